This design comes from an exercise in tuning for small area, a short achievable clock period and few clock cycles on the open sky130 flow, not from production work. At most, simulation tests tie the RTL to the original design; equivalence was not proved. Runs are listed by start time; runs that overlapped did not see each other's results, and the first one shown may already differ from the original design. The series may have gaps, and a smaller design here may also do less where the tests do not look. Function not checked in runs 2 to 5, 7 and 8: the RTL went through the layout flow alone. Power figures rest on the tool's default switching activity, not on a simulated workload.

===== flow/config.mk =====
export PLATFORM = sky130hd
export DESIGN_NAME = mext_top
export DESIGN_NICKNAME = mext_top
export VERILOG_FILES = /design/flow/design.v
export SDC_FILE = /design/flow/constraint.sdc
export NUM_CORES = 4
export LEC_CHECK = 0
export CAP_MARGIN = 20
export CORE_MARGIN = 2
export CORE_UTILIZATION = 40
export SETUP_SLACK_MARGIN = 0.3
export SLEW_MARGIN = 20

===== flow/design.v =====
typedef enum logic [16-1:0] {
    MTIME_LOW_R     = 16'hbff8,
    MTIME_HIGH_R    = 16'hbffc,
    MTIMECMP_LOW_R  = 16'h4000,
    MTIMECMP_HIGH_R = 16'h4004
} type_mtime_regs_e;
localparam int unsigned CSR_MTVEC_BASE_ALIGN_VECTOR = 6;
localparam int unsigned CSR_MTVEC_BASE_ALIGN_DIRECT = 2;
localparam int unsigned MODE_BIT = 0;
localparam int unsigned CSR_STVEC_BASE_ALIGN_VECTOR = 6;
localparam int unsigned CSR_STVEC_BASE_ALIGN_DIRECT = 2;
typedef enum logic [11:0] {
    CSR_ADDR_MVENDORID  = 12'hF11,
    CSR_ADDR_MARCHID    = 12'hF12,
    CSR_ADDR_MIMPID     = 12'hF13,
    CSR_ADDR_MHARTID    = 12'hF14,
    CSR_ADDR_MSTATUS    = 12'h300,   
    CSR_ADDR_MISA       = 12'h301,   
    CSR_ADDR_MEDELEG    = 12'h302,   
    CSR_ADDR_MIDELEG    = 12'h303,   
    CSR_ADDR_MIE        = 12'h304,   
    CSR_ADDR_MTVEC      = 12'h305,   
    CSR_ADDR_MCOUNTEREN = 12'h306,   
    CSR_ADDR_MSTATUSH   = 12'h310,   
    CSR_ADDR_MSCRATCH   = 12'h340,   
    CSR_ADDR_MEPC       = 12'h341,   
    CSR_ADDR_MCAUSE     = 12'h342,   
    CSR_ADDR_MTVAL      = 12'h343,   
    CSR_ADDR_MIP        = 12'h344,   
    CSR_ADDR_SSTATUS    = 12'h100,
    CSR_ADDR_SIE        = 12'h104,
    CSR_ADDR_STVEC      = 12'h105,
    CSR_ADDR_SCOUNTEREN = 12'h106,
    CSR_ADDR_SSCRATCH   = 12'h140,
    CSR_ADDR_SEPC       = 12'h141,
    CSR_ADDR_SCAUSE     = 12'h142,
    CSR_ADDR_STVAL      = 12'h143,
    CSR_ADDR_SIP        = 12'h144,
    CSR_ADDR_SATP       = 12'h180,
    CSR_ADDR_PMPCFG0   = 12'h3A0,
    CSR_ADDR_PMPADDR0  = 12'h3B0,
    CSR_ADDR_PMPADDR1  = 12'h3B1,
    CSR_ADDR_PMPADDR2  = 12'h3B2,
    CSR_ADDR_PMPADDR3  = 12'h3B3,
    CSR_ADDR_MCYCLE        = 12'hB00,
    CSR_ADDR_MCYCLEH       = 12'hB80,
    CSR_ADDR_MINSTRET      = 12'hB02,
    CSR_ADDR_MINSTRETH     = 12'hB82,
    CSR_ADDR_MHPMCOUNTER3  = 12'hB03,
    CSR_ADDR_MHPMCOUNTER3H = 12'hB83,
    CSR_ADDR_MCOUNTINHIBIT = 12'h320,
    CSR_ADDR_CYCLE         = 12'hC00,
    CSR_ADDR_TIME          = 12'hC01,
    CSR_ADDR_INSTRET       = 12'hC02,
    CSR_ADDR_CYCLEH        = 12'hC80,
    CSR_ADDR_TIMEH         = 12'hC81,
    CSR_ADDR_INSTRETH      = 12'hC82
} type_csr_addr_e;
localparam int unsigned EXC_CODE_WIDTH = 4;
typedef enum logic [EXC_CODE_WIDTH-1:0] {
    EXC_CODE_INSTR_MISALIGN        = 4'd0,      
    EXC_CODE_INSTR_ACCESS_FAULT    = 4'd1,      
    EXC_CODE_ILLEGAL_INSTR         = 4'd2,      
    EXC_CODE_BREAKPOINT            = 4'd3,      
    EXC_CODE_LD_ADDR_MISALIGN      = 4'd4,      
    EXC_CODE_LD_ACCESS_FAULT       = 4'd5,      
    EXC_CODE_ST_ADDR_MISALIGN      = 4'd6,      
    EXC_CODE_ST_ACCESS_FAULT       = 4'd7,      
    EXC_CODE_ECALL_UMODE           = 4'd8,      
    EXC_CODE_ECALL_SMODE           = 4'd9,      
    EXC_CODE_ECALL_MMODE           = 4'd11,     
    EXC_CODE_INST_PAGE_FAULT       = 4'd12,     
    EXC_CODE_LD_PAGE_FAULT         = 4'd13,     
    EXC_CODE_ST_PAGE_FAULT         = 4'd15,     
    EXC_CODE_NO_EXCEPTION          = 4'd14      
} type_exc_code_e;
localparam int unsigned S_SOFT_INT_IDX  = 1;
localparam int unsigned M_SOFT_INT_IDX  = 3;
localparam int unsigned S_TIMER_INT_IDX = 5;
localparam int unsigned M_TIMER_INT_IDX = 7;
localparam int unsigned S_EXT_INT_IDX   = 9;
localparam int unsigned M_EXT_INT_IDX   = 11;
localparam logic [32-1:0] MIE_SSIP = 1 << S_SOFT_INT_IDX;
localparam logic [32-1:0] MIE_MSIP = 1 << M_SOFT_INT_IDX;
localparam logic [32-1:0] MIE_STIP = 1 << S_TIMER_INT_IDX;
localparam logic [32-1:0] MIE_MTIP = 1 << M_TIMER_INT_IDX;
localparam logic [32-1:0] MIE_SEIP = 1 << S_EXT_INT_IDX;
localparam logic [32-1:0] MIE_MEIP = 1 << M_EXT_INT_IDX;
localparam logic [32-1:0] MIE_MASK = MIE_SSIP | MIE_STIP | MIE_SEIP | MIE_MSIP | MIE_MTIP | MIE_MEIP;
localparam logic [32-1:0] MIP_MASK = MIE_MASK;
localparam logic [32-1:0] SIE_MASK = MIE_SSIP | MIE_STIP | MIE_SEIP;
localparam logic [32-1:0] SIP_MASK = SIE_MASK;
localparam logic [32-1:0] SIE_SSIP = MIE_SSIP;
localparam logic [32-1:0] SIP_SSIP = SIE_SSIP;
localparam int unsigned IRQ_CODE_WIDTH = 4;
typedef enum logic [IRQ_CODE_WIDTH-1:0] {
    IRQ_CODE_NONE       = 4'd0,
    IRQ_CODE_S_SOFTWARE = 4'd1,      
    IRQ_CODE_M_SOFTWARE = 4'd3,      
    IRQ_CODE_S_TIMER    = 4'd5,      
    IRQ_CODE_M_TIMER    = 4'd7,      
    IRQ_CODE_S_EXTERNAL = 4'd9,      
    IRQ_CODE_M_EXTERNAL = 4'd11      
} type_irq_code_e;
typedef enum logic[1:0] {
    PRIV_MODE_M = 2'b11,
    PRIV_MODE_S = 2'b01,
    PRIV_MODE_U = 2'b00
} type_priv_mode_e;
 typedef struct packed {
    logic              sd;      
    logic [7:0]        wpri3;   
    logic              tsr;     
    logic              tw;      
    logic              tvm;     
    logic              mxr;     
    logic              sum;     
    logic              mprv;    
    logic [1:0]        xs;      
    logic [1:0]        fs;      
    type_priv_mode_e   mpp;     
    logic [1:0]        vs;      
    logic              spp;     
    logic              mpie;    
    logic              ube;     
    logic              spie;    
    logic              wpri2;   
    logic              mie;     
    logic              wpri1;   
    logic              sie;     
    logic              wpri0;   
} type_status_reg_s;
localparam logic [32-1:0] STATUS_SIE  = 'h00000002;
localparam logic [32-1:0] STATUS_SPIE = 'h00000020;
localparam logic [32-1:0] STATUS_UBE  = 'h00000040;
localparam logic [32-1:0] STATUS_SPP  = 'h00000100;
localparam logic [32-1:0] STATUS_VS   = 'h00000600;
localparam logic [32-1:0] STATUS_FS   = 'h00006000;
localparam logic [32-1:0] STATUS_XS   = 'h00018000;
localparam logic [32-1:0] STATUS_SUM  = 'h00040000;
localparam logic [32-1:0] STATUS_MXR  = 'h00080000;
localparam logic [32-1:0] STATUS_SD   = 'h80000000;
localparam logic [32-1:0] SSTATUS_READ_MASK  = STATUS_SIE | STATUS_SPIE
                                                | STATUS_UBE | STATUS_SPP
                                                | STATUS_VS  | STATUS_FS
                                                | STATUS_XS  | STATUS_SUM
                                                | STATUS_MXR | STATUS_SD;
localparam logic [32-1:0] SSTATUS_WRITE_MASK = STATUS_SIE | STATUS_SPIE
                                                | STATUS_SPP | STATUS_FS
                                                | STATUS_SUM | STATUS_MXR;
localparam logic [32-1:0] SATP_ASID_MASK  = 'h803FFFFF;
localparam SATP_MODE_WIDTH = 1;
localparam SATP_ASID_WIDTH = 9;
localparam SATP_PPN_WIDTH  = 22;
localparam MODE_SV32       = 1;
typedef struct packed {
    logic [SATP_MODE_WIDTH-1:0] mode;
    logic [SATP_ASID_WIDTH-1:0] asid;
    logic [SATP_PPN_WIDTH-1:0]  ppn;
} type_satp_reg_s;
localparam TVEC_MODE_WIDTH = 2;
localparam TVEC_BASE_WIDTH = 30;
typedef struct packed {
    logic [TVEC_BASE_WIDTH-1:0] base;
    logic [TVEC_MODE_WIDTH-1:0] mode;
} type_tvec_reg_s;
typedef struct packed {
    logic [14:0]                warl7;    
    logic                       uart;
    logic [3:0]                 warl6;
    logic                       meie;     
    logic                       warl5;
    logic                       seie;     
    logic                       warl4;
    logic                       mtie;     
    logic                       warl3;
    logic                       stie;     
    logic                       warl2;
    logic                       msie;     
    logic                       warl1;
    logic                       ssie;     
    logic                       warl0;
} type_mie_reg_s;
typedef struct packed {
    logic [14:0]                warl7;    
    logic                       uart;
    logic [3:0]                 warl6;
    logic                       meip;     
    logic                       warl5;
    logic                       seip;     
    logic                       warl4;
    logic                       mtip;     
    logic                       warl3;
    logic                       stip;     
    logic                       warl2;
    logic                       msip;     
    logic                       warl1;
    logic                       ssip;     
    logic                       warl0;
} type_mip_reg_s;
typedef struct packed {
    logic [14:0]                warl10;    
    logic                       uart;
    logic [3:0]                 warl9;
    logic                       warl8;   
    logic                       warl7;
    logic                       seie;     
    logic                       warl6;
    logic                       warl5;    
    logic                       warl4;
    logic                       stie;     
    logic                       warl3;
    logic                       warl2;    
    logic                       warl1;
    logic                       ssie;     
    logic                       warl0;
} type_sie_reg_s;
typedef struct packed {
    logic [14:0]                warl10;    
    logic                       uart;
    logic [3:0]                 warl9;
    logic                       warl8;   
    logic                       warl7;
    logic                       seip;     
    logic                       warl6;
    logic                       warl5;    
    logic                       warl4;
    logic                       stip;     
    logic                       warl3;
    logic                       warl2;    
    logic                       warl1;
    logic                       ssip;     
    logic                       warl0;
} type_sip_reg_s;
typedef struct packed {
    logic [27:0]               warl1;
    logic                       hpm3;
    logic                       ir;
    logic                       warl0;
    logic                       cy;
} type_mcountinhibit_reg_s;
 typedef enum logic [3:0] {
    AMO_OPS_NONE = '0,
    AMO_OPS_LR,
    AMO_OPS_SC,
    AMO_OPS_SWAP,
    AMO_OPS_ADD,
    AMO_OPS_XOR,
    AMO_OPS_AND,
    AMO_OPS_OR,
    AMO_OPS_MIN,
    AMO_OPS_MAX,
    AMO_OPS_MINU,
    AMO_OPS_MAXU
} type_amo_ops_e;
typedef enum logic [2:0] {
    AMO_IDLE  = 3'h0,
    AMO_LOAD  = 3'h1,
    AMO_OP    = 3'h2,
    AMO_ST    = 3'h3,
    AMO_DONE  = 3'h4
} type_amo_states_e;
typedef struct packed {                            
    type_amo_ops_e                   amo_ops;              
    logic                            is_amo; 
    logic                            amo_flush; 
    logic                            ack;  
} type_lsu2amo_ctrl_s;
typedef struct packed {                            
    logic [32-1:0]                lsu_addr;
    logic [32-1:0]                rs2_operand;
    logic [32-1:0]                r_data; 
} type_lsu2amo_data_s;
typedef struct packed {                      
    logic                            amo_done;      
    logic                            ld_req;     
    logic                            st_req; 
    logic                            rd_wr_req;
} type_amo2lsu_ctrl_s;
typedef struct packed {                            
    logic [32-1:0]                w_data; 
    logic [32-1:0]                amo_wrb_data; 
} type_amo2lsu_data_s;
typedef enum logic [4:0] {
    OPCODE_LOAD_INST      = 5'b00000,
    OPCODE_STORE_INST     = 5'b01000,
    OPCODE_MEM_FENCE_INST = 5'b00011,
    OPCODE_IMM_INST       = 5'b00100,
    OPCODE_AUIPC_INST     = 5'b00101,
    OPCODE_ARITH_INST     = 5'b01100,
    OPCODE_LUI_INST       = 5'b01101,
    OPCODE_BRANCH_INST    = 5'b11000,
    OPCODE_JALR_INST      = 5'b11001,
    OPCODE_JAL_INST       = 5'b11011,
    OPCODE_AMO_INST       = 5'b01011,
    OPCODE_SYSTEM_INST    = 5'b11100
} type_rv_opcode_e;
typedef enum logic {
    ALU_OPR1_PC = '0,        
    ALU_OPR1_REG             
} type_alu_opr1_sel_e;
typedef enum logic {
    ALU_OPR2_IMM = '0,      
    ALU_OPR2_REG            
} type_alu_opr2_sel_e;
typedef enum logic {
    ALU_CMP_OPR2_IMM = '0,  
    ALU_CMP_OPR2_REG        
} type_alu_cmp_opr2_sel_e;
typedef enum logic [3:0] {
    ALU_I_OPS_NONE = '0,    
    ALU_I_OPS_ADD,           
    ALU_I_OPS_SUB,           
    ALU_I_OPS_AND,           
    ALU_I_OPS_OR,            
    ALU_I_OPS_XOR,           
    ALU_I_OPS_SLT,           
    ALU_I_OPS_SLTU,          
    ALU_I_OPS_SLL,           
    ALU_I_OPS_SRL,           
    ALU_I_OPS_SRA,           
    ALU_I_OPS_COPY_OPR1,     
    ALU_I_OPS_COPY_OPR2      
} type_alu_i_ops_e;
typedef enum logic [3:0] {
    ALU_M_OPS_NONE = '0,    
    ALU_M_OPS_MUL    =  4'b0100,         
    ALU_M_OPS_MULH   =  4'b0101,         
    ALU_M_OPS_MULHSU =  4'b0110,         
    ALU_M_OPS_MULHU  =  4'b0111,         
    ALU_M_OPS_DIV    =  4'b1000,           
    ALU_M_OPS_DIVU   =  4'b1001,          
    ALU_M_OPS_REM    =  4'b1010,           
    ALU_M_OPS_REMU   =  4'b1011           
} type_alu_m_ops_e;
typedef enum logic [2:0] {
    BR_OPS_NONE = '0,   
    BR_OPS_EQ,           
    BR_OPS_NE,           
    BR_OPS_GE,           
    BR_OPS_GEU,          
    BR_OPS_LT,           
    BR_OPS_LTU           
} type_br_ops_e;
typedef enum logic [2:0] {
    LD_OPS_NONE = '0,
    LD_OPS_LB,
    LD_OPS_LBU,
    LD_OPS_LH,
    LD_OPS_LHU,
    LD_OPS_LW
} type_ld_ops_e;
typedef enum logic [1:0] {
    ST_OPS_NONE = '0,
    ST_OPS_SB,
    ST_OPS_SH,
    ST_OPS_SW
} type_st_ops_e;
typedef enum logic [2:0] {
    RD_WRB_NONE = '0,
    RD_WRB_ALU,                            
    RD_WRB_INC_PC,                         
    RD_WRB_DMEM,                           
    RD_WRB_CSR,                            
    RD_WRB_M_ALU                           
} type_rd_wrb_sel_e;
 typedef enum logic [2:0] {
    SYS_OPS_NONE = '0,
    SYS_OPS_SFENCE_VMA,
    SYS_OPS_SRET,
    SYS_OPS_MRET,
    SYS_OPS_WFI 
} type_sys_ops_e;
 typedef enum logic [1:0] {
    CSR_OPS_NONE = '0,
    CSR_OPS_WRITE,
    CSR_OPS_SET,
    CSR_OPS_CLEAR
} type_csr_ops_e;
typedef enum logic {
    CSR_OPR_REG = '0,        
    CSR_OPR_IMM              
} type_csr_opr_sel_e;
typedef struct packed {                            
    logic [32-1:0]                addr;
    logic                            req; 
} type_if2imem_s;
typedef struct packed {                            
    logic [32-1:0]                r_data;
    logic                            ack;  
} type_imem2if_s;
typedef struct packed {
    logic [32-1:0]                instr;
} type_pref2if_data_s;
typedef struct packed {
    logic                           stall;
    logic [1:0]                     fifo_empty;
    logic                           ack;
} type_pref2if_ctrl_s;
typedef struct packed {
    logic                           pc_ff;
    logic                           instr_req;
    logic                           is_comp;
    logic                           clear;
} type_if2pref_s;
typedef struct packed {                            
    logic [32-1:0]                instr;
    type_exc_code_e                  exc_code;
    logic                            instr_flushed;
} type_if2id_data_s;
typedef struct packed {                            
    logic                            exc_req;
} type_if2id_ctrl_s;
typedef struct packed {                            
    logic [32-1:0]                rs1_data;     
    logic [32-1:0]                rs2_data;
    logic [32-1:0]                instr;
    logic [32-1:0]                pc;
    logic [32-1:0]                pc_next;
    logic [32-1:0]                imm;  
    type_exc_code_e                  exc_code;
    logic                            instr_flushed;   
} type_id2exe_data_s;
typedef struct packed {                           
    type_alu_i_ops_e                 alu_i_ops;
    type_alu_m_ops_e                 alu_m_ops;
    type_ld_ops_e                    ld_ops;
    type_st_ops_e                    st_ops;
    type_br_ops_e                    branch_ops;
    type_csr_ops_e                   csr_ops;
    type_amo_ops_e                   amo_ops;
    type_sys_ops_e                   sys_ops;
    type_alu_opr1_sel_e              alu_opr1_sel;
    type_alu_opr2_sel_e              alu_opr2_sel;
    type_alu_cmp_opr2_sel_e          alu_cmp_opr2_sel;
    type_csr_opr_sel_e               csr_opr_sel;
    type_rd_wrb_sel_e                rd_wrb_sel;
    logic                            exc_req;
    logic                            rd_wr_req;
    logic                            jump_req;
    logic                            branch_req;
    logic                            fence_i_req;
    logic                            fence_req;
} type_id2exe_ctrl_s;
typedef struct packed {                            
    logic [32-1:0]                alu_result;
    logic [32-1:0]                pc_next;
    logic [32-1:0]                rs2_data;
} type_exe2lsu_data_s;
typedef struct packed {  
    logic [4:0]                      rd_addr;                         
    type_rd_wrb_sel_e                rd_wrb_sel;
    type_ld_ops_e                    ld_ops;
    type_st_ops_e                    st_ops;
    type_amo_ops_e                   amo_ops;
    logic                            rd_wr_req;
    logic                            jump_req;
    logic                            branch_req;
    logic                            fence_req;
} type_exe2lsu_ctrl_s;
typedef struct packed {                            
    logic [11:0]                     csr_addr;
    logic [32-1:0]                pc;
    logic [32-1:0]                instr;
    logic [32-1:0]                csr_wdata;  
    type_exc_code_e                  exc_code; 
    logic                            instr_flushed;     
} type_exe2csr_data_s;
typedef struct packed {                           
    type_csr_ops_e                   csr_ops;
    type_sys_ops_e                   sys_ops;
    logic                            exc_req;
    logic                            csr_rd_req;
    logic                            csr_wr_req;
    logic                            fence_i_req;
} type_exe2csr_ctrl_s;
typedef struct packed {                           
    type_ld_ops_e                    ld_ops;
    type_st_ops_e                    st_ops;
    logic                            ld_page_fault;
    logic                            st_page_fault;
    logic                            dcache_flush_ack;  
} type_lsu2csr_ctrl_s;
typedef struct packed {                            
    logic [32-1:0]                dbus_addr;
    logic [32-1:0]                pc_next; 
} type_lsu2csr_data_s;
typedef struct packed {                            
    logic [32-1:0]                csr_rdata;     
} type_csr2wrb_data_s;
typedef struct packed { 
    logic [32-1:0]                csr_mhartid;                           
    logic [1:0]                      ext_irq;   
    logic                            timer_irq;   
    logic                            soft_irq; 
    logic                            uart_irq;    
} type_pipe2csr_s;
typedef struct packed {                            
    logic [32-1:0]                alu_result;
    logic [32-1:0]                pc_next;
    logic [32-1:0]                r_data;  
    logic [5-1:0]           rd_addr; 
} type_lsu2wrb_data_s;
typedef struct packed {                           
    type_rd_wrb_sel_e                rd_wrb_sel;
    logic                            rd_wr_req;
} type_lsu2wrb_ctrl_s;
typedef struct packed {                            
    logic [32-1:0]                addr;
    logic [32-1:0]                w_data;
    type_st_ops_e                    st_ops;
    logic                            ld_req;  
    logic                            st_req;  
} type_lsu2dbus_s;
typedef struct packed {                            
    logic [32-1:0]                r_data;
    logic                            ack;  
} type_dbus2lsu_s;
typedef struct packed {                            
    logic [32-1:0]                addr;
    logic [32-1:0]                w_data;
    logic [3:0]                      sel_byte;  
    logic                            w_en;  
    logic                            req;
} type_dbus2peri_s;
typedef struct packed {                            
    logic [32-1:0]                r_data;
    logic                            ack;  
} type_peri2dbus_s;
typedef struct packed {                            
    logic [32-1:0]                pc_new;
} type_exe2if_fb_s;
typedef struct packed {                            
    logic [32-1:0]                pc_new;
    logic                            icache_flush;  
} type_csr2if_fb_s;
typedef struct packed {                            
    type_priv_mode_e                 priv_mode;
} type_csr2id_fb_s;
typedef struct packed {                            
    logic [32-1:0]                rd_data;
    logic [5-1:0]           rd_addr;
    logic                            rd_wr_req;  
} type_wrb2id_fb_s;
typedef struct packed {                        
    logic [5-1:0]           rd_addr;
    logic                            rd_wr_req;  
    logic                            lsu_req;
    logic                            lsu_ack;   
} type_lsu2fwd_s;
typedef struct packed {                            
    logic [5-1:0]           rd_addr;
    logic                            rd_wr_req;    
} type_wrb2fwd_s;
typedef struct packed {                            
    logic [5-1:0]           rs1_addr;
    logic [5-1:0]           rs2_addr;
    logic                            new_pc_req;  
    logic                            use_rs1;
    logic                            use_rs2; 
} type_exe2fwd_s;
typedef struct packed {                            
    logic                            new_pc_req; 
    logic                            irq_flush_lsu;
    logic                            wfi_req; 
    logic                            csr_read_req;
} type_csr2fwd_s;
typedef struct packed {  
    logic                            exe_new_pc_req;                            
    logic                            csr_new_pc_req;
    logic                            wfi_req; 
    logic                            if_stall;
} type_fwd2if_s;
typedef struct packed {                            
    logic                            fwd_wrb_rs1;
    logic                            fwd_wrb_rs2; 
    logic                            fwd_lsu_rs1;
    logic                            fwd_lsu_rs2; 
} type_fwd2exe_s;
typedef struct packed {  
    logic                            if2id_pipe_flush; 
    logic                            if2id_pipe_stall;
    logic                            id2exe_pipe_flush;  
    logic                            id2exe_pipe_stall; 
    logic                            exe2lsu_pipe_stall;
    logic                            exe2lsu_pipe_flush;
    logic                            lsu2wrb_pipe_flush; 
    logic                            pipe_fwd_wrb_rs1; 
    logic                            pipe_fwd_wrb_rs2;                          
} type_fwd2ptop_s;
typedef struct packed {  
    logic                            pipe_stall; 
    logic                            irq_stall;                           
} type_fwd2csr_s;
typedef struct packed {  
    logic                            lsu_flush;                           
} type_fwd2lsu_s;
typedef struct packed {                            
    logic [22-1:0]           satp_ppn;  
    logic                            en_vaddr;
    logic                            en_ld_st_vaddr;
    logic                            mxr; 
    logic                            tlb_flush;
    logic                            dcache_flush;
} type_csr2lsu_data_s;
typedef struct packed {                            
    logic [32-1:0]                timer_val;  
    logic                            flag;
} type_clint2csr_s;
typedef struct packed {                            
    logic [32-1:0]                reg_data;
    logic [5-1:0]           reg_addr;
    logic                            reg_wr_req;  
} type_debug_port_s;
typedef struct packed {                            
    logic [32-1:0]                alu_operand_1;     
    logic [32-1:0]                alu_operand_2; 
    type_alu_m_ops_e                 alu_m_ops;
} type_exe2mul_s;
typedef struct packed {                            
    logic                            mul_req;
    logic                            mul_ack;
} type_mul2fwd_s;
typedef struct packed {                            
    logic  [32-1:0]                alu_m_result;   
} type_mul2wrb_s;
typedef enum logic [1:0] {
    MULDIV_IDLE  = 2'h0,
    MULDIV_START = 2'h1,
    MULDIV_DONE  = 2'h2
} type_muldiv_states_e;
module divider (     
    input wire logic                        clk,      
    input wire logic                        rst,      
    input wire logic                        start_i,  
    input wire logic [32-1:0]            opr1_i,   
    input wire logic [32-1:0]            opr2_i,   
    output     logic                        done_o,   
    output     logic [32-1:0]            quo_o,    
    output     logic [32-1:0]            rem_o     
);
    logic                       busy_ff;
    logic                       done_ff;
    logic [32-1:0]           opr2_ff;              
    logic [32-1:0]           quo_ff, quo_next;     
    logic [32:0]             acc_ff, acc_next;     
    logic [32:0]             rem_ff;               
    logic [$clog2(32)-1:0]   counter;              
    always_comb begin
        if (acc_ff >= {1'b0, opr2_ff}) begin
            acc_next = acc_ff - opr2_ff;
            {acc_next, quo_next} = {acc_next[32-1:0], quo_ff, 1'b1};
        end else begin
            {acc_next, quo_next} = {acc_ff, quo_ff} << 1;
        end
    end
    always_ff @(posedge clk) begin
        done_ff <= 0;
        if (!rst) begin
            busy_ff <= 0;
            done_ff <= 0;
            quo_ff  <= 0;
            rem_ff  <= 0;
        end else if (busy_ff) begin
            if (counter == 32-1) begin         
                busy_ff <= 0;
                done_ff <= 1;
                quo_ff  <= quo_next;
                rem_ff  <= acc_next[32:1];     
            end else begin                        
                counter <= counter + 1;
                acc_ff  <= acc_next;
                quo_ff  <= quo_next;
            end
        end else if (start_i) begin
            counter <= 0;
            if (opr2_i == 0) begin                
                busy_ff <= 0;
                done_ff <= 1;
                quo_ff  <= {32{1'b1}};
                rem_ff  <= opr1_i;
            end else begin
                busy_ff <= 1;
                opr2_ff <= opr2_i;
                {acc_ff, quo_ff} <= {{32{1'b0}}, opr1_i, 1'b0};   
            end
        end
    end
assign rem_o  = rem_ff;
assign quo_o  = quo_ff;
assign done_o = done_ff;
endmodule
module muldiv (
    input   logic                        rst_n,                     
    input   logic                        clk,                       
    input  wire type_exe2mul_s           exe2mul_i,
    input wire                           fwd2mul_stall_i,
    input wire                           fwd2mul_flush_i,
    output type_mul2fwd_s                mul2fwd_o,
    output type_mul2wrb_s                mul2wrb_o
);
type_exe2mul_s                       exe2mul;
type_mul2fwd_s                       mul2fwd;
type_mul2wrb_s                       mul2wrb;
type_alu_m_ops_e                     alu_m_ops, alu_m_ops_next, alu_m_ops_ff;
logic  [32-1:0]                   alu_opr_1, alu_m_opr_1, alu_m_opr1_next, alu_m_opr1_ff;
logic  [32-1:0]                   alu_opr_2, alu_m_opr_2, alu_m_opr2_next, alu_m_opr2_ff;
logic                                alu_m_opr1_sign_next, alu_m_opr1_sign_ff;
logic                                alu_m_opr2_sign_next, alu_m_opr2_sign_ff;
logic                                alu_m_req;
logic                                alu_m_ack_next, alu_m_ack_ff;
logic  [32-1:0]                   alu_m_result_next;
logic  [2*32-1:0]                 mult;
logic  [2*32-1:0]                 mult_ss;
logic  [2*32-1:0]                 mult_su;
logic  [2*32-1:0]                 mult_su_int;
logic  [32-1:0]                   div;
logic  [32-1:0]                   div_u;
logic  [32-1:0]                   rem;
logic  [32-1:0]                   rem_u;
logic                                div_done;
logic                                div_valid;
assign exe2mul = exe2mul_i;
assign alu_m_ops = type_alu_m_ops_e'(exe2mul.alu_m_ops);
assign alu_opr_1 = exe2mul.alu_operand_1;
assign alu_opr_2 = exe2mul.alu_operand_2;
assign alu_m_req = |alu_m_ops_ff;
always_comb begin
    if (alu_m_ops == ALU_M_OPS_DIV || alu_m_ops == ALU_M_OPS_REM || alu_m_ops == ALU_M_OPS_MULHSU) begin
        alu_m_opr_1 = alu_opr_1[32-1] ? (~alu_opr_1 + 1) : alu_opr_1;
    end else begin
        alu_m_opr_1 = alu_opr_1;
    end
end
always_comb begin
    if (alu_m_ops == ALU_M_OPS_DIV || alu_m_ops == ALU_M_OPS_REM) begin
        alu_m_opr_2 = alu_opr_2[32-1] ? (~alu_opr_2+1) : alu_opr_2;
    end else begin
        alu_m_opr_2 = alu_opr_2;
    end
end
always_ff @(negedge rst_n, posedge clk ) begin
    if (~rst_n) begin
        alu_m_ops_ff       <= type_alu_m_ops_e'(0);
        alu_m_opr1_ff      <= '0;
        alu_m_opr2_ff      <= '0;
        alu_m_opr1_sign_ff <= '0;
        alu_m_opr2_sign_ff <= '0;
    end else if (fwd2mul_flush_i) begin
        alu_m_ops_ff       <= type_alu_m_ops_e'(0);
        alu_m_opr1_ff      <= '0;
        alu_m_opr2_ff      <= '0;
        alu_m_opr1_sign_ff <= '0;
        alu_m_opr2_sign_ff <= '0;
    end else begin
        alu_m_ops_ff       <= alu_m_ops_next; 
        alu_m_opr1_ff      <= alu_m_opr1_next;
        alu_m_opr2_ff      <= alu_m_opr2_next;
        alu_m_opr1_sign_ff <= alu_m_opr1_sign_next;
        alu_m_opr2_sign_ff <= alu_m_opr2_sign_next;
    end 
end
always_comb begin
    if (fwd2mul_stall_i) begin
        alu_m_ops_next       = alu_m_ops_ff; 
        alu_m_opr1_next      = alu_m_opr1_ff;
        alu_m_opr2_next      = alu_m_opr2_ff;
        alu_m_opr1_sign_next = alu_m_opr1_sign_ff;
        alu_m_opr2_sign_next = alu_m_opr2_sign_ff;
    end else begin
        alu_m_ops_next       = alu_m_ops;
        alu_m_opr1_next      = alu_m_opr_1;
        alu_m_opr2_next      = alu_m_opr_2;
        alu_m_opr1_sign_next = alu_opr_1[32-1];
        alu_m_opr2_sign_next = alu_opr_2[32-1];
    end
end
always_comb begin
    mult    = alu_m_opr1_ff          * alu_m_opr2_ff;
    mult_ss = $signed(alu_m_opr1_ff) * $signed(alu_m_opr2_ff);
end
always_comb begin
    alu_m_result_next = '0;
    alu_m_ack_next    = '0;
    mult_su_int       = alu_m_opr1_sign_ff ? (~mult + 1) : mult;
    case (alu_m_ops_ff)
        ALU_M_OPS_MUL    : begin
            alu_m_ack_next    = 1'b1;
            alu_m_result_next = mult_ss[31:0];
        end
        ALU_M_OPS_MULH   : begin
            alu_m_ack_next    = 1'b1;
            alu_m_result_next = mult_ss[63:32];
        end
        ALU_M_OPS_MULHSU : begin
            alu_m_ack_next    = 1'b1;
            alu_m_result_next = mult_su_int[63:32];
        end
        ALU_M_OPS_MULHU  : begin
            alu_m_ack_next    = 1'b1;
            alu_m_result_next = mult[63:32];
        end
        ALU_M_OPS_DIV  : begin
            alu_m_ack_next    = div_done; 
            alu_m_result_next = ((alu_m_opr1_sign_ff ^ alu_m_opr2_sign_ff) && ~div_u[32-1]) 
                              ? (~div_u+1): div_u;
        end
        ALU_M_OPS_DIVU  : begin
            alu_m_ack_next    = div_done; 
            alu_m_result_next = div_u;
        end
        ALU_M_OPS_REM  : begin
            alu_m_ack_next    = div_done; 
            alu_m_result_next = ((alu_m_opr1_sign_ff && ~alu_m_opr2_sign_ff) || (alu_m_opr1_sign_ff && alu_m_opr2_sign_ff)) 
                              ? (~rem_u+1): rem_u;
        end
        ALU_M_OPS_REMU  : begin
            alu_m_ack_next    = div_done; 
            alu_m_result_next = rem_u;
        end
        default : begin
            alu_m_ack_next    = 1'b0;
            alu_m_result_next = '0;
        end
    endcase
end
always_ff @(negedge rst_n, posedge clk ) begin
    if (~rst_n) begin
        alu_m_ack_ff <= 1'b0;       
    end else begin
        alu_m_ack_ff <= alu_m_ack_next & fwd2mul_stall_i & ~fwd2mul_flush_i;
    end
end
assign mul2fwd.mul_req = alu_m_req; 
assign mul2wrb.alu_m_result = alu_m_result_next; 
assign mul2fwd.mul_ack      = alu_m_ack_ff;
assign mul2fwd_o = mul2fwd;
assign mul2wrb_o = mul2wrb;
divider divider_module(                                                         
    .clk                (clk),                                                  
    .rst                (rst_n & ~fwd2mul_flush_i),                                                
    .start_i            (alu_m_ops_ff[3] & ~(alu_m_ack_next | alu_m_ack_ff)),   
    .opr1_i             (alu_m_opr1_ff),                                        
    .opr2_i             (alu_m_opr2_ff),                                        
    .done_o             (div_done),                                             
    .quo_o              (div_u),                                                
    .rem_o              (rem_u)                                                 
);
endmodule
module mext_top (
    input  logic        rst_n,           
    input  logic        clk,             
    input  logic [31:0] alu_operand_1,
    input  logic [31:0] alu_operand_2,
    input  logic [3:0]  alu_m_ops,
    input  logic        stall_i,
    input  logic        flush_i,
    output logic        mul_req_o,
    output logic        mul_ack_o,
    output logic [31:0] alu_m_result_o
);
type_exe2mul_s  exe2mul;
type_mul2fwd_s  mul2fwd;
type_mul2wrb_s  mul2wrb;
assign exe2mul.alu_operand_1 = alu_operand_1;
assign exe2mul.alu_operand_2 = alu_operand_2;
assign exe2mul.alu_m_ops     = type_alu_m_ops_e'(alu_m_ops);
muldiv muldiv_module (
    .rst_n            (rst_n),
    .clk              (clk),
    .exe2mul_i        (exe2mul),
    .fwd2mul_stall_i  (stall_i),
    .fwd2mul_flush_i  (flush_i),
    .mul2fwd_o        (mul2fwd),
    .mul2wrb_o        (mul2wrb)
);
assign mul_req_o      = mul2fwd.mul_req;
assign mul_ack_o      = mul2fwd.mul_ack;
assign alu_m_result_o = mul2wrb.alu_m_result;
endmodule

===== flow/constraint.sdc =====
create_clock -name core_clock -period 14.5 [get_ports {clk}]
set_input_delay 2.9000 -clock core_clock [delete_from_list [all_inputs] [get_ports {clk}]]
set_output_delay 2.9000 -clock core_clock [all_outputs]
set_load 0.01 [all_outputs]

===== flow/run.sh =====
#!/bin/bash
# synth_recipe.tcl (not shown) runs the flow's synth.tcl, then flattens the netlist and writes it again
# the make line also repeats each setting of config.mk as NAME=value (left out here)
make -C /OpenROAD-flow-scripts/flow DESIGN_CONFIG=/design/flow/config.mk WORK_HOME=/design/flow/orfs CLKGATE_MAP_FILE= SYNTH_SCRIPT=/design/flow/synth_recipe.tcl finish

==> results by group, run 1 <==
Setup path
  • Slack of the worst reg-to-reg path: 9.79 ns
  • CP endpoint kind: primary output
  • Dominant cell type by count on the critical path: sky130_fd_sc_hd__fa_1
  • Critical path origin: muldiv_module.alu_m_opr1_ff[2]$_DFFE_PN0P_
  • Largest fanout of any net on the critical path: 17
  • Slowest stage cell, crit path: sky130_fd_sc_hd__dfrtp_1
  • Max incr delay on CP: 1.03 ns
  • Critical Path Start Type: flip-flop
  • Endpoint of the most critical register-to-register path: muldiv_module.divider_module.rem_ff[0]$_SDFFE_PN0P_
  • Destination of the critical timing path: alu_m_result_o[8]
  • Worst Path Arrival: 11.07 ns
  • Start-to-end type of the worst setup path: reg -> out
  • Startpoint of the most critical register-to-register path: muldiv_module.divider_module.opr2_ff[1]$_DFFE_PP_
  • Logic depth of the worst register-to-register path: 14
  • Required arrival time at the worst endpoint: 11.60 ns

Global routing
  • Total grt overflow: 0
  • Global router's overall resource usage: 0.273
  • Number of antenna violations at the first check in global routing: 18
  • Vias in the first global route: 55.9k
  • Global-route wire length before repair: 351,000 µm
  • Pin count of the biggest net entering global routing: 104

Worst hold path
  • Hold path cells: 2
  • Min-delay worst type: reg -> reg

Floorplan
  • Ports placed on the boundary: 106
  • Die area: 171,000 µm²
  • Effective utilization at floorplan: 0.402
  • Number of cell rows: 150
  • Width of the chip: 414 µm
  • Core area: 167,000 µm²
  • Floorplan die height: 414 µm

Timing
  • Final-report hold violation count: 0
  • Setup TNS Final: 0 ns
  • Ratio of final minimum period to clock period: 0.963
  • Worst setup slack after layout: 0.533 ns
  • Clk_skew: 0.0271 ns
  • Max transition margin: 0.267
  • Shortest period the worst path allows: 13.97 ns
  • Max Clock Freq: 71.6 MHz
  • Transition time at the pin with the least slew margin: 1.09 ns
  • Unrepaired setup endpoints after global routing: true
  • Final slew viol count: 0
  • # setup viols final: 0

Yosys
  • Post-synthesis register bit count: 207
  • Net count after synthesis: 9,509
  • Avg Synthesized Cell Area: 8.92 µm²
  • Top cell types by occurrence after synthesis: 1,715 x sky130_fd_sc_hd__inv_1, 1,473 x sky130_fd_sc_hd__fa_1, 700 x sky130_fd_sc_hd__nand2_1, 571 x sky130_fd_sc_hd__and2_1, 430 x sky130_fd_sc_hd__ha_1
  • Top-count cell post-synth: sky130_fd_sc_hd__inv_1
  • Cells after synthesis: 7,534
  • Portion of the post-synthesis area used by sequential elements: 0.0774
  • Predominant post-synthesis flop cell: sky130_fd_sc_hd__dfrtp_1
  • Count of flip-flops with a built-in enable after synthesis: 70
  • Leading area contributor after synthesis: sky130_fd_sc_hd__fa_1
  • Cells taking the most area after synthesis: sky130_fd_sc_hd__fa_1 44%, sky130_fd_sc_hd__inv_1 9.6%, sky130_fd_sc_hd__ha_1 8.0%
  • Number of synthesis warnings: 2
  • Post-synthesis async set-or-reset flop share: 0.343
  • Count of cell types in the netlist: 98
  • Cell area after synthesis: 67,200 µm²
  • Area share of the largest cell type after synthesis: 0.439

Final layout
  • Multi-input gate area in the final layout: 54,200 µm²
  • Final nets: 9,449
  • Synthesis-to-layout area growth: 7.02%
  • FILL cells: 16.5k
  • Layout cell share with drive strength beyond 1: 0.0474
  • Combined flip-flop and latch cell area: 5290 µm²

Power and ir drop
  • Worst-case vdd ir drop: 0.0689 mV
  • Leakage: 33.7 nW
  • PD cells: 73.2 nW/µm²

CTS
  • Clk Latency, worst-skew pair: 0.55 ns
  • Maximum level of the CTS H-tree: 1
  • Number of buffers on the longest clock path: 3
  • TritonCTS buffer count: 22
  • CTS tree: done
  • Root cell of the clock tree: sky130_fd_sc_hd__clkbuf_16
  • Clk sink count: 207
  • Clock transition time at the flip-flop clock pins of the worst setup and hold paths: 0.07 ns

Detailed routing
  • Starting DRC count in detailed routing: 4,388
  • Initial DRT Pass Iterations: 6
  • Number of routed nets with antenna violations: 0
  • Total wirelength of the detailed-routed design: 230,000 µm
  • Number of DRC violations after detailed routing: 0
  • Number of vias per cell: 5.39
  • Wire per inst: 23.7 µm
  • Via total after detailed routing: 52.3k

Placed design
  • DP HPWL: 195,000 µm
  • Final RePlAce weighted congestion: 0.972
  • Post-Place Worst Slack: 0.328 ns
  • Number of port buffers: 105

Job
  • Number of max-cap violations: 0

Outcome
  • Result of the run: complete, no violations
==> report_power, final <==
part	internal, mW	leakage, nW	switching [mW]
registers	0.622	2.04	0.113
clock network	0.328	0.351	0.261
logic	1.40	31.3	2.54
total	2.35	33.7	2.92
==> what timing repair did <==
item / in CTS / in global routing
setup buffers: 0 / 8
gates resized for setup: 31 / 24
setup endpoints to repair: 32 / 31
pin swaps: 0 / 3
cloned: 0 / 0
hold buffers: 0 / 0
==> through the flow <==
step | hold slack, ns | util | cell area [µm²] | cells | power, mW
after floorplan | 0.423 | - | 67200 | 7534 | 3.26
after global placement | 0.469 | 0.425 | 71000 | 9646 | 4.63
after detailed placement | 0.480 | 0.425 | 71000 | 9646 | 4.65
after CTS | 0.490 | 0.430 | 71800 | 9686 | 5.26
after global routing | 0.517 | 0.431 | 71900 | 9694 | 5.71
final | 0.495 | 0.431 | 71900 | 9698 | 5.27
==> worst max-delay path: cells and delay by family (launching register included) <==
kind / cells / cell delay, ns
flip-flops: 1 / 1.03
buffers and inverters: 7 / 1.60
XOR/XNOR: 2 / 0.41
AO/OA/AOI/OAI: 4 / 1.43
AND/OR/NAND/NOR: 7 / 2.03
adder cells (fa/ha/maj): 9 / 3.97
==> registers in the layout (all words and copies together) (netlist names) <==
name / cells
muldiv_module.divider_module.opr2_ff: 32
muldiv_module.alu_m_opr2_ff: 32
muldiv_module.alu_m_opr1_ff: 32
muldiv_module.divider_module.rem_ff: 32
muldiv_module.alu_m_opr1_sign_ff: 1
muldiv_module.divider_module.busy_ff: 1
muldiv_module.alu_m_ack_ff: 1
muldiv_module.divider_module.quo_ff: 32
muldiv_module.alu_m_ops_ff: 4
muldiv_module.divider_module.done_ff: 1
muldiv_module.divider_module.counter: 5
muldiv_module.divider_module.acc_ff: 33
muldiv_module.alu_m_opr2_sign_ff: 1
==> how the worst min path moves through the flow <==
| stage | start | endpoint | slack [ns] |
|---|---|---|---|
| CTS | muldiv_module.divider_module.rem_ff[11]$_SDFFE_PN0P_ | muldiv_module.divider_module.rem_ff[11]$_SDFFE_PN0P_ | 0.49 |
| global placement | muldiv_module.divider_module.rem_ff[11]$_SDFFE_PN0P_ | muldiv_module.divider_module.rem_ff[11]$_SDFFE_PN0P_ | 0.47 |
| detailed placement | muldiv_module.divider_module.rem_ff[11]$_SDFFE_PN0P_ | muldiv_module.divider_module.rem_ff[11]$_SDFFE_PN0P_ | 0.48 |
| floorplan | muldiv_module.alu_m_opr2_ff[0]$_DFFE_PN0P_ | muldiv_module.divider_module.opr2_ff[0]$_DFFE_PP_ | 0.42 |
| global route | muldiv_module.divider_module.rem_ff[11]$_SDFFE_PN0P_ | muldiv_module.divider_module.rem_ff[11]$_SDFFE_PN0P_ | 0.52 |
| finish | muldiv_module.divider_module.rem_ff[11]$_SDFFE_PN0P_ | muldiv_module.divider_module.rem_ff[11]$_SDFFE_PN0P_ | 0.50 |
==> logic make-up (layout without fill, tap and decap cells) <==
group,count (synthesis),after routing,synth area share
XOR/XNOR,263,263,0.0343
other,0,4,0
multiplexers,52,52,0.00785
AND/OR/NAND/NOR,2034,2034,0.150
adder cells (fa/ha/maj),1903,1903,0.519
buffers and inverters,2099,2055,0.118
AO/OA/AOI/OAI,976,976,0.0942
flip-flops,207,207,0.0774
==> routing by layer <==
metal / global-route usage / vias up / share of wire
met5: 0 / - / 0.000052
met4: 0.0891 / 2 / 0.042
met3: 0.0284 / 359 / 0.065
met2: 0.451 / 1777 / 0.47
met1: 0.377 / 27200 / 0.42
li1: - / 22900 / -
==> layout by cell type (no fill, tap or decap), types with 35 or more instances in the layout <==
cell / instances
sky130_fd_sc_hd__edfxtp_1: 70
sky130_fd_sc_hd__nand2b_1: 46
sky130_fd_sc_hd__a21oi_1: 313
sky130_fd_sc_hd__nor4_1: 35
sky130_fd_sc_hd__nor2_1: 393
sky130_fd_sc_hd__xor2_1: 103
sky130_fd_sc_hd__ha_1: 430
sky130_fd_sc_hd__xnor2_1: 159
sky130_fd_sc_hd__nor3_1: 55
sky130_fd_sc_hd__mux2i_1: 46
sky130_fd_sc_hd__a211oi_1: 76
sky130_fd_sc_hd__buf_4: 192
sky130_fd_sc_hd__dfrtp_2: 42
sky130_fd_sc_hd__inv_1: 1715
sky130_fd_sc_hd__and2_1: 571
sky130_fd_sc_hd__o21ai_0: 156
sky130_fd_sc_hd__dfxtp_1: 65
sky130_fd_sc_hd__clkdlybuf4s50_1: 102
sky130_fd_sc_hd__fa_1: 1473
sky130_fd_sc_hd__o22ai_1: 43
sky130_fd_sc_hd__nand3_1: 47
sky130_fd_sc_hd__a21o_1: 80
sky130_fd_sc_hd__nand2_1: 699
==> area by class of cell <==
cell class | instances | area share
flip-flops and latches | 207 | 0.0736
clock buffers | 35 | 0.00962
diodes | 4 | 0.000139
inverters | 1716 | 0.0895
multi-input cells | 5228 | 0.753
repair buffers | 299 | 0.0353
clock inverters | 5 | 0.000470
well taps | 2204 | 0.0383
Testbench counts, summed over its fixed seeds: cycles 140,943.
==> run 2, diff against run 1 <==
--- a/flow/design.v
+++ b/flow/design.v
@@ -630,221 +630,44 @@
     MULDIV_DONE  = 2'h2
 } type_muldiv_states_e;
-module divider (     
-    input wire logic                        clk,      
-    input wire logic                        rst,      
-    input wire logic                        start_i,  
-    input wire logic [32-1:0]            opr1_i,   
-    input wire logic [32-1:0]            opr2_i,   
-    output     logic                        done_o,   
-    output     logic [32-1:0]            quo_o,    
-    output     logic [32-1:0]            rem_o     
+module lzc32 (
+    input  logic [31:0] x,
+    output logic [5:0]  n
 );
-    logic                       busy_ff;
-    logic                       done_ff;
-    logic [32-1:0]           opr2_ff;              
-    logic [32-1:0]           quo_ff, quo_next;     
-    logic [32:0]             acc_ff, acc_next;     
-    logic [32:0]             rem_ff;               
-    logic [$clog2(32)-1:0]   counter;              
-    always_comb begin
-        if (acc_ff >= {1'b0, opr2_ff}) begin
-            acc_next = acc_ff - opr2_ff;
-            {acc_next, quo_next} = {acc_next[32-1:0], quo_ff, 1'b1};
-        end else begin
-            {acc_next, quo_next} = {acc_ff, quo_ff} << 1;
-        end
-    end
-    always_ff @(posedge clk) begin
-        done_ff <= 0;
-        if (!rst) begin
-            busy_ff <= 0;
-            done_ff <= 0;
-            quo_ff  <= 0;
-            rem_ff  <= 0;
-        end else if (busy_ff) begin
-            if (counter == 32-1) begin         
-                busy_ff <= 0;
-                done_ff <= 1;
-                quo_ff  <= quo_next;
-                rem_ff  <= acc_next[32:1];     
-            end else begin                        
-                counter <= counter + 1;
-                acc_ff  <= acc_next;
-                quo_ff  <= quo_next;
-            end
-        end else if (start_i) begin
-            counter <= 0;
-            if (opr2_i == 0) begin                
-                busy_ff <= 0;
-                done_ff <= 1;
-                quo_ff  <= {32{1'b1}};
-                rem_ff  <= opr1_i;
-            end else begin
-                busy_ff <= 1;
-                opr2_ff <= opr2_i;
-                {acc_ff, quo_ff} <= {{32{1'b0}}, opr1_i, 1'b0};   
-            end
-        end
-    end
-assign rem_o  = rem_ff;
-assign quo_o  = quo_ff;
-assign done_o = done_ff;
-endmodule
-module muldiv (
-    input   logic                        rst_n,                     
-    input   logic                        clk,                       
-    input  wire type_exe2mul_s           exe2mul_i,
-    input wire                           fwd2mul_stall_i,
-    input wire                           fwd2mul_flush_i,
-    output type_mul2fwd_s                mul2fwd_o,
-    output type_mul2wrb_s                mul2wrb_o
-);
-type_exe2mul_s                       exe2mul;
-type_mul2fwd_s                       mul2fwd;
-type_mul2wrb_s                       mul2wrb;
-type_alu_m_ops_e                     alu_m_ops, alu_m_ops_next, alu_m_ops_ff;
-logic  [32-1:0]                   alu_opr_1, alu_m_opr_1, alu_m_opr1_next, alu_m_opr1_ff;
-logic  [32-1:0]                   alu_opr_2, alu_m_opr_2, alu_m_opr2_next, alu_m_opr2_ff;
-logic                                alu_m_opr1_sign_next, alu_m_opr1_sign_ff;
-logic                                alu_m_opr2_sign_next, alu_m_opr2_sign_ff;
-logic                                alu_m_req;
-logic                                alu_m_ack_next, alu_m_ack_ff;
-logic  [32-1:0]                   alu_m_result_next;
-logic  [2*32-1:0]                 mult;
-logic  [2*32-1:0]                 mult_ss;
-logic  [2*32-1:0]                 mult_su;
-logic  [2*32-1:0]                 mult_su_int;
-logic  [32-1:0]                   div;
-logic  [32-1:0]                   div_u;
-logic  [32-1:0]                   rem;
-logic  [32-1:0]                   rem_u;
-logic                                div_done;
-logic                                div_valid;
-assign exe2mul = exe2mul_i;
-assign alu_m_ops = type_alu_m_ops_e'(exe2mul.alu_m_ops);
-assign alu_opr_1 = exe2mul.alu_operand_1;
-assign alu_opr_2 = exe2mul.alu_operand_2;
-assign alu_m_req = |alu_m_ops_ff;
-always_comb begin
-    if (alu_m_ops == ALU_M_OPS_DIV || alu_m_ops == ALU_M_OPS_REM || alu_m_ops == ALU_M_OPS_MULHSU) begin
-        alu_m_opr_1 = alu_opr_1[32-1] ? (~alu_opr_1 + 1) : alu_opr_1;
-    end else begin
-        alu_m_opr_1 = alu_opr_1;
-    end
-end
 always_comb begin
-    if (alu_m_ops == ALU_M_OPS_DIV || alu_m_ops == ALU_M_OPS_REM) begin
-        alu_m_opr_2 = alu_opr_2[32-1] ? (~alu_opr_2+1) : alu_opr_2;
-    end else begin
-        alu_m_opr_2 = alu_opr_2;
-    end
-end
-always_ff @(negedge rst_n, posedge clk ) begin
-    if (~rst_n) begin
-        alu_m_ops_ff       <= type_alu_m_ops_e'(0);
-        alu_m_opr1_ff      <= '0;
-        alu_m_opr2_ff      <= '0;
-        alu_m_opr1_sign_ff <= '0;
-        alu_m_opr2_sign_ff <= '0;
-    end else if (fwd2mul_flush_i) begin
-        alu_m_ops_ff       <= type_alu_m_ops_e'(0);
-        alu_m_opr1_ff      <= '0;
-        alu_m_opr2_ff      <= '0;
-        alu_m_opr1_sign_ff <= '0;
-        alu_m_opr2_sign_ff <= '0;
-    end else begin
-        alu_m_ops_ff       <= alu_m_ops_next; 
-        alu_m_opr1_ff      <= alu_m_opr1_next;
-        alu_m_opr2_ff      <= alu_m_opr2_next;
-        alu_m_opr1_sign_ff <= alu_m_opr1_sign_next;
-        alu_m_opr2_sign_ff <= alu_m_opr2_sign_next;
-    end 
+    n = 6'd32;
+    for (int i = 0; i < 32; i++)
+        if (x[i]) n = 6'(31 - i);
 end
+endmodule
+module mul33 (
+    input  logic [32:0] a,
+    input  logic [32:0] b,
+    output logic [63:0] p
+);
+localparam int NR = 17;
+localparam logic [63:0] SEXT = 64'h5555555600000000;
+logic [34:0] bx;        
+logic [34:0] ax;        
+assign bx = {b[32], b, 1'b0};
+assign ax = {a[32], a, 1'b0};
+logic [63:0]   rows [NR+1];
+logic [NR-1:0] one, two, neg;
+logic [33:0]   pp [NR];
 always_comb begin
-    if (fwd2mul_stall_i) begin
-        alu_m_ops_next       = alu_m_ops_ff; 
-        alu_m_opr1_next      = alu_m_opr1_ff;
-        alu_m_opr2_next      = alu_m_opr2_ff;
-        alu_m_opr1_sign_next = alu_m_opr1_sign_ff;
-        alu_m_opr2_sign_next = alu_m_opr2_sign_ff;
-    end else begin
-        alu_m_ops_next       = alu_m_ops;
-        alu_m_opr1_next      = alu_m_opr_1;
-        alu_m_opr2_next      = alu_m_opr_2;
-        alu_m_opr1_sign_next = alu_opr_1[32-1];
-        alu_m_opr2_sign_next = alu_opr_2[32-1];
+    for (int i = 0; i < NR; i++) begin
+        one[i] = bx[2*i+1] ^ bx[2*i];
+        two[i] = (bx[2*i+2] & ~bx[2*i+1] & ~bx[2*i]) | (~bx[2*i+2] & bx[2*i+1] & bx[2*i]);
+        neg[i] = bx[2*i+2];
+        for (int j = 0; j < 34; j++)
+            pp[i][j] = ((one[i] & ax[j+1]) | (two[i] & ax[j])) ^ neg[i];
+        rows[i] = 64'({~pp[i][33], pp[i][32:0]}) << (2*i);
     end
+    rows[NR] = '0;
+    for (int i = 0; i < NR; i++) rows[NR][2*i] = neg[i];
 end
 always_comb begin
-    mult    = alu_m_opr1_ff          * alu_m_opr2_ff;
-    mult_ss = $signed(alu_m_opr1_ff) * $signed(alu_m_opr2_ff);
+    p = SEXT;
+    for (int i = 0; i <= NR; i++) p = p + rows[i];
 end
-always_comb begin
-    alu_m_result_next = '0;
-    alu_m_ack_next    = '0;
-    mult_su_int       = alu_m_opr1_sign_ff ? (~mult + 1) : mult;
-    case (alu_m_ops_ff)
-        ALU_M_OPS_MUL    : begin
-            alu_m_ack_next    = 1'b1;
-            alu_m_result_next = mult_ss[31:0];
-        end
-        ALU_M_OPS_MULH   : begin
-            alu_m_ack_next    = 1'b1;
-            alu_m_result_next = mult_ss[63:32];
-        end
-        ALU_M_OPS_MULHSU : begin
-            alu_m_ack_next    = 1'b1;
-            alu_m_result_next = mult_su_int[63:32];
-        end
-        ALU_M_OPS_MULHU  : begin
-            alu_m_ack_next    = 1'b1;
-            alu_m_result_next = mult[63:32];
-        end
-        ALU_M_OPS_DIV  : begin
-            alu_m_ack_next    = div_done; 
-            alu_m_result_next = ((alu_m_opr1_sign_ff ^ alu_m_opr2_sign_ff) && ~div_u[32-1]) 
-                              ? (~div_u+1): div_u;
-        end
-        ALU_M_OPS_DIVU  : begin
-            alu_m_ack_next    = div_done; 
-            alu_m_result_next = div_u;
-        end
-        ALU_M_OPS_REM  : begin
-            alu_m_ack_next    = div_done; 
-            alu_m_result_next = ((alu_m_opr1_sign_ff && ~alu_m_opr2_sign_ff) || (alu_m_opr1_sign_ff && alu_m_opr2_sign_ff)) 
-                              ? (~rem_u+1): rem_u;
-        end
-        ALU_M_OPS_REMU  : begin
-            alu_m_ack_next    = div_done; 
-            alu_m_result_next = rem_u;
-        end
-        default : begin
-            alu_m_ack_next    = 1'b0;
-            alu_m_result_next = '0;
-        end
-    endcase
-end
-always_ff @(negedge rst_n, posedge clk ) begin
-    if (~rst_n) begin
-        alu_m_ack_ff <= 1'b0;       
-    end else begin
-        alu_m_ack_ff <= alu_m_ack_next & fwd2mul_stall_i & ~fwd2mul_flush_i;
-    end
-end
-assign mul2fwd.mul_req = alu_m_req; 
-assign mul2wrb.alu_m_result = alu_m_result_next; 
-assign mul2fwd.mul_ack      = alu_m_ack_ff;
-assign mul2fwd_o = mul2fwd;
-assign mul2wrb_o = mul2wrb;
-divider divider_module(                                                         
-    .clk                (clk),                                                  
-    .rst                (rst_n & ~fwd2mul_flush_i),                                                
-    .start_i            (alu_m_ops_ff[3] & ~(alu_m_ack_next | alu_m_ack_ff)),   
-    .opr1_i             (alu_m_opr1_ff),                                        
-    .opr2_i             (alu_m_opr2_ff),                                        
-    .done_o             (div_done),                                             
-    .quo_o              (div_u),                                                
-    .rem_o              (rem_u)                                                 
-);
 endmodule
 module mext_top (
@@ -860,21 +683,107 @@
     output logic [31:0] alu_m_result_o
 );
-type_exe2mul_s  exe2mul;
-type_mul2fwd_s  mul2fwd;
-type_mul2wrb_s  mul2wrb;
-assign exe2mul.alu_operand_1 = alu_operand_1;
-assign exe2mul.alu_operand_2 = alu_operand_2;
-assign exe2mul.alu_m_ops     = type_alu_m_ops_e'(alu_m_ops);
-muldiv muldiv_module (
-    .rst_n            (rst_n),
-    .clk              (clk),
-    .exe2mul_i        (exe2mul),
-    .fwd2mul_stall_i  (stall_i),
-    .fwd2mul_flush_i  (flush_i),
-    .mul2fwd_o        (mul2fwd),
-    .mul2wrb_o        (mul2wrb)
-);
-assign mul_req_o      = mul2fwd.mul_req;
-assign mul_ack_o      = mul2fwd.mul_ack;
-assign alu_m_result_o = mul2wrb.alu_m_result;
+localparam int K  = 3;           
+localparam int DW = 32 + K;      
+localparam int CW = 4;           
+logic [3:0]  op;
+logic [31:0] a, b;
+assign op = alu_m_ops;
+assign a  = alu_operand_1;
+assign b  = alu_operand_2;
+logic is_div, is_mul, div_sgn, a_neg, b_neg, b_zero;
+assign is_div  = op[3];
+assign is_mul  = ~op[3] & op[2];
+assign div_sgn = is_div & ~op[0];
+assign a_neg   = div_sgn & a[31];
+assign b_neg   = div_sgn & b[31];
+assign b_zero  = (b == 32'd0);
+logic [31:0] a_abs, b_abs;
+assign a_abs = a_neg ? (~a + 32'd1) : a;
+assign b_abs = b_neg ? (~b + 32'd1) : b;
+logic [5:0] lza, lzb;    
+lzc32 u_lza (.x(a_neg ? ~a : a), .n(lza));
+lzc32 u_lzb (.x(b_neg ? ~b : b), .n(lzb));
+logic signed [7:0] nbits;
+assign nbits = $signed({2'b0, lzb}) - $signed({2'b0, lza}) + $signed({7'b0, a_neg}) + 8'sd1;
+logic        div_now;      
+assign div_now = b_zero | (nbits <= 0);
+logic [CW-1:0] ncyc;
+logic [5:0]    shamt;
+always_comb begin
+    ncyc  = '0;
+    shamt = '0;
+    if (is_div && !div_now) begin
+        ncyc  = CW'((nbits + K - 1) / K);
+        shamt = 6'(ncyc * K - 1);
+    end
+end
+logic [DW-1:0] b_al;
+assign b_al = DW'({{(DW-32){1'b0}}, b_abs} << shamt);
+logic          held_ff, ack_ff;
+logic [CW-1:0] cnt_ff;
+logic [31:0]   r_ff;        
+logic [DW-1:0] d_ff;        
+logic [31:0]   q_ff;        
+logic          xa_ff, xb_ff;    
+logic [1:0]    sel_ff;      
+logic          neg_ff;      
+logic take;
+assign take = ~stall_i;
+logic          iter;
+logic [31:0]   r_it;
+logic [31:0]   q_it;
+assign iter = (cnt_ff != '0);
+always_comb begin
+    logic [DW-1:0] t;
+    logic [32:0]   diff;
+    logic          ge;
+    r_it = r_ff;
+    q_it = q_ff;
+    for (int j = 0; j < K; j++) begin
+        t    = d_ff >> j;
+        diff = {1'b0, r_it} - {1'b0, t[31:0]};
+        ge   = ~diff[32] & (t[DW-1:32] == '0);
+        if (ge) r_it = diff[31:0];
+        q_it = {q_it[30:0], ge};
+    end
+end
+always_ff @(posedge clk or negedge rst_n) begin
+    if (~rst_n) begin
+        held_ff <= 1'b0;
+        ack_ff  <= 1'b0;
+    end else if (flush_i) begin
+        held_ff <= 1'b0;
+        ack_ff  <= 1'b0;
+    end else if (take) begin
+        held_ff <= is_div | is_mul;
+        ack_ff  <= is_mul | (is_div & div_now);
+    end else begin
+        ack_ff  <= ack_ff | (held_ff & (cnt_ff == CW'(1)));
+    end
+end
+always_ff @(posedge clk) begin
+    if (take) begin
+        cnt_ff <= ncyc;
+        r_ff   <= a_abs;
+        d_ff   <= b_al;
+        q_ff   <= {32{b_zero}};
+        xa_ff  <= is_mul & ~(op[1] & op[0]) & a[31];
+        xb_ff  <= is_mul & ~op[1] & b[31];
+        sel_ff <= {is_div, is_div ? op[1] : (op[1:0] != 2'b00)};
+        neg_ff <= op[1] ? a_neg : ((a_neg ^ b_neg) & ~b_zero);
+    end else if (iter) begin
+        cnt_ff <= cnt_ff - CW'(1);
+        r_ff   <= r_it;
+        d_ff   <= d_ff >> K;
+        q_ff   <= q_it;
+    end
+end
+logic [63:0] prod;
+mul33 u_mul (.a({xa_ff, r_ff}), .b({xb_ff, d_ff[31:0]}), .p(prod));
+logic [31:0] dv, dv_o;
+assign dv   = sel_ff[0] ? r_ff : q_ff;
+assign dv_o = neg_ff ? (~dv + 32'd1) : dv;
+assign alu_m_result_o = sel_ff[1] ? dv_o : (sel_ff[0] ? prod[63:32] : prod[31:0]);
+assign mul_req_o      = held_ff;
+assign mul_ack_o      = ack_ff;
 endmodule
--- a/flow/config.mk
+++ b/flow/config.mk
@@ -6,4 +6,5 @@
 export NUM_CORES = 4
 export LEC_CHECK = 0
+export ABC_AREA = 1
 export CAP_MARGIN = 20
 export CORE_MARGIN = 2
==> results by group, run 2 <==
Floorplan
  • Floorplan die height: 328 µm
  • Width of the chip: 328 µm
  • Effective utilization at floorplan: 0.404
  • Core area: 104,000 µm²
  • Die area: 107,000 µm²
  • Ports placed on the boundary: 106
  • Number of cell rows: 118

Yosys
  • Area share of the largest cell type after synthesis: 0.218
  • Post-synthesis register bit count: 110
  • Cell area after synthesis: 41,900 µm²
  • Top-count cell post-synth: sky130_fd_sc_hd__nand2_1
  • Avg Synthesized Cell Area: 7.37 µm²
  • Number of synthesis warnings: 5
  • Cells after synthesis: 5,683
  • Cells taking the most area after synthesis: sky130_fd_sc_hd__fa_1 22%, sky130_fd_sc_hd__xor2_1 14%, sky130_fd_sc_hd__ha_1 10%
  • Count of cell types in the netlist: 59
  • Leading area contributor after synthesis: sky130_fd_sc_hd__fa_1
  • Net count after synthesis: 6,550
  • Post-synthesis async set-or-reset flop share: 0.0182
  • Portion of the post-synthesis area used by sequential elements: 0.0786
  • Count of flip-flops with a built-in enable after synthesis: 108
  • Top cell types by occurrence after synthesis: 934 x sky130_fd_sc_hd__nand2_1, 731 x sky130_fd_sc_hd__inv_1, 655 x sky130_fd_sc_hd__xor2_1, 529 x sky130_fd_sc_hd__o22ai_1, 456 x sky130_fd_sc_hd__fa_1
  • Predominant post-synthesis flop cell: sky130_fd_sc_hd__edfxtp_1

Timing
  • Unrepaired setup endpoints after global routing: false
  • Final slew viol count: 0
  • Clk_skew: 0.0307 ns
  • Max Clock Freq: 74.2 MHz
  • Shortest period the worst path allows: 13.48 ns
  • # setup viols final: 0
  • Setup TNS Final: 0 ns
  • Worst setup slack after layout: 1.02 ns
  • Hold_ws: 0.539 ns
  • Max transition margin: 0.227
  • Ratio of final minimum period to clock period: 0.930
  • Transition time at the pin with the least slew margin: 1.16 ns
  • Final-report hold violation count: 0

Setup path
  • Largest fanout of any net on the critical path: 29
  • Slowest stage cell, crit path: sky130_fd_sc_hd__nand2_1
  • Critical Path Start Type: flip-flop
  • Worst Path Arrival: 10.58 ns
  • Start-to-end type of the worst setup path: reg -> out
  • Dominant cell type by count on the critical path: sky130_fd_sc_hd__a21oi_1
  • Max incr delay on CP: 0.75 ns
  • CP endpoint kind: primary output
  • Slack of the worst reg-to-reg path: 1.84 ns
  • Count of buffer and inverter cells on the critical path: 8
  • Required arrival time at the worst endpoint: 11.60 ns
  • Family of cells with the greatest summed delay on the critical path: compound AO/OA/AOI/OAI gates

CTS
  • Root cell of the clock tree: sky130_fd_sc_hd__clkbuf_16
  • Hold-fix buffers at CTS: 0
  • Clk sink count: 110
  • Clock transition time at the flip-flop clock pins of the worst setup and hold paths: 0.12 ns
  • CTS tree: done
  • TritonCTS buffer count: 9
  • Maximum level of the CTS H-tree: 3
  • Clk Latency, worst-skew pair: 0.41 ns
  • Number of buffers on the longest clock path: 2

Detailed routing
  • Starting DRC count in detailed routing: 4,465
  • Number of vias per cell: 5.94
  • Via total after detailed routing: 41.5k
  • Wire per inst: 24.1 µm
  • Number of routed nets with antenna violations: 0
  • Number of DRC violations after detailed routing: 0
  • Initial DRT Pass Iterations: 8
  • Total wirelength of the detailed-routed design: 169,000 µm

Placed design
  • Post-Place Worst Slack: 0.862 ns
  • Number of port buffers: 105
  • Final RePlAce weighted congestion: 1.05
  • # placed instances: 6,972
  • DP HPWL: 130,000 µm

Final layout
  • Register ranked first by flip-flop count: d_ff
  • FILL cells: 10.7k
  • Top library cells by usage in the layout, fill and taps aside: 932 x sky130_fd_sc_hd__nand2_1, 728 x sky130_fd_sc_hd__inv_1, 654 x sky130_fd_sc_hd__xor2_1
  • Registers with the highest flip-flop counts: d_ff x35, q_ff x32, r_ff x32
  • Synthesis-to-layout area growth: 7.42%
  • Most common cell after layout, fill and taps aside: sky130_fd_sc_hd__nand2_1
  • Layout cell share with drive strength beyond 1: 0.0520
  • Final nets: 6,473
  • Non-filler instance count after layout: 6,993
  • Largest register FFs: 35

Global routing
  • Number of antenna violations at the first check in global routing: 4
  • Global-route wire length before repair: 254,000 µm
  • Global router's overall resource usage: 0.310
  • Vias in the first global route: 40.7k
  • Pin count of the biggest net entering global routing: 80
  • Total grt overflow: 0

Job
  • Number of max-cap violations: 0

Outcome
  • Result of the run: complete, no violations

Worst hold path
  • Min-delay worst type: reg -> reg
run 2: kinds of logic after synthesis:
| logic type | count (synthesis) | share of synthesized area |
|---|---|---|
| flops | 110 | 0.0786 |
| fa+ha+maj | 795 | 0.319 |
| xor+xnor | 737 | 0.154 |
| buf+inv | 1121 | 0.102 |
| simple gates | 1592 | 0.162 |
| compound gates | 1328 | 0.185 |
run 2: final timing paths:
check / from / endpoint / cells after the start
max: d_ff[3]$_DFFE_PP_ / alu_m_result_o[20] / 39
min: q_ff[26]$_DFFE_PP_ / q_ff[29]$_DFFE_PP_ / 2
max reg2reg: r_ff[0]$_DFFE_PP_ / r_ff[6]$_DFFE_PP_ / 80
min reg2reg: q_ff[26]$_DFFE_PP_ / q_ff[29]$_DFFE_PP_ / 2
max in group asynchronous: rst_n / held_ff$_DFFE_PN0P_ / 1
min in group asynchronous: rst_n / ack_ff$_DFF_PN0_ / 1
run 2: cell type report:
class	count	area (µm²)	area share
Clock buffer	9	225	0.00500
Tap cell	1380	1730	0.0384
Inverter	754	2840	0.0631
Clock inverter	7	96.3	0.00214
Multi-Input combinational cell	4452	34500	0.766
Timing Repair Buffer	278	2340	0.0521
Antenna cell	2	5.00	0.000111
Timing Repair inverter	1	7.51	0.000167
Sequential cell	110	3290	0.0732
run 2: worst reg2reg max path, delay by kind of cell, from the launching register on:
kind / cells / cell delay (ns)
buf+inv: 14 / 1.85
flops: 1 / 0.53
fa+ha+maj: 5 / 1.57
simple gates: 28 / 2.69
compound gates: 33 / 5.75
run 2: per-stage QoR:
step,utilization,instance area (µm²)
after floorplan,-,41900
after global placement,0.430,44600
after detailed placement,0.430,44600
after CTS,0.433,44900
after global routing,0.434,45000
final,0.434,45000
run 2: repair_timing:
item                                    in CTS  in global routing
setup buffers                                0                  2
gates resized for setup                      0                 13
endpoints found under the setup margin       0                 66
run 2: metal layers:
layer / global-route usage / routed length [µm] / vias to the layer above
met3: 0.0749 / 18400 / 559
met5: 0 / 12 / -
met4: 0.182 / 12000 / 2
met2: 0.490 / 74300 / 2285
met1: 0.385 / 64200 / 19900
li1: - / - / 18800
Power of run 2 is left out: the tool's default activity adds up to more than one toggle a clock period on the data nets, which glitch-free logic cannot reach.
## Run 3: large edit since run 2, in outline
flow/design.v: 789 -> 4271 lines; modules unchanged: 0
  lzc32: edited, 10 -> 31 lines
  mul33cs: new, 3485 lines, shown in part
  mext_top: edited, 117 -> 124 lines
  removed: mul33
==> module lzc32 as of run 3 <==
module lzc32 (
    input  logic [31:0] x,
    output logic [5:0]  n
);
logic [15:0] v1;  logic [15:0][0:0] p1;
logic [7:0]  v2;  logic [7:0][1:0]  p2;
logic [3:0]  v3;  logic [3:0][2:0]  p3;
logic [1:0]  v4;  logic [1:0][3:0]  p4;
logic        v5;  logic [4:0]       p5;
always_comb begin
    for (int i = 0; i < 16; i++) begin
        v1[i] = x[2*i+1] | x[2*i];
        p1[i] = ~x[2*i+1];
    end
    for (int i = 0; i < 8; i++) begin
        v2[i] = v1[2*i+1] | v1[2*i];
        p2[i] = v1[2*i+1] ? {1'b0, p1[2*i+1]} : {1'b1, p1[2*i]};
    end
    for (int i = 0; i < 4; i++) begin
        v3[i] = v2[2*i+1] | v2[2*i];
        p3[i] = v2[2*i+1] ? {1'b0, p2[2*i+1]} : {1'b1, p2[2*i]};
    end
    for (int i = 0; i < 2; i++) begin
        v4[i] = v3[2*i+1] | v3[2*i];
        p4[i] = v3[2*i+1] ? {1'b0, p3[2*i+1]} : {1'b1, p3[2*i]};
    end
    v5 = v4[1] | v4[0];
    p5 = v4[1] ? {1'b0, p4[1]} : {1'b1, p4[0]};
    n  = v5 ? {1'b0, p5} : 6'd32;
end
endmodule
==> module mul33cs as of run 3, first 46 of 3485 lines <==
module mul33cs (
    input  logic [32:0] a,
    input  logic [32:0] b,
    output logic [63:0] s,
    output logic [63:0] c
);
logic [34:0] bx;
logic [33:0] ax;
assign bx = {b[32], b, 1'b0};
assign ax = {a[32], a};
logic [16:0] one, two, neg;
assign one[0] = bx[1] ^ bx[0];
assign two[0] = (bx[2] & ~bx[1] & ~bx[0]) | (~bx[2] & bx[1] & bx[0]);
assign neg[0] = bx[2];
assign one[1] = bx[3] ^ bx[2];
assign two[1] = (bx[4] & ~bx[3] & ~bx[2]) | (~bx[4] & bx[3] & bx[2]);
assign neg[1] = bx[4];
assign one[2] = bx[5] ^ bx[4];
assign two[2] = (bx[6] & ~bx[5] & ~bx[4]) | (~bx[6] & bx[5] & bx[4]);
assign neg[2] = bx[6];
assign one[3] = bx[7] ^ bx[6];
assign two[3] = (bx[8] & ~bx[7] & ~bx[6]) | (~bx[8] & bx[7] & bx[6]);
assign neg[3] = bx[8];
assign one[4] = bx[9] ^ bx[8];
assign two[4] = (bx[10] & ~bx[9] & ~bx[8]) | (~bx[10] & bx[9] & bx[8]);
assign neg[4] = bx[10];
assign one[5] = bx[11] ^ bx[10];
assign two[5] = (bx[12] & ~bx[11] & ~bx[10]) | (~bx[12] & bx[11] & bx[10]);
assign neg[5] = bx[12];
assign one[6] = bx[13] ^ bx[12];
assign two[6] = (bx[14] & ~bx[13] & ~bx[12]) | (~bx[14] & bx[13] & bx[12]);
assign neg[6] = bx[14];
assign one[7] = bx[15] ^ bx[14];
assign two[7] = (bx[16] & ~bx[15] & ~bx[14]) | (~bx[16] & bx[15] & bx[14]);
assign neg[7] = bx[16];
assign one[8] = bx[17] ^ bx[16];
assign two[8] = (bx[18] & ~bx[17] & ~bx[16]) | (~bx[18] & bx[17] & bx[16]);
assign neg[8] = bx[18];
assign one[9] = bx[19] ^ bx[18];
assign two[9] = (bx[20] & ~bx[19] & ~bx[18]) | (~bx[20] & bx[19] & bx[18]);
assign neg[9] = bx[20];
assign one[10] = bx[21] ^ bx[20];
assign two[10] = (bx[22] & ~bx[21] & ~bx[20]) | (~bx[22] & bx[21] & bx[20]);
assign neg[10] = bx[22];
assign one[11] = bx[23] ^ bx[22];
assign two[11] = (bx[24] & ~bx[23] & ~bx[22]) | (~bx[24] & bx[23] & bx[22]);
==> module mext_top as of run 3 <==
module mext_top (
    input  logic        rst_n,           
    input  logic        clk,             
    input  logic [31:0] alu_operand_1,
    input  logic [31:0] alu_operand_2,
    input  logic [3:0]  alu_m_ops,
    input  logic        stall_i,
    input  logic        flush_i,
    output logic        mul_req_o,
    output logic        mul_ack_o,
    output logic [31:0] alu_m_result_o
);
localparam int LK = 2;          
localparam int K  = 1 << LK;    
localparam int DW = 32 + K;      
localparam int CW = 4;           
logic [3:0]  op;
logic [31:0] a, b;
assign op = alu_m_ops;
assign a  = alu_operand_1;
assign b  = alu_operand_2;
logic is_div, is_mul, div_sgn, a_neg, b_neg, b_zero;
assign is_div  = op[3];
assign is_mul  = ~op[3] & op[2];
assign div_sgn = is_div & ~op[0];
assign a_neg   = div_sgn & a[31];
assign b_neg   = div_sgn & b[31];
assign b_zero  = (b == 32'd0);
logic        xa, xb;
logic [63:0] ms, mc;
assign xa = ~(op[1] & op[0]) & a[31];
assign xb = ~op[1] & b[31];
mul33cs u_mul (.a({xa, a}), .b({xb, b}), .s(ms), .c(mc));
logic [31:0] a_abs, b_abs;
assign a_abs = a_neg ? (~a + 32'd1) : a;
assign b_abs = b_neg ? (~b + 32'd1) : b;
logic [5:0] lza, lzb;
lzc32 u_lza (.x(a_neg ? ~a : a), .n(lza));
lzc32 u_lzb (.x(b_neg ? ~b : b), .n(lzb));
logic signed [7:0] nbits;
assign nbits = $signed({2'b0, lzb}) - $signed({2'b0, lza}) + $signed({7'b0, a_neg}) + 8'sd1;
logic div_now;       
assign div_now = b_zero | (nbits <= 0);
logic [CW-1:0] ncyc;
logic [5:0]    shamt;
always_comb begin
    ncyc  = '0;
    shamt = '0;
    if (!div_now) begin
        shamt = 6'(nbits - 8'sd1) | 6'(K - 1);
        ncyc  = CW'(shamt >> LK) + CW'(1);
    end
end
logic [DW-1:0] b_al;
assign b_al = DW'({{(DW-32){1'b0}}, b_abs} << shamt);
logic          held_ff, ack_ff;
logic [CW-1:0] cnt_ff;
logic [63:0]   s_ff;        
logic [63:0]   c_ff;        
logic [1:0]    sel_ff;      
logic          neg_ff;      
logic take;
assign take = ~stall_i;
logic          iter;
logic [31:0]   r_it, q_it;
logic [DW-1:0] d_cur;
assign iter  = (cnt_ff != '0);
assign d_cur = c_ff[DW-1:0];
always_comb begin
    logic [DW-1:0] t;
    logic [32:0]   diff;
    logic          ge;
    r_it = s_ff[31:0];
    q_it = s_ff[63:32];
    for (int j = 0; j < K; j++) begin
        t    = d_cur >> j;
        diff = {1'b0, r_it} - {1'b0, t[31:0]};
        ge   = ~diff[32] & (t[DW-1:32] == '0);
        if (ge) r_it = diff[31:0];
        q_it = {q_it[30:0], ge};
    end
end
always_ff @(posedge clk or negedge rst_n) begin
    if (~rst_n) begin
        held_ff <= 1'b0;
        ack_ff  <= 1'b0;
    end else if (flush_i) begin
        held_ff <= 1'b0;
        ack_ff  <= 1'b0;
    end else if (take) begin
        held_ff <= is_div | is_mul;
        ack_ff  <= is_mul | (is_div & div_now);
    end else begin
        ack_ff  <= ack_ff | (held_ff & (cnt_ff == CW'(1)));
    end
end
always_ff @(posedge clk) begin
    if (take) begin
        cnt_ff <= is_div ? ncyc : '0;
        sel_ff <= {is_div, is_div ? op[1] : (op[1:0] != 2'b00)};
        neg_ff <= op[1] ? a_neg : ((a_neg ^ b_neg) & ~b_zero);
        if (is_div) begin
            s_ff           <= {{32{b_zero}}, a_abs};
            c_ff[DW-1:0]   <= b_al;
        end else begin
            s_ff           <= ms;
            c_ff[DW-1:0]   <= mc[DW-1:0];
        end
        c_ff[63:DW] <= mc[63:DW];
    end else if (iter) begin
        cnt_ff       <= cnt_ff - CW'(1);
        s_ff         <= {q_it, r_it};
        c_ff[DW-1:0] <= d_cur >> K;
    end
end
logic [63:0] prod;
assign prod = s_ff + c_ff;
logic [31:0] dv, dv_o;
assign dv   = sel_ff[0] ? s_ff[31:0] : s_ff[63:32];
assign dv_o = neg_ff ? (~dv + 32'd1) : dv;
assign alu_m_result_o = sel_ff[1] ? dv_o : (sel_ff[0] ? prod[63:32] : prod[31:0]);
assign mul_req_o      = held_ff;
assign mul_ack_o      = ack_ff;
endmodule
==> results by group, run 3 <==
CTS
  • Clock transition time at the flip-flop clock pins of the worst setup and hold paths: 0.07 ns
  • Maximum level of the CTS H-tree: 4
  • TritonCTS buffer count: 17
  • Post-CTS setup repair buffer count: 0
  • Hold-fix buffers at CTS: 0
  • CTS tree: done
  • Root cell of the clock tree: sky130_fd_sc_hd__clkbuf_16
  • Number of buffers on the longest clock path: 2
  • Clk sink count: 137
  • Post-CTS Resized: 0
  • Clk Latency, worst-skew pair: 0.46 ns

Yosys
  • Count of cell types in the netlist: 65
  • Post-synthesis register bit count: 137
  • Cells taking the most area after synthesis: sky130_fd_sc_hd__fa_1 20%, sky130_fd_sc_hd__xor2_1 12%, sky130_fd_sc_hd__edfxtp_1 8.6%
  • Portion of the post-synthesis area used by sequential elements: 0.0872
  • Count of flip-flops with a built-in enable after synthesis: 135
  • Top cell types by occurrence after synthesis: 1,078 x sky130_fd_sc_hd__nand2_1, 1,046 x sky130_fd_sc_hd__inv_1, 664 x sky130_fd_sc_hd__xor2_1, 521 x sky130_fd_sc_hd__o22ai_1, 489 x sky130_fd_sc_hd__a21oi_1
  • Predominant post-synthesis flop cell: sky130_fd_sc_hd__edfxtp_1
  • Post-synthesis async set-or-reset flop share: 0.0146
  • Top-count cell post-synth: sky130_fd_sc_hd__nand2_1
  • Number of synthesis warnings: 2
  • Cells after synthesis: 6,783
  • Avg Synthesized Cell Area: 6.94 µm²
  • Area share of the largest cell type after synthesis: 0.198
  • Net count after synthesis: 7,600
  • Leading area contributor after synthesis: sky130_fd_sc_hd__fa_1
  • Cell area after synthesis: 47,100 µm²

Floorplan
  • Core area: 117,000 µm²
  • Number of cell rows: 125
  • Width of the chip: 347 µm
  • Floorplan die height: 347 µm
  • Effective utilization at floorplan: 0.404
  • Ports placed on the boundary: 106
  • Die area: 120,000 µm²

Outcome
  • Result of the run: complete, no violations

Timing
  • Max transition margin: 0.283
  • Final-report hold violation count: 0
  • Transition time at the pin with the least slew margin: 1.06 ns
  • Unrepaired setup endpoints after global routing: false
  • # setup viols final: 0
  • Clk_skew: 0.0185 ns
  • Ratio of final minimum period to clock period: 0.832
  • Setup TNS Final: 0 ns
  • Max Clock Freq: 82.9 MHz
  • Final slew viol count: 0
  • Shortest period the worst path allows: 12.07 ns

Global routing
  • Global-route wire length before repair: 350,000 µm
  • Pin count of the biggest net entering global routing: 84
  • Number of antenna violations at the first check in global routing: 8
  • Total grt overflow: 0
  • Vias in the first global route: 49.0k
  • Global router's overall resource usage: 0.400

Final layout
  • Synthesis-to-layout area growth: 6.37%
  • Most common cell after layout, fill and taps aside: sky130_fd_sc_hd__nand2_1
  • Final nets: 7,471
  • Layout cell share with drive strength beyond 1: 0.0405
  • Registers with the highest flip-flop counts: c_ff x64, s_ff x64, cnt_ff x4
  • Top library cells by usage in the layout, fill and taps aside: 1,077 x sky130_fd_sc_hd__nand2_1, 1,027 x sky130_fd_sc_hd__inv_1, 664 x sky130_fd_sc_hd__xor2_1

Placed design
  • DP HPWL: 192,000 µm
  • Number of port buffers: 105
  • Final RePlAce weighted congestion: 1.07

Setup path
  • Logic depth of the worst register-to-register path: 65
  • CP endpoint kind: flip-flop
  • Largest fanout of any net on the critical path: 35
  • Start-to-end type of the worst setup path: reg -> reg
  • Slowest stage cell, crit path: sky130_fd_sc_hd__inv_1
  • Startpoint of the most critical register-to-register path: c_ff[23]$_DFFE_PP_
  • Endpoint of the most critical register-to-register path: s_ff[8]$_DFFE_PP_
  • Dominant cell type by count on the critical path: sky130_fd_sc_hd__nand2_1
  • Worst Path Arrival: 12.38 ns
  • Slack of the worst reg-to-reg path: 2.43 ns
  • Required arrival time at the worst endpoint: 14.81 ns
  • Max incr delay on CP: 0.54 ns
  • Critical Path Start Type: flip-flop

Detailed routing
  • Number of vias per cell: 6.16
  • Number of routed nets with antenna violations: 0
  • Via total after detailed routing: 50.4k
  • Number of DRC violations after detailed routing: 0
  • Starting DRC count in detailed routing: 6,171
  • Total wirelength of the detailed-routed design: 248,000 µm
  • Initial DRT Pass Iterations: 10
  • Wire per inst: 30.2 µm

Worst hold path
  • Hold EP: c_ff[24]$_DFFE_PP_
  • Hold path cells: 2
  • Min-Delay Startpoint: c_ff[28]$_DFFE_PP_
  • Min-delay worst type: reg -> reg

Job
  • Number of max-cap violations: 0
==> run 3: cell types whose count changed in the layout (fill, tap and decap cells not counted), sizes merged, moves of 30 or more <==
| cell | before | now |
|---|---|---|
| inv | 749 | 1066 |
| a21oi | 277 | 489 |
| nor2 | 246 | 446 |
| nand2 | 953 | 1083 |
| o21ai | 366 | 437 |
| ha | 339 | 280 |
| nand3 | 279 | 333 |
| buf | 174 | 135 |
| xnor2 | 82 | 43 |
| clkinv | 11 | 41 |
==> run 3: worst max path at each step <==
stage                               to  slack (ns)               start  cells after the start
floorplan           s_ff[18]$_DFFE_PP_        5.87   s_ff[0]$_DFFE_PP_                     72
global route         s_ff[9]$_DFFE_PP_        1.55  c_ff[21]$_DFFE_PP_                     67
CTS                  s_ff[9]$_DFFE_PP_        2.71  c_ff[23]$_DFFE_PP_                     67
finish               s_ff[8]$_DFFE_PP_        2.43  c_ff[23]$_DFFE_PP_                     65
global placement     s_ff[0]$_DFFE_PP_        2.93  c_ff[23]$_DFFE_PP_                     65
detailed placement   s_ff[9]$_DFFE_PP_        2.76  c_ff[23]$_DFFE_PP_                     67
==> run 3: cells by family after synthesis <==
kind of cell,after synthesis,synth area share
mux,3,0.000691
flops,137,0.0872
fa+ha+maj,745,0.272
simple gates,2052,0.185
xor+xnor,707,0.132
compound gates,1659,0.203
buf+inv,1480,0.120
==> run 3: worst max-delay path, delay by kind of cell (launching register included) <==
kind | cells | cell delay [ns]
flip-flops | 1 | 0.43
AND/OR/NAND/NOR | 34 | 4.09
AO/OA/AOI/OAI | 11 | 2.17
buffers and inverters | 14 | 3.26
adder cells (fa/ha/maj) | 6 | 1.89
==> run 3: stage by stage <==
stage                     setup WS, ns  area [µm²]  instances  hold slack (ns)  utilization
after floorplan                   5.87       47100       6783            0.544            -
final                             2.43       50100       8192            0.671        0.430
after global placement            2.93       49500       8157            0.630        0.425
after global routing              1.55       50100       8191            0.690        0.430
after detailed placement          2.76       49500       8157            0.643        0.425
after CTS                         2.71       50000       8189            0.662        0.430
==> run 3: metal layers <==
layer  global-route usage  vias up  routed length, µm
li1                     -    22100                  -
met1                0.503    24100              94900
met2                0.617     3401             106000
met3               0.0907      869              26600
met4                0.254       12              20000
met5                    0        -                154
==> run 3: area by class of cell <==
class                           instances  area [µm²]
Fill cell                           12300       66400
Multi-Input combinational cell       5166       37300
Inverter                             1093        4110
Sequential cell                       137        4100
Timing Repair Buffer                  239        2050
Tap cell                             1524        1910
Clock buffer                           17         425
Clock inverter                         15         133
Antenna cell                            1        2.50
Power of run 3 is left out for the same reason.
==> run 4, diff against run 3 <==
--- a/flow/config.mk
+++ b/flow/config.mk
@@ -9,5 +9,5 @@
 export CAP_MARGIN = 20
 export CORE_MARGIN = 2
-export CORE_UTILIZATION = 40
-export SETUP_SLACK_MARGIN = 0.3
+export CORE_UTILIZATION = 60
+export SETUP_SLACK_MARGIN = 4.5
 export SLEW_MARGIN = 20
==> results by group, run 4 <==
Setup path
  • Start-to-end type of the worst setup path: reg -> reg
  • Slowest stage cell, crit path: sky130_fd_sc_hd__nor2_2
  • Required arrival time at the worst endpoint: 14.70 ns
  • Dominant cell type by count on the critical path: sky130_fd_sc_hd__nand2_1
  • Startpoint of the most critical register-to-register path: c_ff[35]$_SDFFCE_PP0P_
  • CP endpoint kind: flip-flop
  • Logic depth of the worst register-to-register path: 50
  • Worst Path Arrival: 10.05 ns
  • Max incr delay on CP: 0.80 ns
  • Largest fanout of any net on the critical path: 11
  • Endpoint of the most critical register-to-register path: s_ff[1]$_DFFE_PP_
  • Critical Path Start Type: flip-flop
  • Slack of the worst reg-to-reg path: 4.65 ns

Timing
  • Worst setup slack after layout: 4.65 ns
  • Final slew viol count: 0
  • Shortest period the worst path allows: 9.85 ns
  • Max Clock Freq: 102 MHz
  • Unrepaired setup endpoints after global routing: false
  • Clk_skew: 0.0172 ns
  • Transition time at the pin with the least slew margin: 1.16 ns
  • Final-report hold violation count: 0
  • Setup TNS Final: 0 ns
  • Max transition margin: 0.224
  • # setup viols final: 0
  • Ratio of final minimum period to clock period: 0.679

Final layout
  • Most common cell after layout, fill and taps aside: sky130_fd_sc_hd__nand2_1
  • Layout cell share with drive strength beyond 1: 0.0588
  • Final nets: 7,521
  • Registers with the highest flip-flop counts: c_ff x64, s_ff x64, cnt_ff x4
  • Final core utilization: 0.651
  • Top library cells by usage in the layout, fill and taps aside: 1,064 x sky130_fd_sc_hd__nand2_1, 1,029 x sky130_fd_sc_hd__inv_1, 663 x sky130_fd_sc_hd__xor2_1
  • Synthesis-to-layout area growth: 7.24%
  • Non-filler instance count after layout: 7,763

Yosys
  • Avg Synthesized Cell Area: 6.94 µm²
  • Post-synthesis register bit count: 137
  • Number of synthesis warnings: 2
  • Count of flip-flops with a built-in enable after synthesis: 135
  • Top cell types by occurrence after synthesis: 1,078 x sky130_fd_sc_hd__nand2_1, 1,046 x sky130_fd_sc_hd__inv_1, 664 x sky130_fd_sc_hd__xor2_1, 521 x sky130_fd_sc_hd__o22ai_1, 489 x sky130_fd_sc_hd__a21oi_1
  • Count of cell types in the netlist: 65
  • Area share of the largest cell type after synthesis: 0.198
  • Top-count cell post-synth: sky130_fd_sc_hd__nand2_1
  • Cells taking the most area after synthesis: sky130_fd_sc_hd__fa_1 20%, sky130_fd_sc_hd__xor2_1 12%, sky130_fd_sc_hd__edfxtp_1 8.6%
  • Post-synthesis async set-or-reset flop share: 0.0146
  • Net count after synthesis: 7,600
  • Predominant post-synthesis flop cell: sky130_fd_sc_hd__edfxtp_1
  • Cells after synthesis: 6,783
  • Portion of the post-synthesis area used by sequential elements: 0.0872
  • Leading area contributor after synthesis: sky130_fd_sc_hd__fa_1
  • Cell area after synthesis: 47,100 µm²

CTS
  • Number of buffers on the longest clock path: 2
  • Maximum level of the CTS H-tree: 4
  • TritonCTS buffer count: 17
  • Hold-fix buffers at CTS: 0
  • CTS tree: done
  • Clock transition time at the flip-flop clock pins of the worst setup and hold paths: 0.06 ns
  • Root cell of the clock tree: sky130_fd_sc_hd__clkbuf_16
  • Clk sink count: 137
  • Clk Latency, worst-skew pair: 0.47 ns

Detailed routing
  • Via total after detailed routing: 53.1k
  • Starting DRC count in detailed routing: 8,426
  • Number of routed nets with antenna violations: 0
  • Number of DRC violations after detailed routing: 0
  • Wire per inst: 29.0 µm
  • Initial DRT Pass Iterations: 12
  • Total wirelength of the detailed-routed design: 225,000 µm
  • Number of vias per cell: 6.84

Floorplan
  • Number of cell rows: 102
  • Floorplan die height: 284 µm
  • Core area: 77,600 µm²
  • Ports placed on the boundary: 106
  • Die area: 80,700 µm²
  • Width of the chip: 284 µm
  • Effective utilization at floorplan: 0.607

Global routing
  • Pin count of the biggest net entering global routing: 84
  • Number of antenna violations at the first check in global routing: 11
  • Global-route wire length before repair: 324,000 µm
  • Total grt overflow: 0
  • Vias in the first global route: 50.9k
  • Global router's overall resource usage: 0.538

Worst hold path
  • Hold EP: cnt_ff[0]$_DFFE_PP_
  • Min-delay worst type: reg -> reg
  • Hold path cells: 1
  • Min-Delay Startpoint: cnt_ff[0]$_DFFE_PP_

Placed design
  • DP HPWL: 167,000 µm
  • # placed instances: 7,660
  • Post-Place Worst Slack: 1.68 ns
  • Number of port buffers: 105
  • Final RePlAce weighted congestion: 1.11

Job
  • Number of max-cap violations: 0

Outcome
  • Result of the run: complete, no violations
## run 4: cell counts after synthesis
Identical to the previous run, type by type.
## run 4: per-stage QoR
step / hold slack, ns / area [µm²]
detailed placement: 0.619 / 48800
floorplan: 0.544 / 47100
global route: 0.679 / 50500
CTS: 0.658 / 49600
finish: 0.660 / 50500
global placement: 0.625 / 48800
## run 4: cell type report
| class | count | area [µm²] |
|---|---|---|
| clock buffers | 17 | 425 |
| multi-input cells | 5172 | 37800 |
| inverters | 1093 | 4170 |
| diodes | 6 | 15.0 |
| clock inverters | 15 | 159 |
| fillers | 6871 | 27100 |
| flip-flops and latches | 137 | 4100 |
| well taps | 1040 | 1300 |
| repair buffers | 282 | 2480 |
| repair inverters | 1 | 7.51 |
## run 4: critical path: cells and delay by family (launching register included)
kind	cells	cell delay (ns)
simple gates	28	4.41
flops	1	0.58
fa+ha+maj	5	1.56
compound gates	11	2.17
buf+inv	6	0.86
## run 4: layer usage
metal	vias up	global-route usage	part of all wire
li1	22200	-	-
met4	18	0.476	0.12
met1	24100	0.621	0.32
met3	1812	0.205	0.16
met5	-	0.0125	0.0011
met2	5009	0.774	0.40
## run 4: worst max path at each step
stage / startpoint / end / depth (start not counted) / slack [ns]
floorplan: s_ff[0]$_DFFE_PP_ / s_ff[18]$_DFFE_PP_ / 72 / 5.87
global placement: c_ff[3]$_DFFE_PP_ / s_ff[0]$_DFFE_PP_ / 66 / 2.00
detailed placement: c_ff[21]$_DFFE_PP_ / s_ff[0]$_DFFE_PP_ / 61 / 1.68
CTS: c_ff[3]$_DFFE_PP_ / s_ff[31]$_DFFE_PP_ / 59 / 4.53
global route: s_ff[0]$_DFFE_PP_ / s_ff[0]$_DFFE_PP_ / 69 / 4.41
finish: c_ff[35]$_SDFFCE_PP0P_ / s_ff[1]$_DFFE_PP_ / 50 / 4.65
## run 4: timing repair
item,CTS,global route
pin swaps,3,18
resized for setup,46,101
endpoints found under the hold margin,0,0
gates cloned,2,8
setup endpoints to repair,65,66
setup buffers,9,46
## run 4: kinds of logic after synthesis
kind of cell               share of synthesized area
and+or+nand+nor                                0.185
adders and majority gates                      0.272
buffers and inverters                          0.120
xor gates and xnor gates                       0.132
AOI/OAI and AO/OA                              0.203
DFF                                           0.0872
muxes                                       0.000691
Power of run 4 is left out for the same reason.
==> run 5, diff against run 4 <==
--- a/flow/config.mk
+++ b/flow/config.mk
@@ -9,5 +9,5 @@
 export CAP_MARGIN = 20
 export CORE_MARGIN = 2
-export CORE_UTILIZATION = 60
-export SETUP_SLACK_MARGIN = 4.5
+export CORE_UTILIZATION = 50
+export SETUP_SLACK_MARGIN = 5
 export SLEW_MARGIN = 20
==> results by group, run 5 <==
Detailed routing
  • Initial DRT Pass Iterations: 9
  • Number of DRC violations after detailed routing: 0
  • Via total after detailed routing: 52.1k
  • Wire per inst: 29.9 µm
  • Number of routed nets with antenna violations: 0
  • Total wirelength of the detailed-routed design: 240,000 µm
  • Starting DRC count in detailed routing: 7,094
  • Number of vias per cell: 6.50

Setup path
  • Max incr delay on CP: 1.03 ns
  • Critical path, cell by cell: clkdlybuf4s50_1 > nand2_1 > inv_1 > o21ai_0 > xor2_1 > fa_1 > inv_1 > fa_1 > inv_1 > fa_1 > fa_1 > fa_1 > inv_1 > fa_1 > a21oi_1 > a22oi_1
  • Slowest stage cell, crit path: sky130_fd_sc_hd__clkdlybuf4s50_1
  • Worst Path Arrival: 9.94 ns
  • Largest fanout of any net on the critical path: 12
  • Required arrival time at the worst endpoint: 14.69 ns
  • Logic depth of the worst register-to-register path: 62
  • Startpoint of the most critical register-to-register path: s_ff[0]$_DFFE_PP_
  • Critical Path Start Type: input pin
  • Dominant cell type by count on the critical path: sky130_fd_sc_hd__fa_1
  • CP endpoint kind: flip-flop
  • Family of cells with the greatest summed delay on the critical path: adder cells
  • Critical path origin: alu_operand_1[31]
  • Endpoint of the most critical register-to-register path: s_ff[0]$_DFFE_PP_
  • Slack of the worst reg-to-reg path: 5.31 ns
  • Count of buffer and inverter cells on the critical path: 5
  • Start-to-end type of the worst setup path: in -> reg

Final layout
  • Registers with the highest flip-flop counts: c_ff x64, s_ff x64, cnt_ff x4
  • Combined flip-flop and latch cell area: 4100 µm²
  • Layout cell share with drive strength beyond 1: 0.0771
  • Most common cell after layout, fill and taps aside: sky130_fd_sc_hd__nand2_1
  • Multi-input gate area in the final layout: 38,300 µm²
  • Synthesis-to-layout area growth: 9.81%
  • Top library cells by usage in the layout, fill and taps aside: 1,056 x sky130_fd_sc_hd__nand2_1, 1,002 x sky130_fd_sc_hd__inv_1, 664 x sky130_fd_sc_hd__xor2_1
  • Final nets: 7,546
  • FILL cells: 9,314

Yosys
  • Cell area after synthesis: 47,100 µm²
  • Simple-Gate Fraction of Synth Area: 0.185
  • Count of flip-flops with a built-in enable after synthesis: 135
  • Avg Synthesized Cell Area: 6.94 µm²
  • Post-synthesis register bit count: 137
  • Post-Synth Adder-Cell Area: 0.272
  • Cells after synthesis: 6,783
  • Synthesized-area fraction occupied by ao, oa, aoi and oai cells: 0.203
  • Count of cell types in the netlist: 65
  • Area share of the largest cell type after synthesis: 0.198
  • XOR/XNOR share of the synthesized area: 0.132
  • Top cell types by occurrence after synthesis: 1,078 x sky130_fd_sc_hd__nand2_1, 1,046 x sky130_fd_sc_hd__inv_1, 664 x sky130_fd_sc_hd__xor2_1, 521 x sky130_fd_sc_hd__o22ai_1, 489 x sky130_fd_sc_hd__a21oi_1
  • Top-count cell post-synth: sky130_fd_sc_hd__nand2_1
  • Largest family of logic cells by synthesized area: adder cells
  • Leading area contributor after synthesis: sky130_fd_sc_hd__fa_1
  • Portion of the post-synthesis area used by sequential elements: 0.0872
  • Cells taking the most area after synthesis: sky130_fd_sc_hd__fa_1 20%, sky130_fd_sc_hd__xor2_1 12%, sky130_fd_sc_hd__edfxtp_1 8.6%
  • Mux contribution to synthesized area: 0.000691
  • Net count after synthesis: 7,600
  • Number of synthesis warnings: 2
  • Predominant post-synthesis flop cell: sky130_fd_sc_hd__edfxtp_1
  • Post-synthesis async set-or-reset flop share: 0.0146

Global routing
  • Vias in the first global route: 49.5k
  • Global router's overall resource usage: 0.478
  • Total grt overflow: 0
  • Global-route wire length before repair: 340,000 µm
  • Pin count of the biggest net entering global routing: 81
  • Number of antenna violations at the first check in global routing: 14

Timing
  • Max transition margin: 0.170
  • Final-report hold violation count: 0
  • Final slew viol count: 0
  • Transition time at the pin with the least slew margin: 1.23 ns
  • Clk_skew: 0.0211 ns
  • Setup TNS Final: 0 ns
  • Shortest period the worst path allows: 9.75 ns
  • # setup viols final: 0
  • Max Clock Freq: 103 MHz
  • Ratio of final minimum period to clock period: 0.673
  • Unrepaired setup endpoints after global routing: true

Floorplan
  • Ports placed on the boundary: 106
  • Width of the chip: 311 µm
  • Core area: 93,300 µm²
  • Effective utilization at floorplan: 0.504
  • Die area: 96,600 µm²
  • Number of cell rows: 112
  • Floorplan die height: 311 µm

Placed design
  • DP HPWL: 180,000 µm
  • Final RePlAce weighted congestion: 1.06
  • Number of port buffers: 105

Worst hold path
  • Min-delay worst type: reg -> reg
  • Min-Delay Startpoint: held_ff$_DFFE_PN0P_
  • Hold path cells: 2
  • Hold EP: held_ff$_DFFE_PN0P_

CTS
  • Clock transition time at the flip-flop clock pins of the worst setup and hold paths: 0.08 ns
  • CTS tree: done
  • Clk sink count: 137
  • Maximum level of the CTS H-tree: 4
  • Clk Latency, worst-skew pair: 0.47 ns
  • TritonCTS buffer count: 17
  • Root cell of the clock tree: sky130_fd_sc_hd__clkbuf_16
  • Number of buffers on the longest clock path: 2

Job
  • Number of max-cap violations: 0

Outcome
  • Result of the run: complete, no violations
-- run 5: cell counts after synthesis --
Identical to the previous run, type by type.
-- run 5: layer usage --
| layer | vias up | track usage | wire length, µm |
|---|---|---|---|
| met5 | - | 0 | 34 |
| met4 | 6 | 0.349 | 22800 |
| met3 | 1157 | 0.159 | 32500 |
| met2 | 4132 | 0.709 | 99300 |
| met1 | 24500 | 0.578 | 85200 |
| li1 | 22300 | - | - |
-- run 5: cell type report --
cell class / instances / share of cell area
tap: 1254 / 0.0304
antenna: 12 / 0.000581
multi-input combinational: 5171 / 0.741
inverter: 1093 / 0.0812
timing repair buffer: 309 / 0.0557
clock inverter: 15 / 0.00332
sequential: 137 / 0.0794
clock buffer: 17 / 0.00823
-- run 5: through the flow --
stage	util	std cells	instance area [µm²]	setup WS (ns)	hold slack, ns
floorplan	-	6783	47100	5.87	0.544
global placement	0.526	7878	49100	2.92	0.541
detailed placement	0.526	7878	49100	2.69	0.552
CTS	0.541	7946	50500	5.04	0.568
global route	0.554	7999	51700	4.91	0.607
finish	0.554	8008	51700	4.75	0.560
-- run 5: worst max path at each step --
stage | slack, ns | depth (start not counted) | end
floorplan | 5.87 | 72 | s_ff[18]$_DFFE_PP_
finish | 4.75 | 16 | s_ff[37]$_DFFE_PP_
global route | 4.91 | 60 | s_ff[28]$_DFFE_PP_
global placement | 2.92 | 68 | s_ff[0]$_DFFE_PP_
detailed placement | 2.69 | 68 | s_ff[29]$_DFFE_PP_
CTS | 5.04 | 69 | s_ff[0]$_DFFE_PP_
-- run 5: cells by family (layout without fill, tap and decap cells) --
logic type                 Yosys count  in the layout
and+or+nand+nor                   2052           2057
AOI/OAI and AO/OA                 1659           1659
buffers and inverters             1480           1434
adders and majority gates          745            745
xor gates and xnor gates           707            707
DFF                                137            137
muxes                                3              3
other                                0             12
-- run 5: worst reg2reg max path, delay by kind of cell (launching register included) --
family / cells / cell delay (ns)
compound gates: 8 / 1.22
fa+ha+maj: 6 / 1.78
buf+inv: 13 / 1.73
flops: 1 / 0.37
simple gates: 35 / 3.96
-- run 5: what timing repair did --
| action | in CTS | in global routing |
|---|---|---|
| setup endpoints to repair | 76 | 75 |
| buffers inserted | 26 | 49 |
| hold buffers | 0 | 0 |
| gates resized for setup | 97 | 197 |
| pin swaps | 13 | 33 |
| gates cloned | 10 | 1 |
Power of run 5 is left out for the same reason.
==> run 6, diff against run 5 <==
--- a/flow/design.v
+++ b/flow/design.v
@@ -4188,13 +4188,13 @@
 assign nbits = $signed({2'b0, lzb}) - $signed({2'b0, lza}) + $signed({7'b0, a_neg}) + 8'sd1;
 logic div_now;       
-assign div_now = b_zero | (nbits <= 0);
+assign div_now = b_zero | (nbits <= 2);
 logic [CW-1:0] ncyc;
 logic [5:0]    shamt;
 always_comb begin
     ncyc  = '0;
-    shamt = '0;
+    shamt = 6'd1;
     if (!div_now) begin
-        shamt = 6'(nbits - 8'sd1) | 6'(K - 1);
-        ncyc  = CW'(shamt >> LK) + CW'(1);
+        shamt = (6'(nbits - 8'sd3) | 6'(K - 1)) + 6'd2;
+        ncyc  = CW'((shamt - 6'd1) >> LK);
     end
 end
@@ -4263,6 +4263,21 @@
 logic [63:0] prod;
 assign prod = s_ff + c_ff;
+logic [31:0] rlast, qlast;
+always_comb begin
+    logic [DW-1:0] t;
+    logic [32:0]   diff;
+    logic          ge;
+    rlast = s_ff[31:0];
+    qlast = s_ff[63:32];
+    for (int j = 0; j < 2; j++) begin
+        t    = d_cur >> j;
+        diff = {1'b0, rlast} - {1'b0, t[31:0]};
+        ge   = ~diff[32] & (t[DW-1:32] == '0);
+        if (ge) rlast = diff[31:0];
+        qlast = {qlast[30:0], ge};
+    end
+end
 logic [31:0] dv, dv_o;
-assign dv   = sel_ff[0] ? s_ff[31:0] : s_ff[63:32];
+assign dv   = sel_ff[0] ? rlast : qlast;
 assign dv_o = neg_ff ? (~dv + 32'd1) : dv;
 assign alu_m_result_o = sel_ff[1] ? dv_o : (sel_ff[0] ? prod[63:32] : prod[31:0]);
--- a/flow/config.mk
+++ b/flow/config.mk
@@ -9,5 +9,5 @@
 export CAP_MARGIN = 20
 export CORE_MARGIN = 2
-export CORE_UTILIZATION = 50
+export CORE_UTILIZATION = 40
 export SETUP_SLACK_MARGIN = 5
 export SLEW_MARGIN = 20
==> results by group, run 6 <==
Floorplan
  • Die area: 121,000 µm²
  • Width of the chip: 348 µm
  • Core area: 118,000 µm²
  • Effective utilization at floorplan: 0.402
  • Number of cell rows: 126
  • Floorplan die height: 348 µm
  • Ports placed on the boundary: 106

Setup path
  • Largest fanout of any net on the critical path: 17
  • CP endpoint kind: primary output
  • Max incr delay on CP: 0.54 ns
  • Worst Path Arrival: 6.43 ns
  • Required arrival time at the worst endpoint: 11.60 ns
  • Slowest stage cell, crit path: sky130_fd_sc_hd__edfxtp_1
  • Start-to-end type of the worst setup path: reg -> out
  • Critical Path Start Type: flip-flop

Yosys
  • Count of cell types in the netlist: 62
  • Net count after synthesis: 7,668
  • Cells after synthesis: 6,851
  • Predominant post-synthesis flop cell: sky130_fd_sc_hd__edfxtp_1
  • Number of synthesis warnings: 2
  • Area share of the largest cell type after synthesis: 0.197
  • Cells taking the most area after synthesis: sky130_fd_sc_hd__fa_1 20%, sky130_fd_sc_hd__xor2_1 12%, sky130_fd_sc_hd__nand2_1 9.7%
  • Count of flip-flops with a built-in enable after synthesis: 135
  • Cell area after synthesis: 47,200 µm²
  • Post-synthesis async set-or-reset flop share: 0.0146
  • Avg Synthesized Cell Area: 6.90 µm²
  • Portion of the post-synthesis area used by sequential elements: 0.0869
  • Top-count cell post-synth: sky130_fd_sc_hd__nand2_1
  • Post-synthesis register bit count: 137
  • Top cell types by occurrence after synthesis: 1,219 x sky130_fd_sc_hd__nand2_1, 1,105 x sky130_fd_sc_hd__inv_1, 642 x sky130_fd_sc_hd__xor2_1, 522 x sky130_fd_sc_hd__o22ai_1, 465 x sky130_fd_sc_hd__fa_1
  • Leading area contributor after synthesis: sky130_fd_sc_hd__fa_1

Timing
  • Transition time at the pin with the least slew margin: 1.17 ns
  • Final-report hold violation count: 0
  • Shortest period the worst path allows: 9.33 ns
  • Unrepaired setup endpoints after global routing: true
  • Clk_skew: 0.0198 ns
  • Final slew viol count: 0
  • Max transition margin: 0.222
  • Setup TNS Final: 0 ns
  • Hold_ws: 0.574 ns
  • # setup viols final: 0
  • Ratio of final minimum period to clock period: 0.643
  • Max Clock Freq: 107 MHz

Final layout
  • Synthesis-to-layout area growth: 10.9%
  • Final design instance area without fill: 52,400 µm²
  • Layout cell share with drive strength beyond 1: 0.0918
  • Registers with the highest flip-flop counts: c_ff x64, s_ff x64, cnt_ff x4
  • Final nets: 7,621
  • Top library cells by usage in the layout, fill and taps aside: 1,160 x sky130_fd_sc_hd__nand2_1, 1,060 x sky130_fd_sc_hd__inv_1, 641 x sky130_fd_sc_hd__xor2_1
  • Most common cell after layout, fill and taps aside: sky130_fd_sc_hd__nand2_1

CTS
  • CTS tree: done
  • Maximum level of the CTS H-tree: 4
  • Clk sink count: 137
  • Hold-fix buffers at CTS: 0
  • TritonCTS buffer count: 17
  • Clock transition time at the flip-flop clock pins of the worst setup and hold paths: 0.08 ns
  • Root cell of the clock tree: sky130_fd_sc_hd__clkbuf_16
  • Number of buffers on the longest clock path: 2
  • Clk Latency, worst-skew pair: 0.50 ns

Global routing
  • Vias in the first global route: 49.2k
  • Number of antenna violations at the first check in global routing: 7
  • Total grt overflow: 0
  • Global router's overall resource usage: 0.388
  • Pin count of the biggest net entering global routing: 71
  • Global-route wire length before repair: 342,000 µm

Placed design
  • Placed Instance Area: 49,500 µm²
  • DP HPWL: 180,000 µm
  • Final RePlAce weighted congestion: 1.11
  • Number of port buffers: 105

Job
  • Number of max-cap violations: 0

Detailed routing
  • Initial DRT Pass Iterations: 9
  • Wire per inst: 29.0 µm
  • Total wirelength of the detailed-routed design: 242,000 µm
  • Number of vias per cell: 6.17
  • Number of routed nets with antenna violations: 0
  • Starting DRC count in detailed routing: 6,899
  • Number of DRC violations after detailed routing: 0
  • Via total after detailed routing: 51.5k

Outcome
  • Result of the run: complete, no violations

Worst hold path
  • Min-delay worst type: reg -> reg
==> run 6: cell types whose count changed in the layout (fill, tap and decap cells not counted), moves of 28 or more <==
cell,before,now
sky130_fd_sc_hd__inv_1,1002,1060
sky130_fd_sc_hd__a21oi_1,467,427
sky130_fd_sc_hd__clkdlybuf4s50_1,101,73
sky130_fd_sc_hd__nand2_1,1056,1160
sky130_fd_sc_hd__nor2_1,422,388
sky130_fd_sc_hd__nand3_1,319,284
sky130_fd_sc_hd__o21ai_0,386,308
sky130_fd_sc_hd__nand2_2,20,77
==> run 6: layout make-up <==
class / instances / area (µm²)
Antenna cell: 3 / 7.51
Clock buffer: 17 / 425
Clock inverter: 15 / 159
Fill cell: 12400 / 65200
Inverter: 1156 / 4450
Multi-Input combinational cell: 5174 / 38500
Sequential cell: 137 / 4100
Tap cell: 1536 / 1920
Timing Repair Buffer: 315 / 2850
Timing Repair inverter: 3 / 27.5
==> run 6: kinds of logic (layout without fill, tap and decap cells) <==
family	after synthesis	count (layout)	synth area share
buffers and inverters	1545	1506	0.127
XOR/XNOR	680	680	0.126
flip-flops	137	137	0.0869
other	0	3	0
multiplexers	2	2	0.000477
adder cells (fa/ha/maj)	745	745	0.271
AND/OR/NAND/NOR	2147	2152	0.191
AO/OA/AOI/OAI	1595	1595	0.197
==> run 6: critical path, delay by kind of cell (launching register included) <==
| kind | cells | cell delay [ns] |
|---|---|---|
| buf+inv | 8 | 1.18 |
| fa+ha+maj | 2 | 0.63 |
| flops | 1 | 0.54 |
| simple gates | 23 | 2.72 |
| compound gates | 5 | 0.81 |
==> run 6: routing by layer <==
metal,up-vias,share of wire,global-route usage
met5,-,0.0018,0.00640
met4,12,0.089,0.273
met3,1033,0.12,0.120
met2,3657,0.42,0.582
met1,24500,0.37,0.473
li1,22300,-,-
==> run 6: stage by stage <==
stage | instances | setup WS (ns) | util
4_1_cts | 8302 | 4.82 | 0.434
6_report | 8356 | 5.17 | 0.445
2_1_floorplan | 6851 | 5.98 | -
5_1_grt | 8353 | 4.89 | 0.445
3_5_place_dp | 8224 | 2.50 | 0.421
3_3_place_gp | 8223 | 2.60 | 0.421
==> run 6: path summary, 6_finish.rpt <==
path,startpoint,to,slack (ns),cells after the start
min in group asynchronous,rst_n,held_ff$_DFFE_PN0P_,2.56,1
hold / removal,held_ff$_DFFE_PN0P_,held_ff$_DFFE_PN0P_,0.57,2
hold reg to reg,held_ff$_DFFE_PN0P_,held_ff$_DFFE_PN0P_,0.57,2
setup reg to reg,c_ff[9]$_DFFE_PP_,s_ff[21]$_DFFE_PP_,5.24,50
setup / recovery,c_ff[9]$_DFFE_PP_,alu_m_result_o[21],5.17,38
max in group asynchronous,rst_n,ack_ff$_DFF_PN0_,11.82,1
==> run 6: timing repair <==
action,4_1_cts,5_1_grt
buffers inserted,38,48
pin swaps,20,44
setup endpoints to repair,100,99
resized for setup,179,241
cloned,8,3
Testbench counts for the RTL of run 6, summed over its fixed seeds: cycles 15,872.
Power of run 6 is left out for the same reason.
==> run 7, diff against run 6 <==
--- a/flow/design.v
+++ b/flow/design.v
@@ -4210,5 +4210,6 @@
 assign take = ~stall_i;
 logic          iter;
-logic [31:0]   r_it, q_it;
+logic [31:0]   r_it, q_it;       
+logic [31:0]   rlast, qlast;     
 logic [DW-1:0] d_cur;
 assign iter  = (cnt_ff != '0);
@@ -4218,6 +4219,8 @@
     logic [32:0]   diff;
     logic          ge;
-    r_it = s_ff[31:0];
-    q_it = s_ff[63:32];
+    r_it  = s_ff[31:0];
+    q_it  = s_ff[63:32];
+    rlast = '0;
+    qlast = '0;
     for (int j = 0; j < K; j++) begin
         t    = d_cur >> j;
@@ -4226,4 +4229,8 @@
         if (ge) r_it = diff[31:0];
         q_it = {q_it[30:0], ge};
+        if (j == 1) begin
+            rlast = r_it;
+            qlast = q_it;
+        end
     end
 end
@@ -4263,19 +4270,4 @@
 logic [63:0] prod;
 assign prod = s_ff + c_ff;
-logic [31:0] rlast, qlast;
-always_comb begin
-    logic [DW-1:0] t;
-    logic [32:0]   diff;
-    logic          ge;
-    rlast = s_ff[31:0];
-    qlast = s_ff[63:32];
-    for (int j = 0; j < 2; j++) begin
-        t    = d_cur >> j;
-        diff = {1'b0, rlast} - {1'b0, t[31:0]};
-        ge   = ~diff[32] & (t[DW-1:32] == '0);
-        if (ge) rlast = diff[31:0];
-        qlast = {qlast[30:0], ge};
-    end
-end
 logic [31:0] dv, dv_o;
 assign dv   = sel_ff[0] ? rlast : qlast;
==> flow/flow/run.sh (new file) <==
#!/bin/bash
# Standard layout with two changes in how it is made:
#  1. after the standard synthesis, full adders are re-polarised to drop
#     the inverters between them (fa_polarity.py; same function, same
#     registers and ports);
#  2. timing repair aims below the clock period (SETUP_SLACK_MARGIN); the
#     constraints and the clock period are the design's.
set -euo pipefail
bash standard.sh synth > synth.log 2>&1
R=orfs/results/${FLOW_PLATFORM}/mext_top/base
cp $R/1_2_yosys.v 1_2_yosys.orig.v
python3 flow/fa_polarity.py 1_2_yosys.orig.v $R/1_2_yosys.v > fa_polarity.log 2>&1
rm -f $R/1_synth.odb
bash standard.sh synth > synth_odb.log 2>&1
bash standard.sh finish SETUP_SLACK_MARGIN=6 > layout.log 2>&1
==> flow/flow/fa_polarity.py (new file) <==
#!/usr/bin/env python3
"""Remove inverters around full adders in a flat sky130hd gate netlist.

A full adder is self-dual: FA(~a,~b,~c) = (~sum, ~cout). Each full adder may
therefore be implemented in either polarity; this script picks, per full
adder, the polarity that needs the fewest inverters, removes all inverter
cells and re-inserts one inverter per signal whose complement is still
needed. The function of every register input and output port is unchanged;
registers, ports and all other cells keep their names.

usage: fa_polarity.py IN.v OUT.v
"""
import re, sys, collections

src = open(sys.argv[1]).read()
INV = re.compile(r'sky130_fd_sc_hd__(clk)?inv_\d+$')
FA = re.compile(r'sky130_fd_sc_hd__fa_\d+$')
OUT_PINS = {'X', 'Y', 'Q', 'Q_N', 'SUM', 'COUT'}

inst_re = re.compile(r'^(\s*)(sky130_fd_sc_hd__\w+)\s+(\\\S+\s|\S+)\s*\((.*?)\);\s*$', re.S | re.M)
pin_re = re.compile(r'\.(\w+)\(\s*(\\\S+\s|[^()\s]+)\s*\)')

def norm(n):
    n = n.strip()
    return n

cells = []
spans = []
for m in inst_re.finditer(src):
    typ, name, body = m.group(2), m.group(3), m.group(4)
    pins = [(p, norm(n)) for p, n in pin_re.findall(body)]
    cells.append((typ, name, pins))
    spans.append((m.start(), m.end()))

# module header: output ports
hdr = src[:spans[0][0]]
outputs = set()
for m in re.finditer(r'^\s*output\s+(\[(\d+):(\d+)\]\s+)?(\w+)\s*;', hdr, re.M):
    if m.group(1):
        hi, lo = int(m.group(2)), int(m.group(3))
        for i in range(min(hi, lo), max(hi, lo) + 1):
            outputs.add(f"{m.group(4)}[{i}]")
    else:
        outputs.add(m.group(4))
inputs = set()
for m in re.finditer(r'^\s*input\s+(\[(\d+):(\d+)\]\s+)?(\w+)\s*;', hdr, re.M):
    if m.group(1):
        hi, lo = int(m.group(2)), int(m.group(3))
        for i in range(min(hi, lo), max(hi, lo) + 1):
            inputs.add(f"{m.group(4)}[{i}]")
    else:
        inputs.add(m.group(4))

driver = {}
for ci, (typ, name, pins) in enumerate(cells):
    for p, n in pins:
        if p in OUT_PINS:
            assert n not in driver, n
            driver[n] = (ci, p)

def is_const(n):
    return bool(re.match(r"^\d+'[bh][01]$", n))

# resolve inverter chains: net -> (base net, polarity)
memo = {}
def resolve(n):
    if n in memo:
        return memo[n]
    d = driver.get(n)
    if d is not None and INV.match(cells[d[0]][0]):
        a = dict(cells[d[0]][2])['A']
        b, p = resolve(a)
        r = (b, p ^ 1)
    else:
        r = (n, 0)
    memo[n] = r
    return r

fa_ids = [ci for ci, c in enumerate(cells) if FA.match(c[0])]
# full adders with constant inputs are left alone
flippable = set()
for ci in fa_ids:
    pins = dict(cells[ci][2])
    if not any(is_const(pins[p]) for p in ('A', 'B', 'CIN')) and \
       not any(pins[p] in outputs for p in ('SUM', 'COUT')):
        flippable.add(ci)

# loads: list of (kind, ref, base, pol) ; kind 'pin' (ci, pin) or 'port' (net)
loads = []
for ci, (typ, name, pins) in enumerate(cells):
    if INV.match(typ):
        continue
    for p, n in pins:
        if p in OUT_PINS or is_const(n):
            continue
        b, pol = resolve(n)
        loads.append(('pin', (ci, p), b, pol))
for n in outputs:
    d = driver.get(n)
    b, pol = resolve(n)
    if d is not None and not INV.match(cells[d[0]][0]):
        continue            # driven directly by its cell: untouched
    loads.append(('port', n, b, pol))

flip = collections.defaultdict(int)
base_driver_fa = {}
for n, (ci, p) in driver.items():
    if ci in flippable:
        base_driver_fa[n] = ci

loads_by_base = collections.defaultdict(list)
for i, (k, ref, b, pol) in enumerate(loads):
    loads_by_base[b].append(i)
bases_of_fa_inputs = collections.defaultdict(set)
for i, (k, ref, b, pol) in enumerate(loads):
    if k == 'pin' and ref[0] in flippable:
        bases_of_fa_inputs[ref[0]].add(b)

def need(i):
    k, ref, b, pol = loads[i]
    want = pol ^ (flip[ref[0]] if k == 'pin' and ref[0] in flippable else 0)
    return want

def base_cost(b):
    phys = flip[base_driver_fa[b]] if b in base_driver_fa else 0
    return 1 if any(need(i) != phys for i in loads_by_base[b]) else 0

def fa_bases(ci):
    pins = dict(cells[ci][2])
    s = set(bases_of_fa_inputs[ci])
    s.add(pins['SUM']); s.add(pins['COUT'])
    return s

total0 = sum(base_cost(b) for b in loads_by_base)
improved = True
rounds = 0
while improved and rounds < 50:
    improved = False
    rounds += 1
    for ci in sorted(flippable):
        bs = fa_bases(ci)
        before = sum(base_cost(b) for b in bs)
        flip[ci] ^= 1
        after = sum(base_cost(b) for b in bs)
        if after < before:
            improved = True
        else:
            flip[ci] ^= 1
total1 = sum(base_cost(b) for b in loads_by_base)
print(f"inverters: {sum(1 for c in cells if INV.match(c[0]))} cells, "
      f"{total0} needed before, {total1} after; {sum(flip.values())} full adders flipped",
      file=sys.stderr)

# names: for (base, pol) pick a net name
names = {}
for n in driver:
    b, p = resolve(n)
    if (b, p) not in names or n in outputs:
        names[(b, p)] = n
for n in inputs:
    names.setdefault((n, 0), n)
fresh = [0]
new_wires = []
def name_of(b, p):
    if (b, p) not in names:
        fresh[0] += 1
        nm = f"_fapol_{fresh[0]}_"
        names[(b, p)] = nm
        new_wires.append(nm)
    return names[(b, p)]

# physical polarity of each base's driver output
def phys(b):
    return flip[base_driver_fa[b]] if b in base_driver_fa else 0

newpins = {}
for ci in range(len(cells)):
    typ, name, pins = cells[ci]
    if INV.match(typ):
        continue
    np_ = []
    for p, n in pins:
        if p in OUT_PINS:
            if ci in flippable:
                np_.append((p, name_of(n, flip[ci])))
            else:
                np_.append((p, n))
        elif is_const(n):
            np_.append((p, n))
        else:
            b, pol = resolve(n)
            want = pol ^ (flip[ci] if ci in flippable else 0)
            np_.append((p, name_of(b, want)))
    newpins[ci] = np_

# inverters: for every (base, pol) demanded that its driver does not give
demanded = set()
for ci, np_ in newpins.items():
    pass
for i, (k, ref, b, pol) in enumerate(loads):
    demanded.add((b, need(i)))
def vn(n):
    return n + ' ' if n.startswith(chr(92)) else n

inv_lines = []
k = 0
for (b, p) in sorted(demanded):
    if p != phys(b):
        k += 1
        inv_lines.append(f"  sky130_fd_sc_hd__inv_1 _fapol_inv_{k}_ (\n"
                         f"    .A({vn(name_of(b, phys(b)))}),\n    .Y({vn(name_of(b, p))})\n  );\n")
# a base whose physical output net has no name yet (no loads in its own polarity)
out = []
pos = 0
for ci, (s, e) in enumerate(spans):
    out.append(src[pos:s])
    typ, name, pins = cells[ci]
    if ci in newpins:
        indent = re.match(r'\s*', src[s:e]).group(0)
        body = ",\n".join(f"    .{p}({n}{' ' if n.startswith(chr(92)) else ''})" for p, n in newpins[ci])
        out.append(f"{indent}{typ} {name}{'' if name.endswith(' ') else ' '}(\n{body}\n  );")
    pos = e
tail = src[pos:]
endm = tail.rfind('endmodule')
out.append(tail[:endm])
out.append("".join(inv_lines))
out.append(tail[endm:])
res = "".join(out)
# declare new wires after the module header's port declarations
decl = "".join(f"  wire {w};\n" for w in new_wires)
res = re.sub(r'(\n\s*output\s+\[31:0\]\s+alu_m_result_o;\n)', lambda m: m.group(1) + decl, res, count=1) \
    if decl else res
if decl and decl not in res:
    first = res.index(';', res.index('module')) + 1
    res = res[:first] + "\n" + decl + res[first:]
open(sys.argv[2], "w").write(res)
print(f"{k} inverters inserted, {len(new_wires)} new nets", file=sys.stderr)
==> flow/standard.sh (new file) <==
#!/bin/bash
# synth_recipe.tcl (not shown) runs the flow's synth.tcl, then flattens the netlist and writes it again
# the make line also repeats each setting of config.mk as NAME=value (left out here)
make -C /OpenROAD-flow-scripts/flow DESIGN_CONFIG=/design/flow/config.mk WORK_HOME=/design/flow/orfs CLKGATE_MAP_FILE= SYNTH_SCRIPT=/design/flow/synth_recipe.tcl "${@:-finish}"
removed: flow/run.sh
==> results by group, run 7 <==
Job
  • Number of max-cap violations: 0

Worst hold path
  • Min-delay worst type: reg -> reg

CTS
  • Number of buffers on the longest clock path: 2
  • Hold-fix buffers at CTS: 0
  • Clk sink count: 137
  • Clk Latency, worst-skew pair: 0.48 ns
  • Clock transition time at the flip-flop clock pins of the worst setup and hold paths: 0.07 ns
  • TritonCTS buffer count: 17
  • Maximum level of the CTS H-tree: 4
  • Root cell of the clock tree: sky130_fd_sc_hd__clkbuf_16
  • CTS tree: done

Global routing
  • Number of antenna violations at the first check in global routing: 17
  • Total grt overflow: 0
  • Global router's overall resource usage: 0.411
  • Pin count of the biggest net entering global routing: 68
  • Vias in the first global route: 49.7k
  • Global-route wire length before repair: 353,000 µm

Final layout
  • Top library cells by usage in the layout, fill and taps aside: 1,055 x sky130_fd_sc_hd__nand2_1, 836 x sky130_fd_sc_hd__inv_1, 635 x sky130_fd_sc_hd__xor2_1
  • FILL cells: 11.5k
  • Final core utilization: 0.493
  • Multi-input gate area in the final layout: 40,800 µm²
  • Most common cell after layout, fill and taps aside: sky130_fd_sc_hd__nand2_1
  • Synthesis-to-layout area growth: 21.9%
  • Layout cell share with drive strength beyond 1: 0.182
  • Registers with the highest flip-flop counts: c_ff x64, s_ff x64, cnt_ff x4
  • Final nets: 7,615
  • Combined flip-flop and latch cell area: 4100 µm²

Timing
  • Ratio of final minimum period to clock period: 0.647
  • Clk_skew: 0.0101 ns
  • Hold_ws: 0.560 ns
  • Setup TNS Final: 0 ns
  • Unrepaired setup endpoints after global routing: true
  • Max transition margin: 0.113
  • Transition time at the pin with the least slew margin: 1.32 ns
  • Shortest period the worst path allows: 9.39 ns
  • Final-report hold violation count: 0
  • Max Clock Freq: 107 MHz
  • Final slew viol count: 0
  • # setup viols final: 0

Yosys
  • Cells after synthesis: 6,623
  • Net count after synthesis: 7,440
  • Number of synthesis warnings: 2
  • Cell area after synthesis: 46,400 µm²
  • Avg Synthesized Cell Area: 7.00 µm²

Floorplan
  • Number of cell rows: 124
  • Width of the chip: 345 µm
  • Core area: 115,000 µm²
  • Effective utilization at floorplan: 0.405
  • Die area: 119,000 µm²
  • Floorplan die height: 345 µm
  • Ports placed on the boundary: 106

Detailed routing
  • Total wirelength of the detailed-routed design: 253,000 µm
  • Number of routed nets with antenna violations: 0
  • Wire per inst: 30.3 µm
  • Initial DRT Pass Iterations: 10
  • Via total after detailed routing: 52.3k
  • Number of vias per cell: 6.28
  • Number of DRC violations after detailed routing: 0
  • Starting DRC count in detailed routing: 7,002

Setup path
  • Largest fanout of any net on the critical path: 5
  • Max incr delay on CP: 0.44 ns
  • Slowest stage cell, crit path: sky130_fd_sc_hd__ha_1
  • Required arrival time at the worst endpoint: 11.60 ns
  • CP endpoint kind: primary output
  • Start-to-end type of the worst setup path: reg -> out
  • Worst Path Arrival: 6.49 ns
  • Critical Path Start Type: flip-flop

Placed design
  • DP HPWL: 181,000 µm
  • Number of port buffers: 105
  • Final RePlAce weighted congestion: 1.05

Outcome
  • Result of the run: complete, no violations
## run 7: cell count changes in the layout (fill, tap and decap cells not counted), sizes merged, moves of 3 or more
cell / change
dlygate4sd2: -18
bufinv: +4
clkinvlp: +19
buf: +225
clkinv: -17
dlymetal6s2s: -4
diode: +3
nand2: +3
bufbuf: +10
clkbuf: +15
clkdlybuf4s50: -12
inv: -230
## run 7: worst max-delay path: cells and delay by family, from the launching register on
kind            cells  cell delay (ns)
compound gates      6             1.10
fa+ha+maj           3             0.87
buf+inv            10             1.59
flops               1             0.40
simple gates       18             1.98
## run 7: routing by layer
metal  vias up  track usage  wire length, µm
li1      22400            -                -
met2      3864        0.613           105000
met3      1056        0.130            33000
met4        24        0.281            21900
met5         -      0.00120              303
met1     25000        0.506            92000
## run 7: through the flow
stage	instances	cell area [µm²]	setup slack, ns
floorplan	6623	46400	6.03
global placement	7980	48700	2.75
detailed placement	7980	48700	2.73
CTS	8215	53800	5.41
global route	8324	56500	4.92
finish	8329	56600	5.11
## run 7: path summary, 6_finish.rpt
check                               startpoint                  end  slack (ns)  depth (start not counted)
max                          c_ff[3]$_DFFE_PP_   alu_m_result_o[18]        5.11                         37
min                        held_ff$_DFFE_PN0P_  held_ff$_DFFE_PN0P_        0.56                          2
max reg2reg                  c_ff[3]$_DFFE_PP_   s_ff[24]$_DFFE_PP_        5.29                         57
min reg2reg                held_ff$_DFFE_PN0P_  held_ff$_DFFE_PN0P_        0.56                          2
max in group asynchronous                rst_n     ack_ff$_DFF_PN0_       11.81                          1
min in group asynchronous                rst_n  held_ff$_DFFE_PN0P_        2.58                          1
## run 7: what timing repair did
action,in CTS,in global routing
setup endpoints to repair,140,106
buffers inserted,174,97
resized for setup,852,433
cloned,29,10
pin swaps,136,143
## run 7: layout make-up
class / count / share of cell area
inverters: 928 / 0.0642
repair inverters: 7 / 0.000841
repair buffers: 530 / 0.0960
multi-input cells: 5177 / 0.721
clock inverters: 15 / 0.00423
clock buffers: 17 / 0.00752
flip-flops and latches: 137 / 0.0726
well taps: 1512 / 0.0335
diodes: 6 / 0.000265
Power of run 7 is left out for the same reason.
==> run 8, diff against run 7 <==
--- a/flow/flow/run.sh
+++ b/flow/flow/run.sh
@@ -4,5 +4,6 @@
 #     the inverters between them (fa_polarity.py; same function, same
 #     registers and ports);
-#  2. timing repair aims below the clock period (SETUP_SLACK_MARGIN); the
+#  2. port buffers are buf_4 rather than a delay cell;
+#  3. timing repair aims below the clock period (SETUP_SLACK_MARGIN); the
 #     constraints and the clock period are the design's.
 set -euo pipefail
@@ -13,3 +14,3 @@
 rm -f $R/1_synth.odb
 bash standard.sh synth > synth_odb.log 2>&1
-bash standard.sh finish SETUP_SLACK_MARGIN=6 > layout.log 2>&1
+bash standard.sh finish SETUP_SLACK_MARGIN=5.5 "BUFFER_PORTS_ARGS=-buffer_cell sky130_fd_sc_hd__buf_4" > layout.log 2>&1
==> results by group, run 8 <==
Timing
  • Max Clock Freq: 108 MHz
  • Clk_skew: 0.0184 ns
  • Final slew viol count: 0
  • Transition time at the pin with the least slew margin: 1.32 ns
  • # setup viols final: 0
  • Max transition margin: 0.112
  • Final-report hold violation count: 0
  • Shortest period the worst path allows: 9.24 ns
  • Ratio of final minimum period to clock period: 0.638
  • Unrepaired setup endpoints after global routing: true
  • Setup TNS Final: 0 ns

Global routing
  • Number of antenna violations at the first check in global routing: 13
  • Total grt overflow: 0
  • Global router's overall resource usage: 0.426
  • Global-route wire length before repair: 364,000 µm
  • Pin count of the biggest net entering global routing: 73
  • Vias in the first global route: 50.1k

Yosys
  • Cells after synthesis: 6,623
  • Cell area after synthesis: 46,400 µm²
  • Avg Synthesized Cell Area: 7.00 µm²
  • Number of synthesis warnings: 2
  • Net count after synthesis: 7,440

Setup path
  • Required arrival time at the worst endpoint: 11.60 ns
  • Critical Path Start Type: flip-flop
  • Largest fanout of any net on the critical path: 8
  • Family of cells with the greatest summed delay on the critical path: simple AND/OR/NAND/NOR gates
  • CP endpoint kind: primary output
  • Logic depth of the worst register-to-register path: 56
  • Count of buffer and inverter cells on the critical path: 7
  • Dominant cell type by count on the critical path: sky130_fd_sc_hd__nand2_2
  • Worst Path Arrival: 6.34 ns
  • Start-to-end type of the worst setup path: reg -> out
  • Slack of the worst reg-to-reg path: 5.37 ns
  • Max incr delay on CP: 0.59 ns
  • Path length in cells of the critical path: 43
  • Slowest stage cell, crit path: sky130_fd_sc_hd__edfxtp_1

Final layout
  • Synthesis-to-layout area growth: 19.2%
  • Final nets: 7,569
  • Top library cells by usage in the layout, fill and taps aside: 1,055 x sky130_fd_sc_hd__nand2_1, 848 x sky130_fd_sc_hd__inv_1, 635 x sky130_fd_sc_hd__xor2_1
  • Layout cell share with drive strength beyond 1: 0.179
  • Registers with the highest flip-flop counts: c_ff x64, s_ff x64, cnt_ff x4
  • Most common cell after layout, fill and taps aside: sky130_fd_sc_hd__nand2_1

CTS
  • Clk sink count: 137
  • Clock transition time at the flip-flop clock pins of the worst setup and hold paths: 0.08 ns
  • TritonCTS buffer count: 17
  • Clk Latency, worst-skew pair: 0.48 ns
  • CTS tree: done
  • Maximum level of the CTS H-tree: 4
  • Number of buffers on the longest clock path: 2
  • Root cell of the clock tree: sky130_fd_sc_hd__clkbuf_16

Floorplan
  • Die area: 119,000 µm²
  • Core area: 115,000 µm²
  • Floorplan die height: 345 µm
  • Effective utilization at floorplan: 0.405
  • Number of cell rows: 124
  • Ports placed on the boundary: 106
  • Width of the chip: 345 µm

Worst hold path
  • Hold path cells: 2
  • Min-delay worst type: reg -> reg

Job
  • Number of max-cap violations: 0

Detailed routing
  • Number of DRC violations after detailed routing: 0
  • Via total after detailed routing: 52.3k
  • Initial DRT Pass Iterations: 7
  • Number of vias per cell: 6.32
  • Number of routed nets with antenna violations: 0
  • Starting DRC count in detailed routing: 6,492
  • Total wirelength of the detailed-routed design: 260,000 µm
  • Wire per inst: 31.4 µm

Placed design
  • DP HPWL: 192,000 µm
  • Final RePlAce weighted congestion: 1.08
  • Number of port buffers: 105

Outcome
  • Result of the run: complete, no violations
-- run 8: stage by stage --
| step | area, µm² | worst slack, ns | instances | utilization | hold WS, ns |
|---|---|---|---|---|---|
| 6_report | 55300 | 5.26 | 8281 | 0.482 | 0.564 |
| 5_1_grt | 55300 | 5.12 | 8277 | 0.482 | 0.622 |
| 4_1_cts | 52800 | 5.35 | 8192 | 0.461 | 0.572 |
| 3_5_place_dp | 48800 | 3.22 | 8021 | 0.425 | 0.556 |
| 3_3_place_gp | 48800 | 3.13 | 8021 | 0.425 | 0.538 |
| 2_1_floorplan | 46400 | 5.90 | 6623 | - | 0.540 |
-- run 8: cell type report --
class / count / area [µm²]
fill: 11600 / 59400
inverter: 928 / 3600
antenna: 4 / 10.0
multi-input combinational: 5174 / 40700
clock buffer: 17 / 425
tap: 1512 / 1890
timing repair inverter: 4 / 27.5
timing repair buffer: 490 / 4420
sequential: 137 / 4100
clock inverter: 15 / 151
-- run 8: routing by layer --
| layer | global-route usage | wire length (µm) |
|---|---|---|
| met1 | 0.527 | 97300 |
| met2 | 0.640 | 108000 |
| met3 | 0.124 | 30500 |
| met4 | 0.287 | 23400 |
| met5 | 0 | 107 |
-- run 8: worst reg2reg max path, delay by kind of cell, from the launching register on --
kind	cells	cell delay [ns]
AOI/OAI and AO/OA	12	2.41
buffers and inverters	13	2.04
xor gates and xnor gates	1	0.34
adders and majority gates	5	1.52
DFF	1	0.59
and+or+nand+nor	25	1.98
-- run 8: worst paths after layout --
kind | startpoint | end
min in group asynchronous | rst_n | held_ff$_DFFE_PN0P_
min | held_ff$_DFFE_PN0P_ | held_ff$_DFFE_PN0P_
max in group asynchronous | rst_n | ack_ff$_DFF_PN0_
max reg2reg | c_ff[16]$_DFFE_PP_ | s_ff[21]$_DFFE_PP_
max | c_ff[16]$_DFFE_PP_ | alu_m_result_o[29]
min reg2reg | held_ff$_DFFE_PN0P_ | held_ff$_DFFE_PN0P_
-- run 8: what timing repair did --
item,CTS,global route
setup endpoints to repair,101,99
pin swaps,129,158
resized for setup,529,398
hold endpoints to repair,0,0
setup buffers,119,77
hold buffers,0,0
gates cloned,20,5
Power of run 8 is left out for the same reason.
==> run 9, diff against run 8 <==
--- a/flow/design.v
+++ b/flow/design.v
@@ -4182,9 +4182,16 @@
 assign a_abs = a_neg ? (~a + 32'd1) : a;
 assign b_abs = b_neg ? (~b + 32'd1) : b;
-logic [5:0] lza, lzb;
-lzc32 u_lza (.x(a_neg ? ~a : a), .n(lza));
-lzc32 u_lzb (.x(b_neg ? ~b : b), .n(lzb));
+logic [31:0] a_oc, b_oc;
+logic [5:0]  lza, lzb;
+logic        a_p2, b_p2;
+assign a_oc = a_neg ? ~a : a;
+assign b_oc = b_neg ? ~b : b;
+lzc32 u_lza (.x(a_oc), .n(lza));
+lzc32 u_lzb (.x(b_oc), .n(lzb));
+assign a_p2 = a_neg & (((a_oc >> 1) & ~a_oc) == 32'd0);
+assign b_p2 = b_neg & (((b_oc >> 1) & ~b_oc) == 32'd0);
 logic signed [7:0] nbits;
-assign nbits = $signed({2'b0, lzb}) - $signed({2'b0, lza}) + $signed({7'b0, a_neg}) + 8'sd1;
+assign nbits = $signed({2'b0, lzb}) - $signed({2'b0, lza}) + $signed({7'b0, a_p2})
+             - $signed({7'b0, b_p2}) + 8'sd1;
 logic div_now;       
 assign div_now = b_zero | (nbits <= 2);
==> flow/run.sh (new file) <==
#!/bin/bash
# synth_recipe.tcl (not shown) runs the flow's synth.tcl, then flattens the netlist and writes it again
# the make line also repeats each setting of config.mk as NAME=value (left out here)
make -C /OpenROAD-flow-scripts/flow DESIGN_CONFIG=/design/flow/config.mk WORK_HOME=/design/flow/orfs CLKGATE_MAP_FILE= SYNTH_SCRIPT=/design/flow/synth_recipe.tcl finish
removed: flow/flow/run.sh
removed: flow/flow/fa_polarity.py
removed: flow/standard.sh
==> results by group, run 9 <==
Outcome
  • Result of the run: complete, no violations

Yosys
  • Number of synthesis warnings: 2
  • Top cell types by occurrence after synthesis: 1,233 x sky130_fd_sc_hd__nand2_1, 1,120 x sky130_fd_sc_hd__inv_1, 690 x sky130_fd_sc_hd__xor2_1, 531 x sky130_fd_sc_hd__o22ai_1, 466 x sky130_fd_sc_hd__fa_1
  • Post-synthesis async set-or-reset flop share: 0.0146
  • Portion of the post-synthesis area used by sequential elements: 0.0847
  • Avg Synthesized Cell Area: 6.93 µm²
  • Top-count cell post-synth: sky130_fd_sc_hd__nand2_1
  • Net count after synthesis: 7,808
  • Leading area contributor after synthesis: sky130_fd_sc_hd__fa_1
  • Cells taking the most area after synthesis: sky130_fd_sc_hd__fa_1 19%, sky130_fd_sc_hd__xor2_1 12%, sky130_fd_sc_hd__nand2_1 9.6%
  • Area share of the largest cell type after synthesis: 0.193
  • Count of cell types in the netlist: 69
  • Cell area after synthesis: 48,400 µm²
  • Cells after synthesis: 6,985
  • Post-synthesis register bit count: 137
  • Count of flip-flops with a built-in enable after synthesis: 135
  • Predominant post-synthesis flop cell: sky130_fd_sc_hd__edfxtp_1

Timing
  • Clk_skew: 0.0138 ns
  • Setup TNS Final: 0 ns
  • Final slew viol count: 0
  • Max Clock Freq: 105 MHz
  • Shortest period the worst path allows: 9.52 ns
  • Transition time at the pin with the least slew margin: 1.22 ns
  • Max transition margin: 0.180
  • Ratio of final minimum period to clock period: 0.657
  • Unrepaired setup endpoints after global routing: true
  • Final-report hold violation count: 0
  • # setup viols final: 0

Floorplan
  • Ports placed on the boundary: 106
  • Width of the chip: 352 µm
  • Floorplan die height: 352 µm
  • Core area: 120,000 µm²
  • Number of cell rows: 127
  • Effective utilization at floorplan: 0.404
  • Die area: 124,000 µm²

Setup path
  • Slowest stage cell, crit path: sky130_fd_sc_hd__edfxtp_1
  • CP endpoint kind: primary output
  • Required arrival time at the worst endpoint: 11.60 ns
  • Critical Path Start Type: flip-flop
  • Start-to-end type of the worst setup path: reg -> out
  • Max incr delay on CP: 0.55 ns
  • Worst Path Arrival: 6.62 ns
  • Dominant cell type by count on the critical path: sky130_fd_sc_hd__nand2_1
  • Largest fanout of any net on the critical path: 13

Detailed routing
  • Via total after detailed routing: 53.6k
  • Initial DRT Pass Iterations: 8
  • Number of vias per cell: 6.22
  • Total wirelength of the detailed-routed design: 264,000 µm
  • Starting DRC count in detailed routing: 7,224
  • Number of routed nets with antenna violations: 0
  • Wire per inst: 30.6 µm
  • Number of DRC violations after detailed routing: 0

CTS
  • Maximum level of the CTS H-tree: 4
  • Clock transition time at the flip-flop clock pins of the worst setup and hold paths: 0.07 ns
  • Hold-fix buffers at CTS: 0
  • CTS tree: done
  • TritonCTS buffer count: 17
  • Clk sink count: 137
  • Root cell of the clock tree: sky130_fd_sc_hd__clkbuf_16
  • Clk Latency, worst-skew pair: 0.46 ns
  • Number of buffers on the longest clock path: 2

Global routing
  • Global router's overall resource usage: 0.407
  • Pin count of the biggest net entering global routing: 79
  • Vias in the first global route: 51.1k
  • Total grt overflow: 0
  • Global-route wire length before repair: 370,000 µm
  • Number of antenna violations at the first check in global routing: 12

Final layout
  • Most common cell after layout, fill and taps aside: sky130_fd_sc_hd__nand2_1
  • Top library cells by usage in the layout, fill and taps aside: 1,180 x sky130_fd_sc_hd__nand2_1, 1,070 x sky130_fd_sc_hd__inv_1, 690 x sky130_fd_sc_hd__xor2_1
  • Synthesis-to-layout area growth: 12.3%
  • Layout cell share with drive strength beyond 1: 0.115
  • Final nets: 7,810
  • FILL cells: 12.6k
  • Combined flip-flop and latch cell area: 4100 µm²
  • Registers with the highest flip-flop counts: c_ff x64, s_ff x64, cnt_ff x4
  • Multi-input gate area in the final layout: 39,900 µm²

Placed design
  • Final RePlAce weighted congestion: 1.08
  • Number of port buffers: 105
  • DP HPWL: 194,000 µm

Worst hold path
  • Min-delay worst type: reg -> reg

Job
  • Number of max-cap violations: 0
## run 9: worst max-delay path: cells and delay by family, from the launching register on
| family | cells | cell delay, ns |
|---|---|---|
| adders and majority gates | 2 | 0.70 |
| AOI/OAI and AO/OA | 3 | 0.59 |
| DFF | 1 | 0.55 |
| and+or+nand+nor | 23 | 3.13 |
| buffers and inverters | 5 | 1.19 |
## run 9: timing repair
item,CTS,global route
cloned,10,10
endpoints found under the setup margin,106,99
gates resized for setup,180,265
setup buffers,42,84
pin swaps,22,63
## run 9: routing by layer
metal,routed length [µm],part of all wire,GRT usage
met5,135,0.00051,0.00308
met2,110000,0.42,0.609
met1,99100,0.38,0.511
met4,23000,0.087,0.274
met3,31500,0.12,0.111
## run 9: logic make-up (layout without fill, tap and decap cells)
group | after synthesis | count (layout) | synth area share
other | 0 | 4 | 0
XOR/XNOR | 734 | 734 | 0.133
AO/OA/AOI/OAI | 1555 | 1557 | 0.188
multiplexers | 2 | 2 | 0.000465
buffers and inverters | 1569 | 1569 | 0.128
adder cells (fa/ha/maj) | 751 | 751 | 0.266
AND/OR/NAND/NOR | 2237 | 2250 | 0.200
flip-flops | 137 | 137 | 0.0847
## run 9: worst paths after layout
check / endpoint / depth (start not counted) / startpoint / slack [ns]
min in group asynchronous: ack_ff$_DFF_PN0_ / 1 / rst_n / 2.61
worst min-delay path: held_ff$_DFFE_PN0P_ / 2 / held_ff$_DFFE_PN0P_ / 0.55
worst max-delay path: alu_m_result_o[22] / 33 / s_ff[2]$_DFFE_PP_ / 4.98
worst max register to register: s_ff[6]$_DFFE_PP_ / 51 / s_ff[2]$_DFFE_PP_ / 5.09
worst min register to register: held_ff$_DFFE_PN0P_ / 2 / held_ff$_DFFE_PN0P_ / 0.55
max in group asynchronous: ack_ff$_DFF_PN0_ / 1 / rst_n / 11.78
## run 9: layout make-up
type | count | share of cell area
diodes | 4 | 0.000184
repair buffers | 358 | 0.0595
well taps | 1612 | 0.0371
flip-flops and latches | 137 | 0.0755
repair inverters | 2 | 0.000230
inverters | 1177 | 0.0831
clock buffers | 17 | 0.00782
clock inverters | 15 | 0.00283
multi-input cells | 5294 | 0.734
## run 9: metrics by stage
step	util	worst slack, ns	area (µm²)	cells	hold slack (ns)
2_1_floorplan	-	5.64	48400	6985	0.540
3_3_place_gp	0.423	2.19	50700	8433	0.544
3_5_place_dp	0.423	2.38	50700	8434	0.552
4_1_cts	0.437	4.97	52400	8518	0.564
5_1_grt	0.453	4.84	54400	8612	0.596
6_report	0.453	4.98	54400	8616	0.549
Testbench counts for the RTL of run 9, summed over its fixed seeds: cycles 15,731.
Power of run 9 is left out for the same reason.
==> run 10, diff against run 9 <==
==> flow/flow/run.sh (new file) <==
#!/bin/bash
set -euo pipefail
bash standard.sh synth > synth.log 2>&1
R=orfs/results/${FLOW_PLATFORM}/mext_top/base
cp $R/1_2_yosys.v 1_2_yosys.orig.v
python3 flow/fa_polarity.py 1_2_yosys.orig.v $R/1_2_yosys.v > fa_polarity.log 2>&1
rm -f $R/1_synth.odb
bash standard.sh synth > synth_odb.log 2>&1
bash standard.sh finish "BUFFER_PORTS_ARGS=-buffer_cell sky130_fd_sc_hd__buf_4" > layout.log 2>&1
==> flow/flow/fa_polarity.py: back to that of run 7 <==
==> flow/standard.sh (new file) <==
#!/bin/bash
# synth_recipe.tcl (not shown) runs the flow's synth.tcl, then flattens the netlist and writes it again
# the make line also repeats each setting of config.mk as NAME=value (left out here)
make -C /OpenROAD-flow-scripts/flow DESIGN_CONFIG=/design/flow/config.mk WORK_HOME=/design/flow/orfs CLKGATE_MAP_FILE= SYNTH_SCRIPT=/design/flow/synth_recipe.tcl "${@:-finish}"
removed: flow/run.sh
==> results by group, run 10 <==
Setup path
  • Count of buffer and inverter cells on the critical path: 7
  • Start-to-end type of the worst setup path: reg -> out
  • Max incr delay on CP: 0.43 ns
  • CP endpoint kind: primary output
  • Family of cells with the greatest summed delay on the critical path: simple AND/OR/NAND/NOR gates
  • Worst Path Arrival: 6.45 ns
  • Critical Path Start Type: flip-flop
  • Largest fanout of any net on the critical path: 7
  • Required arrival time at the worst endpoint: 11.60 ns
  • Slowest stage cell, crit path: sky130_fd_sc_hd__edfxtp_1

Global routing
  • Vias in the first global route: 49.6k
  • Global router's overall resource usage: 0.404
  • Total grt overflow: 0
  • Number of antenna violations at the first check in global routing: 11
  • Global-route wire length before repair: 358,000 µm
  • Pin count of the biggest net entering global routing: 69

CTS
  • Clock transition time at the flip-flop clock pins of the worst setup and hold paths: 0.08 ns
  • CTS tree: done
  • Clk sink count: 137
  • Clk Latency, worst-skew pair: 0.48 ns
  • Root cell of the clock tree: sky130_fd_sc_hd__clkbuf_16
  • TritonCTS buffer count: 17
  • Number of buffers on the longest clock path: 2
  • Maximum level of the CTS H-tree: 4

Timing
  • Clk_skew: 0.0169 ns
  • # setup viols final: 0
  • Max transition margin: 0.116
  • Unrepaired setup endpoints after global routing: false
  • Setup TNS Final: 0 ns
  • Final slew viol count: 0
  • Max Clock Freq: 107 MHz
  • Shortest period the worst path allows: 9.35 ns
  • Final-report hold violation count: 0
  • Transition time at the pin with the least slew margin: 1.31 ns
  • Ratio of final minimum period to clock period: 0.645

Final layout
  • Most common cell after layout, fill and taps aside: sky130_fd_sc_hd__nand2_1
  • Layout cell share with drive strength beyond 1: 0.112
  • Combined flip-flop and latch cell area: 4100 µm²
  • Top library cells by usage in the layout, fill and taps aside: 1,209 x sky130_fd_sc_hd__nand2_1, 888 x sky130_fd_sc_hd__inv_1, 685 x sky130_fd_sc_hd__xor2_1
  • Final nets: 7,533
  • Non-filler instance count after layout: 8,262
  • Registers with the highest flip-flop counts: c_ff x64, s_ff x64, cnt_ff x4
  • Final core utilization: 0.443
  • Synthesis-to-layout area growth: 10.0%
  • Multi-input gate area in the final layout: 39,500 µm²
  • FILL cells: 12.4k

Yosys
  • Avg Synthesized Cell Area: 7.04 µm²
  • Cells after synthesis: 6,760
  • Cell area after synthesis: 47,600 µm²
  • Net count after synthesis: 7,583
  • Number of synthesis warnings: 2

Placed design
  • # placed instances: 8,114
  • DP HPWL: 186,000 µm
  • Number of port buffers: 105
  • Final RePlAce weighted congestion: 1.15

Worst hold path
  • Min-delay worst type: reg -> reg

Detailed routing
  • Initial DRT Pass Iterations: 12
  • Number of DRC violations after detailed routing: 0
  • Wire per inst: 30.7 µm
  • Starting DRC count in detailed routing: 6,888
  • Total wirelength of the detailed-routed design: 253,000 µm
  • Number of routed nets with antenna violations: 0
  • Via total after detailed routing: 51.5k
  • Number of vias per cell: 6.24

Floorplan
  • Ports placed on the boundary: 106
  • Core area: 118,000 µm²
  • Number of cell rows: 126
  • Effective utilization at floorplan: 0.403
  • Width of the chip: 349 µm
  • Floorplan die height: 349 µm
  • Die area: 122,000 µm²

Outcome
  • Result of the run: complete, no violations

Job
  • Number of max-cap violations: 0
## run 10: cell types whose count changed in the layout (fill, tap and decap cells not counted), moves of 12 or more
cell,previous run,this run
sky130_fd_sc_hd__buf_4,229,293
sky130_fd_sc_hd__clkdlybuf4s50_1,86,0
sky130_fd_sc_hd__clkinv_1,24,9
sky130_fd_sc_hd__dlymetal6s2s_1,13,0
sky130_fd_sc_hd__ha_1,227,239
sky130_fd_sc_hd__ha_2,23,7
sky130_fd_sc_hd__inv_1,1070,888
sky130_fd_sc_hd__inv_2,57,39
sky130_fd_sc_hd__nand2_1,1180,1209
sky130_fd_sc_hd__nand2_2,104,84
sky130_fd_sc_hd__nand2_4,21,8
## run 10: final cells by class
type                            count  area share
Inverter                          952      0.0694
Tap cell                         1536      0.0367
Clock buffer                       17     0.00812
Timing Repair Buffer              310      0.0491
Clock inverter                     15     0.00370
Antenna cell                        3    0.000143
Multi-Input combinational cell   5290       0.754
Sequential cell                   137      0.0784
Timing Repair inverter              2    0.000287
## run 10: per-stage QoR
stage          area (µm²)  hold slack, ns  setup WS (ns)
3_5_place_dp        49400           0.549           3.03
2_1_floorplan       47600           0.540           5.65
4_1_cts             50600           0.568           4.98
5_1_grt             52400           0.600           4.89
6_report            52400           0.552           5.15
3_3_place_gp        49400           0.545           3.24
## run 10: what timing repair did
item / in CTS / in global routing
pin swaps: 20 / 30
hold buffers: 0 / 0
gates cloned: 13 / 5
endpoints found under the setup margin: 99 / 97
resized for setup: 78 / 224
buffers inserted: 23 / 71
## run 10: worst reg2reg max path: cells and delay by family, from the launching register on
kind                     cells  cell delay, ns
buffers and inverters        9            1.32
AND/OR/NAND/NOR             26            2.76
AO/OA/AOI/OAI               17            2.79
flip-flops                   1            0.43
adder cells (fa/ha/maj)      6            1.64
## run 10: path summary, 6_finish.rpt
| path | start | depth (start not counted) | endpoint | slack, ns |
|---|---|---|---|---|
| setup / recovery | c_ff[31]$_DFFE_PP_ | 37 | alu_m_result_o[28] | 5.15 |
| hold / removal | held_ff$_DFFE_PN0P_ | 2 | held_ff$_DFFE_PN0P_ | 0.55 |
| setup reg to reg | c_ff[31]$_DFFE_PP_ | 58 | s_ff[26]$_DFFE_PP_ | 5.31 |
| hold reg to reg | held_ff$_DFFE_PN0P_ | 2 | held_ff$_DFFE_PN0P_ | 0.55 |
| max in group asynchronous | rst_n | 1 | held_ff$_DFFE_PN0P_ | 12.21 |
| min in group asynchronous | rst_n | 1 | ack_ff$_DFF_PN0_ | 2.20 |
## run 10: metal layers
metal	track usage	wire (µm)
met1	0.509	95600
met2	0.611	107000
met3	0.103	29400
met4	0.268	21400
met5	0	96
Power of run 10 is left out for the same reason.
==> run 11, diff against run 10 <==
--- a/flow/config.mk
+++ b/flow/config.mk
@@ -6,5 +6,5 @@
 export NUM_CORES = 4
 export LEC_CHECK = 0
-export ABC_AREA = 1
+export ABC_AREA = 0
 export CAP_MARGIN = 20
 export CORE_MARGIN = 2
==> results by group, run 11 <==
Placed design
  • DP HPWL: 159,000 µm
  • Final RePlAce weighted congestion: 1.04
  • Number of port buffers: 105
  • Placed Instance Area: 47,200 µm²

Final layout
  • Final nets: 6,298
  • Most common cell after layout, fill and taps aside: sky130_fd_sc_hd__xnor2_1
  • Layout cell share with drive strength beyond 1: 0.155
  • Final core utilization: 0.462
  • Top library cells by usage in the layout, fill and taps aside: 688 x sky130_fd_sc_hd__xnor2_1, 527 x sky130_fd_sc_hd__a22oi_1, 462 x sky130_fd_sc_hd__fa_1
  • Combined flip-flop and latch cell area: 4100 µm²
  • FILL cells: 11.1k
  • Registers with the highest flip-flop counts: c_ff x64, s_ff x64, cnt_ff x4
  • Multi-input gate area in the final layout: 40,500 µm²
  • Synthesis-to-layout area growth: 14.7%
  • Final design instance area without fill: 52,000 µm²

Setup path
  • Dominant cell type by count on the critical path: sky130_fd_sc_hd__buf_4
  • Slack of the worst reg-to-reg path: 3.72 ns
  • Count of buffer and inverter cells on the critical path: 23
  • Path length in cells of the critical path: 60
  • Largest fanout of any net on the critical path: 12
  • Family of cells with the greatest summed delay on the critical path: buffers and inverters
  • Logic depth of the worst register-to-register path: 60
  • Worst Path Arrival: 10.97 ns
  • Required arrival time at the worst endpoint: 14.69 ns
  • Critical path origin: c_ff[24]$_DFFE_PP_
  • Start-to-end type of the worst setup path: reg -> reg
  • Slowest stage cell, crit path: sky130_fd_sc_hd__or4b_4
  • Startpoint of the most critical register-to-register path: c_ff[24]$_DFFE_PP_
  • Max incr delay on CP: 0.54 ns
  • CP endpoint kind: flip-flop
  • Endpoint of the most critical register-to-register path: s_ff[9]$_DFFE_PP_
  • Critical Path Start Type: flip-flop
  • Destination of the critical timing path: s_ff[9]$_DFFE_PP_

Global routing
  • Global-route wire length before repair: 318,000 µm
  • Pin count of the biggest net entering global routing: 103
  • Global router's overall resource usage: 0.373
  • Total grt overflow: 0
  • Vias in the first global route: 44.0k
  • Number of antenna violations at the first check in global routing: 16

Timing
  • Setup TNS Final: 0 ns
  • Max Clock Freq: 92.7 MHz
  • Transition time at the pin with the least slew margin: 1.12 ns
  • Ratio of final minimum period to clock period: 0.744
  • Shortest period the worst path allows: 10.78 ns
  • # setup viols final: 0
  • Unrepaired setup endpoints after global routing: true
  • Hold_ws: 0.571 ns
  • Final-report hold violation count: 0
  • Max transition margin: 0.233
  • Clk_skew: 0.0173 ns
  • Final slew viol count: 0

Detailed routing
  • Starting DRC count in detailed routing: 6,168
  • Total wirelength of the detailed-routed design: 224,000 µm
  • Number of DRC violations after detailed routing: 0
  • Wire per inst: 32.1 µm
  • Initial DRT Pass Iterations: 7
  • Number of routed nets with antenna violations: 0
  • Number of vias per cell: 6.56
  • Via total after detailed routing: 45.9k

Yosys
  • Net count after synthesis: 6,391
  • Cells after synthesis: 5,568
  • Cell area after synthesis: 45,300 µm²
  • Avg Synthesized Cell Area: 8.14 µm²
  • Number of synthesis warnings: 2

CTS
  • Number of buffers on the longest clock path: 2
  • CTS tree: done
  • Clock transition time at the flip-flop clock pins of the worst setup and hold paths: 0.08 ns
  • Clk Latency, worst-skew pair: 0.47 ns
  • Root cell of the clock tree: sky130_fd_sc_hd__clkbuf_16
  • Clk sink count: 137
  • TritonCTS buffer count: 17
  • Maximum level of the CTS H-tree: 4

Floorplan
  • Core area: 112,000 µm²
  • Effective utilization at floorplan: 0.403
  • Number of cell rows: 123
  • Die area: 116,000 µm²
  • Ports placed on the boundary: 106
  • Width of the chip: 341 µm
  • Floorplan die height: 341 µm

Job
  • Number of max-cap violations: 0

Worst hold path
  • Min-delay worst type: reg -> reg
  • Hold path cells: 2

Outcome
  • Result of the run: complete, no violations
==> run 11: worst min-delay path by stage <==
stage / start / end / slack (ns)
floorplan: s_ff[47]$_DFFE_PP_ / s_ff[51]$_DFFE_PP_ / 0.54
global route: held_ff$_DFFE_PN0P_ / held_ff$_DFFE_PN0P_ / 0.62
finish: held_ff$_DFFE_PN0P_ / held_ff$_DFFE_PN0P_ / 0.57
detailed placement: ack_ff$_DFF_PN0_ / ack_ff$_DFF_PN0_ / 0.56
global placement: held_ff$_DFFE_PN0P_ / held_ff$_DFFE_PN0P_ / 0.53
CTS: ack_ff$_DFF_PN0_ / ack_ff$_DFF_PN0_ / 0.57
==> run 11: final cells by class <==
cell class	instances	share of cell area
multi-input cells	4550	0.779
flip-flops and latches	137	0.0790
repair buffers	380	0.0650
well taps	1500	0.0361
inverters	389	0.0286
clock buffers	17	0.00819
clock inverters	15	0.00373
diodes	5	0.000241
==> run 11: metrics by stage <==
stage	instances	setup slack, ns
final	6993	3.72
after floorplan	5568	4.28
after detailed placement	6775	1.50
after global routing	6989	3.43
after global placement	6775	1.70
after CTS	6916	3.81
==> run 11: worst reg2reg max path: cells and delay by family (launching register included) <==
family	cells	cell delay (ns)
AOI/OAI and AO/OA	15	2.83
xor gates and xnor gates	1	0.09
adders and majority gates	5	1.35
buffers and inverters	23	2.86
DFF	1	0.45
muxes	2	0.61
and+or+nand+nor	14	2.27
==> run 11: layer usage <==
layer	GRT usage	vias up	routed length, µm
met5	0.000817	-	81
met2	0.559	3080	95200
met1	0.485	22600	86900
met3	0.0856	708	24200
li1	-	19500	-
met4	0.235	14	17800
==> run 11: timing repair <==
item | CTS | global route
endpoints found under the setup margin | 101 | 99
hold buffers | 0 | 0
gates cloned | 7 | 2
setup buffers | 102 | 70
gates resized for setup | 350 | 214
pin swaps | 114 | 110
Power of run 11 is left out for the same reason.

separate check: timing with driven ports:
The results above use ideal ports. As a check the final layouts listed here were re-extracted and re-timed, cells and wires unchanged. Step 1 assumes that a clkbuf_16 drives the clock port and a buf_2 every other input. Step 2 adds t to the input delays and takes it off the output delays; t is the mean of the earliest and latest rising clock arrival at the registers after step 1. Input paths then give back, and output paths get back, about the clock's delay inside the block. a / b / c = ideal / step 1 / step 2; a / b = the first two.
| run | t (ns) | setup WS [ns] | latest minus earliest clock arrival (ns) | slew at the worst register clock pin (ns) | worst data-port slew with drivers (ns) |
|---|---|---|---|---|---|
| run 1 | 0.577 | 0.533 / 0.491 / 1.068 | 0.027 / 0.027 | 0.08 / 0.08 | 0.09 |
| run 2 | 0.460 | 1.020 / 0.960 / 1.095 | 0.033 / 0.033 | 0.12 / 0.12 | 0.04 |
| run 3 | 0.522 | 2.430 / 2.430 / 2.430 | 0.019 / 0.019 | 0.08 / 0.08 | 0.22 |
| run 4 | 0.512 | 4.649 / 4.649 / 4.199 | 0.018 / 0.017 | 0.08 / 0.08 | 0.09 |
| run 5 | 0.512 | 4.749 / 4.778 / 4.267 | 0.021 / 0.021 | 0.08 / 0.08 | 0.10 |
| run 6 | 0.544 | 5.174 / 5.120 / 4.712 | 0.020 / 0.020 | 0.09 / 0.09 | 0.04 |
| run 7 | 0.531 | 5.114 / 5.057 / 5.293 | 0.014 / 0.014 | 0.07 / 0.07 | 0.05 |
| run 8 | 0.527 | 5.256 / 5.198 / 4.996 | 0.020 / 0.020 | 0.08 / 0.08 | 0.19 |
| run 9 | 0.515 | 4.977 / 4.918 / 4.527 | 0.014 / 0.014 | 0.08 / 0.08 | 0.22 |
| run 10 | 0.527 | 5.149 / 5.090 / 4.679 | 0.018 / 0.018 | 0.08 / 0.08 | 0.28 |
| run 11 | 0.525 | 3.716 / 3.716 / 3.716 | 0.018 / 0.018 | 0.08 / 0.08 | 0.25 |
After both steps every run listed still meets setup and hold. The setup slack of run 5, which loses most, moves by +0.029 ns with the drivers and by -0.482 ns with both steps.
